What follows belongs to an exercise in optimizing a design on an open flow for small area and a short achievable clock period; a production flow would make more cautious choices. At most, simulation tests tie the RTL to the original design; equivalence was not proved. Runs are listed by start time; runs that overlapped did not see each other's results, and the first one shown may already differ from the original design. Some runs may be left out. An edit can pass the tests and still lose a function that they never use. The RTL of runs 3 to 8, 11, 12 and 17 was laid out without a check of its function. The clock port is modelled as an ideal driver; clocking choices that lean on that would not hold on a real chip. Power is estimated from default activity; no workload was simulated.

==> flow/design.v <==
module half_adder(a, b, sum, carry);
	input a, b;
	output sum, carry;
	assign sum = a^b;
	assign carry = a&b;
endmodule
module add4b(a,b,sum);
	input [3:0] a,b;
	output [3:0] sum;
	wire [3:0] sum;
	assign sum = a + b;
endmodule
module add6b(a, b, sum);
	input [5:0] a,b;
	output [5:0] sum;
	wire [5:0] sum;
	assign sum = a + b;
endmodule
module add8b(a,b,sum);
	input [7:0] a,b;
	output [7:0] sum;
	wire [7:0] sum;
	assign sum = a + b;
endmodule
module add12b(a,b,sum);
	input [11:0] a,b;
	output [11:0] sum;
	wire [11:0] sum;
	assign sum = a + b;
endmodule
module add16b(a,b,sum);
	input [15:0] a,b;
	output [15:0] sum;
	wire [15:0] sum;
	assign sum = a + b;
endmodule
module add24b(a,b,sum);
	input [23:0] a,b;
	output [23:0] sum;
	wire [23:0] sum;
	assign sum = a + b;
endmodule
module add32b(a,b,sum);
	input [31:0] a,b;
	output [31:0] sum;
	wire [31:0] sum;
	assign sum = a + b;
endmodule
module add48b (
    input [47:0] a,
    input [47:0] b,
    output [47:0] sum
);
    assign sum = a + b;
endmodule
module vedic_multiplier_2x2(a, b, result_2x2);
	input[1:0] a, b;
	output[3:0] result_2x2;
	wire[3:0] temp;
	assign result_2x2[0] = a[0] & b[0];
	assign temp[0] = a[0] & b[1];
	assign temp[1] = a[1] & b[0];
	assign temp[2] = a[1] & b[1];
	half_adder h1(temp[0], temp[1], result_2x2[1], temp[3]);
	half_adder h2(temp[2], temp[3], result_2x2[2], result_2x2[3]);
endmodule
module vedic_multiplier_4x4(a, b, result_4x4);
	input[3:0] a, b;
	output[7:0] result_4x4;
	wire[3:0] q0, q1, q2, q3, w0, w1;
	wire[5:0] w2, w3, w4, w5, w6;
	vedic_multiplier_2x2 v2_0(a[1:0], b[1:0], q0[3:0]);
	vedic_multiplier_2x2 v2_1(a[1:0], b[3:2], q1[3:0]);
	vedic_multiplier_2x2 v2_2(a[3:2], b[1:0], q2[3:0]);
	vedic_multiplier_2x2 v2_3(a[3:2], b[3:2], q3[3:0]);
	assign w0[3:0] = {2'b0, q0[3:2]};
	add4b a4_0(w0[3:0], q1[3:0], w1[3:0]);
	assign w2 = {2'b0, q2[3:0]};
	assign w3 = {q3[3:0], 2'b0};
	add6b a6_0(w2, w3, w4);
	assign w5 = {2'b0, w1[3:0]};
	add6b a6_1(w4, w5, w6);
	assign result_4x4[7:2] = w6[5:0];
	assign result_4x4[1:0] = q0[1:0];
endmodule
module vedic_multiplier_8x8(a, b, result_8x8);
	input[7:0] a, b;
	output[15:0] result_8x8;
	wire[15:0] q0, q1, q2, q3;
	wire[7:0] w0, w1;
	wire[11:0] w2, w3, w4, w5, w6;
	vedic_multiplier_4x4 v4_0(a[3:0], b[3:0], q0[15:0]);
	vedic_multiplier_4x4 v4_1(a[3:0], b[7:4], q1[15:0]);
	vedic_multiplier_4x4 v4_2(a[7:4], b[3:0], q2[15:0]);
	vedic_multiplier_4x4 v4_3(a[7:4], b[7:4], q3[15:0]);
   assign w0[7:0] = {4'b0, q0[7:4]};
	add8b a8_0(w0, q1, w1);
	assign w2 = {4'b0, q2[7:0]};
	assign w3 = {q3[7:0], 4'b0};
	add12b a12_0(w2, w3, w4);
	assign w5 = {4'b0, w1[7:0]};
	add12b a12_1(w4, w5, w6);
	assign result_8x8[15:4] = w6[11:0];
	assign result_8x8[3:0] = q0[3:0];
endmodule
module vedic_multiplier_16x16(a, b, result_16x16);
	input[15:0] a, b;
	output[31:0] result_16x16;
	wire[15:0] q0, q1, q2, q3;
	wire[15:0] w0, w1;
	wire[23:0] w2, w3, w4, w5, w6;
	vedic_multiplier_8x8 v8_0(a[7:0], b[7:0], q0[15:0]);
	vedic_multiplier_8x8 v8_1(a[7:0], b[15:8], q1[15:0]);
	vedic_multiplier_8x8 v8_2(a[15:8], b[7:0], q2[15:0]);
	vedic_multiplier_8x8 v8_3(a[15:8], b[15:8], q3[15:0]);
   assign w0[15:0] = {8'b0, q0[15:8]};
	add16b a16_0(w0, q1, w1);
	assign w2 = {8'b0, q2[15:0]};
	assign w3 = {q3[15:0], 8'b0};
	add24b a24_0(w2, w3, w4);
	assign w5 = {8'b0, w1[15:0]};
	add24b a24_1(w4, w5, w6);
	assign result_16x16[31:8] = w6[23:0];
	assign result_16x16[7:0] = q0[7:0];
endmodule
module vedic_multiplier_32x32_pipelined(
    input clk,
    input [31:0] a, b,
    output reg [63:0] result_32x32
);
    wire [31:0] q0, q1, q2, q3;
    reg [31:0] q0_reg, q1_reg, q2_reg, q3_reg;
    reg [31:0] w1_reg;
    reg [47:0] w2, w3, w4_reg, w5_reg, w6_reg;
    reg [15:0] lo_d1, lo_d2, lo_d3;
    vedic_multiplier_16x16 v16_0(.a(a[15:0]), .b(b[15:0]), .result_16x16(q0));
    vedic_multiplier_16x16 v16_1(.a(a[15:0]), .b(b[31:16]), .result_16x16(q1));
    vedic_multiplier_16x16 v16_2(.a(a[31:16]), .b(b[15:0]), .result_16x16(q2));
    vedic_multiplier_16x16 v16_3(.a(a[31:16]), .b(b[31:16]), .result_16x16(q3));
    always @(posedge clk) begin
        q0_reg <= q0;
        q1_reg <= q1;
        q2_reg <= q2;
        q3_reg <= q3;
    end
    always @(posedge clk) begin
        w1_reg <= {16'b0, q0_reg[31:16]} + q1_reg;
    end
    always @(posedge clk) begin
        w2 <= {16'b0, q2_reg};
        w3 <= {q3_reg, 16'b0};
        w4_reg <= w2 + w3;
    end
    always @(posedge clk) begin
        w5_reg <= {16'b0, w1_reg};
        w6_reg <= w4_reg + w5_reg;
    end
    always @(posedge clk) begin
        lo_d1 <= q0_reg[15:0];
        lo_d2 <= lo_d1;
        lo_d3 <= lo_d2;
    end
	 always @(posedge clk) begin
	     result_32x32[63:16] <= w6_reg;
        result_32x32[15:0] <= lo_d3;
	 end 
endmodule
==> flow/run.sh <==
#!/bin/bash
# synth_recipe.tcl (not shown) runs the flow's synth.tcl, then flattens the netlist and writes it again
# the make line also repeats each setting of config.mk as NAME=value (left out here)
make -C /OpenROAD-flow-scripts/flow DESIGN_CONFIG=/design/flow/config.mk WORK_HOME=/design/flow/orfs CLKGATE_MAP_FILE= SYNTH_SCRIPT=/design/flow/synth_recipe.tcl finish
==> flow/config.mk <==
export PLATFORM = sky130hd
export DESIGN_NAME = vedic_multiplier_32x32_pipelined
export DESIGN_NICKNAME = vedic_multiplier_32x32_pipelined
export VERILOG_FILES = /design/flow/design.v
export SDC_FILE = /design/flow/constraint.sdc
export NUM_CORES = 4
export LEC_CHECK = 0
export CAP_MARGIN = 20
export CORE_MARGIN = 2
export CORE_UTILIZATION = 40
export SLEW_MARGIN = 20
==> flow/constraint.sdc <==
create_clock -name core_clock -period 11.5 [get_ports {clk}]
set_input_delay 2.3000 -clock core_clock [delete_from_list [all_inputs] [get_ports {clk}]]
set_output_delay 2.3000 -clock core_clock [all_outputs]
set_load 0.01 [all_outputs]
==> run summary, run 1 <==
CTS root buffer=clkbuf_16; Overflow after GRT=0; crit path kind=primary input to register; top cells by area, synth=ha_1, dfxtp_1, fa_1; Clk Latency, worst-skew pair=0.66 ns; FF+latch area=0.009289 mm2; Syn Inst Count=just under 7,000; via count=45,990; Arr. time, crit path=11.69 ns; crit-path max cell delay=0.57 ns; antenna violations before repair=12; drt first pass iters=5; Wirelength per Cell=16.18 um; total CTS buffers=52; fmax=90.09 MHz; share of synthesized registers carrying an async set or reset=0%; post-route ant nets=0; Yosys top cell area share=29.60%; CTS H-Tree Depth=2; Max-Cap Viols=0; Synth cell types=75; post-synthesis cell area=slightly above 0.06 mm2; most frequent cells in the layout=ha_1, and2_1, inv_1; Final #Nets=9,152; footprint of the multi-input gates=0.04977 mm2; CTS Buffer Depth=3; largest family of logic cells by synthesized area=adder cells; Crit-path slowest cell=fa_2; CORE AREA=0.1542 mm2; Worst Setup End Kind=register; Synth area leader=ha_1; PortBufs=128; area share of fa/ha/maj cells after synthesis=42.31%; fin. max-slew vios=0; RePlAce Congestion=0.8902; Synth Warn #=6; Main synth FF type=dfxtp_1; HPWL Detailed=125,100 um; Final Critical Period=11.10 ns; WL final=about 150,000 um; first-pass GRT wire length=around 240,000 um; Compound-Gate Fraction of Synth Area=10.62%; Slew headroom=about 35%; Post-synth EDFFs=0; Synth Area in Simple Gates=~15%; worst hold margin=0.3059 ns; clock-pin transition on the worst setup and hold timing paths=0.06 ns; Setup Skew=between 0.04 and 0.05 ns; layout cell share with drive strength beyond 1=9.087%; Mean Syn Cell Area=9.148 um2; register bit total from synthesis=~460; crit-path most repeated cell=ha_1; IO Pins=around 130; Rows=144; die width=398.4 um; vias in the first global route=47,690; Total Die Area=between 0.15 and 0.2 mm2; max reg flops=64; final hold viol count=0; outcome=finished clean; clk sinks=between 400 and 500; mux cell area share after synthesis=less than 1%; Min-Delay Path Class=register to register; 1st-iter DRT viols=roughly 1,700; Via density=4.940; Synth-to-Final Area Change=14.24%; TritonCTS clock tree=built; most common cell after layout, fill and taps aside=ha_1; Initial Util=40.34%; Finish-stage setup viols=0; Fillers=around 15,000; crit path launch type=primary input; Crit path required time=12.09 ns; post-synthesis xor/xnor area fraction=10.66%; final worst-path cycle share=about 97%; Tightest Pin Transition=0.9779 ns; gr usage total=~19%; largest net degree at the start of global routing=33; Seq/Total Area, Yosys=14.93%; DRC errors left=0; Die H=about 400 um; post-synthesis net count=between 8,000 and 9,000; Crit Path Max Fanout=5
## layer usage
layer / vias up / GRT usage (%) / wire length, um
li1: 23410 / - / -
met3: 157 / 2.673 / 6589
met1: 21840 / 25.45 / 71680
met2: 572 / 32.92 / 68600
met4: 6 / 4.367 / 3695
met5: - / 0 / 34
## synthesized netlist by cell type, types with 37 or more instances
| cell type | n |
|---|---|
| a21o_1 | 291 |
| nor2b_1 | 59 |
| inv_1 | 787 |
| nand2_1 | 247 |
| fa_1 | 395 |
| dfxtp_1 | 464 |
| a21oi_1 | 346 |
| and2_1 | 971 |
| o21bai_1 | 37 |
| o21ai_0 | 103 |
| nor2_1 | 176 |
| clkbuf_1 | 200 |
| o21a_1 | 51 |
| ha_1 | 1472 |
| xnor2_1 | 561 |
| xor2_1 | 196 |
| nand3_1 | 59 |
| nor3_1 | 50 |
## cell type report
class,instances,share of cell area (%)
clock inverter,36,0.6461
sequential,464,13.07
tap,2044,3.598
timing repair buffer,566,6.602
inverter,787,4.156
multi-input combinational,5349,70.02
clock buffer,61,1.907
antenna,1,0.003521
## cell families after synthesis
family	after synthesis
fa+ha+maj	1867
simple gates	1714
compound gates	1007
buf+inv	988
xor+xnor	757
flops	464
mux	4
## worst paths after layout
check                           slack, ns  depth (start not counted)       start    endpoint
worst min-delay path                 0.31                          0  q3_reg[10]      w3[26]
worst min register to register       0.31                          0  q3_reg[10]      w3[26]
worst max-delay path                 0.40                         46        a[1]  q1_reg[29]
worst max register to register       7.96                         10   q1_reg[1]  w1_reg[18]
## per-stage QoR
stage | instance area [um2] | setup TNS (ns) | utilization (%) | setup WS (ns) | cells
after floorplan | 62210 | 0 | - | 0.1889 | 6801
after global placement | 68640 | -16.20 | 44.51 | -0.7374 | 9202
after detailed placement | 68640 | -21.61 | 44.51 | -0.9505 | 9202
after CTS | 70470 | -0.02087 | 45.69 | -0.02087 | 9299
after global routing | 71070 | -0.7004 | 46.08 | -0.1203 | 9307
final | 71070 | 0 | 46.08 | 0.4005 | 9308
## worst max-delay path, delay by kind of cell
kind	cells	cell delay, ns
AO/OA/AOI/OAI	13	2.16
XOR/XNOR	6	0.90
adder cells (fa/ha/maj)	12	4.14
buffers and inverters	6	0.97
AND/OR/NAND/NOR	9	1.23
## timing repair
| item | in CTS | in global routing |
|---|---|---|
| setup buffers | 0 | 8 |
| hold buffers | 0 | 0 |
| pin swaps | 1 | 59 |
| resized for setup | 7 | 124 |
| setup endpoints to repair | 9 | 46 |
Power of run 1 is not shown: default switching activity piles up to over one toggle a cycle in this logic, so the estimate is an artifact.
--- run 2: outline of the changes from run 1 ---
flow/design.v: 167 -> 3117 lines; modules unchanged: 0
  fa_m: new, 4 lines
  ha_m: new, 4 lines
  vedic_multiplier_32x32_pipelined: edited, 42 -> 3109 lines, shown in part
  removed: half_adder, add4b, add6b, add8b, add12b, add16b, add24b, add32b, add48b, vedic_multiplier_2x2, vedic_multiplier_4x4, vedic_multiplier_8x8, vedic_multiplier_16x16
==> module fa_m as of run 2 <==
module fa_m(input x, input y, input z, output s, output c);
    assign s = x ^ y ^ z;
    assign c = (x & y) | (x & z) | (y & z);
endmodule
==> module ha_m as of run 2 <==
module ha_m(input x, input y, output s, output c);
    assign s = x ^ y;
    assign c = x & y;
endmodule
==> module vedic_multiplier_32x32_pipelined, changes in run 2, first 78 of 3143 lines <==
@@ -4,39 +4,3106 @@
     output reg [63:0] result_32x32
 );
-    wire [31:0] q0, q1, q2, q3;
-    reg [31:0] q0_reg, q1_reg, q2_reg, q3_reg;
-    reg [31:0] w1_reg;
-    reg [47:0] w2, w3, w4_reg, w5_reg, w6_reg;
-    reg [15:0] lo_d1, lo_d2, lo_d3;
-    vedic_multiplier_16x16 v16_0(.a(a[15:0]), .b(b[15:0]), .result_16x16(q0));
-    vedic_multiplier_16x16 v16_1(.a(a[15:0]), .b(b[31:16]), .result_16x16(q1));
-    vedic_multiplier_16x16 v16_2(.a(a[31:16]), .b(b[15:0]), .result_16x16(q2));
-    vedic_multiplier_16x16 v16_3(.a(a[31:16]), .b(b[31:16]), .result_16x16(q3));
-    always @(posedge clk) begin
-        q0_reg <= q0;
-        q1_reg <= q1;
-        q2_reg <= q2;
-        q3_reg <= q3;
-    end
-    always @(posedge clk) begin
-        w1_reg <= {16'b0, q0_reg[31:16]} + q1_reg;
-    end
-    always @(posedge clk) begin
-        w2 <= {16'b0, q2_reg};
-        w3 <= {q3_reg, 16'b0};
-        w4_reg <= w2 + w3;
-    end
-    always @(posedge clk) begin
-        w5_reg <= {16'b0, w1_reg};
-        w6_reg <= w4_reg + w5_reg;
-    end
-    always @(posedge clk) begin
-        lo_d1 <= q0_reg[15:0];
-        lo_d2 <= lo_d1;
-        lo_d3 <= lo_d2;
-    end
-	 always @(posedge clk) begin
-	     result_32x32[63:16] <= w6_reg;
-        result_32x32[15:0] <= lo_d3;
-	 end 
+reg [31:0] a_r, b_r;
+reg [223:0] r2;
+reg [63:0] p3, p4;
+wire one0, two0, neg0;
+wire pp1;
+wire pp2;
+wire pp3;
+wire pp4;
+wire pp5;
+wire pp6;
+wire pp7;
+wire pp8;
+wire pp9;
+wire pp10;
+wire pp11;
+wire pp12;
+wire pp13;
+wire pp14;
+wire pp15;
+wire pp16;
+wire pp17;
+wire pp18;
+wire pp19;
+wire pp20;
+wire pp21;
+wire pp22;
+wire pp23;
+wire pp24;
+wire pp25;
+wire pp26;
+wire pp27;
+wire pp28;
+wire pp29;
+wire pp30;
+wire pp31;
+wire pp32;
+wire pp33;
+wire ng34;
+wire nn35;
--- a/flow/config.mk
+++ b/flow/config.mk
@@ -6,6 +6,9 @@
 export NUM_CORES = 4
 export LEC_CHECK = 0
+export ABC_AREA = 1
 export CAP_MARGIN = 20
 export CORE_MARGIN = 2
-export CORE_UTILIZATION = 40
+export CORE_UTILIZATION = 55
 export SLEW_MARGIN = 20
+export SYNTH_HIERARCHICAL = 1
+export SYNTH_MINIMUM_KEEP_SIZE = 0
==> run summary, run 2 <==
layout cell share with drive strength beyond 1=10.60%; Via density=6.363; HPWL Detailed=77,310 um; crit-path most repeated cell=fa_2; Yosys top cell area share=30.54%; Clk Latency, worst-skew pair=about 0.64 ns; Final #Nets=between 3,000 and 4,000; antenna violations before repair=5; final setup TNS=0 ns; Post-CTS Hold Buffers=0; Tightest Pin Transition=~1.2 ns; commonest cells in the netlist=xor2_1, fa_1, dfxtp_1; Slew headroom=21.53%; max reg flops=224; drt first pass iters=6; Final Util=approximately three fifths; Worst Setup End Kind=register; CTS Buffer Depth=3; Synth area leader=fa_1; Synth-to-Final Area Change=11.57%; TritonCTS clock tree=built; WL final=118,700 um; Fillers=4,923; Setup Skew=~0.027 ns; DRC errors left=0; Synth Warn #=7; fmax=88.01 MHz; Syn Inst Count=3,262; Initial Util=55.50%; outcome=finished clean; first-pass GRT wire length=174,600 um; Seq/Total Area, Yosys=28.74%; most frequent cells in the layout=xor2_1, fa_1, o22ai_1; Crit Path Max Fanout=4; PortBufs=about 130; RePlAce Congestion=0.9308; Top reg by flops=r2; Mean Syn Cell Area=10.25 um2; Min-Delay Path Class=register to register; vias in the first global route=27,590; crit path launch type=register; Crit-path slowest cell=fa_2; Total Die Area=between 0.06 and 0.07 mm2; top cells by area, synth=fa_1, dfxtp_1, xor2_1; die width=~250 um; gr usage total=37.86%; most common cell in the netlist=xor2_1; via count=25,940; share of synthesized registers carrying an async set or reset=0%; clk sinks=480; RSZ-0062 raised after global routing=true; Overflow after GRT=0; dpl ws=-0.4492 ns; post-synthesis net count=3,876; final hold viol count=0; final worst-path cycle share=98.80%; largest net degree at the start of global routing=39; Rows=90; register bit total from synthesis=480; Crit path required time=11.99 ns; post-route ant nets=0; Max-Cap Viols=0; Final Critical Period=roughly 11 ns; CTS H-Tree Depth=2; crit-path max cell delay=0.58 ns; Final Instance Count excl. Fillers=4,077; 1st-iter DRT viols=2,810; Wirelength per Cell=29.11 um; crit path kind=register to register; final worst slack=~0.14 ns; Die H=~250 um; IO Pins=between 100 and 150; fin. max-slew vios=0; clock-pin transition on the worst setup and hold timing paths=0.06 ns; most common cell after layout, fill and taps aside=xor2_1; post-synthesis cell area=approximately 0.033 mm2; Synth cell types=34; Main synth FF type=dfxtp_1; CORE AREA=0.06025 mm2; CTS root buffer=clkbuf_16; Finish-stage setup viols=0; Post-synth EDFFs=0; total CTS buffers=52; Arr. time, crit path=11.85 ns; placed cell count=3,981
[run 2: final cells by class]
| type | count | area, um2 | share of cell area, % |
|---|---|---|---|
| diodes | 3 | 7.507 | 0.02012 |
| clock buffers | 76 | 1531 | 4.105 |
| clock inverters | 15 | 201.4 | 0.5400 |
| inverters | 262 | 983.4 | 2.636 |
| multi-input cells | 2257 | 22070 | 59.16 |
| flip-flops and latches | 480 | 9634 | 25.83 |
| well taps | 782 | 978.4 | 2.623 |
| repair buffers | 202 | 1897 | 5.085 |
[run 2: worst paths after layout]
kind | startpoint | end | slack, ns | depth (start not counted)
worst max-delay path | r2[6] | p3[36] | 0.14 | 35
worst min-delay path | p4[53] | result_32x32[53] | 0.32 | 0
worst max register to register | r2[6] | p3[36] | 0.14 | 35
worst min register to register | p4[53] | result_32x32[53] | 0.32 | 0
[run 2: stage by stage]
step           hold WS, ns  area (um2)
2_1_floorplan       0.3096       33510
3_5_place_dp        0.3121       35370
6_report            0.3225       37300
3_3_place_gp        0.3100       35310
5_1_grt             0.3276       37300
4_1_cts             0.3242       37130
[run 2: critical path, delay by kind of cell (launching register included)]
kind / cells / cell delay, ns
buf+inv: 3 / 0.32
simple gates: 3 / 0.37
xor+xnor: 1 / 0.14
compound gates: 1 / 0.09
flops: 1 / 0.32
fa+ha+maj: 27 / 9.97
[run 2: logic make-up after synthesis]
logic type               synth area share [%]
adder cells (fa/ha/maj)                 32.00
XOR/XNOR                                14.46
AND/OR/NAND/NOR                         7.383
AO/OA/AOI/OAI                           10.97
buffers and inverters                   6.448
flip-flops                              28.74
[run 2: modules after synthesis (local to each module, per instance)]
module                            times used  cells
vedic_multiplier_32x32_pipelined           1   2747
fa_m                                     510      1
ha_m                                       5      1
[run 2: layer usage]
metal | GRT usage, % | routed length, um | vias to the layer above
li1 | - | - | 10590
met1 | 46.16 | 43220 | 12800
met2 | 59.43 | 53120 | 1978
met3 | 12.56 | 14560 | 575
met4 | 20.80 | 7750 | 4
met5 | 0 | 24 | -
[run 2: timing repair]
item | in CTS | in global routing
pin swaps | 20 | 36
endpoints found under the setup margin | 32 | 32
setup buffers | 0 | 1
cloned | 0 | 0
gates resized for setup | 10 | 38
Power of run 2 is left out for the same reason.
--- run 3: outline of the changes from run 2 ---
flow/design.v: 3117 -> 4024 lines; modules unchanged: 2
  vedic_multiplier_32x32_pipelined: edited, 3109 -> 4016 lines, shown in part
==> module vedic_multiplier_32x32_pipelined, changes in run 3, first 104 of 2767 lines <==
@@ -4,8 +4,8 @@
     output reg [63:0] result_32x32
 );
-reg [31:0] a_r, b_r;
-reg [223:0] r2;
+reg [31:0] a_r;
+reg [174:0] r2;
 reg [63:0] p3, p4;
-wire one0, two0, neg0;
+reg one0, two0, neg0;
 wire pp1;
 wire pp2;
@@ -43,5 +43,5 @@
 wire ng34;
 wire nn35;
-wire one1, two1, neg1;
+reg one1, two1, neg1;
 wire pp36;
 wire pp37;
@@ -79,5 +79,5 @@
 wire ng69;
 wire nn70;
-wire one2, two2, neg2;
+reg one2, two2, neg2;
 wire pp71;
 wire pp72;
@@ -115,5 +115,5 @@
 wire ng104;
 wire nn105;
-wire one3, two3, neg3;
+reg one3, two3, neg3;
 wire pp106;
 wire pp107;
@@ -151,5 +151,5 @@
 wire ng139;
 wire nn140;
-wire one4, two4, neg4;
+reg one4, two4, neg4;
 wire pp141;
 wire pp142;
@@ -187,5 +187,5 @@
 wire ng174;
 wire nn175;
-wire one5, two5, neg5;
+reg one5, two5, neg5;
 wire pp176;
 wire pp177;
@@ -223,5 +223,5 @@
 wire ng209;
 wire nn210;
-wire one6, two6, neg6;
+reg one6, two6, neg6;
 wire pp211;
 wire pp212;
@@ -259,5 +259,5 @@
 wire ng244;
 wire nn245;
-wire one7, two7, neg7;
+reg one7, two7, neg7;
 wire pp246;
 wire pp247;
@@ -295,5 +295,5 @@
 wire ng279;
 wire nn280;
-wire one8, two8, neg8;
+reg one8, two8, neg8;
 wire pp281;
 wire pp282;
@@ -331,5 +331,5 @@
 wire ng314;
 wire nn315;
-wire one9, two9, neg9;
+reg one9, two9, neg9;
 wire pp316;
 wire pp317;
@@ -367,5 +367,5 @@
 wire ng349;
 wire nn350;
-wire one10, two10, neg10;
+reg one10, two10, neg10;
 wire pp351;
 wire pp352;
@@ -403,5 +403,5 @@
 wire ng384;
 wire nn385;
-wire one11, two11, neg11;
+reg one11, two11, neg11;
 wire pp386;
 wire pp387;
@@ -439,5 +439,5 @@
 wire ng419;
 wire nn420;
-wire one12, two12, neg12;
+reg one12, two12, neg12;
 wire pp421;
 wire pp422;
@@ -475,5 +475,5 @@
 wire ng454;
 wire nn455;
-wire one13, two13, neg13;
+reg one13, two13, neg13;
 wire pp456;
 wire pp457;
@@ -511,5 +511,5 @@
==> run summary, run 3 <==
layout cell share with drive strength beyond 1=between 8 and 9%; clk sinks=447; most common cell after layout, fill and taps aside=xor2_1; Crit path required time=roughly 12 ns; share of synthesized registers carrying an async set or reset=0%; RSZ-0062 raised after global routing=true; post-route design area=about 0.035 mm2; vias in the first global route=between 20,000 and 25,000; CP startpoint=r2[8]; outcome=finished clean; Slew headroom=25.14%; Synth Warn #=7; TritonCTS clock tree=built; WL final=about 95,000 um; total CTS buffers=47; DRC errors left=0; Yosys top cell area share=32.28%; Via density=6.070; Die H=243.8 um; reg-to-reg startpoint=r2[8]; Overflow after GRT=0; Mean Syn Cell Area=10.54 um2; die width=around 240 um; mux cell area share after synthesis=less than 1%; RePlAce Congestion=0.9156; PortBufs=128; commonest cells in the netlist=xor2_1, fa_1, o22ai_1; post-synthesis cell area=0.03163 mm2; CTS root buffer=clkbuf_16; placed cell areas=0.03358 mm2; largest net degree at the start of global routing=44; Synth area leader=fa_1; Crit-path slowest cell=fa_2; setup slack, reg-to-reg=0.19 ns; Arr. time, crit path=11.79 ns; 1st-iter DRT viols=approximately 2,600; R2R depth=37; post-synthesis net count=around 3,600; Finish-stage setup viols=0; Compound-Gate Fraction of Synth Area=about a tenth; Crit Path Max Fanout=15; RR Endpoint=p3[55]; final worst slack=approximately 0.19 ns; Post-CTS Hold Buffers=0; Total Die Area=0.05944 mm2; Wirelength per Cell=24.93 um; post-synthesis xor/xnor area fraction=15.18%; CTS Buffer Depth=3; most common cell in the netlist=xor2_1; crit-path max cell delay=0.41 ns; HPWL Detailed=62,550 um; Final Critical Period=11.31 ns; fmax=88.45 MHz; Main synth FF type=dfxtp_1; Synth-to-Final Area Change=11.77%; Top reg by flops=r2; CORE AREA=around 0.057 mm2; Critical Path End=p3[55]; Initial Util=between 50 and 60%; Clk Latency, worst-skew pair=0.60 ns; Seq/Total Area, Yosys=28.29%; Synth Area in Simple Gates=5.281%; crit-path most repeated cell=fa_2; Setup Skew=between 0.02 and 0.025 ns; register bit total from synthesis=between 400 and 500; drt first pass iters=7; Rows=between 80 and 90; via count=23,030; max reg flops=~180; crit path launch type=register; antenna violations before repair=8; clock-pin transition on the worst setup and hold timing paths=about 0.060 ns; CTS H-Tree Depth=2; first-pass GRT wire length=144,300 um; fin. max-slew vios=0; final hold viol count=0; Tightest Pin Transition=1.122 ns; IO Pins=129; crit path kind=register to register; largest family of logic cells by synthesized area=adder cells; most frequent cells in the layout=xor2_1, o22ai_1, fa_1; area share of fa/ha/maj cells after synthesis=between 30% and 40%; dpl ws=-0.5170 ns; final worst-path cycle share=between 90% and 100%; gr usage total=31.80%; Worst Setup End Kind=register; Synth cell types=36; Post-synth EDFFs=0; top cells by area, synth=fa_1, dfxtp_1, xor2_1; post-route ant nets=0; Final #Nets=around 3,600; Syn Inst Count=3,000; Max-Cap Viols=0; Min-Delay Path Class=register to register
[run 3: cell count changes in the layout (fill, tap and decap cells not counted), moves of 14 or more]
cell	before	now
dfxtp_1	462	432
a21oi_4	14	0
nand2_1	330	212
o22ai_1	466	496
o22ai_2	30	0
o21ai_0	29	10
inv_1	232	250
buf_4	71	85
mux2_2	0	15
nor2_1	116	78
nand2_2	28	9
inv_2	22	4
[run 3: layout make-up]
class / instances / area (um2)
clock buffers: 63 / 1359
inverters: 256 / 960.9
multi-input cells: 2034 / 20810
diodes: 1 / 2.502
flip-flops and latches: 447 / 8975
well taps: 756 / 945.9
clock inverters: 17 / 257.7
repair buffers: 219 / 2036
fillers: 4692 / 21250
[run 3: metal layers]
layer,vias up,share of wire (%),GRT usage (%)
li1,9779,-,-
met5,-,0.14,0.4902
met4,16,3.9,11.73
met3,297,12,11.05
met1,11530,40,43.10
met2,1402,44,47.19
[run 3: through the flow]
step	util (%)	hold slack (ns)	instances	setup TNS, ns
after CTS	62.23	0.3253	3788	0
after global routing	62.45	0.3273	3793	-1.390
after detailed placement	59.32	0.3121	3708	-11.76
final	62.45	0.3235	3793	0
after global placement	59.32	0.3095	3708	-10.32
after floorplan	-	0.3096	3000	0
[run 3: how the worst min path moves through the flow]
stage                     cells past startpoint   start                to  slack [ns]
final                                         0  p4[18]  result_32x32[18]        0.32
after global routing                          0  p4[11]  result_32x32[11]        0.33
after CTS                                     0  p4[59]  result_32x32[59]        0.33
after detailed placement                      0  p4[31]  result_32x32[31]        0.31
after global placement                        0  p4[46]  result_32x32[46]        0.31
after floorplan                               0   r2[0]             p3[0]        0.31
[run 3: critical path, delay by kind of cell, from the launching register on]
family                   cells  cell delay (ns)
adder cells (fa/ha/maj)     27             9.93
buffers and inverters        2             0.22
AND/OR/NAND/NOR              8             0.68
flip-flops                   1             0.32
[run 3: cells by family (layout without fill, tap and decap cells)]
| family | Yosys count | in the layout |
|---|---|---|
| fa+ha+maj | 552 | 552 |
| flops | 447 | 447 |
| xor+xnor | 548 | 548 |
| buf+inv | 519 | 555 |
| mux | 15 | 15 |
| other cells | 0 | 1 |
| compound gates | 531 | 531 |
| simple gates | 388 | 388 |
[run 3: timing repair]
action,in CTS,in global routing
endpoints found under the setup margin,31,30
gates cloned,0,2
resized for setup,8,17
buffers inserted,0,2
pin swaps,11,37
[run 3: Yosys stat by module, one instance, submodules excluded]
module                            flip-flops and latches  area (um2)  copies in the design  cells inside
fa_m                                                   0       20.02                   510             1
ha_m                                                   0       12.51                    22             1
vedic_multiplier_32x32_pipelined                     447       21140                     1          2468
Power of run 3 is not shown: the default activity estimate is doubtful for this run.
## Run 4: large edit since run 3, in outline
flow/design.v: 4024 -> 4565 lines; modules unchanged: 2
  vedic_multiplier_32x32_pipelined: edited, 4016 -> 4557 lines, shown in part
==> module vedic_multiplier_32x32_pipelined as of run 4, first 149 of 4557 lines <==
module vedic_multiplier_32x32_pipelined(
    input clk,
    input [31:0] a, b,
    output reg [63:0] result_32x32
);
reg [31:0] a_r;
reg [242:0] r2;
reg [63:0] p3, p4;
reg one0, two0, neg0;
wire pp1;
wire pp2;
wire pp3;
wire pp4;
wire pp5;
wire pp6;
wire pp7;
wire pp8;
wire pp9;
wire pp10;
wire pp11;
wire pp12;
wire pp13;
wire pp14;
wire pp15;
wire pp16;
wire pp17;
wire pp18;
wire pp19;
wire pp20;
wire pp21;
wire pp22;
wire pp23;
wire pp24;
wire pp25;
wire pp26;
wire pp27;
wire pp28;
wire pp29;
wire pp30;
wire pp31;
wire pp32;
wire pp33;
wire ng34;
wire nn35;
reg one1, two1, neg1;
wire pp36;
wire pp37;
wire pp38;
wire pp39;
wire pp40;
wire pp41;
wire pp42;
wire pp43;
wire pp44;
wire pp45;
wire pp46;
wire pp47;
wire pp48;
wire pp49;
wire pp50;
wire pp51;
wire pp52;
wire pp53;
wire pp54;
wire pp55;
wire pp56;
wire pp57;
wire pp58;
wire pp59;
wire pp60;
wire pp61;
wire pp62;
wire pp63;
wire pp64;
wire pp65;
wire pp66;
wire pp67;
wire pp68;
wire ng69;
wire nn70;
reg one2, two2, neg2;
wire pp71;
wire pp72;
wire pp73;
wire pp74;
wire pp75;
wire pp76;
wire pp77;
wire pp78;
wire pp79;
wire pp80;
wire pp81;
wire pp82;
wire pp83;
wire pp84;
wire pp85;
wire pp86;
wire pp87;
wire pp88;
wire pp89;
wire pp90;
wire pp91;
wire pp92;
wire pp93;
wire pp94;
wire pp95;
wire pp96;
wire pp97;
wire pp98;
wire pp99;
wire pp100;
wire pp101;
wire pp102;
wire pp103;
wire ng104;
wire nn105;
reg one3, two3, neg3;
wire pp106;
wire pp107;
wire pp108;
wire pp109;
wire pp110;
wire pp111;
wire pp112;
wire pp113;
wire pp114;
wire pp115;
wire pp116;
wire pp117;
wire pp118;
wire pp119;
wire pp120;
wire pp121;
wire pp122;
wire pp123;
wire pp124;
wire pp125;
wire pp126;
wire pp127;
wire pp128;
wire pp129;
wire pp130;
wire pp131;
wire pp132;
wire pp133;
wire pp134;
wire pp135;
wire pp136;
wire pp137;
--- a/flow/config.mk
+++ b/flow/config.mk
@@ -7,8 +7,8 @@
 export LEC_CHECK = 0
 export ABC_AREA = 1
-export CAP_MARGIN = 20
+export CAP_MARGIN = 50
 export CORE_MARGIN = 2
 export CORE_UTILIZATION = 55
-export SLEW_MARGIN = 20
+export SLEW_MARGIN = 70
 export SYNTH_HIERARCHICAL = 1
 export SYNTH_MINIMUM_KEEP_SIZE = 0
==> run summary, run 4 <==
outcome=finished clean; post-synthesis net count=3,898; vias in the first global route=26,480; antenna violations before repair=6; Syn Inst Count=roughly 3,200; most common cell after layout, fill and taps aside=xor2_1; Via density=roughly 6.1; Arr. time, crit path=1.51 ns; die width=approximately 250 um; Clk Latency, worst-skew pair=approximately 0.65 ns; gr usage total=between 30 and 40%; Post-synth EDFFs=0; top cells by area, synth=dfxtp_1, fa_1, xor2_1; post-CTS repair timing setup buffer count=0; DRC errors left=0; Worst Setup End Kind=output port; Crit-path slowest cell=clkdlybuf4s50_1; crit-path max cell delay=0.56 ns; HPWL Detailed=64,400 um; Rows=90; CTS root buffer=clkbuf_16; final worst-path cycle share=around 33%; CORE AREA=0.06058 mm2; total CTS buffers=55; Yosys top cell area share=30.59%; Setup Skew=about 0.056 ns; share of synthesized registers carrying an async set or reset=0%; Synth area leader=dfxtp_1; Tightest Pin Transition=between 0.4 and 0.5 ns; Die H=251.8 um; register bit total from synthesis=516; IO Pins=~130; Crit path required time=between 9 and 10 ns; n_diodes=0; Wirelength per Cell=between 20 and 25 um; 1st-iter DRT viols=2,476; post-route ant nets=0; Max-Cap Viols=0; Final Critical Period=3.811 ns; CTS Buffer Depth=3; via count=24,820; TritonCTS clock tree=built; Top reg by flops=r2; post-synthesis cell area=0.03377 mm2; Synth cell types=33; Min-Delay Path Class=register to register; Initial Util=55.74%; most frequent cells in the layout=xor2_1, o22ai_1, dfxtp_1; Synth-to-Final Area Change=12.72%; CP Cell Sequence=clkdlybuf4s50_1; WL final=98,460 um; crit path launch type=register; final hold viol count=0; RePlAce Congestion=0.8876; layout cell share with drive strength beyond 1=7.735%; commonest cells in the netlist=xor2_1, dfxtp_1, o22ai_1; Final #Nets=between 3,000 and 4,000; Total Die Area=0.06340 mm2; WP buf/inv=1; first-pass GRT wire length=~150,000 um; post-CTS sizing=0; delay-heaviest family, CP=buffers and inverters; Synth Warn #=7; Overflow after GRT=0; Mean Syn Cell Area=10.42 um2; fmax=262.4 MHz; crit path kind=register to output port; clock-pin transition on the worst setup and hold timing paths=0.06 ns; final setup TNS=0 ns; Slew headroom=69.09%; largest net degree at the start of global routing=36; PortBufs=between 100 and 150; RSZ-0062 raised after global routing=false; worst hold margin=0.3239 ns; most common cell in the netlist=xor2_1; Main synth FF type=dfxtp_1; Seq/Total Area, Yosys=~31%; clk sinks=roughly 520; CTS H-Tree Depth=2; Crit Path Max Fanout=1; max reg flops=about 240; Post-CTS Hold Buffers=0; Finish-stage setup viols=0; fin. max-slew vios=0; drt first pass iters=6
[run 4: layout make-up]
class | instances | area [um2]
Fill cell | 4838 | 22520
Multi-Input combinational cell | 2246 | 21580
Sequential cell | 516 | 10410
Timing Repair Buffer | 213 | 2529
Clock buffer | 69 | 1499
Tap cell | 782 | 978.4
Inverter | 182 | 683.2
Clock inverter | 32 | 390.4
[run 4: final timing paths]
path               startpoint               end  slack, ns  cells after the start
max          result_32x32[53]  result_32x32[53]       7.69                      1
min                    p3[46]            p4[46]       0.32                      0
max reg2reg           a_r[27]           r2[106]       7.89                      7
min reg2reg            p3[46]            p4[46]       0.32                      0
[run 4: stage by stage]
step	setup slack, ns	std cells	area (um2)	util (%)
after detailed placement	7.856	3939	36140	59.65
after global placement	7.667	3921	35370	58.39
after floorplan	8.315	3242	33770	-
after CTS	7.637	4040	38030	62.77
after global routing	7.642	4040	38070	62.83
final	7.689	4040	38070	62.83
[run 4: cell families after synthesis]
family,after synthesis,share of synthesized area (%)
buf+inv,480,5.576
xor+xnor,563,14.60
fa+ha+maj,591,32.35
simple gates,508,6.210
compound gates,584,10.67
flops,516,30.59
[run 4: modules after synthesis (local to each module, per instance)]
module,flip-flops and latches,cell area [um2],cells,times used
ha_m,0,12.51,1,105
vedic_multiplier_32x32_pipelined,516,23050,2667,1
fa_m,0,20.02,1,470
[run 4: layer usage]
metal | vias up | track usage (%) | share of wire [%]
met5 | - | 0 | 0.066
met2 | 1652 | 49.21 | 45
met1 | 12240 | 40.81 | 39
met3 | 338 | 8.903 | 11
met4 | 10 | 12.60 | 4.3
li1 | 10580 | - | -
Power of run 4 is not shown: the default activity estimate is doubtful for this run.
==> run 5: changes to the inputs <==
--- a/flow/config.mk
+++ b/flow/config.mk
@@ -7,8 +7,8 @@
 export LEC_CHECK = 0
 export ABC_AREA = 1
-export CAP_MARGIN = 50
+export CAP_MARGIN = 20
 export CORE_MARGIN = 2
 export CORE_UTILIZATION = 55
-export SLEW_MARGIN = 70
+export SLEW_MARGIN = 20
 export SYNTH_HIERARCHICAL = 1
 export SYNTH_MINIMUM_KEEP_SIZE = 0
==> run summary, run 5 <==
share of synthesized registers carrying an async set or reset=0%; register bit total from synthesis=516; Worst Setup End Kind=register; antenna violations before repair=4; reg-to-reg startpoint=r2[20]; most common cell in the netlist=xor2_1; total CTS buffers=54; Synth-to-Final Area Change=10.20%; Synth Warn #=7; Synth cell types=33; first-pass GRT wire length=150,500 um; Die H=251.8 um; largest net degree at the start of global routing=36; fmax=255.6 MHz; IO Pins=129; most frequent cells in the layout=xor2_1, o22ai_1, dfxtp_1; Overflow after GRT=0; CORE AREA=0.06058 mm2; CTS root buffer=clkbuf_16; post-route design area=0.03721 mm2; setup slack, reg-to-reg=7.59 ns; most common cell after layout, fill and taps aside=xor2_1; Post-synth EDFFs=0; Initial Util=between 50 and 60%; Tightest Pin Transition=roughly 1.1 ns; post-synthesis xor/xnor area fraction=14.60%; RePlAce Congestion=0.8876; area share of fa/ha/maj cells after synthesis=32.35%; Rows=90; post-CTS sizing=0; Syn Inst Count=3,242; CTS H-Tree Depth=2; R2R depth=12; drt first pass iters=6; final hold viol count=0; Setup Skew=0.02070 ns; post-synthesis cell area=0.03377 mm2; largest family of logic cells by synthesized area=adder cells; gr usage total=31.03%; Mean Syn Cell Area=roughly 10 um2; Critical Path End=p3[33]; Main synth FF type=dfxtp_1; Yosys top cell area share=30.59%; placed cell areas=0.03537 mm2; final worst-path cycle share=34.02%; mux cell area share after synthesis=0%; HPWL Detailed=62,020 um; DRC errors left=0; post-synthesis net count=3,898; Compound-Gate Fraction of Synth Area=a little over a tenth; final setup TNS=0 ns; Synth Area in Simple Gates=6.210%; clock-pin transition on the worst setup and hold timing paths=0.06 ns; Final Instance Count excl. Fillers=4,021; clk sinks=between 500 and 600; Max-Cap Viols=0; Via density=slightly above 6; Seq/Total Area, Yosys=between 30% and 40%; max reg flops=243; Top reg by flops=r2; crit path kind=register to register; outcome=finished clean; Arr. time, crit path=between 4 and 5 ns; Min-Delay Path Class=register to register; placed cell count=a little under 4,000; Wirelength per Cell=24.31 um; WL final=~100,000 um; CP startpoint=r2[20]; CTS Buffer Depth=3; Total Die Area=about 0.063 mm2; final worst slack=7.588 ns; Final Critical Period=about 4 ns; Fillers=approximately 4,900; Synth area leader=dfxtp_1; 1st-iter DRT viols=roughly 2,300; vias in the first global route=around 26,000; TritonCTS clock tree=built; Final #Nets=3,851; crit path launch type=register; layout cell share with drive strength beyond 1=6.977%; post-route ant nets=0; commonest cells in the netlist=xor2_1, dfxtp_1, o22ai_1; die width=~250 um; fin. max-slew vios=0; Crit Path Max Fanout=31; n_diodes=0; dpl ws=roughly 7.6 ns; Crit path required time=12.05 ns; via count=~25,000; Finish-stage setup viols=0; Slew headroom=27.22%; Clk Latency, worst-skew pair=0.63 ns; RR Endpoint=p3[33]; post-CTS repair timing setup buffer count=0; top cells by area, synth=dfxtp_1, fa_1, xor2_1; RSZ-0062 raised after global routing=false; PortBufs=around 130; Post-CTS Hold Buffers=0
## run 5: worst max-delay path: stages (launching register included)
cell and delay, ns:
dfxtp_1 0.31, fa_1 0.57, fa_1 0.43, ha_1 0.36
a21oi_1 0.21, nand3_2 0.18, nand2_1 0.09, nand2_1 0.33
nand2_1 0.19, nand2_2 0.45, ha_1 0.43, nor2_1 0.13
xnor2_1 0.13
## run 5: cell type report
class                      count  area (um2)  area share [%]
timing repair buffer         195        1784           4.795
sequential                   516       10370           27.87
clock inverter                22       269.0          0.7229
clock buffer                  78        1572           4.223
tap                          782       978.4           2.629
multi-input combinational   2246       21560           57.93
inverter                     182       683.2           1.836
## run 5: logic make-up (layout without fill, tap and decap cells)
family / after synthesis / in the layout
DFF: 516 / 516
and+or+nand+nor: 508 / 508
xor gates and xnor gates: 563 / 563
buffers and inverters: 480 / 477
adders and majority gates: 591 / 591
AOI/OAI and AO/OA: 584 / 584
## run 5: modules after synthesis, one instance, submodules excluded
module	flops+latches	cell area [um2]	cells	times used
fa_m	0	20.02	1	470
vedic_multiplier_32x32_pipelined	516	23050	2667	1
ha_m	0	12.51	1	105
## run 5: worst min-delay path by stage
stage	start	to	depth (start not counted)
finish	p4[19]	result_32x32[19]	0
global route	p4[31]	result_32x32[31]	0
CTS	p4[19]	result_32x32[19]	0
detailed placement	p4[16]	result_32x32[16]	0
global placement	p3[12]	p4[12]	0
floorplan	r2[0]	p3[0]	0
## run 5: per-layer routing
layer / share of wire (%) / global-route usage [%] / wire length, um / up-vias
li1: - / - / - / 10550
met3: 11 / 8.253 / 10950 / 332
met4: 4.2 / 13.05 / 4106 / 8
met1: 39 / 40.20 / 37880 / 12180
met2: 46 / 49.44 / 44790 / 1539
met5: 0.045 / 0 / 44 / -
## run 5: stage by stage
step	utilization [%]	hold WS [ns]
global route	61.42	0.3253
finish	61.42	0.3210
floorplan	-	0.3096
CTS	61.42	0.3227
detailed placement	58.39	0.3121
global placement	58.39	0.3095
Power of run 5 is not shown: the default activity estimate is doubtful for this run.
==> run 6: changes to the inputs <==
--- a/flow/config.mk
+++ b/flow/config.mk
@@ -7,8 +7,10 @@
 export LEC_CHECK = 0
 export ABC_AREA = 1
-export CAP_MARGIN = 20
+export CAP_MARGIN = 50
 export CORE_MARGIN = 2
 export CORE_UTILIZATION = 55
-export SLEW_MARGIN = 20
+export CTS_CLUSTER_DIAMETER = 60
+export CTS_CLUSTER_SIZE = 30
+export SLEW_MARGIN = 70
 export SYNTH_HIERARCHICAL = 1
 export SYNTH_MINIMUM_KEEP_SIZE = 0
==> run summary, run 6 <==
RePlAce Congestion=0.8876; crit path launch type=register; Max-Cap Viols=0; worst hold margin=0.3263 ns; most frequent cells in the layout=xor2_1, o22ai_1, dfxtp_1; Overflow after GRT=0; most common cell after layout, fill and taps aside=xor2_1; Final Util=62.34%; most common cell in the netlist=xor2_1; Rows=90; Total Die Area=0.06340 mm2; CTS H-Tree Depth=2; Initial Util=55.74%; Finish-stage setup viols=0; layout cell share with drive strength beyond 1=7.295%; antenna violations before repair=6; WP buf/inv=1; clk sinks=516; Post-synth EDFFs=0; Syn Inst Count=3,242; share of synthesized registers carrying an async set or reset=0%; Arr. time, crit path=1.49 ns; Final #Nets=3,858; Tightest Pin Transition=between 0.4 and 0.5 ns; max reg flops=243; commonest cells in the netlist=xor2_1, dfxtp_1, o22ai_1; top cells by area, synth=dfxtp_1, fa_1, xor2_1; Slew headroom=between 60% and 70%; vias in the first global route=around 26,000; n_diodes=0; final hold viol count=0; Top reg by flops=r2; via count=24,780; post-CTS sizing=0; total CTS buffers=between 40 and 50; final worst-path cycle share=between 30 and 40%; post-synthesis cell area=0.03377 mm2; Seq/Total Area, Yosys=30.59%; crit path kind=register to output port; die width=around 250 um; register bit total from synthesis=516; WL final=approximately 100,000 um; Fillers=4,847; Main synth FF type=dfxtp_1; CP Cell Sequence=clkdlybuf4s50_1; DRC errors left=0; Crit path required time=9.20 ns; Worst Setup End Kind=output port; outcome=finished clean; fin. max-slew vios=0; RSZ-0062 raised after global routing=false; Setup Skew=0.03258 ns; Post-CTS Hold Buffers=0; IO Pins=129; Final Critical Period=3.785 ns; 1st-iter DRT viols=2,531; drt first pass iters=6; Clk Latency, worst-skew pair=0.60 ns; Synth Warn #=7; post-CTS repair timing setup buffer count=0; FF+latch area=0.01041 mm2; first-pass GRT wire length=about 150,000 um; PortBufs=around 130; HPWL Detailed=64,400 um; CTS Buffer Depth=3; Synth area leader=dfxtp_1; CORE AREA=0.06058 mm2; Min-Delay Path Class=register to register; final setup TNS=0 ns; CTS root buffer=clkbuf_16; Synth cell types=33; delay-heaviest family, CP=buffers and inverters; Via density=~6.2; Wirelength per Cell=24.37 um; Crit-path slowest cell=clkdlybuf4s50_1; largest net degree at the start of global routing=36; crit-path max cell delay=0.57 ns; Yosys top cell area share=between 30 and 40%; Mean Syn Cell Area=approximately 10 um2; Die H=between 200 and 300 um; Crit Path Max Fanout=1; clock-pin transition on the worst setup and hold timing paths=0.08 ns; Synth-to-Final Area Change=11.84%; post-route ant nets=0; post-synthesis net count=3,898; gr usage total=31.07%; footprint of the multi-input gates=about 0.022 mm2; TritonCTS clock tree=built; fmax=264.2 MHz
==> run 6: cell counts after synthesis <==
Identical to the previous run, type by type.
==> run 6: layout make-up <==
class | count | area share [%]
clock buffers | 45 | 2.922
clock inverters | 31 | 1.133
inverters | 182 | 1.809
multi-input cells | 2246 | 57.14
flip-flops and latches | 516 | 27.55
well taps | 782 | 2.591
repair buffers | 215 | 6.851
==> run 6: final timing paths <==
check                   start                to  slack (ns)  cells after the start
max          result_32x32[53]  result_32x32[53]        7.71                      1
min                    p4[60]  result_32x32[60]        0.33                      0
max reg2reg           a_r[29]           r2[118]        7.86                      7
min reg2reg            p4[60]  result_32x32[60]        0.33                      0
==> run 6: kinds of logic (layout without fill, tap and decap cells) <==
| family | count (synthesis) | count (layout) | share of synthesized area, % |
|---|---|---|---|
| xor gates and xnor gates | 563 | 563 | 14.60 |
| DFF | 516 | 516 | 30.59 |
| AOI/OAI and AO/OA | 584 | 584 | 10.67 |
| buffers and inverters | 480 | 473 | 5.576 |
| adders and majority gates | 591 | 591 | 32.35 |
| and+or+nand+nor | 508 | 508 | 6.210 |
==> run 6: Yosys stat by module, one instance, submodules excluded <==
module                            area, um2  flip-flops and latches  cells
ha_m                                  12.51                       0      1
fa_m                                  20.02                       0      1
vedic_multiplier_32x32_pipelined      23050                     516   2667
==> run 6: routing by layer <==
metal / wire (um) / GRT usage, % / part of all wire [%] / vias to the layer above
met3: 10900 / 8.542 / 11 / 314
met5: 65 / 0 / 0.066 / -
met4: 4059 / 12.21 / 4.1 / 10
li1: - / - / - / 10560
met1: 38370 / 40.80 / 39 / 12320
met2: 44510 / 49.04 / 45 / 1585
==> run 6: stage by stage <==
stage | area [um2] | setup slack, ns | std cells
floorplan | 33770 | 8.315 | 3242
global placement | 35370 | 7.667 | 3921
detailed placement | 36140 | 7.856 | 3939
CTS | 37670 | 7.679 | 4015
global route | 37770 | 7.684 | 4017
finish | 37770 | 7.715 | 4017
Power of run 6 is not shown: the default activity estimate is doubtful for this run.
==> run 7: changes to the inputs <==
==> flow/flow/run.sh (new file) <==
#!/bin/bash
# Own layout flow: the standard ORFS flow (standard.sh, unchanged synthesis),
# with the I/O port buffers made of sky130_fd_sc_hd__buf_2 cells instead of the
# delay-cell buffer that buffer_ports picks by default.
# make's full output goes to standard_flow.log here; ORFS keeps each step's log
# under orfs/logs/.
set -euo pipefail
bash standard.sh "BUFFER_PORTS_ARGS=-buffer_cell sky130_fd_sc_hd__buf_2" finish > standard_flow.log 2>&1
==> flow/standard.sh (new file) <==
#!/bin/bash
# synth_recipe.tcl (not shown) runs the flow's synth.tcl, then flattens the netlist and writes it again
# the make line also repeats each setting of config.mk as NAME=value (left out here)
make -C /OpenROAD-flow-scripts/flow DESIGN_CONFIG=/design/flow/config.mk WORK_HOME=/design/flow/orfs CLKGATE_MAP_FILE= SYNTH_SCRIPT=/design/flow/synth_recipe.tcl "${@:-finish}"
--- a/flow/config.mk
+++ b/flow/config.mk
@@ -10,6 +10,4 @@
 export CORE_MARGIN = 2
 export CORE_UTILIZATION = 55
-export CTS_CLUSTER_DIAMETER = 60
-export CTS_CLUSTER_SIZE = 30
 export SLEW_MARGIN = 70
 export SYNTH_HIERARCHICAL = 1
removed: flow/run.sh
==> run summary, run 7 <==
Finish-stage setup viols=0; PortBufs=128; final hold viol count=0; first-pass GRT wire length=149,700 um; outcome=finished clean; Synth cell types=33; CTS root buffer=clkbuf_16; final worst-path cycle share=31.57%; most common cell in the netlist=xor2_1; Tightest Pin Transition=0.4582 ns; CP startpoint=a_r[29]; 1st-iter DRT viols=2,790; Mean Syn Cell Area=around 10 um2; Top reg by flops=r2; most common cell after layout, fill and taps aside=xor2_1; Final Critical Period=3.631 ns; crit path launch type=register; Crit Path Max Fanout=27; Max-Cap Viols=0; Post-synth EDFFs=0; worst hold start=p4[39]; Wirelength per Cell=23.85 um; clock-pin transition on the worst setup and hold timing paths=around 0.060 ns; layout cell share with drive strength beyond 1=~12%; Rows=90; antenna violations before repair=8; max reg flops=243; Initial Util=55.74%; total CTS buffers=55; Yosys top cell area share=30.59%; RSZ-0062 raised after global routing=false; Synth-to-Final Area Change=11.06%; fin. max-slew vios=0; Via density=slightly above 6; placed cell areas=between 0.03 and 0.04 mm2; Overflow after GRT=0; post-CTS sizing=0; Synth Warn #=7; Arr. time, crit path=a little over 4 ns; Seq/Total Area, Yosys=a little under a third; Synth area leader=dfxtp_1; commonest cells in the netlist=xor2_1, dfxtp_1, o22ai_1; post-route ant nets=0; post-route design area=between 0.03 and 0.04 mm2; Clk Latency, worst-skew pair=0.63 ns; most frequent cells in the layout=xor2_1, o22ai_1, dfxtp_1; Min-Delay Path Class=register to register; Crit path required time=11.97 ns; Final #Nets=3,874; CTS Buffer Depth=3; die width=251.8 um; post-synthesis cell area=0.03377 mm2; WL final=96,560 um; CTS H-Tree Depth=2; share of synthesized registers carrying an async set or reset=0%; register bit total from synthesis=516; Die H=around 250 um; HPWL Detailed=about 62,000 um; largest net degree at the start of global routing=36; Setup Skew=0.02428 ns; Syn Inst Count=3,242; fmax=around 280 MHz; Slew headroom=between 60% and 70%; IO Pins=129; TritonCTS clock tree=built; top cells by area, synth=dfxtp_1, fa_1, xor2_1; post-synthesis net count=3,898; CORE AREA=0.06058 mm2; drt first pass iters=5; Main synth FF type=dfxtp_1; final setup TNS=0 ns; Post-CTS Hold Buffers=0; clk sinks=~520; post-CTS repair timing setup buffer count=0; Worst Setup End Kind=register; crit path kind=register to register; via count=~25,000; vias in the first global route=26,490; worst hold margin=0.3188 ns; gr usage total=30.56%; Total Die Area=0.06340 mm2; reg-to-reg startpoint=a_r[29]; RePlAce Congestion=between 0.8 and 0.9; DRC errors left=0
-- run 7: cell counts after synthesis --
Identical to the previous run, type by type.
-- run 7: worst paths after layout --
| check | slack, ns | cells after the start | to |
|---|---|---|---|
| worst min register to register | 0.32 | 0 | result_32x32[39] |
| worst max register to register | 7.87 | 7 | r2[114] |
| worst min-delay path | 0.32 | 0 | result_32x32[39] |
| worst max-delay path | 7.87 | 7 | r2[114] |
-- run 7: metrics by stage --
stage	util, %	instances	setup slack [ns]
floorplan	-	3242	8.315
global placement	57.37	3925	7.655
detailed placement	58.51	3940	7.972
CTS	61.69	4042	7.958
global route	61.90	4047	7.762
finish	61.90	4048	7.869
-- run 7: area by class of cell --
class | count | area, um2
Multi-Input combinational cell | 2246 | 21570
Fill cell | 4951 | 23080
Inverter | 182 | 683.2
Tap cell | 782 | 978.4
Clock buffer | 77 | 1612
Timing Repair Buffer | 217 | 1941
Antenna cell | 3 | 7.507
Clock inverter | 25 | 316.6
Sequential cell | 516 | 10390
-- run 7: critical path: stages, from the launching register on --
cell and delay, ns:
dfxtp_1 0.49, buf_4 0.41, o22ai_1 0.17, xor2_1 0.19, fa_1 0.52, fa_1 0.63, fa_1 0.51, fa_1 0.53
-- run 7: Yosys stat by module (local to each module, per instance) --
| module | cell area [um2] | copies in the design |
|---|---|---|
| fa_m | 20.02 | 470 |
| vedic_multiplier_32x32_pipelined | 23050 | 1 |
| ha_m | 12.51 | 105 |
-- run 7: kinds of logic (layout without fill, tap and decap cells) --
kind of cell / Yosys count / count (layout) / synth area share (%)
compound gates: 584 / 584 / 10.67
xor+xnor: 563 / 563 / 14.60
fa+ha+maj: 591 / 591 / 32.35
buf+inv: 480 / 501 / 5.576
flops: 516 / 516 / 30.59
other cells: 0 / 3 / 0
simple gates: 508 / 508 / 6.210
-- run 7: metal layers --
layer / vias to the layer above / wire length (um) / global-route usage (%)
met5: - / 69 / 0
met4: 10 / 3761 / 11.99
met3: 315 / 11350 / 9.337
met2: 1639 / 43860 / 48.18
met1: 12310 / 37520 / 39.58
li1: 10610 / - / -
Power of run 7 is not shown: the default activity estimate is doubtful for this run.
## Run 8: large edit since run 7, in outline
flow/design.v: 4565 -> 4374 lines; modules unchanged: 2
  vedic_multiplier_32x32_pipelined: edited, 4557 -> 4366 lines, shown in part
==> module vedic_multiplier_32x32_pipelined as of run 8, first 150 of 4366 lines <==
module vedic_multiplier_32x32_pipelined(
    input clk,
    input [31:0] a, b,
    output reg [63:0] result_32x32
);
reg [31:0] a_r;
reg [223:0] r2;
reg one0, two0, neg0;
wire pp1;
wire pp2;
wire pp3;
wire pp4;
wire pp5;
wire pp6;
wire pp7;
wire pp8;
wire pp9;
wire pp10;
wire pp11;
wire pp12;
wire pp13;
wire pp14;
wire pp15;
wire pp16;
wire pp17;
wire pp18;
wire pp19;
wire pp20;
wire pp21;
wire pp22;
wire pp23;
wire pp24;
wire pp25;
wire pp26;
wire pp27;
wire pp28;
wire pp29;
wire pp30;
wire pp31;
wire pp32;
wire pp33;
wire ng34;
wire nn35;
reg one1, two1, neg1;
wire pp36;
wire pp37;
wire pp38;
wire pp39;
wire pp40;
wire pp41;
wire pp42;
wire pp43;
wire pp44;
wire pp45;
wire pp46;
wire pp47;
wire pp48;
wire pp49;
wire pp50;
wire pp51;
wire pp52;
wire pp53;
wire pp54;
wire pp55;
wire pp56;
wire pp57;
wire pp58;
wire pp59;
wire pp60;
wire pp61;
wire pp62;
wire pp63;
wire pp64;
wire pp65;
wire pp66;
wire pp67;
wire pp68;
wire ng69;
wire nn70;
reg one2, two2, neg2;
wire pp71;
wire pp72;
wire pp73;
wire pp74;
wire pp75;
wire pp76;
wire pp77;
wire pp78;
wire pp79;
wire pp80;
wire pp81;
wire pp82;
wire pp83;
wire pp84;
wire pp85;
wire pp86;
wire pp87;
wire pp88;
wire pp89;
wire pp90;
wire pp91;
wire pp92;
wire pp93;
wire pp94;
wire pp95;
wire pp96;
wire pp97;
wire pp98;
wire pp99;
wire pp100;
wire pp101;
wire pp102;
wire pp103;
wire ng104;
wire nn105;
reg one3, two3, neg3;
wire pp106;
wire pp107;
wire pp108;
wire pp109;
wire pp110;
wire pp111;
wire pp112;
wire pp113;
wire pp114;
wire pp115;
wire pp116;
wire pp117;
wire pp118;
wire pp119;
wire pp120;
wire pp121;
wire pp122;
wire pp123;
wire pp124;
wire pp125;
wire pp126;
wire pp127;
wire pp128;
wire pp129;
wire pp130;
wire pp131;
wire pp132;
wire pp133;
wire pp134;
wire pp135;
wire pp136;
wire pp137;
wire pp138;
wire ng139;
==> run summary, run 8 <==
share of synthesized registers carrying an async set or reset=0%; post-CTS repair timing setup buffer count=0; Total Power=12.34 mW; max reg flops=between 200 and 250; Max-Cap Viols=0; CTS root buffer=clkbuf_16; Synth-to-Final Area Change=12.28%; WL final=just over 90,000 um; Worst Setup End Kind=register; commonest cells in the netlist=xor2_1, dfxtp_1, o22ai_1; crit-path max cell delay=roughly 0.56 ns; register bit total from synthesis=530; CTS Buffer Depth=3; Worst Hold Depth=0; IO Pins=129; Die H=251.4 um; Mean Syn Cell Area=10.68 um2; Syn Inst Count=3,152; delay-heaviest family, CP=adder cells; clk sinks=530; Seq/Total Area, Yosys=roughly a third; PortBufs=128; Synth area leader=dfxtp_1; Post-CTS Hold Buffers=0; die width=251.4 um; first-pass GRT wire length=144,100 um; Crit-path slowest cell=fa_1; post-route ant nets=0; crit path kind=register to register; HPWL Detailed=63,600 um; Rows=90; Post-synth EDFFs=0; clock-pin transition on the worst setup and hold timing paths=0.06 ns; Fillers=4,794; Yosys top cell area share=31.51%; 1st-iter DRT viols=2,395; most common cell in the netlist=xor2_1; post-synthesis xor/xnor area fraction=14.69%; post-CTS sizing=0; Crit path required time=11.98 ns; mux cell area share after synthesis=0%; via count=24,170; most frequent cells in the layout=xor2_1, o22ai_1, dfxtp_1; largest family of logic cells by synthesized area=adder cells; fin. max-slew vios=0; Clk Latency, worst-skew pair=0.64 ns; post-synthesis cell area=0.03367 mm2; area share of fa/ha/maj cells after synthesis=approximately a third; gr usage total=between 20 and 30%; fmax=296.3 MHz; Slew headroom=69.40%; top cells by area, synth=dfxtp_1, fa_1, xor2_1; Via density=6.087; Wirelength per Cell=23.17 um; Max VDD drop=0.2336 mV; Final Critical Period=3.375 ns; CORE AREA=about 0.060 mm2; Initial Util=55.69%; Overflow after GRT=0; FF+latch area=0.01072 mm2; footprint of the multi-input gates=0.02125 mm2; Tightest Pin Transition=0.4590 ns; Stages on worst setup path=13; antenna violations before repair=7; Arr. time, crit path=3.86 ns; most common cell after layout, fill and taps aside=xor2_1; leak pwr=16.53 nW; Synth Warn #=7; DRC errors left=0; CP Cell Sequence=fa_1 > fa_1 > fa_1 > ha_1 > a21oi_1 > nor2_1 > nor2_1 > and2_1 > nor2_1 > nor2_1 > nand2_1 > ha_1 > or2_2; Final #Nets=3,805; Finish-stage setup viols=0; Compound-Gate Fraction of Synth Area=10.30%; total CTS buffers=54; WP buf/inv=0; Top reg by flops=r2; final worst-path cycle share=a little under 30%; Setup Skew=0.04993 ns; final setup TNS=0 ns; vias in the first global route=25,350; Total Die Area=0.06322 mm2; drt first pass iters=6; Synth cell types=35; TritonCTS clock tree=built; CTS H-Tree Depth=2; Synth Area in Simple Gates=5.362%; Crit Path Max Fanout=4; outcome=finished clean; Final Util=62.53%; largest net degree at the start of global routing=34; Main synth FF type=dfxtp_1; RSZ-0062 raised after global routing=false; power density over the cells=326.2 mW/mm2; crit-path most repeated cell=nor2_1; RePlAce Congestion=~0.86; crit path launch type=register; final hold viol count=0; layout cell share with drive strength beyond 1=between 10% and 20%; post-synthesis net count=3,817; Min-Delay Path Class=register to register; R2R depth=13
## run 8: path summary, 6_finish.rpt
check	slack, ns	to	from
max	8.13	r3[32]	r2[76]
min	0.32	result_32x32[13]	p3[13]
max reg2reg	8.13	r3[32]	r2[76]
min reg2reg	0.32	result_32x32[13]	p3[13]
## run 8: cells by family (layout without fill, tap and decap cells)
| group | after synthesis | in the layout |
|---|---|---|
| fa+ha+maj | 600 | 600 |
| xor+xnor | 565 | 565 |
| compound gates | 564 | 564 |
| flops | 530 | 530 |
| buf+inv | 463 | 497 |
| simple gates | 430 | 430 |
| other cells | 0 | 2 |
## run 8: per-stage QoR
| step | std cells | area, um2 | hold slack, ns | setup slack (ns) |
|---|---|---|---|---|
| detailed placement | 3861 | 35650 | 0.3121 | 8.126 |
| global placement | 3827 | 34590 | 0.3097 | 8.136 |
| CTS | 3963 | 37610 | 0.3262 | 8.088 |
| global route | 3970 | 37810 | 0.3293 | 7.897 |
| finish | 3970 | 37810 | 0.3219 | 8.125 |
| floorplan | 3152 | 33670 | 0.3096 | 8.316 |
## run 8: area by class of cell
cell class | count | area share [%]
clock buffer | 75 | 4.242
timing repair buffer | 225 | 5.983
tap | 782 | 2.588
clock inverter | 27 | 0.9398
multi-input combinational | 2159 | 56.21
antenna | 2 | 0.01324
sequential | 530 | 28.34
inverter | 170 | 1.688
## run 8: power by group
group	total [mW]	switching, mW	internal (mW)	leakage, nW
combinational	7.27	4.24	3.03	11.1
clock	1.89	0.749	1.14	0.958
sequential	3.17	0.325	2.85	4.48
total	12.3	5.31	7.02	16.5
## run 8: metal layers
metal	routed length, um	up-vias	GRT usage [%]
met5	64	-	0
met4	3100	10	11.17
met3	10020	278	8.821
met2	41180	1405	45.14
met1	37630	12120	39.65
li1	-	10350	-
## run 8: worst register-to-register path: stages, from the launching register on
cell,delay (ns)
dfxtp_1,0.31
fa_1,0.44
fa_1,0.56
fa_1,0.43
ha_1,0.36
a21oi_1,0.21
nor2_1,0.06
nor2_1,0.09
and2_1,0.17
nor2_1,0.05
nor2_1,0.08
nand2_1,0.06
ha_1,0.16
or2_2,0.28
## run 8: modules after synthesis (local to each module, per instance)
module	cells	cell area, um2	flip-flops and latches
fa_m	1	20.02	0
ha_m	1	12.51	0
vedic_multiplier_32x32_pipelined	2577	22970	530
--- run 9: outline of the changes from run 8 ---
flow/design.v: 4374 -> 4327 lines; modules unchanged: 2
  vedic_multiplier_32x32_pipelined: edited, 4366 -> 4319 lines, shown in part
==> module vedic_multiplier_32x32_pipelined, changes in run 9, first 134 of 3206 lines <==
@@ -5,5 +5,5 @@
 );
 reg [31:0] a_r;
-reg [223:0] r2;
+reg [213:0] r2;
 reg one0, two0, neg0;
 wire pp1;
@@ -1677,6 +1677,6 @@
 wire s1653;
 wire c1654;
-wire s1655;
-wire c1656;
+wire g1655;
+wire p1656;
 wire g1657;
 wire p1658;
@@ -1715,22 +1715,22 @@
 wire g1691;
 wire p1692;
-wire g1693;
-wire p1694;
-wire g1695;
-wire p1696;
-wire g1697;
-wire p1698;
-wire g1699;
-wire p1700;
-wire g1701;
-wire p1702;
-wire g1703;
-wire p1704;
-wire g1705;
-wire p1706;
-wire g1707;
-wire p1708;
-wire g1709;
-wire p1710;
+wire k1693;
+wire k1694;
+wire k1695;
+wire k1696;
+wire k1697;
+wire k1698;
+wire k1699;
+wire k1700;
+wire k1701;
+wire k1702;
+wire k1703;
+wire k1704;
+wire k1705;
+wire k1706;
+wire k1707;
+wire k1708;
+wire k1709;
+wire k1710;
 wire k1711;
 wire k1712;
@@ -1849,82 +1849,83 @@
 wire k1825;
 wire k1826;
-wire k1827;
-wire k1828;
-wire k1829;
-wire k1830;
-wire k1831;
-wire k1832;
-wire k1833;
-wire k1834;
-wire k1835;
-wire k1836;
-wire k1837;
-wire k1838;
-wire k1839;
-wire k1840;
-wire k1841;
-wire k1842;
-wire k1843;
-wire k1844;
-wire k1845;
-wire k1846;
-wire k1847;
-wire k1848;
-wire k1849;
-wire k1850;
-wire k1851;
-wire k1852;
-wire k1853;
-wire k1854;
-wire k1855;
-wire k1856;
-wire k1857;
-wire k1858;
-wire k1859;
-wire k1860;
-wire k1861;
-wire k1862;
-wire k1863;
-wire k1864;
-wire k1865;
-wire k1866;
-wire k1867;
-wire k1868;
-wire k1869;
-wire k1870;
-wire k1871;
-wire k1872;
-wire k1873;
-wire k1874;
-wire k1875;
-wire k1876;
-wire k1877;
-wire k1878;
-wire k1879;
-wire k1880;
-wire k1881;
-wire k1882;
-wire k1883;
-wire k1884;
-wire k1885;
-wire k1886;
-wire k1887;
-wire k1888;
-wire k1889;
-wire k1890;
-wire k1891;
-wire k1892;
-wire k1893;
-wire k1894;
-wire k1895;
-wire k1896;
-wire k1897;
-wire k1898;
-wire k1899;
-wire k1900;
==> run summary, run 9 <==
IO Pins=about 130; Initial Util=between 50% and 60%; reg-to-reg startpoint=neg6; Max VDD drop=approximately 0.29 mV; fin. max-slew vios=0; combinational share of power=55.0%; Final Critical Period=between 3 and 4 ns; Total Die Area=0.06256 mm2; Post-CTS Hold Buffers=0; Top reg by flops=r2; Crit path required time=9.20 ns; PortBufs=approximately 130; Synth-to-Final Area Change=9.930%; via count=around 24,000; drt first pass iters=8; DRC errors left=0; WL met1=just over 40,000 um; placed cell count=3,774; Worst Hold Depth=0; crit path kind=register to output port; final setup TNS=0 ns; Synth cell types=31; post-CTS sizing=0; CP startpoint=result_32x32[3]; Main synth FF type=dfxtp_1; Post-synth EDFFs=0; share of synthesized registers carrying an async set or reset=0%; met2 wire len=42,290 um; most common cell in the netlist=xor2_1; outcome=finished clean; Worst Setup End Kind=output port; CTS H-Tree Depth=2; RePlAce Congestion=0.8876; Finish-stage setup viols=0; Yosys top cell area share=a little under a third; Syn Inst Count=around 3,100; R2R depth=8; Crit Path Max Fanout=1; vias in the first global route=between 20,000 and 25,000; Mean Syn Cell Area=roughly 11 um2; worst hold start=r3[16]; Total Power=10.84 mW; post-route ant nets=0; 1st-iter DRT viols=around 2,600; CORE AREA=0.06013 mm2; register bit total from synthesis=roughly 530; Max-Cap Viols=0; largest net degree at the start of global routing=35; Synth area leader=dfxtp_1; crit path launch type=register; gr usage total=31.61%; total CTS buffers=52; Switching Share=41.64%; Crit-path slowest cell=dfxtp_1; CTS Buffer Depth=3; Via density=a little over 6; Overflow after GRT=0; fmax=297.8 MHz; Clk Latency, worst-skew pair=about 0.62 ns; clk sinks=527; Sequential Power Share=28.9%; Fillers=about 4,900; Final Util=60.91%; Rows=90; post-synthesis net count=about 3,700; routed wl met3=11,860 um; post-CTS repair timing setup buffer count=0; most common cell after layout, fill and taps aside=xor2_1; CP Cell Sequence=buf_2; Final #Nets=3,709; TritonCTS clock tree=built; crit-path max cell delay=0.32 ns; Slew headroom=69.51%; Die H=250.1 um; Synth Warn #=7; Seq/Total Area, Yosys=31.67%; switching power=4.512 mW; dpl ws=8.370 ns; Wirelength per Cell=25.48 um; top cells by area, synth=dfxtp_1, fa_1, xor2_1; WHS Endpoint=p3[16]; die width=250.1 um; WP buf/inv=1; final worst-path cycle share=29.20%; power density over the cells=295.9 mW/mm2; antenna violations before repair=4; layout cell share with drive strength beyond 1=11.31%; Min-Delay Path Class=register to register; clock-pin transition on the worst setup and hold timing paths=0.07 ns; WL final=98,580 um; Arr. time, crit path=around 1.1 ns; post-synthesis cell area=about 0.033 mm2; commonest cells in the netlist=xor2_1, dfxtp_1, o22ai_1; final hold viol count=0; Tightest Pin Transition=0.4573 ns; highest metal used=met5; first-pass GRT wire length=150,300 um; clock network power share=16.1%; final worst slack=8.142 ns; P_int=6.323 mW; most frequent cells in the layout=xor2_1, dfxtp_1, o22ai_1; RSZ-0062 raised after global routing=false; RR Endpoint=r2[173]; Setup Skew=0.03256 ns; setup slack, reg-to-reg=8.31 ns; HPWL Detailed=63,320 um; Final Instance Count excl. Fillers=3,869; CTS root buffer=clkbuf_16; leak pwr=15.99 nW; delay-heaviest family, CP=flip-flops; max reg flops=approximately 210
==> run 9: worst max-delay path by stage <==
| stage | end | depth (start not counted) | slack [ns] |
|---|---|---|---|
| 6_report | result_32x32[3] | 1 | 8.14 |
| 5_1_grt | result_32x32[1] | 1 | 8.10 |
| 4_1_cts | result_32x32[17] | 1 | 8.12 |
| 3_5_place_dp | r2[173] | 8 | 8.37 |
| 3_3_place_gp | r2[192] | 7 | 8.03 |
| 2_1_floorplan | r2[165] | 8 | 8.56 |
==> run 9: per-layer routing <==
layer / vias up / GRT usage, %
met2: 1489 / 46.71
met3: 278 / 10.05
met4: 6 / 10.66
met5: - / 0
li1: 10060 / -
met1: 11700 / 44.13
==> run 9: power groups by stage <==
stage	clock network [mW]	registers, mW	logic (mW)
final	1.74	3.13	5.96
after global routing	1.86	3.21	6.85
after CTS	1.79	3.14	6.02
after detailed placement	0	3.17	5.98
after global placement	0	3.15	5.79
after floorplan	0	3.15	4.06
==> run 9: through the flow <==
stage	cell area (um2)	hold slack (ns)
global placement	34380	0.3095
global route	36620	0.3306
detailed placement	34830	0.3121
floorplan	33320	0.3096
CTS	36600	0.3237
finish	36620	0.3223
==> run 9: area by class of cell <==
cell class                      count  area [um2]  area share, %
Antenna cell                        1       2.502       0.006833
Tap cell                          782       978.4          2.672
Sequential cell                   527       10580          28.88
Multi-Input combinational cell   2091       21000          57.33
Clock buffer                       68        1463          3.994
Timing Repair Buffer              213        1690          4.615
Inverter                          161       604.3          1.650
Clock inverter                     26       310.3         0.8473
==> run 9: cell families (layout without fill, tap and decap cells) <==
| kind of cell | Yosys count | in the layout | synth area share, % |
|---|---|---|---|
| fa+ha+maj | 598 | 598 | 33.03 |
| xor+xnor | 569 | 569 | 14.96 |
| compound gates | 568 | 568 | 10.56 |
| flops | 527 | 527 | 31.67 |
| buf+inv | 453 | 468 | 5.333 |
| simple gates | 356 | 356 | 4.458 |
| other cells | 0 | 1 | 0 |
==> run 9: modules after synthesis, one instance, submodules excluded <==
module,cells inside,flip-flops and latches
fa_m,1,0
vedic_multiplier_32x32_pipelined,2498,527
ha_m,1,0
==> run 10: changes to the inputs <==
--- a/flow/config.mk
+++ b/flow/config.mk
@@ -10,4 +10,6 @@
 export CORE_MARGIN = 2
 export CORE_UTILIZATION = 55
+export CTS_CLUSTER_DIAMETER = 120
+export CTS_CLUSTER_SIZE = 26
 export SLEW_MARGIN = 70
 export SYNTH_HIERARCHICAL = 1
==> run summary, run 10 <==
crit-path max cell delay=0.33 ns; Arr. time, crit path=roughly 1.1 ns; Initial Util=55.40%; die width=250.1 um; commonest cells in the netlist=xor2_1, dfxtp_1, o22ai_1; Final Util=between 50% and 60%; Fillers=4,978; Wirelength per Cell=25.66 um; Crit Path Max Fanout=1; Slew headroom=between 60% and 70%; Critical Path End=result_32x32[3]; WL met1=41,280 um; WP buf/inv=1; reg-to-reg startpoint=neg8; power density over the cells=282.1 mW/mm2; delay-heaviest family, CP=flip-flops; worst hold start=p3[1]; Synth area leader=dfxtp_1; Seq/Total Area, Yosys=31.67%; Crit path required time=9.20 ns; CTS root buffer=clkbuf_16; drt first pass iters=6; most common cell after layout, fill and taps aside=xor2_1; Min-Delay Path Class=register to register; Mean Syn Cell Area=10.85 um2; routed wl met3=11,120 um; Overflow after GRT=0; Stages on worst setup path=1; fin. max-slew vios=0; setup slack, reg-to-reg=8.34 ns; Main synth FF type=dfxtp_1; CTS Buffer Depth=3; Total Die Area=0.06256 mm2; Finish-stage setup viols=0; largest family of logic cells by synthesized area=adder cells; worst hold margin=0.3190 ns; CP Cell Sequence=buf_2; crit path launch type=register; RePlAce Congestion=0.8876; R2R depth=8; area share of fa/ha/maj cells after synthesis=33.03%; post-route design area=approximately 0.036 mm2; Via density=6.127; Rows=90; Syn Inst Count=3,071; Setup Skew=0.03910 ns; post-synthesis cell area=0.03332 mm2; CORE AREA=0.06013 mm2; crit path kind=register to output port; Post-synth EDFFs=0; leak pwr=roughly 15 nW; antenna violations before repair=4; Top reg by flops=r2; post-synthesis xor/xnor area fraction=between 10 and 15%; Tightest Pin Transition=0.4552 ns; Synth-to-Final Area Change=6.666%; Max-Cap Viols=0; DRC errors left=0; via count=23,310; Worst Setup End Kind=output port; highest metal used=met5; final hold viol count=0; Synth Warn #=7; most frequent cells in the layout=xor2_1, dfxtp_1, o22ai_1; mux cell area share after synthesis=0%; CTS H-Tree Depth=1; Yosys top cell area share=31.67%; Final Critical Period=3.355 ns; CP startpoint=result_32x32[3]; first-pass GRT wire length=148,800 um; post-synthesis net count=3,734; largest net degree at the start of global routing=35; Clk Latency, worst-skew pair=just over 0.6 ns; post-route ant nets=0; Max VDD drop=0.3036 mV; clock-pin transition on the worst setup and hold timing paths=0.10 ns; total CTS buffers=24; Compound-Gate Fraction of Synth Area=a little over a tenth; Die H=250.1 um; fmax=298.0 MHz; HPWL Detailed=63,320 um; Synth cell types=31; dpl ws=~8.4 ns; WL final=~100,000 um; RR Endpoint=r2[176]; Crit-path slowest cell=dfxtp_1; most common cell in the netlist=xor2_1; 1st-iter DRT viols=2,488; share of synthesized registers carrying an async set or reset=0%; post-CTS repair timing setup buffer count=0; final worst-path cycle share=29.18%; gr usage total=31.22%; Synth Area in Simple Gates=approximately 4.5%; outcome=finished clean; placed cell areas=0.03483 mm2; IO Pins=129; Final #Nets=3,682; Post-CTS Hold Buffers=0; max reg flops=214; vias in the first global route=24,320; PortBufs=128; final setup TNS=0 ns; register bit total from synthesis=527; RSZ-0062 raised after global routing=false; TritonCTS clock tree=built; top cells by area, synth=dfxtp_1, fa_1, xor2_1; post-CTS sizing=0; clk sinks=527; layout cell share with drive strength beyond 1=a little under a tenth; met2 wire len=41,750 um; final worst slack=between 8 and 9 ns
==> run 10: worst min-delay path by stage <==
stage,depth (start not counted),slack (ns),endpoint
4_1_cts,0,0.33,r3[0]
6_report,0,0.32,result_32x32[1]
2_1_floorplan,0,0.31,p3[0]
3_5_place_dp,0,0.31,result_32x32[8]
3_3_place_gp,0,0.31,p3[17]
5_1_grt,0,0.33,result_32x32[15]
==> run 10: per-stage QoR <==
step,instances,power (mW)
6_report,3805,10.03
5_1_grt,3805,11.10
4_1_cts,3803,10.14
3_5_place_dp,3774,9.156
3_3_place_gp,3768,8.945
2_1_floorplan,3071,7.215
==> run 10: per-module statistics from Yosys (local to each module, per instance) <==
module / cells / flops+latches / cell area [um2]
ha_m: 1 / 0 / 12.51
vedic_multiplier_32x32_pipelined: 2498 / 527 / 22630
fa_m: 1 / 0 / 20.02
==> run 10: power by group <==
group          switching, mW  internal, mW
Clock                  0.555         0.395
Sequential             0.297          2.82
Combinational           3.48          2.48
==> run 10: area by class of cell <==
| cell class | instances | area [um2] | area share (%) |
|---|---|---|---|
| Multi-Input combinational cell | 2091 | 21000 | 59.09 |
| Sequential cell | 527 | 10580 | 29.77 |
| Timing Repair Buffer | 214 | 1718 | 4.834 |
| Tap cell | 782 | 978.4 | 2.753 |
| Clock buffer | 27 | 633.1 | 1.782 |
| Inverter | 161 | 604.3 | 1.701 |
| Clock inverter | 2 | 25.02 | 0.07042 |
| Antenna cell | 1 | 2.502 | 0.007042 |
==> run 10: per-layer routing <==
| metal | global-route usage [%] | up-vias |
|---|---|---|
| li1 | - | 9965 |
| met1 | 44.33 | 11660 |
| met2 | 46.36 | 1409 |
| met3 | 8.449 | 272 |
| met4 | 10.62 | 6 |
| met5 | 0.2317 | - |
==> run 10: kinds of logic after synthesis <==
logic type | count (synthesis)
AO/OA/AOI/OAI | 568
flip-flops | 527
XOR/XNOR | 569
AND/OR/NAND/NOR | 356
buffers and inverters | 453
adder cells (fa/ha/maj) | 598
--- run 11: outline of the changes from run 10 ---
flow/design.v: 4327 -> 4297 lines; modules unchanged: 2
  vedic_multiplier_32x32_pipelined: edited, 4319 -> 4289 lines, shown in part
==> module vedic_multiplier_32x32_pipelined, changes in run 11, first 135 of 2892 lines <==
@@ -5,5 +5,5 @@
 );
 reg [31:0] a_r;
-reg [213:0] r2;
+reg [199:0] r2;
 reg one0, two0, neg0;
 wire pp1;
@@ -1715,36 +1715,36 @@
 wire g1691;
 wire p1692;
-wire k1693;
-wire k1694;
-wire k1695;
-wire k1696;
-wire k1697;
-wire k1698;
-wire k1699;
-wire k1700;
-wire k1701;
-wire k1702;
-wire k1703;
-wire k1704;
-wire k1705;
-wire k1706;
-wire k1707;
-wire k1708;
-wire k1709;
-wire k1710;
-wire k1711;
-wire k1712;
-wire k1713;
-wire k1714;
-wire k1715;
-wire k1716;
-wire k1717;
-wire k1718;
-wire k1719;
-wire k1720;
-wire k1721;
-wire k1722;
-wire k1723;
-wire k1724;
+wire g1693;
+wire p1694;
+wire g1695;
+wire p1696;
+wire g1697;
+wire p1698;
+wire g1699;
+wire p1700;
+wire g1701;
+wire p1702;
+wire g1703;
+wire p1704;
+wire g1705;
+wire p1706;
+wire g1707;
+wire p1708;
+wire g1709;
+wire p1710;
+wire g1711;
+wire p1712;
+wire g1713;
+wire p1714;
+wire g1715;
+wire p1716;
+wire g1717;
+wire p1718;
+wire g1719;
+wire p1720;
+wire g1721;
+wire p1722;
+wire g1723;
+wire p1724;
 wire k1725;
 wire k1726;
@@ -1849,83 +1849,82 @@
 wire k1825;
 wire k1826;
-reg [103:0] r3;
-wire g1827;
-wire p1828;
-wire g1829;
-wire p1830;
-wire g1831;
-wire p1832;
-wire g1833;
-wire p1834;
-wire g1835;
-wire p1836;
-wire g1837;
-wire p1838;
-wire g1839;
-wire p1840;
-wire g1841;
-wire p1842;
-wire g1843;
-wire p1844;
-wire g1845;
-wire p1846;
-wire g1847;
-wire p1848;
-wire g1849;
-wire p1850;
-wire g1851;
-wire p1852;
-wire g1853;
-wire p1854;
-wire g1855;
-wire p1856;
-wire g1857;
-wire p1858;
-wire g1859;
-wire p1860;
-wire g1861;
-wire p1862;
-wire g1863;
-wire p1864;
-wire g1865;
-wire p1866;
-wire g1867;
-wire p1868;
-wire g1869;
-wire p1870;
-wire g1871;
-wire p1872;
-wire g1873;
-wire p1874;
-wire g1875;
-wire p1876;
-wire g1877;
-wire p1878;
-wire g1879;
-wire p1880;
-wire g1881;
--- a/flow/config.mk
+++ b/flow/config.mk
@@ -9,7 +9,5 @@
 export CAP_MARGIN = 50
 export CORE_MARGIN = 2
-export CORE_UTILIZATION = 55
-export CTS_CLUSTER_DIAMETER = 120
-export CTS_CLUSTER_SIZE = 26
+export CORE_UTILIZATION = 65
 export SLEW_MARGIN = 70
 export SYNTH_HIERARCHICAL = 1
==> run summary, run 11 <==
Initial Util=65.50%; Clk Latency, worst-skew pair=0.60 ns; WL final=between 90,000 and 100,000 um; vias in the first global route=25,770; clock-pin transition on the worst setup and hold timing paths=0.06 ns; most common cell in the netlist=xor2_1; crit-path most repeated cell=fa_1; TritonCTS clock tree=built; antenna violations before repair=5; CORE AREA=~0.05 mm2; CTS H-Tree Depth=2; Slew headroom=a little over two thirds; HPWL Detailed=59,950 um; post-CTS repair timing setup buffer count=0; max reg flops=200; Crit Path Max Fanout=10; Die H=228.2 um; total CTS buffers=51; post-synthesis cell area=0.03266 mm2; commonest cells in the netlist=xor2_1, dfxtp_1, o22ai_1; clk sinks=497; Main synth FF type=dfxtp_1; PortBufs=128; crit-path max cell delay=0.55 ns; largest net degree at the start of global routing=36; Arr. time, crit path=3.90 ns; R2R depth=11; Rows=82; 1st-iter DRT viols=2,702; RePlAce Congestion=0.9033; RR Endpoint=r3[32]; drt first pass iters=12; Finish-stage setup viols=0; Post-synth EDFFs=0; Post-CTS Hold Buffers=0; Yosys top cell area share=a little under a third; Worst Hold Depth=0; Overflow after GRT=0; first-pass GRT wire length=147,100 um; post-CTS sizing=0; post-synthesis net count=around 3,700; die width=228.2 um; CP startpoint=r2[77]; Synth-to-Final Area Change=10.08%; Final Critical Period=3.386 ns; most frequent cells in the layout=xor2_1, o22ai_1, fa_1; delay-heaviest family, CP=adder cells; Final #Nets=between 3,000 and 4,000; WP buf/inv=0; IO Pins=about 130; gr usage total=36.66%; Total Die Area=0.05206 mm2; crit path kind=register to register; share of synthesized registers carrying an async set or reset=0%; Crit path required time=12.02 ns; final setup TNS=0 ns; Synth cell types=35; Max-Cap Viols=0; Synth Warn #=7; CTS root buffer=clkbuf_16; final hold viol count=0; layout cell share with drive strength beyond 1=11.97%; fin. max-slew vios=0; Seq/Total Area, Yosys=30.46%; worst hold start=p3[8]; Syn Inst Count=3,021; Crit-path slowest cell=fa_1; outcome=finished clean; setup slack, reg-to-reg=8.11 ns; Wirelength per Cell=25.36 um; Top reg by flops=r2; Mean Syn Cell Area=10.81 um2; Worst Setup End Kind=register; Setup Skew=0.02170 ns; post-route ant nets=0; most common cell after layout, fill and taps aside=xor2_1; top cells by area, synth=dfxtp_1, fa_1, xor2_1; final worst-path cycle share=29.44%; WHS Endpoint=result_32x32[8]; reg-to-reg startpoint=r2[77]; Via density=roughly 6.4; crit path launch type=register; register bit total from synthesis=497; Min-Delay Path Class=register to register; fmax=295.3 MHz; RSZ-0062 raised after global routing=false; via count=about 24,000; CTS Buffer Depth=3; Synth area leader=dfxtp_1; CP Cell Sequence=fa_1 > fa_1 > fa_1 > ha_1 > a21oi_1 > o21ai_0 > a21oi_1 > nand3_4 > ha_1 > nor2_1 > xnor2_1; DRC errors left=0; Tightest Pin Transition=0.4556 ns
-- run 11: cell types whose count changed in the layout (fill, tap and decap cells not counted), sizes merged, moves of 9 or more --
cell    previous run  this run
inv              160       151
nand3             27        38
dfxtp            527       497
a21oi             56        66
clkbuf            28        68
nand2            189       164
-- run 11: per-stage QoR --
| step | hold slack [ns] | setup WS, ns | std cells | cell area [um2] | util [%] |
|---|---|---|---|---|---|
| 3_5_place_dp | 0.3121 | 8.130 | 3609 | 34070 | 68.32 |
| 5_1_grt | 0.3235 | 7.907 | 3705 | 35950 | 72.10 |
| 6_report | 0.3223 | 8.114 | 3707 | 35950 | 72.11 |
| 2_1_floorplan | 0.3096 | 8.410 | 3021 | 32660 | - |
| 4_1_cts | 0.3217 | 8.085 | 3702 | 35810 | 71.83 |
| 3_3_place_gp | 0.3095 | 8.076 | 3599 | 33540 | 67.26 |
-- run 11: worst reg2reg max path, stage by stage (launching register included) --
cell     delay, ns
dfxtp_1       0.31
fa_1          0.45
fa_1          0.55
fa_1          0.44
ha_1          0.36
a21oi_1       0.15
o21ai_0       0.09
a21oi_1       0.22
nand3_4       0.22
ha_1          0.25
nor2_1        0.14
xnor2_1       0.14
-- run 11: cells by family (layout without fill, tap and decap cells) --
logic type,Yosys count,after routing,share of synthesized area (%)
buffers and inverters,436,448,5.229
other,0,2,0
AO/OA/AOI/OAI,574,574,10.78
adder cells (fa/ha/maj),598,598,33.69
AND/OR/NAND/NOR,343,343,4.474
flip-flops,497,497,30.46
XOR/XNOR,573,573,15.37
-- run 11: cell type report --
| type | instances | area, um2 |
|---|---|---|
| well taps | 672 | 840.8 |
| fillers | 3533 | 13910 |
| flip-flops and latches | 497 | 10020 |
| clock inverters | 27 | 304.0 |
| diodes | 2 | 5.005 |
| clock buffers | 66 | 1443 |
| inverters | 144 | 540.5 |
| multi-input cells | 2088 | 21000 |
| repair buffers | 211 | 1802 |
-- run 11: worst max-delay path by stage --
stage / cells past startpoint / end
6_report: 11 / r3[32]
5_1_grt: 11 / r3[32]
4_1_cts: 11 / r3[32]
3_5_place_dp: 11 / r3[32]
3_3_place_gp: 7 / r2[71]
2_1_floorplan: 11 / r3[32]
-- run 11: Yosys stat by module, one instance, submodules excluded --
module | cells | area [um2]
vedic_multiplier_32x32_pipelined | 2448 | 21970
ha_m | 1 | 12.51
fa_m | 1 | 20.02
-- run 11: routing by layer --
| metal | routed length, um | GRT usage [%] |
|---|---|---|
| met1 | 35430 | 48.29 |
| met2 | 41540 | 55.74 |
| met3 | 12540 | 12.15 |
| met4 | 4472 | 15.95 |
| met5 | 43 | 0 |
Power of run 11 is not shown: the default activity estimate is doubtful for this run.
==> run 12: changes to the inputs <==
--- a/flow/design.v
+++ b/flow/design.v
@@ -1948,50 +1948,51 @@
 wire k1916;
 wire k1917;
-wire k1918;
-wire k1919;
-wire k1920;
-wire k1921;
-wire k1922;
-wire k1923;
-wire k1924;
-wire k1925;
-wire k1926;
-wire k1927;
-wire k1928;
-wire k1929;
-wire k1930;
-wire k1931;
-wire k1932;
-wire k1933;
-wire k1934;
-wire k1935;
-wire k1936;
-wire k1937;
-wire k1938;
-wire k1939;
-wire k1940;
-wire k1941;
-wire k1942;
-wire k1943;
-wire k1944;
-wire k1945;
-wire k1946;
-wire k1947;
-wire k1948;
-wire k1949;
-wire k1950;
-wire k1951;
-wire k1952;
-wire k1953;
-wire k1954;
-wire k1955;
-wire k1956;
-wire k1957;
-wire k1958;
-wire k1959;
-wire k1960;
-wire k1961;
-wire k1962;
-wire k1963;
+reg [87:0] r3;
+wire g1918;
+wire p1919;
+wire g1920;
+wire p1921;
+wire g1922;
+wire p1923;
+wire g1924;
+wire p1925;
+wire g1926;
+wire p1927;
+wire g1928;
+wire p1929;
+wire g1930;
+wire p1931;
+wire g1932;
+wire p1933;
+wire g1934;
+wire p1935;
+wire g1936;
+wire p1937;
+wire g1938;
+wire p1939;
+wire g1940;
+wire p1941;
+wire g1942;
+wire p1943;
+wire g1944;
+wire p1945;
+wire g1946;
+wire p1947;
+wire g1948;
+wire p1949;
+wire g1950;
+wire p1951;
+wire g1952;
+wire p1953;
+wire g1954;
+wire p1955;
+wire g1956;
+wire p1957;
+wire g1958;
+wire p1959;
+wire g1960;
+wire p1961;
+wire g1962;
+wire p1963;
 wire k1964;
 wire k1965;
@@ -2033,51 +2034,50 @@
 wire k2001;
 wire k2002;
-reg [87:0] r3;
-wire g2003;
-wire p2004;
-wire g2005;
-wire p2006;
-wire g2007;
-wire p2008;
-wire g2009;
-wire p2010;
-wire g2011;
-wire p2012;
-wire g2013;
-wire p2014;
-wire g2015;
-wire p2016;
-wire g2017;
-wire p2018;
-wire g2019;
-wire p2020;
-wire g2021;
-wire p2022;
-wire g2023;
-wire p2024;
-wire g2025;
-wire p2026;
-wire g2027;
-wire p2028;
-wire g2029;
-wire p2030;
-wire g2031;
-wire p2032;
-wire g2033;
-wire p2034;
-wire g2035;
-wire p2036;
-wire g2037;
-wire p2038;
-wire g2039;
-wire p2040;
-wire g2041;
-wire p2042;
-wire g2043;
-wire p2044;
-wire g2045;
-wire p2046;
-wire g2047;
-wire p2048;
+wire k2003;
+wire k2004;
+wire k2005;
+wire k2006;
+wire k2007;
+wire k2008;
+wire k2009;
+wire k2010;
+wire k2011;
+wire k2012;
+wire k2013;
+wire k2014;
+wire k2015;
+wire k2016;
+wire k2017;
+wire k2018;
+wire k2019;
+wire k2020;
+wire k2021;
+wire k2022;
+wire k2023;
+wire k2024;
+wire k2025;
+wire k2026;
+wire k2027;
+wire k2028;
+wire k2029;
+wire k2030;
+wire k2031;
+wire k2032;
+wire k2033;
+wire k2034;
+wire k2035;
+wire k2036;
+wire k2037;
+wire k2038;
+wire k2039;
+wire k2040;
+wire k2041;
+wire k2042;
+wire k2043;
+wire k2044;
+wire k2045;
+wire k2046;
+wire k2047;
+wire k2048;
 wire k2049;
 wire k2050;
@@ -2120,125 +2120,4 @@
 wire k2087;
 wire k2088;
-wire k2089;
-wire k2090;
-wire k2091;
-wire k2092;
-wire k2093;
-wire k2094;
-wire k2095;
-wire k2096;
-wire k2097;
-wire k2098;
-wire k2099;
-wire k2100;
-wire k2101;
-wire k2102;
-wire k2103;
-wire k2104;
-wire k2105;
-wire k2106;
-wire k2107;
-wire k2108;
-wire k2109;
-wire k2110;
-wire k2111;
-wire k2112;
-wire k2113;
-wire k2114;
-wire k2115;
-wire k2116;
-wire k2117;
-wire k2118;
-wire k2119;
-wire k2120;
-wire k2121;
-wire k2122;
-wire k2123;
-wire k2124;
-wire k2125;
-wire k2126;
-wire k2127;
-wire k2128;
-wire k2129;
-wire k2130;
-wire k2131;
-wire k2132;
-wire k2133;
-wire k2134;
-wire k2135;
-wire k2136;
-wire k2137;
-wire k2138;
-wire k2139;
-wire k2140;
-wire k2141;
-wire k2142;
-wire k2143;
-wire k2144;
-wire k2145;
-wire k2146;
-wire k2147;
-wire k2148;
-wire k2149;
-wire k2150;
-wire k2151;
-wire k2152;
-wire k2153;
-wire k2154;
-wire k2155;
-wire k2156;
-wire k2157;
-wire k2158;
-wire k2159;
-wire k2160;
-wire k2161;
-wire k2162;
-wire k2163;
-wire k2164;
-wire k2165;
-wire k2166;
-wire k2167;
-wire k2168;
-wire k2169;
-wire k2170;
-wire k2171;
-wire k2172;
-wire k2173;
-wire k2174;
-wire k2175;
-wire k2176;
-wire k2177;
-wire k2178;
-wire k2179;
-wire k2180;
-wire k2181;
-wire k2182;
-wire k2183;
-wire k2184;
-wire k2185;
-wire k2186;
-wire k2187;
-wire k2188;
-wire k2189;
-wire k2190;
-wire k2191;
-wire k2192;
-wire k2193;
-wire k2194;
-wire k2195;
-wire k2196;
-wire k2197;
-wire k2198;
-wire k2199;
-wire k2200;
-wire k2201;
-wire k2202;
-wire k2203;
-wire k2204;
-wire k2205;
-wire k2206;
-wire k2207;
-wire k2208;
-wire k2209;
 reg [63:0] p3;
 wire [63:0] prod;
@@ -3726,229 +3605,144 @@
 assign k1776 = g1721 | (p1722 & g1719);
 assign k1777 = p1722 & p1720;
-assign k1778 = p1656 & k1726;
-assign k1779 = k1729 & k1726;
-assign k1780 = p1664 & k1731;
-assign k1781 = g1663 | (p1664 & k1731);
-assign k1782 = p1664 & k1732;
-assign k1783 = k1735 & k1731;
-assign k1784 = k1734 | (k1735 & k1731);
-assign k1785 = k1735 & k1732;
-assign k1786 = p1672 & k1737;
-assign k1787 = g1671 | (p1672 & k1737);
-assign k1788 = p1672 & k1738;
-assign k1789 = k1741 & k1737;
-assign k1790 = k1740 | (k1741 & k1737);
-assign k1791 = k1741 & k1738;
-assign k1792 = p1680 & k1743;
-assign k1793 = g1679 | (p1680 & k1743);
-assign k1794 = p1680 & k1744;
-assign k1795 = k1747 & k1743;
-assign k1796 = k1746 | (k1747 & k1743);
-assign k1797 = k1747 & k1744;
-assign k1798 = p1688 & k1749;
-assign k1799 = g1687 | (p1688 & k1749);
-assign k1800 = p1688 & k1750;
-assign k1801 = k1753 & k1749;
-assign k1802 = k1752 | (k1753 & k1749);
-assign k1803 = k1753 & k1750;
-assign k1804 = p1696 & k1755;
-assign k1805 = g1695 | (p1696 & k1755);
-assign k1806 = p1696 & k1756;
-assign k1807 = k1759 & k1755;
-assign k1808 = k1758 | (k1759 & k1755);
-assign k1809 = k1759 & k1756;
-assign k1810 = p1704 & k1761;
-assign k1811 = g1703 | (p1704 & k1761);
-assign k1812 = p1704 & k1762;
-assign k1813 = k1765 & k1761;
-assign k1814 = k1764 | (k1765 & k1761);
-assign k1815 = k1765 & k1762;
-assign k1816 = p1712 & k1767;
-assign k1817 = g1711 | (p1712 & k1767);
-assign k1818 = p1712 & k1768;
-assign k1819 = k1771 & k1767;
-assign k1820 = k1770 | (k1771 & k1767);
-assign k1821 = k1771 & k1768;
-assign k1822 = p1720 & k1773;
-assign k1823 = g1719 | (p1720 & k1773);
-assign k1824 = p1720 & k1774;
-assign k1825 = k1777 & k1773;
-assign k1826 = k1776 | (k1777 & k1773);
-assign k1827 = k1777 & k1774;
-assign k1828 = p1668 & k1784;
-assign k1829 = g1667 | (p1668 & k1784);
-assign k1830 = p1668 & k1785;
-assign k1831 = k1738 & k1784;
-assign k1832 = k1737 | (k1738 & k1784);
-assign k1833 = k1738 & k1785;
-assign k1834 = k1788 & k1784;
-assign k1835 = k1787 | (k1788 & k1784);
-assign k1836 = k1788 & k1785;
-assign k1837 = k1791 & k1784;
-assign k1838 = k1790 | (k1791 & k1784);
-assign k1839 = k1791 & k1785;
-assign k1840 = p1684 & k1796;
-assign k1841 = g1683 | (p1684 & k1796);
-assign k1842 = p1684 & k1797;
-assign k1843 = k1750 & k1796;
-assign k1844 = k1749 | (k1750 & k1796);
-assign k1845 = k1750 & k1797;
-assign k1846 = k1800 & k1796;
-assign k1847 = k1799 | (k1800 & k1796);
-assign k1848 = k1800 & k1797;
-assign k1849 = k1803 & k1796;
-assign k1850 = k1802 | (k1803 & k1796);
-assign k1851 = k1803 & k1797;
-assign k1852 = p1700 & k1808;
-assign k1853 = g1699 | (p1700 & k1808);
-assign k1854 = p1700 & k1809;
-assign k1855 = k1762 & k1808;
-assign k1856 = k1761 | (k1762 & k1808);
-assign k1857 = k1762 & k1809;
-assign k1858 = k1812 & k1808;
-assign k1859 = k1811 | (k1812 & k1808);
-assign k1860 = k1812 & k1809;
-assign k1861 = k1815 & k1808;
-assign k1862 = k1814 | (k1815 & k1808);
-assign k1863 = k1815 & k1809;
-assign k1864 = p1716 & k1820;
-assign k1865 = g1715 | (p1716 & k1820);
-assign k1866 = p1716 & k1821;
-assign k1867 = k1774 & k1820;
-assign k1868 = k1773 | (k1774 & k1820);
-assign k1869 = k1774 & k1821;
-assign k1870 = k1824 & k1820;
-assign k1871 = k1823 | (k1824 & k1820);
-assign k1872 = k1824 & k1821;
-assign k1873 = k1827 & k1820;
-assign k1874 = k1826 | (k1827 & k1820);
-assign k1875 = k1827 & k1821;
-assign k1876 = p1660 & k1728;
-assign k1877 = g1659 | (p1660 & k1728);
-assign k1878 = k1732 & k1728;
-assign k1879 = k1731 | (k1732 & k1728);
-assign k1880 = k1782 & k1728;
-assign k1881 = k1781 | (k1782 & k1728);
-assign k1882 = k1785 & k1728;
-assign k1883 = k1784 | (k1785 & k1728);
-assign k1884 = k1830 & k1728;
-assign k1885 = k1829 | (k1830 & k1728);
-assign k1886 = k1833 & k1728;
-assign k1887 = k1832 | (k1833 & k1728);
-assign k1888 = k1836 & k1728;
-assign k1889 = k1835 | (k1836 & k1728);
-assign k1890 = k1839 & k1728;
-assign k1891 = k1838 | (k1839 & k1728);
-assign k1892 = p1692 & k1850;
-assign k1893 = g1691 | (p1692 & k1850);
-assign k1894 = p1692 & k1851;
-assign k1895 = k1756 & k1850;
-assign k1896 = k1755 | (k1756 & k1850);
-assign k1897 = k1756 & k1851;
-assign k1898 = k1806 & k1850;
-assign k1899 = k1805 | (k1806 & k1850);
-assign k1900 = k1806 & k1851;
-assign k1901 = k1809 & k1850;
-assign k1902 = k1808 | (k1809 & k1850);
-assign k1903 = k1809 & k1851;
-assign k1904 = k1854 & k1850;
-assign k1905 = k1853 | (k1854 & k1850);
-assign k1906 = k1854 & k1851;
-assign k1907 = k1857 & k1850;
-assign k1908 = k1856 | (k1857 & k1850);
-assign k1909 = k1857 & k1851;
-assign k1910 = k1860 & k1850;
-assign k1911 = k1859 | (k1860 & k1850);
-assign k1912 = k1860 & k1851;
-assign k1913 = k1863 & k1850;
-assign k1914 = k1862 | (k1863 & k1850);
-assign k1915 = k1863 & k1851;
-assign k1916 = p1724 & k1874;
-assign k1917 = g1723 | (p1724 & k1874);
-assign k1918 = p1724 & k1875;
-assign k1919 = p1676 & k1891;
-assign k1920 = g1675 | (p1676 & k1891);
-assign k1921 = k1744 & k1891;
-assign k1922 = k1743 | (k1744 & k1891);
-assign k1923 = k1794 & k1891;
-assign k1924 = k1793 | (k1794 & k1891);
-assign k1925 = k1797 & k1891;
-assign k1926 = k1796 | (k1797 & k1891);
-assign k1927 = k1842 & k1891;
-assign k1928 = k1841 | (k1842 & k1891);
-assign k1929 = k1845 & k1891;
-assign k1930 = k1844 | (k1845 & k1891);
-assign k1931 = k1848 & k1891;
-assign k1932 = k1847 | (k1848 & k1891);
-assign k1933 = k1851 & k1891;
-assign k1934 = k1850 | (k1851 & k1891);
-assign k1935 = k1894 & k1891;
-assign k1936 = k1893 | (k1894 & k1891);
-assign k1937 = k1897 & k1891;
-assign k1938 = k1896 | (k1897 & k1891);
-assign k1939 = k1900 & k1891;
-assign k1940 = k1899 | (k1900 & k1891);
-assign k1941 = k1903 & k1891;
-assign k1942 = k1902 | (k1903 & k1891);
-assign k1943 = k1906 & k1891;
-assign k1944 = k1905 | (k1906 & k1891);
-assign k1945 = k1909 & k1891;
-assign k1946 = k1908 | (k1909 & k1891);
-assign k1947 = k1912 & k1891;
-assign k1948 = k1911 | (k1912 & k1891);
-assign k1949 = k1915 & k1891;
-assign k1950 = k1914 | (k1915 & k1891);
-assign k1951 = p1708 & k1950;
-assign k1952 = g1707 | (p1708 & k1950);
-assign k1953 = k1768 & k1950;
-assign k1954 = k1767 | (k1768 & k1950);
-assign k1955 = k1818 & k1950;
-assign k1956 = k1817 | (k1818 & k1950);
-assign k1957 = k1821 & k1950;
-assign k1958 = k1820 | (k1821 & k1950);
-assign k1959 = k1866 & k1950;
-assign k1960 = k1865 | (k1866 & k1950);
-assign k1961 = k1869 & k1950;
-assign k1962 = k1868 | (k1869 & k1950);
-assign k1963 = k1872 & k1950;
-assign k1964 = k1871 | (k1872 & k1950);
-assign k1965 = k1875 & k1950;
-assign k1966 = k1874 | (k1875 & k1950);
-assign k1967 = k1918 & k1950;
-assign k1968 = k1917 | (k1918 & k1950);
-assign k1969 = p1658 ^ g1655;
-assign k1970 = p1660 ^ k1728;
-assign k1971 = p1662 ^ k1877;
-assign k1972 = p1664 ^ k1879;
-assign k1973 = p1666 ^ k1881;
-assign k1974 = p1668 ^ k1883;
-assign k1975 = p1670 ^ k1885;
-assign k1976 = p1672 ^ k1887;
-assign k1977 = p1674 ^ k1889;
-assign k1978 = p1676 ^ k1891;
-assign k1979 = p1678 ^ k1920;
-assign k1980 = p1680 ^ k1922;
-assign k1981 = p1682 ^ k1924;
-assign k1982 = p1684 ^ k1926;
-assign k1983 = p1686 ^ k1928;
-assign k1984 = p1688 ^ k1930;
-assign k1985 = p1690 ^ k1932;
-assign k1986 = p1692 ^ k1934;
-assign k1987 = p1694 ^ k1936;
-assign k1988 = p1696 ^ k1938;
-assign k1989 = p1698 ^ k1940;
-assign k1990 = p1700 ^ k1942;
-assign k1991 = p1702 ^ k1944;
-assign k1992 = p1704 ^ k1946;
-assign k1993 = p1706 ^ k1948;
-assign k1994 = p1708 ^ k1950;
-assign k1995 = p1710 ^ k1952;
-assign k1996 = p1712 ^ k1954;
-assign k1997 = p1714 ^ k1956;
-assign k1998 = p1716 ^ k1958;
-assign k1999 = p1718 ^ k1960;
-assign k2000 = p1720 ^ k1962;
-assign k2001 = p1722 ^ k1964;
-assign k2002 = p1724 ^ k1966;
+assign k1778 = k1729 & k1726;
+assign k1779 = k1735 & k1731;
+assign k1780 = k1734 | (k1735 & k1731);
+assign k1781 = k1735 & k1732;
+assign k1782 = k1741 & k1737;
+assign k1783 = k1740 | (k1741 & k1737);
+assign k1784 = k1741 & k1738;
+assign k1785 = k1747 & k1743;
+assign k1786 = k1746 | (k1747 & k1743);
+assign k1787 = k1747 & k1744;
+assign k1788 = k1753 & k1749;
+assign k1789 = k1752 | (k1753 & k1749);
+assign k1790 = k1753 & k1750;
+assign k1791 = k1759 & k1755;
+assign k1792 = k1758 | (k1759 & k1755);
+assign k1793 = k1759 & k1756;
+assign k1794 = k1765 & k1761;
+assign k1795 = k1764 | (k1765 & k1761);
+assign k1796 = k1765 & k1762;
+assign k1797 = k1771 & k1767;
+assign k1798 = k1770 | (k1771 & k1767);
+assign k1799 = k1771 & k1768;
+assign k1800 = k1777 & k1773;
+assign k1801 = k1776 | (k1777 & k1773);
+assign k1802 = k1777 & k1774;
+assign k1803 = k1784 & k1780;
+assign k1804 = k1783 | (k1784 & k1780);
+assign k1805 = k1784 & k1781;
+assign k1806 = k1790 & k1786;
+assign k1807 = k1789 | (k1790 & k1786);
+assign k1808 = k1790 & k1787;
+assign k1809 = k1796 & k1792;
+assign k1810 = k1795 | (k1796 & k1792);
+assign k1811 = k1796 & k1793;
+assign k1812 = k1802 & k1798;
+assign k1813 = k1801 | (k1802 & k1798);
+assign k1814 = k1802 & k1799;
+assign k1815 = k1805 & k1728;
+assign k1816 = k1804 | (k1805 & k1728);
+assign k1817 = k1811 & k1807;
+assign k1818 = k1810 | (k1811 & k1807);
+assign k1819 = k1811 & k1808;
+assign k1820 = k1819 & k1816;
+assign k1821 = k1818 | (k1819 & k1816);
+assign k1822 = k1808 & k1816;
+assign k1823 = k1807 | (k1808 & k1816);
+assign k1824 = k1814 & k1821;
+assign k1825 = k1813 | (k1814 & k1821);
+assign k1826 = k1781 & k1728;
+assign k1827 = k1780 | (k1781 & k1728);
+assign k1828 = k1787 & k1816;
+assign k1829 = k1786 | (k1787 & k1816);
+assign k1830 = k1793 & k1823;
+assign k1831 = k1792 | (k1793 & k1823);
+assign k1832 = k1799 & k1821;
+assign k1833 = k1798 | (k1799 & k1821);
+assign k1834 = k1732 & k1728;
+assign k1835 = k1731 | (k1732 & k1728);
+assign k1836 = k1738 & k1827;
+assign k1837 = k1737 | (k1738 & k1827);
+assign k1838 = k1744 & k1816;
+assign k1839 = k1743 | (k1744 & k1816);
+assign k1840 = k1750 & k1829;
+assign k1841 = k1749 | (k1750 & k1829);
+assign k1842 = k1756 & k1823;
+assign k1843 = k1755 | (k1756 & k1823);
+assign k1844 = k1762 & k1831;
+assign k1845 = k1761 | (k1762 & k1831);
+assign k1846 = k1768 & k1821;
+assign k1847 = k1767 | (k1768 & k1821);
+assign k1848 = k1774 & k1833;
+assign k1849 = k1773 | (k1774 & k1833);
+assign k1850 = p1660 & k1728;
+assign k1851 = g1659 | (p1660 & k1728);
+assign k1852 = p1664 & k1835;
+assign k1853 = g1663 | (p1664 & k1835);
+assign k1854 = p1668 & k1827;
+assign k1855 = g1667 | (p1668 & k1827);
+assign k1856 = p1672 & k1837;
+assign k1857 = g1671 | (p1672 & k1837);
+assign k1858 = p1676 & k1816;
+assign k1859 = g1675 | (p1676 & k1816);
+assign k1860 = p1680 & k1839;
+assign k1861 = g1679 | (p1680 & k1839);
+assign k1862 = p1684 & k1829;
+assign k1863 = g1683 | (p1684 & k1829);
+assign k1864 = p1688 & k1841;
+assign k1865 = g1687 | (p1688 & k1841);
+assign k1866 = p1692 & k1823;
+assign k1867 = g1691 | (p1692 & k1823);
+assign k1868 = p1696 & k1843;
+assign k1869 = g1695 | (p1696 & k1843);
+assign k1870 = p1700 & k1831;
+assign k1871 = g1699 | (p1700 & k1831);
+assign k1872 = p1704 & k1845;
+assign k1873 = g1703 | (p1704 & k1845);
+assign k1874 = p1708 & k1821;
+assign k1875 = g1707 | (p1708 & k1821);
+assign k1876 = p1712 & k1847;
+assign k1877 = g1711 | (p1712 & k1847);
+assign k1878 = p1716 & k1833;
+assign k1879 = g1715 | (p1716 & k1833);
+assign k1880 = p1720 & k1849;
+assign k1881 = g1719 | (p1720 & k1849);
+assign k1882 = p1724 & k1825;
+assign k1883 = g1723 | (p1724 & k1825);
+assign k1884 = p1658 ^ g1655;
+assign k1885 = p1660 ^ k1728;
+assign k1886 = p1662 ^ k1851;
+assign k1887 = p1664 ^ k1835;
+assign k1888 = p1666 ^ k1853;
+assign k1889 = p1668 ^ k1827;
+assign k1890 = p1670 ^ k1855;
+assign k1891 = p1672 ^ k1837;
+assign k1892 = p1674 ^ k1857;
+assign k1893 = p1676 ^ k1816;
+assign k1894 = p1678 ^ k1859;
+assign k1895 = p1680 ^ k1839;
+assign k1896 = p1682 ^ k1861;
+assign k1897 = p1684 ^ k1829;
+assign k1898 = p1686 ^ k1863;
+assign k1899 = p1688 ^ k1841;
+assign k1900 = p1690 ^ k1865;
+assign k1901 = p1692 ^ k1823;
+assign k1902 = p1694 ^ k1867;
+assign k1903 = p1696 ^ k1843;
+assign k1904 = p1698 ^ k1869;
+assign k1905 = p1700 ^ k1831;
+assign k1906 = p1702 ^ k1871;
+assign k1907 = p1704 ^ k1845;
+assign k1908 = p1706 ^ k1873;
+assign k1909 = p1708 ^ k1821;
+assign k1910 = p1710 ^ k1875;
+assign k1911 = p1712 ^ k1847;
+assign k1912 = p1714 ^ k1877;
+assign k1913 = p1716 ^ k1833;
+assign k1914 = p1718 ^ k1879;
+assign k1915 = p1720 ^ k1849;
+assign k1916 = p1722 ^ k1881;
+assign k1917 = p1724 ^ k1825;
 always @(posedge clk) begin
   r3[0] <= r2[0];
@@ -3958,39 +3752,39 @@
   r3[4] <= r2[4];
   r3[5] <= p1656;
-  r3[6] <= k1969;
-  r3[7] <= k1970;
-  r3[8] <= k1971;
-  r3[9] <= k1972;
-  r3[10] <= k1973;
-  r3[11] <= k1974;
-  r3[12] <= k1975;
-  r3[13] <= k1976;
-  r3[14] <= k1977;
-  r3[15] <= k1978;
-  r3[16] <= k1979;
-  r3[17] <= k1980;
-  r3[18] <= k1981;
-  r3[19] <= k1982;
-  r3[20] <= k1983;
-  r3[21] <= k1984;
-  r3[22] <= k1985;
-  r3[23] <= k1986;
-  r3[24] <= k1987;
-  r3[25] <= k1988;
-  r3[26] <= k1989;
-  r3[27] <= k1990;
-  r3[28] <= k1991;
-  r3[29] <= k1992;
-  r3[30] <= k1993;
-  r3[31] <= k1994;
-  r3[32] <= k1995;
-  r3[33] <= k1996;
-  r3[34] <= k1997;
-  r3[35] <= k1998;
-  r3[36] <= k1999;
-  r3[37] <= k2000;
-  r3[38] <= k2001;
-  r3[39] <= k2002;
-  r3[40] <= k1968;
+  r3[6] <= k1884;
+  r3[7] <= k1885;
+  r3[8] <= k1886;
+  r3[9] <= k1887;
+  r3[10] <= k1888;
+  r3[11] <= k1889;
+  r3[12] <= k1890;
+  r3[13] <= k1891;
+  r3[14] <= k1892;
+  r3[15] <= k1893;
+  r3[16] <= k1894;
+  r3[17] <= k1895;
+  r3[18] <= k1896;
+  r3[19] <= k1897;
+  r3[20] <= k1898;
+  r3[21] <= k1899;
+  r3[22] <= k1900;
+  r3[23] <= k1901;
+  r3[24] <= k1902;
+  r3[25] <= k1903;
+  r3[26] <= k1904;
+  r3[27] <= k1905;
+  r3[28] <= k1906;
+  r3[29] <= k1907;
+  r3[30] <= k1908;
+  r3[31] <= k1909;
+  r3[32] <= k1910;
+  r3[33] <= k1911;
+  r3[34] <= k1912;
+  r3[35] <= k1913;
+  r3[36] <= k1914;
+  r3[37] <= k1915;
+  r3[38] <= k1916;
+  r3[39] <= k1917;
+  r3[40] <= k1883;
   r3[41] <= c1614;
   r3[42] <= c1616;
@@ -4041,188 +3835,152 @@
   r3[87] <= r2[199];
 end
-ha_m ug2003 (.x(r3[41]), .y(r3[65]), .s(p2004), .c(g2003));
-ha_m ug2005 (.x(r3[42]), .y(r3[66]), .s(p2006), .c(g2005));
-ha_m ug2007 (.x(r3[43]), .y(r3[67]), .s(p2008), .c(g2007));
-ha_m ug2009 (.x(r3[44]), .y(r3[68]), .s(p2010), .c(g2009));
-ha_m ug2011 (.x(r3[45]), .y(r3[69]), .s(p2012), .c(g2011));
-ha_m ug2013 (.x(r3[46]), .y(r3[70]), .s(p2014), .c(g2013));
-ha_m ug2015 (.x(r3[47]), .y(r3[71]), .s(p2016), .c(g2015));
-ha_m ug2017 (.x(r3[48]), .y(r3[72]), .s(p2018), .c(g2017));
-ha_m ug2019 (.x(r3[49]), .y(r3[73]), .s(p2020), .c(g2019));
-ha_m ug2021 (.x(r3[50]), .y(r3[74]), .s(p2022), .c(g2021));
-ha_m ug2023 (.x(r3[51]), .y(r3[75]), .s(p2024), .c(g2023));
-ha_m ug2025 (.x(r3[52]), .y(r3[76]), .s(p2026), .c(g2025));
-ha_m ug2027 (.x(r3[53]), .y(r3[77]), .s(p2028), .c(g2027));
-ha_m ug2029 (.x(r3[54]), .y(r3[78]), .s(p2030), .c(g2029));
-ha_m ug2031 (.x(r3[55]), .y(r3[79]), .s(p2032), .c(g2031));
-ha_m ug2033 (.x(r3[56]), .y(r3[80]), .s(p2034), .c(g2033));
-ha_m ug2035 (.x(r3[57]), .y(r3[81]), .s(p2036), .c(g2035));
-ha_m ug2037 (.x(r3[58]), .y(r3[82]), .s(p2038), .c(g2037));
-ha_m ug2039 (.x(r3[59]), .y(r3[83]), .s(p2040), .c(g2039));
-ha_m ug2041 (.x(r3[60]), .y(r3[84]), .s(p2042), .c(g2041));
-ha_m ug2043 (.x(r3[61]), .y(r3[85]), .s(p2044), .c(g2043));
-ha_m ug2045 (.x(r3[62]), .y(r3[86]), .s(p2046), .c(g2045));
-ha_m ug2047 (.x(r3[64]), .y(r3[87]), .s(p2048), .c(g2047));
-assign k2049 = p2004 & r3[40];
-assign k2050 = g2003 | (p2004 & r3[40]);
-assign k2051 = p2008 & g2005;
-assign k2052 = g2007 | (p2008 & g2005);
-assign k2053 = p2008 & p2006;
-assign k2054 = p2012 & g2009;
-assign k2055 = g2011 | (p2012 & g2009);
-assign k2056 = p2012 & p2010;
-assign k2057 = p2016 & g2013;
-assign k2058 = g2015 | (p2016 & g2013);
-assign k2059 = p2016 & p2014;
-assign k2060 = p2020 & g2017;
-assign k2061 = g2019 | (p2020 & g2017);
-assign k2062 = p2020 & p2018;
-assign k2063 = p2024 & g2021;
-assign k2064 = g2023 | (p2024 & g2021);
-assign k2065 = p2024 & p2022;
-assign k2066 = p2028 & g2025;
-assign k2067 = g2027 | (p2028 & g2025);
-assign k2068 = p2028 & p2026;
-assign k2069 = p2032 & g2029;
-assign k2070 = g2031 | (p2032 & g2029);
-assign k2071 = p2032 & p2030;
-assign k2072 = p2036 & g2033;
-assign k2073 = g2035 | (p2036 & g2033);
-assign k2074 = p2036 & p2034;
-assign k2075 = p2040 & g2037;
-assign k2076 = g2039 | (p2040 & g2037);
-assign k2077 = p2040 & p2038;
-assign k2078 = p2044 & g2041;
-assign k2079 = g2043 | (p2044 & g2041);
-assign k2080 = p2044 & p2042;
-assign k2081 = r3[63] & g2045;
-assign k2082 = r3[63] & p2046;
-assign k2083 = p2006 & k2050;
-assign k2084 = g2005 | (p2006 & k2050);
-assign k2085 = k2053 & k2050;
-assign k2086 = k2052 | (k2053 & k2050);
-assign k2087 = p2014 & k2055;
-assign k2088 = g2013 | (p2014 & k2055);
-assign k2089 = p2014 & k2056;
-assign k2090 = k2059 & k2055;
-assign k2091 = k2058 | (k2059 & k2055);
-assign k2092 = k2059 & k2056;
-assign k2093 = p2022 & k2061;
-assign k2094 = g2021 | (p2022 & k2061);
-assign k2095 = p2022 & k2062;
-assign k2096 = k2065 & k2061;
-assign k2097 = k2064 | (k2065 & k2061);
-assign k2098 = k2065 & k2062;
-assign k2099 = p2030 & k2067;
-assign k2100 = g2029 | (p2030 & k2067);
-assign k2101 = p2030 & k2068;
-assign k2102 = k2071 & k2067;
-assign k2103 = k2070 | (k2071 & k2067);
-assign k2104 = k2071 & k2068;
-assign k2105 = p2038 & k2073;
-assign k2106 = g2037 | (p2038 & k2073);
-assign k2107 = p2038 & k2074;
-assign k2108 = k2077 & k2073;
-assign k2109 = k2076 | (k2077 & k2073);
-assign k2110 = k2077 & k2074;
-assign k2111 = p2046 & k2079;
-assign k2112 = g2045 | (p2046 & k2079);
-assign k2113 = p2046 & k2080;
-assign k2114 = k2082 & k2079;
-assign k2115 = k2081 | (k2082 & k2079);
-assign k2116 = k2082 & k2080;
-assign k2117 = p2010 & k2086;
-assign k2118 = g2009 | (p2010 & k2086);
-assign k2119 = k2056 & k2086;
-assign k2120 = k2055 | (k2056 & k2086);
-assign k2121 = k2089 & k2086;
-assign k2122 = k2088 | (k2089 & k2086);
-assign k2123 = k2092 & k2086;
-assign k2124 = k2091 | (k2092 & k2086);
-assign k2125 = p2026 & k2097;
-assign k2126 = g2025 | (p2026 & k2097);
-assign k2127 = p2026 & k2098;
-assign k2128 = k2068 & k2097;
-assign k2129 = k2067 | (k2068 & k2097);
-assign k2130 = k2068 & k2098;
-assign k2131 = k2101 & k2097;
-assign k2132 = k2100 | (k2101 & k2097);
-assign k2133 = k2101 & k2098;
-assign k2134 = k2104 & k2097;
-assign k2135 = k2103 | (k2104 & k2097);
-assign k2136 = k2104 & k2098;
-assign k2137 = p2042 & k2109;
-assign k2138 = g2041 | (p2042 & k2109);
-assign k2139 = p2042 & k2110;
-assign k2140 = k2080 & k2109;
-assign k2141 = k2079 | (k2080 & k2109);
-assign k2142 = k2080 & k2110;
-assign k2143 = k2113 & k2109;
-assign k2144 = k2112 | (k2113 & k2109);
-assign k2145 = k2113 & k2110;
-assign k2146 = k2116 & k2109;
-assign k2147 = k2115 | (k2116 & k2109);
-assign k2148 = k2116 & k2110;
-assign k2149 = p2018 & k2124;
-assign k2150 = g2017 | (p2018 & k2124);
-assign k2151 = k2062 & k2124;
-assign k2152 = k2061 | (k2062 & k2124);
-assign k2153 = k2095 & k2124;
-assign k2154 = k2094 | (k2095 & k2124);
-assign k2155 = k2098 & k2124;
-assign k2156 = k2097 | (k2098 & k2124);
-assign k2157 = k2127 & k2124;
-assign k2158 = k2126 | (k2127 & k2124);
-assign k2159 = k2130 & k2124;
-assign k2160 = k2129 | (k2130 & k2124);
-assign k2161 = k2133 & k2124;
-assign k2162 = k2132 | (k2133 & k2124);
-assign k2163 = k2136 & k2124;
-assign k2164 = k2135 | (k2136 & k2124);
-assign k2165 = p2048 & k2147;
-assign k2166 = g2047 | (p2048 & k2147);
-assign k2167 = p2048 & k2148;
-assign k2168 = p2034 & k2164;
-assign k2169 = g2033 | (p2034 & k2164);
-assign k2170 = k2074 & k2164;
-assign k2171 = k2073 | (k2074 & k2164);
-assign k2172 = k2107 & k2164;
-assign k2173 = k2106 | (k2107 & k2164);
-assign k2174 = k2110 & k2164;
-assign k2175 = k2109 | (k2110 & k2164);
-assign k2176 = k2139 & k2164;
-assign k2177 = k2138 | (k2139 & k2164);
-assign k2178 = k2142 & k2164;
-assign k2179 = k2141 | (k2142 & k2164);
-assign k2180 = k2145 & k2164;
-assign k2181 = k2144 | (k2145 & k2164);
-assign k2182 = k2148 & k2164;
-assign k2183 = k2147 | (k2148 & k2164);
-assign k2184 = k2167 & k2164;
-assign k2185 = k2166 | (k2167 & k2164);
-assign k2186 = p2004 ^ r3[40];
-assign k2187 = p2006 ^ k2050;
-assign k2188 = p2008 ^ k2084;
-assign k2189 = p2010 ^ k2086;
-assign k2190 = p2012 ^ k2118;
-assign k2191 = p2014 ^ k2120;
-assign k2192 = p2016 ^ k2122;
-assign k2193 = p2018 ^ k2124;
-assign k2194 = p2020 ^ k2150;
-assign k2195 = p2022 ^ k2152;
-assign k2196 = p2024 ^ k2154;
-assign k2197 = p2026 ^ k2156;
-assign k2198 = p2028 ^ k2158;
-assign k2199 = p2030 ^ k2160;
-assign k2200 = p2032 ^ k2162;
-assign k2201 = p2034 ^ k2164;
-assign k2202 = p2036 ^ k2169;
-assign k2203 = p2038 ^ k2171;
-assign k2204 = p2040 ^ k2173;
-assign k2205 = p2042 ^ k2175;
-assign k2206 = p2044 ^ k2177;
-assign k2207 = p2046 ^ k2179;
-assign k2208 = r3[63] ^ k2181;
-assign k2209 = p2048 ^ k2183;
+ha_m ug1918 (.x(r3[41]), .y(r3[65]), .s(p1919), .c(g1918));
+ha_m ug1920 (.x(r3[42]), .y(r3[66]), .s(p1921), .c(g1920));
+ha_m ug1922 (.x(r3[43]), .y(r3[67]), .s(p1923), .c(g1922));
+ha_m ug1924 (.x(r3[44]), .y(r3[68]), .s(p1925), .c(g1924));
+ha_m ug1926 (.x(r3[45]), .y(r3[69]), .s(p1927), .c(g1926));
+ha_m ug1928 (.x(r3[46]), .y(r3[70]), .s(p1929), .c(g1928));
+ha_m ug1930 (.x(r3[47]), .y(r3[71]), .s(p1931), .c(g1930));
+ha_m ug1932 (.x(r3[48]), .y(r3[72]), .s(p1933), .c(g1932));
+ha_m ug1934 (.x(r3[49]), .y(r3[73]), .s(p1935), .c(g1934));
+ha_m ug1936 (.x(r3[50]), .y(r3[74]), .s(p1937), .c(g1936));
+ha_m ug1938 (.x(r3[51]), .y(r3[75]), .s(p1939), .c(g1938));
+ha_m ug1940 (.x(r3[52]), .y(r3[76]), .s(p1941), .c(g1940));
+ha_m ug1942 (.x(r3[53]), .y(r3[77]), .s(p1943), .c(g1942));
+ha_m ug1944 (.x(r3[54]), .y(r3[78]), .s(p1945), .c(g1944));
+ha_m ug1946 (.x(r3[55]), .y(r3[79]), .s(p1947), .c(g1946));
+ha_m ug1948 (.x(r3[56]), .y(r3[80]), .s(p1949), .c(g1948));
+ha_m ug1950 (.x(r3[57]), .y(r3[81]), .s(p1951), .c(g1950));
+ha_m ug1952 (.x(r3[58]), .y(r3[82]), .s(p1953), .c(g1952));
+ha_m ug1954 (.x(r3[59]), .y(r3[83]), .s(p1955), .c(g1954));
+ha_m ug1956 (.x(r3[60]), .y(r3[84]), .s(p1957), .c(g1956));
+ha_m ug1958 (.x(r3[61]), .y(r3[85]), .s(p1959), .c(g1958));
+ha_m ug1960 (.x(r3[62]), .y(r3[86]), .s(p1961), .c(g1960));
+ha_m ug1962 (.x(r3[64]), .y(r3[87]), .s(p1963), .c(g1962));
+assign k1964 = p1919 & r3[40];
+assign k1965 = g1918 | (p1919 & r3[40]);
+assign k1966 = p1923 & g1920;
+assign k1967 = g1922 | (p1923 & g1920);
+assign k1968 = p1923 & p1921;
+assign k1969 = p1927 & g1924;
+assign k1970 = g1926 | (p1927 & g1924);
+assign k1971 = p1927 & p1925;
+assign k1972 = p1931 & g1928;
+assign k1973 = g1930 | (p1931 & g1928);
+assign k1974 = p1931 & p1929;
+assign k1975 = p1935 & g1932;
+assign k1976 = g1934 | (p1935 & g1932);
+assign k1977 = p1935 & p1933;
+assign k1978 = p1939 & g1936;
+assign k1979 = g1938 | (p1939 & g1936);
+assign k1980 = p1939 & p1937;
+assign k1981 = p1943 & g1940;
+assign k1982 = g1942 | (p1943 & g1940);
+assign k1983 = p1943 & p1941;
+assign k1984 = p1947 & g1944;
+assign k1985 = g1946 | (p1947 & g1944);
+assign k1986 = p1947 & p1945;
+assign k1987 = p1951 & g1948;
+assign k1988 = g1950 | (p1951 & g1948);
+assign k1989 = p1951 & p1949;
+assign k1990 = p1955 & g1952;
+assign k1991 = g1954 | (p1955 & g1952);
+assign k1992 = p1955 & p1953;
+assign k1993 = p1959 & g1956;
+assign k1994 = g1958 | (p1959 & g1956);
+assign k1995 = p1959 & p1957;
+assign k1996 = r3[63] & g1960;
+assign k1997 = r3[63] & p1961;
+assign k1998 = k1968 & k1965;
+assign k1999 = k1967 | (k1968 & k1965);
+assign k2000 = k1974 & k1970;
+assign k2001 = k1973 | (k1974 & k1970);
+assign k2002 = k1974 & k1971;
+assign k2003 = k1980 & k1976;
+assign k2004 = k1979 | (k1980 & k1976);
+assign k2005 = k1980 & k1977;
+assign k2006 = k1986 & k1982;
+assign k2007 = k1985 | (k1986 & k1982);
+assign k2008 = k1986 & k1983;
+assign k2009 = k1992 & k1988;
+assign k2010 = k1991 | (k1992 & k1988);
+assign k2011 = k1992 & k1989;
+assign k2012 = k1997 & k1994;
+assign k2013 = k1996 | (k1997 & k1994);
+assign k2014 = k1997 & k1995;
+assign k2015 = k2002 & k1999;
+assign k2016 = k2001 | (k2002 & k1999);
+assign k2017 = k2008 & k2004;
+assign k2018 = k2007 | (k2008 & k2004);
+assign k2019 = k2008 & k2005;
+assign k2020 = k2014 & k2010;
+assign k2021 = k2013 | (k2014 & k2010);
+assign k2022 = k2014 & k2011;
+assign k2023 = k2019 & k2016;
+assign k2024 = k2018 | (k2019 & k2016);
+assign k2025 = k2022 & k2024;
+assign k2026 = k2021 | (k2022 & k2024);
+assign k2027 = k2005 & k2016;
+assign k2028 = k2004 | (k2005 & k2016);
+assign k2029 = k2011 & k2024;
+assign k2030 = k2010 | (k2011 & k2024);
+assign k2031 = k1971 & k1999;
+assign k2032 = k1970 | (k1971 & k1999);
+assign k2033 = k1977 & k2016;
+assign k2034 = k1976 | (k1977 & k2016);
+assign k2035 = k1983 & k2028;
+assign k2036 = k1982 | (k1983 & k2028);
+assign k2037 = k1989 & k2024;
+assign k2038 = k1988 | (k1989 & k2024);
+assign k2039 = k1995 & k2030;
+assign k2040 = k1994 | (k1995 & k2030);
+assign k2041 = p1921 & k1965;
+assign k2042 = g1920 | (p1921 & k1965);
+assign k2043 = p1925 & k1999;
+assign k2044 = g1924 | (p1925 & k1999);
+assign k2045 = p1929 & k2032;
+assign k2046 = g1928 | (p1929 & k2032);
+assign k2047 = p1933 & k2016;
+assign k2048 = g1932 | (p1933 & k2016);
+assign k2049 = p1937 & k2034;
+assign k2050 = g1936 | (p1937 & k2034);
+assign k2051 = p1941 & k2028;
+assign k2052 = g1940 | (p1941 & k2028);
+assign k2053 = p1945 & k2036;
+assign k2054 = g1944 | (p1945 & k2036);
+assign k2055 = p1949 & k2024;
+assign k2056 = g1948 | (p1949 & k2024);
+assign k2057 = p1953 & k2038;
+assign k2058 = g1952 | (p1953 & k2038);
+assign k2059 = p1957 & k2030;
+assign k2060 = g1956 | (p1957 & k2030);
+assign k2061 = p1961 & k2040;
+assign k2062 = g1960 | (p1961 & k2040);
+assign k2063 = p1963 & k2026;
+assign k2064 = g1962 | (p1963 & k2026);
+assign k2065 = p1919 ^ r3[40];
+assign k2066 = p1921 ^ k1965;
+assign k2067 = p1923 ^ k2042;
+assign k2068 = p1925 ^ k1999;
+assign k2069 = p1927 ^ k2044;
+assign k2070 = p1929 ^ k2032;
+assign k2071 = p1931 ^ k2046;
+assign k2072 = p1933 ^ k2016;
+assign k2073 = p1935 ^ k2048;
+assign k2074 = p1937 ^ k2034;
+assign k2075 = p1939 ^ k2050;
+assign k2076 = p1941 ^ k2028;
+assign k2077 = p1943 ^ k2052;
+assign k2078 = p1945 ^ k2036;
+assign k2079 = p1947 ^ k2054;
+assign k2080 = p1949 ^ k2024;
+assign k2081 = p1951 ^ k2056;
+assign k2082 = p1953 ^ k2038;
+assign k2083 = p1955 ^ k2058;
+assign k2084 = p1957 ^ k2030;
+assign k2085 = p1959 ^ k2060;
+assign k2086 = p1961 ^ k2040;
+assign k2087 = r3[63] ^ k2062;
+assign k2088 = p1963 ^ k2026;
 always @(posedge clk) begin
   p3[0] <= r3[0];
@@ -4266,28 +4024,28 @@
   p3[38] <= r3[38];
   p3[39] <= r3[39];
-  p3[40] <= k2186;
-  p3[41] <= k2187;
-  p3[42] <= k2188;
-  p3[43] <= k2189;
-  p3[44] <= k2190;
-  p3[45] <= k2191;
-  p3[46] <= k2192;
-  p3[47] <= k2193;
-  p3[48] <= k2194;
-  p3[49] <= k2195;
-  p3[50] <= k2196;
-  p3[51] <= k2197;
-  p3[52] <= k2198;
-  p3[53] <= k2199;
-  p3[54] <= k2200;
-  p3[55] <= k2201;
-  p3[56] <= k2202;
-  p3[57] <= k2203;
-  p3[58] <= k2204;
-  p3[59] <= k2205;
-  p3[60] <= k2206;
-  p3[61] <= k2207;
-  p3[62] <= k2208;
-  p3[63] <= k2209;
+  p3[40] <= k2065;
+  p3[41] <= k2066;
+  p3[42] <= k2067;
+  p3[43] <= k2068;
+  p3[44] <= k2069;
+  p3[45] <= k2070;
+  p3[46] <= k2071;
+  p3[47] <= k2072;
+  p3[48] <= k2073;
+  p3[49] <= k2074;
+  p3[50] <= k2075;
+  p3[51] <= k2076;
+  p3[52] <= k2077;
+  p3[53] <= k2078;
+  p3[54] <= k2079;
+  p3[55] <= k2080;
+  p3[56] <= k2081;
+  p3[57] <= k2082;
+  p3[58] <= k2083;
+  p3[59] <= k2084;
+  p3[60] <= k2085;
+  p3[61] <= k2086;
+  p3[62] <= k2087;
+  p3[63] <= k2088;
 end
 assign prod = {p3[63], p3[62], p3[61], p3[60], p3[59], p3[58], p3[57], p3[56], p3[55], p3[54], p3[53], p3[52], p3[51], p3[50], p3[49], p3[48], p3[47], p3[46], p3[45], p3[44], p3[43], p3[42], p3[41], p3[40], p3[39], p3[38], p3[37], p3[36], p3[35], p3[34], p3[33], p3[32], p3[31], p3[30], p3[29], p3[28], p3[27], p3[26], p3[25], p3[24], p3[23], p3[22], p3[21], p3[20], p3[19], p3[18], p3[17], p3[16], p3[15], p3[14], p3[13], p3[12], p3[11], p3[10], p3[9], p3[8], p3[7], p3[6], p3[5], p3[4], p3[3], p3[2], p3[1], p3[0]};
--- a/flow/config.mk
+++ b/flow/config.mk
@@ -9,5 +9,7 @@
 export CAP_MARGIN = 50
 export CORE_MARGIN = 2
-export CORE_UTILIZATION = 65
+export CORE_UTILIZATION = 55
+export CTS_CLUSTER_DIAMETER = 120
+export CTS_CLUSTER_SIZE = 26
 export SLEW_MARGIN = 70
 export SYNTH_HIERARCHICAL = 1
==> run summary, run 12 <==
total CTS buffers=23; Yosys top cell area share=30.81%; post-route design area=0.03489 mm2; Wirelength per Cell=25.59 um; Finish-stage setup viols=0; gr busiest metal=met2; CTS H-Tree Depth=1; post-synthesis net count=3,572; fmax=approximately 290 MHz; mux cell area share after synthesis=0%; clock-pin transition on the worst setup and hold timing paths=0.10 ns; share of synthesized registers carrying an async set or reset=0%; outcome=finished clean; Total Die Area=about 0.061 mm2; largest net degree at the start of global routing=36; post-CTS sizing=0; HPWL Detailed=62,400 um; placed cell count=3,573; most frequent cells in the layout=xor2_1, o22ai_1, fa_1; Via density=6.195; post-CTS repair timing setup buffer count=0; Mean Syn Cell Area=11.18 um2; fin. max-slew vios=0; delay-heaviest family, CP=adder cells; Min-Delay Path Class=register to register; crit path kind=register to register; crit-path max cell delay=0.54 ns; Synth Area in Simple Gates=3.367%; post-route ant nets=0; Main synth FF type=dfxtp_1; Final Critical Period=3.497 ns; most common cell in the netlist=xor2_1; met1 GRT Util=between 40% and 50%; most common cell after layout, fill and taps aside=xor2_1; 1st-iter DRT viols=between 2,000 and 2,500; Post-synth EDFFs=0; final setup TNS=0 ns; Crit Path Max Fanout=3; Final #Nets=about 3,500; power density over the cells=between 300 and 400 mW/mm2; CP Cell Sequence=fa_1 > fa_1 > fa_1 > ha_1 > nand2_1 > inv_1 > nand2_1 > nand2_1 > a21oi_1 > nand3_2 > nand2_2 > nand2_2 > nand2_1 > nand2_1 > ha_1 > or2_2; Clk Latency, worst-skew pair=roughly 0.60 ns; placed cell areas=0.03412 mm2; final worst-path cycle share=30.41%; crit-path most repeated cell=nand2_1; post-synthesis xor/xnor area fraction=15.46%; CTS root buffer=clkbuf_16; Crit path required time=about 12 ns; commonest cells in the netlist=xor2_1, dfxtp_1, o22ai_1; Max-Cap Viols=0; leak pwr=14.86 nW; gr usage total=30.96%; post-synthesis cell area=0.03230 mm2; Tightest Pin Transition=0.4705 ns; Compound-Gate Fraction of Synth Area=10.53%; IO Pins=roughly 130; dpl ws=7.972 ns; Final Instance Count excl. Fillers=3,612; drt first pass iters=6; top cells by area, synth=dfxtp_1, fa_1, xor2_1; largest family of logic cells by synthesized area=adder cells; Die H=246.3 um; Synth area leader=dfxtp_1; Arr. time, crit path=3.95 ns; register bit total from synthesis=497; layout cell share with drive strength beyond 1=11.28%; WL final=about 90,000 um; Initial Util=a little under three fifths; DRC errors left=0; Crit-path slowest cell=fa_1; CTS Buffer Depth=3; area share of fa/ha/maj cells after synthesis=roughly a third; crit path launch type=register; Syn Inst Count=between 2,000 and 3,000; final worst slack=8.003 ns; via count=22,380; RePlAce Congestion=0.8848; antenna violations before repair=3; die width=around 250 um; Worst Setup End Kind=register; grt met3 use=9.336%; Max VDD drop=0.4702 mV; Final Util=between 60 and 70%; Seq/Total Area, Yosys=30.81%; Synth Warn #=7; final hold viol count=0; vias in the first global route=about 24,000; Slew headroom=68.63%; first-pass GRT wire length=142,200 um; TritonCTS clock tree=built; WP buf/inv=1; Synth cell types=31; clk sinks=497; Top reg by flops=r2; CORE AREA=0.05792 mm2; Synth-to-Final Area Change=8.047%; Setup Skew=between 0.04 and 0.05 ns; PortBufs=128; Post-CTS Hold Buffers=0; met2 Use GR=between 40% and 50%; Rows=88; Overflow after GRT=0; RSZ-0062 raised after global routing=false; max reg flops=200
==> run 12: cell count changes in the layout (fill, tap and decap cells not counted), sizes merged, moves of 5 or more <==
cell      before  now
xnor2         26   40
a31o           0    5
clkinvlp       7    0
nand3         38   14
a21oi         66   35
clkinv         8    0
buf          209  214
inv          151  113
clkbuf        68   30
nand2        164  100
xor2         547  530
ha           129  150
bufinv         5    0
==> run 12: metrics by stage <==
stage	power (mW)	hold WS, ns
floorplan	7.980	0.3096
detailed placement	10.29	0.3121
global route	12.38	0.3390
finish	11.16	0.3287
global placement	10.05	0.3102
CTS	11.29	0.3339
==> run 12: modules after synthesis (local to each module, per instance) <==
module	times used	flops+latches	area, um2	cells inside
ha_m	104	0	12.51	1
fa_m	469	0	20.02	1
vedic_multiplier_32x32_pipelined	1	497	21610	2315
==> run 12: cell families (layout without fill, tap and decap cells) <==
logic type	after synthesis	count (layout)
adder cells (fa/ha/maj)	619	619
XOR/XNOR	570	570
AO/OA/AOI/OAI	546	546
flip-flops	497	497
buffers and inverters	400	357
AND/OR/NAND/NOR	256	256
other	0	2
==> run 12: per-layer routing <==
metal	vias to the layer above	share of wire (%)
met5	-	0.029
met2	1399	45
met3	257	11
li1	9458	-
met4	4	3.9
met1	11260	40
==> run 12: path summary, 6_finish.rpt <==
check / start / endpoint / slack, ns / depth (start not counted)
setup / recovery: r2[77] / r3[40] / 8.00 / 16
hold / removal: p3[39] / result_32x32[39] / 0.33 / 0
setup reg to reg: r2[77] / r3[40] / 8.00 / 16
hold reg to reg: p3[39] / result_32x32[39] / 0.33 / 0
==> run 12: where the power goes <==
group | switching (mW) | internal, mW
logic | 4.03 | 3.20
clock network | 0.539 | 0.374
registers | 0.314 | 2.70
==> run 12: area by class of cell <==
| cell class | instances | area [um2] |
|---|---|---|
| tap | 765 | 957.2 |
| sequential | 497 | 10060 |
| fill | 4793 | 23020 |
| clock inverter | 4 | 35.03 |
| timing repair buffer | 215 | 2079 |
| inverter | 109 | 409.1 |
| clock buffer | 29 | 598.1 |
| antenna | 2 | 5.005 |
| multi-input combinational | 1991 | 20750 |
--- run 13: outline of the changes from run 12 ---
flow/design.v: 4055 -> 4217 lines; modules unchanged: 2
  vedic_multiplier_32x32_pipelined: edited, 4047 -> 4209 lines, shown in part
==> module vedic_multiplier_32x32_pipelined, changes in run 13, first 133 of 2579 lines <==
@@ -5,5 +5,5 @@
 );
 reg [31:0] a_r;
-reg [199:0] r2;
+reg [213:0] r2;
 reg one0, two0, neg0;
 wire pp1;
@@ -1731,20 +1731,20 @@
 wire g1707;
 wire p1708;
-wire g1709;
-wire p1710;
-wire g1711;
-wire p1712;
-wire g1713;
-wire p1714;
-wire g1715;
-wire p1716;
-wire g1717;
-wire p1718;
-wire g1719;
-wire p1720;
-wire g1721;
-wire p1722;
-wire g1723;
-wire p1724;
+wire k1709;
+wire k1710;
+wire k1711;
+wire k1712;
+wire k1713;
+wire k1714;
+wire k1715;
+wire k1716;
+wire k1717;
+wire k1718;
+wire k1719;
+wire k1720;
+wire k1721;
+wire k1722;
+wire k1723;
+wire k1724;
 wire k1725;
 wire k1726;
@@ -1940,11 +1940,11 @@
 wire k1916;
 wire k1917;
-reg [87:0] r3;
-wire g1918;
-wire p1919;
-wire g1920;
-wire p1921;
-wire g1922;
-wire p1923;
+wire k1918;
+wire k1919;
+wire k1920;
+wire k1921;
+wire k1922;
+wire k1923;
+reg [95:0] r3;
 wire g1924;
 wire p1925;
@@ -1987,26 +1987,26 @@
 wire g1962;
 wire p1963;
-wire k1964;
-wire k1965;
-wire k1966;
-wire k1967;
-wire k1968;
-wire k1969;
-wire k1970;
-wire k1971;
-wire k1972;
-wire k1973;
-wire k1974;
-wire k1975;
-wire k1976;
-wire k1977;
-wire k1978;
-wire k1979;
-wire k1980;
-wire k1981;
-wire k1982;
-wire k1983;
-wire k1984;
-wire k1985;
+wire g1964;
+wire p1965;
+wire g1966;
+wire p1967;
+wire g1968;
+wire p1969;
+wire g1970;
+wire p1971;
+wire g1972;
+wire p1973;
+wire g1974;
+wire p1975;
+wire g1976;
+wire p1977;
+wire g1978;
+wire p1979;
+wire g1980;
+wire p1981;
+wire g1982;
+wire p1983;
+wire g1984;
+wire p1985;
 wire k1986;
 wire k1987;
@@ -2112,4 +2112,74 @@
 wire k2087;
 wire k2088;
+wire k2089;
+wire k2090;
+wire k2091;
+wire k2092;
+wire k2093;
+wire k2094;
+wire k2095;
+wire k2096;
+wire k2097;
+wire k2098;
+wire k2099;
+wire k2100;
+wire k2101;
+wire k2102;
+wire k2103;
+wire k2104;
+wire k2105;
+wire k2106;
==> run summary, run 13 <==
combinational share of power=63.6%; largest net degree at the start of global routing=36; post-route ant nets=0; Arr. time, crit path=1.05 ns; Worst Hold Depth=0; met2 Use GR=between 40% and 50%; via count=22,570; most frequent cells in the layout=xor2_1, dfxtp_1, o22ai_1; Die H=between 200 and 250 um; crit path launch type=register; Final Instance Count excl. Fillers=3,722; Crit Path Max Fanout=1; switching power=between 5 and 6 mW; fin. max-slew vios=0; placed cell count=3,683; WP buf/inv=1; die width=249.1 um; Initial Util=55.77%; Post-synth EDFFs=0; Wirelength per Cell=25.18 um; RSZ-0062 raised after global routing=false; crit-path max cell delay=0.33 ns; final hold viol count=0; IO Pins=129; Post-CTS Hold Buffers=0; drt first pass iters=6; most common cell after layout, fill and taps aside=xor2_1; Tightest Pin Transition=0.4614 ns; power density over the cells=318.4 mW/mm2; P_int=6.179 mW; Worst Setup End Kind=output port; Min-Delay Path Class=register to register; Seq/Total Area, Yosys=31.45%; Sequential Power Share=27.6%; Overflow after GRT=0; HPWL Detailed=about 64,000 um; total CTS buffers=24; max reg flops=approximately 210; dpl ws=8.187 ns; first-pass GRT wire length=144,300 um; CTS root buffer=clkbuf_16; TritonCTS clock tree=built; DRC errors left=0; final worst-path cycle share=between 20% and 30%; Syn Inst Count=2,991; 1st-iter DRT viols=2,131; vias in the first global route=23,700; CP Cell Sequence=buf_2; Final Util=59.54%; CTS H-Tree Depth=1; Main synth FF type=dfxtp_1; WL final=93,710 um; gr busiest metal=met2; CTS Buffer Depth=3; antenna violations before repair=5; Synth cell types=37; Final #Nets=3,616; Synth area leader=dfxtp_1; leak pwr=roughly 15 nW; gr usage total=30.20%; most common cell in the netlist=xor2_1; Crit-path slowest cell=dfxtp_1; Mean Syn Cell Area=between 10 and 15 um2; Max-Cap Viols=0; fmax=roughly 300 MHz; post-synthesis net count=3,665; post-CTS repair timing setup buffer count=0; Yosys top cell area share=31.45%; outcome=finished clean; PortBufs=128; commonest cells in the netlist=xor2_1, dfxtp_1, o22ai_1; clk sinks=519; CORE AREA=0.05924 mm2; RePlAce Congestion=0.8888; clock-pin transition on the worst setup and hold timing paths=0.11 ns; Final Critical Period=3.345 ns; Setup Skew=0.02183 ns; clock network power share=8.8%; top cells by area, synth=dfxtp_1, fa_1, xor2_1; layout cell share with drive strength beyond 1=a little over a tenth; setup slack, reg-to-reg=around 8.2 ns; Synth-to-Final Area Change=6.744%; post-synthesis cell area=0.03304 mm2; delay-heaviest family, CP=flip-flops; post-CTS sizing=0; final setup TNS=0 ns; Total Die Area=0.06205 mm2; Finish-stage setup viols=0; grt met3 use=6.813%; Via density=6.063; crit path kind=register to output port; Max VDD drop=0.2985 mV; final worst slack=8.155 ns; Switching Share=44.98%; R2R depth=10; Top reg by flops=r2; register bit total from synthesis=519; Rows=89; Stages on worst setup path=1; Clk Latency, worst-skew pair=0.60 ns; met1 GRT Util=44.44%; share of synthesized registers carrying an async set or reset=0%; Crit path required time=9.20 ns; Synth Warn #=7; Slew headroom=69.20%
[run 13: metal layers]
layer / vias to the layer above / wire (um)
met5: - / 44
met4: 8 / 2072
met3: 146 / 9141
met1: 11430 / 41580
li1: 9788 / -
met2: 1197 / 40870
[run 13: final cells by class]
class	count	area, um2
fillers	4907	23970
multi-input cells	2046	20990
flip-flops and latches	519	10420
repair buffers	217	1690
well taps	773	967.2
clock buffers	29	640.6
inverters	134	503.0
clock inverters	3	55.05
diodes	1	2.502
[run 13: power by group through the flow]
stage / clock (mW) / sequential (mW) / combinational (mW)
floorplan: 0 / 3.12 / 5.02
global placement: 0 / 3.13 / 6.89
detailed placement: 0 / 3.15 / 7.10
CTS: 1.02 / 3.12 / 7.16
global route: 1.09 / 3.19 / 8.14
finish: 0.984 / 3.10 / 7.14
[run 13: worst reg2reg max path: cells and delay by family (launching register included)]
kind,cells,cell delay [ns]
simple gates,1,0.29
fa+ha+maj,5,1.96
flops,1,0.33
compound gates,4,0.62
[run 13: kinds of logic after synthesis]
kind of cell               after synthesis  share of synthesized area [%]
and+or+nand+nor                        308                          4.169
DFF                                    519                          31.45
AOI/OAI and AO/OA                      562                          10.57
adders and majority gates              609                          33.72
buffers and inverters                  426                          5.070
xor gates and xnor gates               567                          15.03
[run 13: per-stage QoR]
step	total power, mW	hold WS [ns]	instance area (um2)
2_1_floorplan	8.134	0.3096	33040
3_3_place_gp	10.02	0.3097	34110
3_5_place_dp	10.24	0.3121	34390
4_1_cts	11.30	0.3182	35080
5_1_grt	12.41	0.3278	35270
6_report	11.23	0.3207	35270
[run 13: per-module statistics from Yosys, one instance, submodules excluded]
module | times used | area [um2] | flops+latches
fa_m | 469 | 20.02 | 0
ha_m | 104 | 12.51 | 0
vedic_multiplier_32x32_pipelined | 1 | 22350 | 519
[run 13: worst paths after layout]
| check | start | to |
|---|---|---|
| worst min-delay path | r2[0] | r3[0] |
| worst min register to register | r2[0] | r3[0] |
| worst max register to register | r2[74] | r3[32] |
| worst max-delay path | result_32x32[57] | result_32x32[57] |
==> run 14: changes to the inputs <==
--- a/flow/config.mk
+++ b/flow/config.mk
@@ -9,5 +9,5 @@
 export CAP_MARGIN = 50
 export CORE_MARGIN = 2
-export CORE_UTILIZATION = 55
+export CORE_UTILIZATION = 65
 export CTS_CLUSTER_DIAMETER = 120
 export CTS_CLUSTER_SIZE = 26
==> run summary, run 14 <==
Mean Syn Cell Area=11.05 um2; die width=229.5 um; top cells by area, synth=dfxtp_1, fa_1, xor2_1; antenna violations before repair=4; Seq/Total Area, Yosys=a little under a third; Synth-to-Final Area Change=6.006%; WP buf/inv=1; Min-Delay Path Class=register to register; Tightest Pin Transition=about 0.47 ns; final setup TNS=0 ns; WHS Endpoint=result_32x32[60]; Max-Cap Viols=0; post-synthesis cell area=0.03304 mm2; dpl ws=8.165 ns; Top reg by flops=r2; Initial Util=65.86%; Crit path required time=9.20 ns; Post-CTS Hold Buffers=0; Setup Skew=0.03530 ns; most common cell in the netlist=xor2_1; share of synthesized registers carrying an async set or reset=0%; post-synthesis xor/xnor area fraction=15.03%; Total Die Area=0.05265 mm2; post-synthesis net count=3,665; Stages on worst setup path=1; worst hold start=p3[60]; reg-to-reg startpoint=r2[74]; Via density=~6.4; CTS Buffer Depth=3; Overflow after GRT=0; WL final=91,340 um; Final #Nets=3,615; Final Critical Period=3.395 ns; post-CTS sizing=0; most frequent cells in the layout=xor2_1, dfxtp_1, o22ai_1; vias in the first global route=between 20,000 and 25,000; final worst slack=just over 8 ns; clock-pin transition on the worst setup and hold timing paths=0.11 ns; first-pass GRT wire length=between 100,000 and 150,000 um; area share of fa/ha/maj cells after synthesis=33.72%; CORE AREA=between 0.05 and 0.06 mm2; fin. max-slew vios=0; Yosys top cell area share=between 30% and 40%; DRC errors left=0; register bit total from synthesis=519; Crit Path Max Fanout=1; delay-heaviest family, CP=flip-flops; Fillers=3,659; setup slack, reg-to-reg=8.18 ns; Synth cell types=37; HPWL Detailed=61,860 um; Synth area leader=dfxtp_1; final worst-path cycle share=roughly 30%; placed cell areas=0.03431 mm2; total CTS buffers=23; outcome=finished clean; gr usage total=35.08%; Compound-Gate Fraction of Synth Area=10.57%; Finish-stage setup viols=0; CTS H-Tree Depth=1; post-CTS repair timing setup buffer count=0; TritonCTS clock tree=built; mux cell area share after synthesis=0%; max reg flops=between 200 and 250; Synth Area in Simple Gates=under 10%; clk sinks=519; Syn Inst Count=2,991; Worst Setup End Kind=output port; layout cell share with drive strength beyond 1=10.43%; Slew headroom=68.63%; IO Pins=129; Rows=82; crit path launch type=register; drt first pass iters=8; Die H=229.5 um; post-route design area=roughly 0.035 mm2; most common cell after layout, fill and taps aside=xor2_1; Arr. time, crit path=1.10 ns; CTS root buffer=clkbuf_16; largest net degree at the start of global routing=36; crit path kind=register to output port; Post-synth EDFFs=0; crit-path max cell delay=0.34 ns; final hold viol count=0; Clk Latency, worst-skew pair=0.61 ns; Wirelength per Cell=around 25 um; largest family of logic cells by synthesized area=adder cells; Worst Hold Depth=0; R2R depth=10; 1st-iter DRT viols=2,549; RR Endpoint=r3[32]; RePlAce Congestion=0.8971; commonest cells in the netlist=xor2_1, dfxtp_1, o22ai_1; fmax=294.5 MHz; via count=approximately 23,000; PortBufs=roughly 130; CP Cell Sequence=buf_2; Main synth FF type=dfxtp_1; Synth Warn #=7; post-route ant nets=0; Crit-path slowest cell=dfxtp_1; RSZ-0062 raised after global routing=false
==> run 14: cell types whose count changed in the layout (fill, tap and decap cells not counted), sizes merged <==
cell,change
clkbuf,-2
bufinv,-1
diode,+1
clkinv,-1
buf,-1
==> run 14: metrics by stage <==
step	cells	hold slack, ns	utilization [%]
floorplan	2991	0.3096	-
global placement	3579	0.3097	67.71
detailed placement	3585	0.3121	68.39
CTS	3612	0.3213	69.57
global route	3616	0.3258	69.81
finish	3617	0.3214	69.81
==> run 14: modules after synthesis (local to each module, per instance) <==
module                            copies in the design  flip-flops and latches
ha_m                                               104                       0
fa_m                                               469                       0
vedic_multiplier_32x32_pipelined                     1                     519
==> run 14: worst max-delay path by stage <==
stage	to	start	slack, ns
after floorplan	r3[32]	r2[74]	8.42
after global placement	r2[211]	neg15	8.12
after detailed placement	r3[32]	r2[74]	8.16
after CTS	result_32x32[60]	result_32x32[60]	8.10
after global routing	r3[32]	r2[74]	8.03
final	result_32x32[60]	result_32x32[60]	8.10
==> run 14: area by class of cell <==
cell class / count / area, um2 / area share, %
clock inverter: 1 / 8.758 / 0.02501
tap: 672 / 840.8 / 2.401
sequential: 519 / 10420 / 29.76
antenna: 2 / 5.005 / 0.01429
timing repair buffer: 217 / 1678 / 4.790
clock buffer: 26 / 586.8 / 1.675
inverter: 134 / 503.0 / 1.436
multi-input combinational: 2046 / 20980 / 59.90
==> run 14: routing by layer <==
| layer | GRT usage (%) | vias up | wire length [um] |
|---|---|---|---|
| met1 | 49.19 | 11340 | 36820 |
| li1 | - | 9788 | - |
| met2 | 53.27 | 1605 | 40400 |
| met5 | 0 | - | 21 |
| met4 | 10.75 | 4 | 2782 |
| met3 | 9.861 | 287 | 11320 |
==> run 14: kinds of logic after synthesis <==
group           Yosys count
simple gates            308
compound gates          562
buf+inv                 426
xor+xnor                567
flops                   519
fa+ha+maj               609
Power of run 14 is not shown: the default activity estimate is doubtful for this run.
==> run 15: changes to the inputs <==
--- a/flow/config.mk
+++ b/flow/config.mk
@@ -7,10 +7,10 @@
 export LEC_CHECK = 0
 export ABC_AREA = 1
-export CAP_MARGIN = 50
+export CAP_MARGIN = 60
 export CORE_MARGIN = 2
-export CORE_UTILIZATION = 65
+export CORE_UTILIZATION = 55
 export CTS_CLUSTER_DIAMETER = 120
 export CTS_CLUSTER_SIZE = 26
-export SLEW_MARGIN = 70
+export SLEW_MARGIN = 85
 export SYNTH_HIERARCHICAL = 1
 export SYNTH_MINIMUM_KEEP_SIZE = 0
==> run summary, run 15 <==
Crit-path slowest cell=dfxtp_1; largest net degree at the start of global routing=28; clock-pin transition on the worst setup and hold timing paths=about 0.10 ns; via count=between 20,000 and 25,000; Synth Warn #=7; HPWL Detailed=roughly 74,000 um; Overflow after GRT=0; Fillers=4,083; post-CTS sizing=0; worst hold margin=0.3243 ns; WL final=97,820 um; IO Pins=129; Max VDD drop=roughly 0.28 mV; crit path kind=register to output port; fin. max-slew vios=0; TritonCTS clock tree=built; outcome=finished clean; CTS Buffer Depth=3; gr busiest metal=met2; die width=249.1 um; Synth area leader=dfxtp_1; met2 Use GR=46.53%; placed cell areas=0.03835 mm2; CTS H-Tree Depth=1; power density over the cells=281.5 mW/mm2; final worst-path cycle share=29.24%; WP buf/inv=1; Mean Syn Cell Area=11.05 um2; leak pwr=17.33 nW; crit path launch type=register; post-synthesis net count=3,665; delay-heaviest family, CP=flip-flops; Worst Hold Depth=0; CORE AREA=0.05924 mm2; Finish-stage setup viols=0; RePlAce Congestion=0.8888; Arr. time, crit path=1.06 ns; grt met3 use=6.980%; top cells by area, synth=dfxtp_1, fa_1, xor2_1; post-CTS repair timing setup buffer count=0; Synth cell types=37; Rows=89; R2R depth=10; WHS Endpoint=result_32x32[9]; DRC errors left=0; post-synthesis cell area=0.03304 mm2; Setup Skew=0.03694 ns; register bit total from synthesis=519; final hold viol count=0; RR Endpoint=r2[144]; Tightest Pin Transition=0.2496 ns; FF+latch area=0.01045 mm2; Top reg by flops=r2; Final #Nets=3,764; most common cell after layout, fill and taps aside=dfxtp_1; Total Die Area=0.06205 mm2; Post-synth EDFFs=0; 1st-iter DRT viols=2,150; max reg flops=214; reg-to-reg startpoint=neg5; Main synth FF type=dfxtp_1; worst hold start=p3[9]; Max-Cap Viols=0; Clk Latency, worst-skew pair=0.60 ns; setup slack, reg-to-reg=around 8 ns; RSZ-0062 raised after global routing=false; Slew headroom=83.36%; share of synthesized registers carrying an async set or reset=0%; PortBufs=128; Via density=6.051; gr usage total=31.15%; post-route design area=0.04182 mm2; Die H=249.1 um; Total Power=11.77 mW; Seq/Total Area, Yosys=31.45%; vias in the first global route=24,570; Synth-to-Final Area Change=26.58%; first-pass GRT wire length=149,500 um; footprint of the multi-input gates=about 0.025 mm2; Final Critical Period=3.362 ns; commonest cells in the netlist=xor2_1, dfxtp_1, o22ai_1; met1 GRT Util=between 40% and 50%; antenna violations before repair=4; Yosys top cell area share=between 30% and 40%; drt first pass iters=7; Post-CTS Hold Buffers=0; Stages on worst setup path=1; Crit path required time=9.20 ns; Crit Path Max Fanout=1; Worst Setup End Kind=output port; post-route ant nets=0; clk sinks=519; crit-path max cell delay=0.34 ns; most frequent cells in the layout=dfxtp_1, fa_1, xor2_1; CTS root buffer=clkbuf_16; CP Cell Sequence=buf_2; layout cell share with drive strength beyond 1=32.11%; total CTS buffers=24; final setup TNS=0 ns; Syn Inst Count=approximately 3,000; Wirelength per Cell=around 25 um; most common cell in the netlist=xor2_1; Initial Util=55.77%; fmax=297.4 MHz; Min-Delay Path Class=register to register
-- run 15: logic make-up after synthesis --
logic type,after synthesis,synth area share [%]
compound gates,562,10.57
buf+inv,426,5.070
simple gates,308,4.169
xor+xnor,567,15.03
fa+ha+maj,609,33.72
flops,519,31.45
-- run 15: power breakdown --
part	internal (mW)	switching [mW]	leakage (nW)
clock	0.399	0.564	0.330
combinational	3.27	4.44	12.6
sequential	2.79	0.306	4.38
-- run 15: per-stage QoR --
step	setup WS (ns)	util, %	cells
floorplan	8.416	-	2991
global placement	8.246	57.57	3681
detailed placement	8.153	64.73	3825
CTS	8.091	65.86	3857
global route	8.009	70.59	3869
finish	8.138	70.60	3870
-- run 15: metal layers --
layer	wire, um	part of all wire, %
met1	41450	42
met2	43430	44
met3	10110	10
met4	2788	2.9
met5	38	0.039
-- run 15: worst register-to-register path, delay by kind of cell, from the launching register on --
kind                       cells  cell delay (ns)
xor gates and xnor gates       1             0.19
adders and majority gates      4             1.83
buffers and inverters          5             0.81
DFF                            1             0.34
-- run 15: cell type report --
| cell class | count | area share [%] |
|---|---|---|
| diodes | 1 | 0.005983 |
| clock inverters | 4 | 0.07778 |
| clock buffers | 28 | 1.523 |
| multi-input cells | 2046 | 59.19 |
| well taps | 773 | 2.313 |
| repair buffers | 365 | 10.70 |
| inverters | 134 | 1.203 |
| flip-flops and latches | 519 | 24.98 |
-- run 15: worst max-delay path by stage --
| stage | endpoint | from | slack [ns] |
|---|---|---|---|
| after global routing | r3[31] | r2[74] | 8.01 |
| after floorplan | r3[32] | r2[74] | 8.42 |
| after detailed placement | r3[32] | r2[74] | 8.15 |
| final | result_32x32[57] | result_32x32[57] | 8.14 |
| after global placement | r3[32] | r2[74] | 8.25 |
| after CTS | result_32x32[57] | result_32x32[57] | 8.09 |
-- run 15: modules after synthesis (local to each module, per instance) --
| module | cell area [um2] | copies in the design |
|---|---|---|
| vedic_multiplier_32x32_pipelined | 22350 | 1 |
| ha_m | 12.51 | 104 |
| fa_m | 20.02 | 469 |
==> run 16: changes to the inputs <==
==> flow/flow/run.sh (replaced) <==
#!/bin/bash
# Own layout flow: the standard ORFS flow (standard.sh, unchanged synthesis)
# with two changes:
#  - the I/O port buffers are sky130_fd_sc_hd__buf_2 cells instead of the
#    delay-cell buffer that buffer_ports picks by default;
#  - after CTS, post_cts.tcl drops the clock tree's root buffer when it only
#    feeds the few first-level clock buffers (one stage less for every register).
# make's full output goes to standard_flow.log here; ORFS keeps each step's log
# under orfs/logs/.
set -euo pipefail
here=$(pwd)
bash standard.sh "BUFFER_PORTS_ARGS=-buffer_cell sky130_fd_sc_hd__buf_2" \
  "POST_CTS_TCL=$here/flow/post_cts.tcl" finish > standard_flow.log 2>&1
==> flow/flow/post_cts.tcl (new file) <==
set block [ord::get_db_block]
set clknet [[$block findBTerm clk] getNet]
set loads {}
foreach it [$clknet getITerms] { lappend loads $it }
if {[llength $loads] == 1} {
  set root [[lindex $loads 0] getInst]
  set master [[$root getMaster] getName]
  set out [$root findITerm X]
  if {[string match "sky130_fd_sc_hd__clkbuf_*" $master] && $out ne "NULL"} {
    set onet [$out getNet]
    set sinks {}
    foreach it [$onet getITerms] {
      if {[$it getInst] ne $root} { lappend sinks $it }
    }
    set ok [expr {[llength $sinks] <= 4 && [llength [$onet getBTerms]] == 0}]
    foreach it $sinks {
      if {![string match "sky130_fd_sc_hd__clkbuf_*" [[[$it getInst] getMaster] getName]]} { set ok 0 }
    }
    if {$ok} {
      puts "post_cts: removing root clock buffer [$root getName] ($master), port clk now feeds [llength $sinks] buffers"
      foreach it $sinks { $it disconnect; $it connect $clknet }
      [lindex $loads 0] disconnect
      odb::dbInst_destroy $root
      odb::dbNet_destroy $onet
    } else {
      puts "post_cts: root clock buffer kept"
    }
  }
}
--- a/flow/config.mk
+++ b/flow/config.mk
@@ -7,10 +7,10 @@
 export LEC_CHECK = 0
 export ABC_AREA = 1
-export CAP_MARGIN = 60
+export CAP_MARGIN = 50
 export CORE_MARGIN = 2
 export CORE_UTILIZATION = 55
 export CTS_CLUSTER_DIAMETER = 120
 export CTS_CLUSTER_SIZE = 26
-export SLEW_MARGIN = 85
+export SLEW_MARGIN = 70
 export SYNTH_HIERARCHICAL = 1
 export SYNTH_MINIMUM_KEEP_SIZE = 0
==> run summary, run 16 <==
outcome=finished clean; Synth cell types=37; most frequent cells in the layout=xor2_1, dfxtp_1, o22ai_1; final setup TNS=0 ns; top cells by area, synth=dfxtp_1, fa_1, xor2_1; Overflow after GRT=0; vias in the first global route=23,710; largest net degree at the start of global routing=36; post-synthesis cell area=0.03304 mm2; max reg flops=214; Slew headroom=around two thirds; Final #Nets=3,614; Synth Warn #=7; commonest cells in the netlist=xor2_1, dfxtp_1, o22ai_1; register bit total from synthesis=519; share of synthesized registers carrying an async set or reset=0%; Final Instance Count excl. Fillers=3,720; leak pwr=15.11 nW; HPWL Detailed=63,680 um; Initial Util=55.77%; Mean Syn Cell Area=approximately 11 um2; layout cell share with drive strength beyond 1=10.45%; Tightest Pin Transition=around 0.48 ns; Yosys top cell area share=around a third; Total Die Area=0.06205 mm2; fmax=303.0 MHz; Arr. time, crit path=3.63 ns; power density over the cells=317.9 mW/mm2; footprint of the multi-input gates=between 0.02 and 0.025 mm2; clk sinks=519; Finish-stage setup viols=0; Synth-to-Final Area Change=6.585%; Wirelength per Cell=25.20 um; DRC errors left=0; most common cell after layout, fill and taps aside=xor2_1; Clk Latency, worst-skew pair=roughly 0.45 ns; Die H=249.1 um; CORE AREA=0.05924 mm2; drt first pass iters=8; Crit path required time=11.83 ns; clock-pin transition on the worst setup and hold timing paths=0.11 ns; Final Util=59.45%; RePlAce Congestion=roughly 0.9; Synth area leader=dfxtp_1; fin. max-slew vios=0; Fillers=4,912; die width=249.1 um; Final Critical Period=3.300 ns; Crit Path Max Fanout=4; first-pass GRT wire length=144,300 um; Syn Inst Count=2,991; Worst Setup End Kind=register; IO Pins=129; TritonCTS clock tree=built; Rows=89; Via density=around 6; post-route ant nets=0; antenna violations before repair=5; crit path launch type=register; PortBufs=128; RSZ-0062 raised after global routing=false; FF+latch area=0.01042 mm2; Main synth FF type=dfxtp_1; most common cell in the netlist=xor2_1; gr usage total=a little under a third; Max VDD drop=0.2988 mV; Post-synth EDFFs=0; crit path kind=register to register; Top reg by flops=r2; final worst-path cycle share=28.69%; final hold viol count=0; Max-Cap Viols=0; WL final=about 94,000 um; 1st-iter DRT viols=~2,100; post-synthesis net count=3,665; Min-Delay Path Class=register to register; via count=roughly 22,000; Seq/Total Area, Yosys=between 30% and 40%; placed cell count=3,683; Setup Skew=~0.021 ns
-- run 16: stage by stage --
stage	hold WS (ns)	area, um2	setup WS [ns]	power (mW)
final	0.3211	35220	8.200	11.20
after global routing	0.3278	35220	7.938	12.38
after detailed placement	0.3121	34390	8.187	10.24
after global placement	0.3097	34110	8.246	10.02
after floorplan	0.3096	33040	8.416	8.134
-- run 16: area by class of cell --
type	instances	share of cell area, %
antenna	1	0.007106
clock buffer	28	1.748
clock inverter	3	0.1563
inverter	134	1.428
multi-input combinational	2046	59.60
sequential	519	29.59
tap	773	2.746
timing repair buffer	216	4.722
-- run 16: report_power, final --
group / internal, mW / total [mW] / switching (mW)
clock network: 0.407 / 0.959 / 0.552
logic: 2.96 / 7.13 / 4.17
registers: 2.79 / 3.10 / 0.308
total: 6.16 / 11.2 / 5.04
-- run 16: cells by family (layout without fill, tap and decap cells) --
kind of cell / count (synthesis) / in the layout / share of synthesized area, %
adder cells (fa/ha/maj): 609 / 609 / 33.72
buffers and inverters: 426 / 381 / 5.070
other: 0 / 1 / 0
XOR/XNOR: 567 / 567 / 15.03
AO/OA/AOI/OAI: 562 / 562 / 10.57
flip-flops: 519 / 519 / 31.45
AND/OR/NAND/NOR: 308 / 308 / 4.169
-- run 16: per-layer routing --
layer,GRT usage (%),part of all wire (%)
met1,44.19,44
met2,45.27,43
met3,6.949,10
met4,7.711,2.4
met5,0,0.049
-- run 16: path summary, 6_finish.rpt --
kind / end / slack, ns / from / cells after the start
worst max-delay path: r3[32] / 8.20 / r2[74] / 10
worst min register to register: r3[0] / 0.32 / r2[0] / 0
worst min-delay path: r3[0] / 0.32 / r2[0] / 0
worst max register to register: r3[32] / 8.20 / r2[74] / 10
-- run 16: per-module statistics from Yosys, one instance, submodules excluded --
module	flip-flops and latches	cells	cell area, um2	copies in the design
vedic_multiplier_32x32_pipelined	519	2418	22350	1
fa_m	0	1	20.02	469
ha_m	0	1	12.51	104
-- run 16: worst max-delay path, cell delays in order, from the launching register on --
cell	delay, ns
dfxtp_1	0.33
fa_1	0.44
fa_1	0.54
fa_1	0.43
ha_1	0.36
a21oi_1	0.23
o21bai_1	0.12
a21oi_1	0.13
o2111ai_1	0.14
ha_1	0.19
or2_2	0.29
==> run 17: too many edits to list; what changed since run 16 <==
flow/design.v: 4217 -> 4172 lines; modules unchanged: 2
  vedic_multiplier_32x32_pipelined: edited, 4209 -> 4164 lines, shown in part
==> module vedic_multiplier_32x32_pipelined, changes in run 17, first 134 of 3050 lines <==
@@ -5,5 +5,5 @@
 );
 reg [31:0] a_r;
-reg [213:0] r2;
+reg [223:0] r2;
 reg one0, two0, neg0;
 wire pp1;
@@ -1677,6 +1677,6 @@
 wire s1653;
 wire c1654;
-wire g1655;
-wire p1656;
+wire s1655;
+wire c1656;
 wire g1657;
 wire p1658;
@@ -1717,18 +1717,18 @@
 wire g1693;
 wire p1694;
-wire g1695;
-wire p1696;
-wire g1697;
-wire p1698;
-wire g1699;
-wire p1700;
-wire g1701;
-wire p1702;
-wire g1703;
-wire p1704;
-wire g1705;
-wire p1706;
-wire g1707;
-wire p1708;
+wire k1695;
+wire k1696;
+wire k1697;
+wire k1698;
+wire k1699;
+wire k1700;
+wire k1701;
+wire k1702;
+wire k1703;
+wire k1704;
+wire k1705;
+wire k1706;
+wire k1707;
+wire k1708;
 wire k1709;
 wire k1710;
@@ -1851,84 +1851,85 @@
 wire k1827;
 wire k1828;
-wire k1829;
-wire k1830;
-wire k1831;
-wire k1832;
-wire k1833;
-wire k1834;
-wire k1835;
-wire k1836;
-wire k1837;
-wire k1838;
-wire k1839;
-wire k1840;
-wire k1841;
-wire k1842;
-wire k1843;
-wire k1844;
-wire k1845;
-wire k1846;
-wire k1847;
-wire k1848;
-wire k1849;
-wire k1850;
-wire k1851;
-wire k1852;
-wire k1853;
-wire k1854;
-wire k1855;
-wire k1856;
-wire k1857;
-wire k1858;
-wire k1859;
-wire k1860;
-wire k1861;
-wire k1862;
-wire k1863;
-wire k1864;
-wire k1865;
-wire k1866;
-wire k1867;
-wire k1868;
-wire k1869;
-wire k1870;
-wire k1871;
-wire k1872;
-wire k1873;
-wire k1874;
-wire k1875;
-wire k1876;
-wire k1877;
-wire k1878;
-wire k1879;
-wire k1880;
-wire k1881;
-wire k1882;
-wire k1883;
-wire k1884;
-wire k1885;
-wire k1886;
-wire k1887;
-wire k1888;
-wire k1889;
-wire k1890;
-wire k1891;
-wire k1892;
-wire k1893;
-wire k1894;
-wire k1895;
-wire k1896;
-wire k1897;
-wire k1898;
-wire k1899;
-wire k1900;
-wire k1901;
-wire k1902;
-wire k1903;
-wire k1904;
-wire k1905;
-wire k1906;
-wire k1907;
-wire k1908;
+reg [104:0] r3;
+wire g1829;
==> run summary, run 17 <==
outcome=finished clean; Initial Util=~55%; first-pass GRT wire length=146,600 um; share of synthesized registers carrying an async set or reset=0%; Crit-path slowest cell=dfxtp_1; Slew headroom=69.21%; power density over the cells=274.3 mW/mm2; Seq/Total Area, Yosys=32.37%; commonest cells in the netlist=dfxtp_1, xor2_1, o22ai_1; gr usage total=30.37%; PortBufs=128; Sequential Power Share=between 30 and 40%; reg-to-reg startpoint=neg1; crit path launch type=register; register bit total from synthesis=538; IO Pins=129; Wirelength per Cell=around 25 um; WP buf/inv=1; Main synth FF type=dfxtp_1; Worst Hold Depth=0; Via density=6.207; Post-synth EDFFs=0; final setup TNS=0 ns; Synth Warn #=7; RePlAce Congestion=0.8755; Synth cell types=35; Syn Inst Count=2,984; Tightest Pin Transition=0.4618 ns; most common cell after layout, fill and taps aside=xor2_1; post-synthesis cell area=0.03327 mm2; final worst-path cycle share=roughly 28%; most frequent cells in the layout=xor2_1, o22ai_1, dfxtp_1; WL final=94,110 um; Yosys top cell area share=32.37%; antenna violations before repair=5; Top reg by flops=r2; setup slack, reg-to-reg=around 8.6 ns; crit-path max cell delay=0.33 ns; DRC errors left=0; P_int=5.849 mW; Setup Skew=0.03748 ns; Final Critical Period=3.217 ns; Min-Delay Path Class=register to register; Clk Latency, worst-skew pair=0.48 ns; Rows=90; Die H=250.0 um; crit path kind=register to output port; worst hold start=p3[8]; vias in the first global route=24,900; die width=between 200 and 250 um; Total Power=10.11 mW; Overflow after GRT=0; final hold viol count=0; combinational share of power=58.2%; top cells by area, synth=dfxtp_1, fa_1, xor2_1; Max VDD drop=~0.21 mV; worst hold margin=0.3256 ns; RR Endpoint=r2[128]; delay-heaviest family, CP=flip-flops; layout cell share with drive strength beyond 1=12.16%; clock network power share=9.8%; Mean Syn Cell Area=11.15 um2; Total Die Area=0.06248 mm2; CP Cell Sequence=buf_2; post-synthesis net count=3,663; drt first pass iters=6; fmax=310.8 MHz; clock-pin transition on the worst setup and hold timing paths=0.10 ns; Switching Share=42.15%; Arr. time, crit path=0.92 ns; Crit path required time=9.20 ns; Finish-stage setup viols=0; Worst Setup End Kind=output port; final worst slack=8.283 ns; leak pwr=15.77 nW; max reg flops=224; fin. max-slew vios=0; Crit Path Max Fanout=1; Synth area leader=dfxtp_1; via count=23,290; CORE AREA=0.06013 mm2; Max-Cap Viols=0; Final #Nets=3,636; 1st-iter DRT viols=roughly 2,600; TritonCTS clock tree=built; RSZ-0062 raised after global routing=false; dpl ws=8.608 ns; Synth-to-Final Area Change=10.78%; most common cell in the netlist=dfxtp_1; largest net degree at the start of global routing=36; R2R depth=8; switching power=between 4 and 5 mW; HPWL Detailed=65,950 um; clk sinks=between 500 and 600; post-route ant nets=0; WHS Endpoint=result_32x32[8]
==> run 17: modules after synthesis, one instance, submodules excluded <==
module	cells inside	area (um2)
ha_m	1	12.51
vedic_multiplier_32x32_pipelined	2409	22570
fa_m	1	20.02
==> run 17: layout make-up <==
type	count	area, um2
diodes	1	2.502
clock buffers	35	641.9
clock inverters	3	50.05
fillers	4891	23270
inverters	129	484.2
multi-input cells	2026	20880
flip-flops and latches	538	10950
well taps	782	978.4
repair buffers	238	2868
==> run 17: stage by stage <==
step / util [%] / instance area (um2) / instances
6_report: 61.30 / 36860 / 3752
5_1_grt: 61.30 / 36860 / 3752
3_5_place_dp: 59.75 / 35930 / 3705
3_3_place_gp: 56.71 / 34100 / 3641
2_1_floorplan: - / 33270 / 2984
==> run 17: power by group through the flow <==
stage          clock network [mW]  logic (mW)  registers, mW
6_report                    0.990        5.89           3.24
5_1_grt                      1.09        6.77           3.32
3_5_place_dp                    0        5.88           3.29
3_3_place_gp                    0        5.55           3.36
2_1_floorplan                   0        4.02           3.21
==> run 17: cells by family (layout without fill, tap and decap cells) <==
kind of cell / count (synthesis) / count (layout) / synth area share, %
compound gates: 554 / 554 / 10.43
xor+xnor: 569 / 569 / 14.98
fa+ha+maj: 614 / 614 / 33.65
buf+inv: 420 / 405 / 4.918
flops: 538 / 538 / 32.37
other cells: 0 / 1 / 0
simple gates: 289 / 289 / 3.659
==> run 17: metal layers <==
layer | wire length (um) | part of all wire, % | global-route usage [%]
met3 | 10520 | 11 | 7.885
met2 | 42290 | 45 | 47.17
met4 | 3949 | 4.2 | 11.94
met5 | 75 | 0.080 | 0
met1 | 37270 | 40 | 40.84
==> run 17: worst max path at each step <==
stage,endpoint,depth (start not counted),slack [ns],startpoint
floorplan,r2[4],8,8.72,a_r[1]
global placement,r2[22],5,8.39,a_r[9]
detailed placement,r2[179],8,8.61,neg6
global route,result_32x32[49],1,8.22,result_32x32[49]
finish,result_32x32[49],1,8.28,result_32x32[49]
==> run 17: worst reg2reg max path, delay by kind of cell (launching register included) <==
kind,cells,cell delay (ns)
XOR/XNOR,1,0.21
adder cells (fa/ha/maj),4,1.59
buffers and inverters,3,0.67
flip-flops,1,0.33
==> run 18: changes to the inputs <==
--- a/flow/design.v
+++ b/flow/design.v
@@ -1725,12 +1725,12 @@
 wire g1693;
 wire p1694;
-wire k1695;
-wire k1696;
-wire k1697;
-wire k1698;
-wire k1699;
-wire k1700;
-wire k1701;
-wire k1702;
+wire g1695;
+wire p1696;
+wire g1697;
+wire p1698;
+wire g1699;
+wire p1700;
+wire g1701;
+wire p1702;
 wire k1703;
 wire k1704;
@@ -1859,124 +1859,124 @@
 wire k1827;
 wire k1828;
-reg [104:0] r3;
-wire g1829;
-wire p1830;
-wire g1831;
-wire p1832;
-wire g1833;
-wire p1834;
-wire g1835;
-wire p1836;
-wire g1837;
-wire p1838;
-wire g1839;
-wire p1840;
-wire g1841;
-wire p1842;
-wire g1843;
-wire p1844;
-wire g1845;
-wire p1846;
-wire g1847;
-wire p1848;
-wire g1849;
-wire p1850;
-wire g1851;
-wire p1852;
-wire g1853;
-wire p1854;
-wire g1855;
-wire p1856;
-wire g1857;
-wire p1858;
-wire g1859;
-wire p1860;
-wire g1861;
-wire p1862;
-wire g1863;
-wire p1864;
-wire g1865;
-wire p1866;
-wire g1867;
-wire p1868;
-wire g1869;
-wire p1870;
-wire g1871;
-wire p1872;
-wire g1873;
-wire p1874;
-wire g1875;
-wire p1876;
-wire g1877;
-wire p1878;
-wire g1879;
-wire p1880;
-wire g1881;
-wire p1882;
-wire g1883;
-wire p1884;
-wire g1885;
-wire p1886;
-wire g1887;
-wire p1888;
-wire g1889;
-wire p1890;
-wire g1891;
-wire p1892;
-wire g1893;
-wire p1894;
-wire g1895;
-wire p1896;
-wire g1897;
-wire p1898;
-wire g1899;
-wire p1900;
-wire g1901;
-wire p1902;
-wire g1903;
-wire p1904;
-wire g1905;
-wire p1906;
-wire g1907;
-wire p1908;
-wire k1909;
-wire k1910;
-wire k1911;
-wire k1912;
-wire k1913;
-wire k1914;
-wire k1915;
-wire k1916;
-wire k1917;
-wire k1918;
-wire k1919;
-wire k1920;
-wire k1921;
-wire k1922;
-wire k1923;
-wire k1924;
-wire k1925;
-wire k1926;
-wire k1927;
-wire k1928;
-wire k1929;
-wire k1930;
-wire k1931;
-wire k1932;
-wire k1933;
-wire k1934;
-wire k1935;
-wire k1936;
-wire k1937;
-wire k1938;
-wire k1939;
-wire k1940;
-wire k1941;
-wire k1942;
-wire k1943;
-wire k1944;
-wire k1945;
-wire k1946;
-wire k1947;
+wire k1829;
+wire k1830;
+wire k1831;
+wire k1832;
+wire k1833;
+wire k1834;
+wire k1835;
+wire k1836;
+wire k1837;
+wire k1838;
+wire k1839;
+wire k1840;
+wire k1841;
+wire k1842;
+wire k1843;
+wire k1844;
+wire k1845;
+wire k1846;
+wire k1847;
+wire k1848;
+wire k1849;
+wire k1850;
+wire k1851;
+wire k1852;
+wire k1853;
+wire k1854;
+wire k1855;
+wire k1856;
+wire k1857;
+wire k1858;
+wire k1859;
+wire k1860;
+wire k1861;
+wire k1862;
+wire k1863;
+wire k1864;
+wire k1865;
+wire k1866;
+wire k1867;
+wire k1868;
+wire k1869;
+wire k1870;
+wire k1871;
+wire k1872;
+wire k1873;
+wire k1874;
+wire k1875;
+reg [100:0] r3;
+wire g1876;
+wire p1877;
+wire g1878;
+wire p1879;
+wire g1880;
+wire p1881;
+wire g1882;
+wire p1883;
+wire g1884;
+wire p1885;
+wire g1886;
+wire p1887;
+wire g1888;
+wire p1889;
+wire g1890;
+wire p1891;
+wire g1892;
+wire p1893;
+wire g1894;
+wire p1895;
+wire g1896;
+wire p1897;
+wire g1898;
+wire p1899;
+wire g1900;
+wire p1901;
+wire g1902;
+wire p1903;
+wire g1904;
+wire p1905;
+wire g1906;
+wire p1907;
+wire g1908;
+wire p1909;
+wire g1910;
+wire p1911;
+wire g1912;
+wire p1913;
+wire g1914;
+wire p1915;
+wire g1916;
+wire p1917;
+wire g1918;
+wire p1919;
+wire g1920;
+wire p1921;
+wire g1922;
+wire p1923;
+wire g1924;
+wire p1925;
+wire g1926;
+wire p1927;
+wire g1928;
+wire p1929;
+wire g1930;
+wire p1931;
+wire g1932;
+wire p1933;
+wire g1934;
+wire p1935;
+wire g1936;
+wire p1937;
+wire g1938;
+wire p1939;
+wire g1940;
+wire p1941;
+wire g1942;
+wire p1943;
+wire g1944;
+wire p1945;
+wire g1946;
+wire p1947;
 wire k1948;
 wire k1949;
@@ -2159,4 +2159,19 @@
 wire k2126;
 wire k2127;
+wire k2128;
+wire k2129;
+wire k2130;
+wire k2131;
+wire k2132;
+wire k2133;
+wire k2134;
+wire k2135;
+wire k2136;
+wire k2137;
+wire k2138;
+wire k2139;
+wire k2140;
+wire k2141;
+wire k2142;
 reg [63:0] p3;
 wire [63:0] prod;
@@ -3600,138 +3615,181 @@
 ha_m ug1691 (.x(c1576), .y(s1577), .s(p1692), .c(g1691));
 ha_m ug1693 (.x(c1578), .y(s1579), .s(p1694), .c(g1693));
-assign k1695 = r2[2] & r2[1];
-assign k1696 = r2[4] & r2[3];
-assign k1697 = p1660 & g1657;
-assign k1698 = g1659 | (p1660 & g1657);
-assign k1699 = p1660 & p1658;
-assign k1700 = p1664 & g1661;
-assign k1701 = g1663 | (p1664 & g1661);
-assign k1702 = p1664 & p1662;
-assign k1703 = p1668 & g1665;
-assign k1704 = g1667 | (p1668 & g1665);
-assign k1705 = p1668 & p1666;
-assign k1706 = p1672 & g1669;
-assign k1707 = g1671 | (p1672 & g1669);
-assign k1708 = p1672 & p1670;
-assign k1709 = p1676 & g1673;
-assign k1710 = g1675 | (p1676 & g1673);
-assign k1711 = p1676 & p1674;
-assign k1712 = p1680 & g1677;
-assign k1713 = g1679 | (p1680 & g1677);
-assign k1714 = p1680 & p1678;
-assign k1715 = p1684 & g1681;
-assign k1716 = g1683 | (p1684 & g1681);
-assign k1717 = p1684 & p1682;
-assign k1718 = p1688 & g1685;
-assign k1719 = g1687 | (p1688 & g1685);
-assign k1720 = p1688 & p1686;
-assign k1721 = p1692 & g1689;
-assign k1722 = g1691 | (p1692 & g1689);
-assign k1723 = p1692 & p1690;
-assign k1724 = p1658 & k1696;
-assign k1725 = k1699 & k1696;
-assign k1726 = p1666 & k1701;
-assign k1727 = g1665 | (p1666 & k1701);
-assign k1728 = p1666 & k1702;
-assign k1729 = k1705 & k1701;
-assign k1730 = k1704 | (k1705 & k1701);
-assign k1731 = k1705 & k1702;
-assign k1732 = p1674 & k1707;
-assign k1733 = g1673 | (p1674 & k1707);
-assign k1734 = p1674 & k1708;
-assign k1735 = k1711 & k1707;
-assign k1736 = k1710 | (k1711 & k1707);
-assign k1737 = k1711 & k1708;
-assign k1738 = p1682 & k1713;
-assign k1739 = g1681 | (p1682 & k1713);
-assign k1740 = p1682 & k1714;
-assign k1741 = k1717 & k1713;
-assign k1742 = k1716 | (k1717 & k1713);
-assign k1743 = k1717 & k1714;
-assign k1744 = p1690 & k1719;
-assign k1745 = g1689 | (p1690 & k1719);
-assign k1746 = p1690 & k1720;
-assign k1747 = k1723 & k1719;
-assign k1748 = k1722 | (k1723 & k1719);
-assign k1749 = k1723 & k1720;
-assign k1750 = p1670 & k1730;
-assign k1751 = g1669 | (p1670 & k1730);
-assign k1752 = p1670 & k1731;
-assign k1753 = k1708 & k1730;
-assign k1754 = k1707 | (k1708 & k1730);
-assign k1755 = k1708 & k1731;
-assign k1756 = k1734 & k1730;
-assign k1757 = k1733 | (k1734 & k1730);
-assign k1758 = k1734 & k1731;
-assign k1759 = k1737 & k1730;
-assign k1760 = k1736 | (k1737 & k1730);
-assign k1761 = k1737 & k1731;
-assign k1762 = p1686 & k1742;
-assign k1763 = g1685 | (p1686 & k1742);
-assign k1764 = p1686 & k1743;
-assign k1765 = k1720 & k1742;
-assign k1766 = k1719 | (k1720 & k1742);
-assign k1767 = k1720 & k1743;
-assign k1768 = k1746 & k1742;
-assign k1769 = k1745 | (k1746 & k1742);
-assign k1770 = k1746 & k1743;
-assign k1771 = k1749 & k1742;
-assign k1772 = k1748 | (k1749 & k1742);
-assign k1773 = k1749 & k1743;
-assign k1774 = p1662 & k1698;
-assign k1775 = g1661 | (p1662 & k1698);
-assign k1776 = k1702 & k1698;
-assign k1777 = k1701 | (k1702 & k1698);
-assign k1778 = k1728 & k1698;
-assign k1779 = k1727 | (k1728 & k1698);
-assign k1780 = k1731 & k1698;
-assign k1781 = k1730 | (k1731 & k1698);
-assign k1782 = k1752 & k1698;
-assign k1783 = k1751 | (k1752 & k1698);
-assign k1784 = k1755 & k1698;
-assign k1785 = k1754 | (k1755 & k1698);
-assign k1786 = k1758 & k1698;
-assign k1787 = k1757 | (k1758 & k1698);
-assign k1788 = k1761 & k1698;
-assign k1789 = k1760 | (k1761 & k1698);
-assign k1790 = p1694 & k1772;
-assign k1791 = g1693 | (p1694 & k1772);
-assign k1792 = p1694 & k1773;
-assign k1793 = p1678 & k1789;
-assign k1794 = g1677 | (p1678 & k1789);
-assign k1795 = k1714 & k1789;
-assign k1796 = k1713 | (k1714 & k1789);
-assign k1797 = k1740 & k1789;
-assign k1798 = k1739 | (k1740 & k1789);
-assign k1799 = k1743 & k1789;
-assign k1800 = k1742 | (k1743 & k1789);
-assign k1801 = k1764 & k1789;
-assign k1802 = k1763 | (k1764 & k1789);
-assign k1803 = k1767 & k1789;
-assign k1804 = k1766 | (k1767 & k1789);
-assign k1805 = k1770 & k1789;
-assign k1806 = k1769 | (k1770 & k1789);
-assign k1807 = k1773 & k1789;
-assign k1808 = k1772 | (k1773 & k1789);
-assign k1809 = k1792 & k1789;
-assign k1810 = k1791 | (k1792 & k1789);
-assign k1811 = p1660 ^ g1657;
-assign k1812 = p1662 ^ k1698;
-assign k1813 = p1664 ^ k1775;
-assign k1814 = p1666 ^ k1777;
-assign k1815 = p1668 ^ k1779;
-assign k1816 = p1670 ^ k1781;
-assign k1817 = p1672 ^ k1783;
-assign k1818 = p1674 ^ k1785;
-assign k1819 = p1676 ^ k1787;
-assign k1820 = p1678 ^ k1789;
-assign k1821 = p1680 ^ k1794;
-assign k1822 = p1682 ^ k1796;
-assign k1823 = p1684 ^ k1798;
-assign k1824 = p1686 ^ k1800;
-assign k1825 = p1688 ^ k1802;
-assign k1826 = p1690 ^ k1804;
-assign k1827 = p1692 ^ k1806;
-assign k1828 = p1694 ^ k1808;
+ha_m ug1695 (.x(c1580), .y(s1581), .s(p1696), .c(g1695));
+ha_m ug1697 (.x(c1582), .y(s1583), .s(p1698), .c(g1697));
+ha_m ug1699 (.x(c1584), .y(s1585), .s(p1700), .c(g1699));
+ha_m ug1701 (.x(c1586), .y(s1587), .s(p1702), .c(g1701));
+assign k1703 = r2[2] & r2[1];
+assign k1704 = r2[4] & r2[3];
+assign k1705 = p1660 & g1657;
+assign k1706 = g1659 | (p1660 & g1657);
+assign k1707 = p1660 & p1658;
+assign k1708 = p1664 & g1661;
+assign k1709 = g1663 | (p1664 & g1661);
+assign k1710 = p1664 & p1662;
+assign k1711 = p1668 & g1665;
+assign k1712 = g1667 | (p1668 & g1665);
+assign k1713 = p1668 & p1666;
+assign k1714 = p1672 & g1669;
+assign k1715 = g1671 | (p1672 & g1669);
+assign k1716 = p1672 & p1670;
+assign k1717 = p1676 & g1673;
+assign k1718 = g1675 | (p1676 & g1673);
+assign k1719 = p1676 & p1674;
+assign k1720 = p1680 & g1677;
+assign k1721 = g1679 | (p1680 & g1677);
+assign k1722 = p1680 & p1678;
+assign k1723 = p1684 & g1681;
+assign k1724 = g1683 | (p1684 & g1681);
+assign k1725 = p1684 & p1682;
+assign k1726 = p1688 & g1685;
+assign k1727 = g1687 | (p1688 & g1685);
+assign k1728 = p1688 & p1686;
+assign k1729 = p1692 & g1689;
+assign k1730 = g1691 | (p1692 & g1689);
+assign k1731 = p1692 & p1690;
+assign k1732 = p1696 & g1693;
+assign k1733 = g1695 | (p1696 & g1693);
+assign k1734 = p1696 & p1694;
+assign k1735 = p1700 & g1697;
+assign k1736 = g1699 | (p1700 & g1697);
+assign k1737 = p1700 & p1698;
+assign k1738 = p1658 & k1704;
+assign k1739 = k1707 & k1704;
+assign k1740 = p1666 & k1709;
+assign k1741 = g1665 | (p1666 & k1709);
+assign k1742 = p1666 & k1710;
+assign k1743 = k1713 & k1709;
+assign k1744 = k1712 | (k1713 & k1709);
+assign k1745 = k1713 & k1710;
+assign k1746 = p1674 & k1715;
+assign k1747 = g1673 | (p1674 & k1715);
+assign k1748 = p1674 & k1716;
+assign k1749 = k1719 & k1715;
+assign k1750 = k1718 | (k1719 & k1715);
+assign k1751 = k1719 & k1716;
+assign k1752 = p1682 & k1721;
+assign k1753 = g1681 | (p1682 & k1721);
+assign k1754 = p1682 & k1722;
+assign k1755 = k1725 & k1721;
+assign k1756 = k1724 | (k1725 & k1721);
+assign k1757 = k1725 & k1722;
+assign k1758 = p1690 & k1727;
+assign k1759 = g1689 | (p1690 & k1727);
+assign k1760 = p1690 & k1728;
+assign k1761 = k1731 & k1727;
+assign k1762 = k1730 | (k1731 & k1727);
+assign k1763 = k1731 & k1728;
+assign k1764 = p1698 & k1733;
+assign k1765 = g1697 | (p1698 & k1733);
+assign k1766 = p1698 & k1734;
+assign k1767 = k1737 & k1733;
+assign k1768 = k1736 | (k1737 & k1733);
+assign k1769 = k1737 & k1734;
+assign k1770 = p1670 & k1744;
+assign k1771 = g1669 | (p1670 & k1744);
+assign k1772 = p1670 & k1745;
+assign k1773 = k1716 & k1744;
+assign k1774 = k1715 | (k1716 & k1744);
+assign k1775 = k1716 & k1745;
+assign k1776 = k1748 & k1744;
+assign k1777 = k1747 | (k1748 & k1744);
+assign k1778 = k1748 & k1745;
+assign k1779 = k1751 & k1744;
+assign k1780 = k1750 | (k1751 & k1744);
+assign k1781 = k1751 & k1745;
+assign k1782 = p1686 & k1756;
+assign k1783 = g1685 | (p1686 & k1756);
+assign k1784 = p1686 & k1757;
+assign k1785 = k1728 & k1756;
+assign k1786 = k1727 | (k1728 & k1756);
+assign k1787 = k1728 & k1757;
+assign k1788 = k1760 & k1756;
+assign k1789 = k1759 | (k1760 & k1756);
+assign k1790 = k1760 & k1757;
+assign k1791 = k1763 & k1756;
+assign k1792 = k1762 | (k1763 & k1756);
+assign k1793 = k1763 & k1757;
+assign k1794 = p1702 & k1768;
+assign k1795 = g1701 | (p1702 & k1768);
+assign k1796 = p1702 & k1769;
+assign k1797 = p1662 & k1706;
+assign k1798 = g1661 | (p1662 & k1706);
+assign k1799 = k1710 & k1706;
+assign k1800 = k1709 | (k1710 & k1706);
+assign k1801 = k1742 & k1706;
+assign k1802 = k1741 | (k1742 & k1706);
+assign k1803 = k1745 & k1706;
+assign k1804 = k1744 | (k1745 & k1706);
+assign k1805 = k1772 & k1706;
+assign k1806 = k1771 | (k1772 & k1706);
+assign k1807 = k1775 & k1706;
+assign k1808 = k1774 | (k1775 & k1706);
+assign k1809 = k1778 & k1706;
+assign k1810 = k1777 | (k1778 & k1706);
+assign k1811 = k1781 & k1706;
+assign k1812 = k1780 | (k1781 & k1706);
+assign k1813 = p1694 & k1792;
+assign k1814 = g1693 | (p1694 & k1792);
+assign k1815 = p1694 & k1793;
+assign k1816 = k1734 & k1792;
+assign k1817 = k1733 | (k1734 & k1792);
+assign k1818 = k1734 & k1793;
+assign k1819 = k1766 & k1792;
+assign k1820 = k1765 | (k1766 & k1792);
+assign k1821 = k1766 & k1793;
+assign k1822 = k1769 & k1792;
+assign k1823 = k1768 | (k1769 & k1792);
+assign k1824 = k1769 & k1793;
+assign k1825 = k1796 & k1792;
+assign k1826 = k1795 | (k1796 & k1792);
+assign k1827 = k1796 & k1793;
+assign k1828 = p1678 & k1812;
+assign k1829 = g1677 | (p1678 & k1812);
+assign k1830 = k1722 & k1812;
+assign k1831 = k1721 | (k1722 & k1812);
+assign k1832 = k1754 & k1812;
+assign k1833 = k1753 | (k1754 & k1812);
+assign k1834 = k1757 & k1812;
+assign k1835 = k1756 | (k1757 & k1812);
+assign k1836 = k1784 & k1812;
+assign k1837 = k1783 | (k1784 & k1812);
+assign k1838 = k1787 & k1812;
+assign k1839 = k1786 | (k1787 & k1812);
+assign k1840 = k1790 & k1812;
+assign k1841 = k1789 | (k1790 & k1812);
+assign k1842 = k1793 & k1812;
+assign k1843 = k1792 | (k1793 & k1812);
+assign k1844 = k1815 & k1812;
+assign k1845 = k1814 | (k1815 & k1812);
+assign k1846 = k1818 & k1812;
+assign k1847 = k1817 | (k1818 & k1812);
+assign k1848 = k1821 & k1812;
+assign k1849 = k1820 | (k1821 & k1812);
+assign k1850 = k1824 & k1812;
+assign k1851 = k1823 | (k1824 & k1812);
+assign k1852 = k1827 & k1812;
+assign k1853 = k1826 | (k1827 & k1812);
+assign k1854 = p1660 ^ g1657;
+assign k1855 = p1662 ^ k1706;
+assign k1856 = p1664 ^ k1798;
+assign k1857 = p1666 ^ k1800;
+assign k1858 = p1668 ^ k1802;
+assign k1859 = p1670 ^ k1804;
+assign k1860 = p1672 ^ k1806;
+assign k1861 = p1674 ^ k1808;
+assign k1862 = p1676 ^ k1810;
+assign k1863 = p1678 ^ k1812;
+assign k1864 = p1680 ^ k1829;
+assign k1865 = p1682 ^ k1831;
+assign k1866 = p1684 ^ k1833;
+assign k1867 = p1686 ^ k1835;
+assign k1868 = p1688 ^ k1837;
+assign k1869 = p1690 ^ k1839;
+assign k1870 = p1692 ^ k1841;
+assign k1871 = p1694 ^ k1843;
+assign k1872 = p1696 ^ k1845;
+assign k1873 = p1698 ^ k1847;
+assign k1874 = p1700 ^ k1849;
+assign k1875 = p1702 ^ k1851;
 always @(posedge clk) begin
   r3[0] <= r2[0];
@@ -3741,27 +3799,27 @@
   r3[4] <= r2[4];
   r3[5] <= p1658;
-  r3[6] <= k1811;
-  r3[7] <= k1812;
-  r3[8] <= k1813;
-  r3[9] <= k1814;
-  r3[10] <= k1815;
-  r3[11] <= k1816;
-  r3[12] <= k1817;
-  r3[13] <= k1818;
-  r3[14] <= k1819;
-  r3[15] <= k1820;
-  r3[16] <= k1821;
-  r3[17] <= k1822;
-  r3[18] <= k1823;
-  r3[19] <= k1824;
-  r3[20] <= k1825;
-  r3[21] <= k1826;
-  r3[22] <= k1827;
-  r3[23] <= k1828;
-  r3[24] <= k1810;
-  r3[25] <= c1580;
-  r3[26] <= c1582;
-  r3[27] <= c1584;
-  r3[28] <= c1586;
+  r3[6] <= k1854;
+  r3[7] <= k1855;
+  r3[8] <= k1856;
+  r3[9] <= k1857;
+  r3[10] <= k1858;
+  r3[11] <= k1859;
+  r3[12] <= k1860;
+  r3[13] <= k1861;
+  r3[14] <= k1862;
+  r3[15] <= k1863;
+  r3[16] <= k1864;
+  r3[17] <= k1865;
+  r3[18] <= k1866;
+  r3[19] <= k1867;
+  r3[20] <= k1868;
+  r3[21] <= k1869;
+  r3[22] <= k1870;
+  r3[23] <= k1871;
+  r3[24] <= k1872;
+  r3[25] <= k1873;
+  r3[26] <= k1874;
+  r3[27] <= k1875;
+  r3[28] <= k1853;
   r3[29] <= c1588;
   r3[30] <= c1590;
@@ -3800,304 +3858,272 @@
   r3[63] <= s1655;
   r3[64] <= c1656;
-  r3[65] <= s1581;
-  r3[66] <= s1583;
-  r3[67] <= s1585;
-  r3[68] <= s1587;
-  r3[69] <= s1589;
-  r3[70] <= s1591;
-  r3[71] <= s1593;
-  r3[72] <= s1595;
-  r3[73] <= s1597;
-  r3[74] <= s1599;
-  r3[75] <= s1601;
-  r3[76] <= s1603;
-  r3[77] <= s1605;
-  r3[78] <= s1607;
-  r3[79] <= s1609;
-  r3[80] <= s1611;
-  r3[81] <= s1613;
-  r3[82] <= s1615;
-  r3[83] <= s1617;
-  r3[84] <= s1619;
-  r3[85] <= s1621;
-  r3[86] <= s1623;
-  r3[87] <= s1625;
-  r3[88] <= s1627;
-  r3[89] <= s1629;
-  r3[90] <= s1631;
-  r3[91] <= s1633;
-  r3[92] <= s1635;
-  r3[93] <= s1637;
-  r3[94] <= s1639;
-  r3[95] <= s1641;
-  r3[96] <= s1643;
-  r3[97] <= s1645;
-  r3[98] <= s1647;
-  r3[99] <= s1649;
-  r3[100] <= s1651;
-  r3[101] <= s1653;
-  r3[102] <= r2[219];
-  r3[103] <= r2[222];
-  r3[104] <= r2[223];
+  r3[65] <= s1589;
+  r3[66] <= s1591;
+  r3[67] <= s1593;
+  r3[68] <= s1595;
+  r3[69] <= s1597;
+  r3[70] <= s1599;
+  r3[71] <= s1601;
+  r3[72] <= s1603;
+  r3[73] <= s1605;
+  r3[74] <= s1607;
+  r3[75] <= s1609;
+  r3[76] <= s1611;
+  r3[77] <= s1613;
+  r3[78] <= s1615;
+  r3[79] <= s1617;
+  r3[80] <= s1619;
+  r3[81] <= s1621;
+  r3[82] <= s1623;
+  r3[83] <= s1625;
+  r3[84] <= s1627;
+  r3[85] <= s1629;
+  r3[86] <= s1631;
+  r3[87] <= s1633;
+  r3[88] <= s1635;
+  r3[89] <= s1637;
+  r3[90] <= s1639;
+  r3[91] <= s1641;
+  r3[92] <= s1643;
+  r3[93] <= s1645;
+  r3[94] <= s1647;
+  r3[95] <= s1649;
+  r3[96] <= s1651;
+  r3[97] <= s1653;
+  r3[98] <= r2[219];
+  r3[99] <= r2[222];
+  r3[100] <= r2[223];
 end
-ha_m ug1829 (.x(r3[25]), .y(r3[65]), .s(p1830), .c(g1829));
-ha_m ug1831 (.x(r3[26]), .y(r3[66]), .s(p1832), .c(g1831));
-ha_m ug1833 (.x(r3[27]), .y(r3[67]), .s(p1834), .c(g1833));
-ha_m ug1835 (.x(r3[28]), .y(r3[68]), .s(p1836), .c(g1835));
-ha_m ug1837 (.x(r3[29]), .y(r3[69]), .s(p1838), .c(g1837));
-ha_m ug1839 (.x(r3[30]), .y(r3[70]), .s(p1840), .c(g1839));
-ha_m ug1841 (.x(r3[31]), .y(r3[71]), .s(p1842), .c(g1841));
-ha_m ug1843 (.x(r3[32]), .y(r3[72]), .s(p1844), .c(g1843));
-ha_m ug1845 (.x(r3[33]), .y(r3[73]), .s(p1846), .c(g1845));
-ha_m ug1847 (.x(r3[34]), .y(r3[74]), .s(p1848), .c(g1847));
-ha_m ug1849 (.x(r3[35]), .y(r3[75]), .s(p1850), .c(g1849));
-ha_m ug1851 (.x(r3[36]), .y(r3[76]), .s(p1852), .c(g1851));
-ha_m ug1853 (.x(r3[37]), .y(r3[77]), .s(p1854), .c(g1853));
-ha_m ug1855 (.x(r3[38]), .y(r3[78]), .s(p1856), .c(g1855));
-ha_m ug1857 (.x(r3[39]), .y(r3[79]), .s(p1858), .c(g1857));
-ha_m ug1859 (.x(r3[40]), .y(r3[80]), .s(p1860), .c(g1859));
-ha_m ug1861 (.x(r3[41]), .y(r3[81]), .s(p1862), .c(g1861));
-ha_m ug1863 (.x(r3[42]), .y(r3[82]), .s(p1864), .c(g1863));
-ha_m ug1865 (.x(r3[43]), .y(r3[83]), .s(p1866), .c(g1865));
-ha_m ug1867 (.x(r3[44]), .y(r3[84]), .s(p1868), .c(g1867));
-ha_m ug1869 (.x(r3[45]), .y(r3[85]), .s(p1870), .c(g1869));
-ha_m ug1871 (.x(r3[46]), .y(r3[86]), .s(p1872), .c(g1871));
-ha_m ug1873 (.x(r3[47]), .y(r3[87]), .s(p1874), .c(g1873));
-ha_m ug1875 (.x(r3[48]), .y(r3[88]), .s(p1876), .c(g1875));
-ha_m ug1877 (.x(r3[49]), .y(r3[89]), .s(p1878), .c(g1877));
-ha_m ug1879 (.x(r3[50]), .y(r3[90]), .s(p1880), .c(g1879));
-ha_m ug1881 (.x(r3[51]), .y(r3[91]), .s(p1882), .c(g1881));
-ha_m ug1883 (.x(r3[52]), .y(r3[92]), .s(p1884), .c(g1883));
-ha_m ug1885 (.x(r3[53]), .y(r3[93]), .s(p1886), .c(g1885));
-ha_m ug1887 (.x(r3[54]), .y(r3[94]), .s(p1888), .c(g1887));
-ha_m ug1889 (.x(r3[55]), .y(r3[95]), .s(p1890), .c(g1889));
-ha_m ug1891 (.x(r3[56]), .y(r3[96]), .s(p1892), .c(g1891));
-ha_m ug1893 (.x(r3[57]), .y(r3[97]), .s(p1894), .c(g1893));
-ha_m ug1895 (.x(r3[58]), .y(r3[98]), .s(p1896), .c(g1895));
-ha_m ug1897 (.x(r3[59]), .y(r3[99]), .s(p1898), .c(g1897));
-ha_m ug1899 (.x(r3[60]), .y(r3[100]), .s(p1900), .c(g1899));
-ha_m ug1901 (.x(r3[61]), .y(r3[101]), .s(p1902), .c(g1901));
-ha_m ug1903 (.x(r3[62]), .y(r3[102]), .s(p1904), .c(g1903));
-ha_m ug1905 (.x(r3[63]), .y(r3[103]), .s(p1906), .c(g1905));
-ha_m ug1907 (.x(r3[64]), .y(r3[104]), .s(p1908), .c(g1907));
-assign k1909 = p1830 & r3[24];
-assign k1910 = g1829 | (p1830 & r3[24]);
-assign k1911 = p1834 & g1831;
-assign k1912 = g1833 | (p1834 & g1831);
-assign k1913 = p1834 & p1832;
-assign k1914 = p1838 & g1835;
-assign k1915 = g1837 | (p1838 & g1835);
-assign k1916 = p1838 & p1836;
-assign k1917 = p1842 & g1839;
-assign k1918 = g1841 | (p1842 & g1839);
-assign k1919 = p1842 & p1840;
-assign k1920 = p1846 & g1843;
-assign k1921 = g1845 | (p1846 & g1843);
-assign k1922 = p1846 & p1844;
-assign k1923 = p1850 & g1847;
-assign k1924 = g1849 | (p1850 & g1847);
-assign k1925 = p1850 & p1848;
-assign k1926 = p1854 & g1851;
-assign k1927 = g1853 | (p1854 & g1851);
-assign k1928 = p1854 & p1852;
-assign k1929 = p1858 & g1855;
-assign k1930 = g1857 | (p1858 & g1855);
-assign k1931 = p1858 & p1856;
-assign k1932 = p1862 & g1859;
-assign k1933 = g1861 | (p1862 & g1859);
-assign k1934 = p1862 & p1860;
-assign k1935 = p1866 & g1863;
-assign k1936 = g1865 | (p1866 & g1863);
-assign k1937 = p1866 & p1864;
-assign k1938 = p1870 & g1867;
-assign k1939 = g1869 | (p1870 & g1867);
-assign k1940 = p1870 & p1868;
-assign k1941 = p1874 & g1871;
-assign k1942 = g1873 | (p1874 & g1871);
-assign k1943 = p1874 & p1872;
-assign k1944 = p1878 & g1875;
-assign k1945 = g1877 | (p1878 & g1875);
-assign k1946 = p1878 & p1876;
-assign k1947 = p1882 & g1879;
-assign k1948 = g1881 | (p1882 & g1879);
-assign k1949 = p1882 & p1880;
-assign k1950 = p1886 & g1883;
-assign k1951 = g1885 | (p1886 & g1883);
-assign k1952 = p1886 & p1884;
-assign k1953 = p1890 & g1887;
-assign k1954 = g1889 | (p1890 & g1887);
-assign k1955 = p1890 & p1888;
-assign k1956 = p1894 & g1891;
-assign k1957 = g1893 | (p1894 & g1891);
-assign k1958 = p1894 & p1892;
-assign k1959 = p1898 & g1895;
-assign k1960 = g1897 | (p1898 & g1895);
-assign k1961 = p1898 & p1896;
-assign k1962 = p1902 & g1899;
-assign k1963 = g1901 | (p1902 & g1899);
-assign k1964 = p1902 & p1900;
-assign k1965 = p1906 & g1903;
-assign k1966 = g1905 | (p1906 & g1903);
-assign k1967 = p1906 & p1904;
-assign k1968 = k1913 & k1910;
-assign k1969 = k1912 | (k1913 & k1910);
-assign k1970 = k1919 & k1915;
-assign k1971 = k1918 | (k1919 & k1915);
-assign k1972 = k1919 & k1916;
-assign k1973 = k1925 & k1921;
-assign k1974 = k1924 | (k1925 & k1921);
-assign k1975 = k1925 & k1922;
-assign k1976 = k1931 & k1927;
-assign k1977 = k1930 | (k1931 & k1927);
-assign k1978 = k1931 & k1928;
-assign k1979 = k1937 & k1933;
-assign k1980 = k1936 | (k1937 & k1933);
-assign k1981 = k1937 & k1934;
-assign k1982 = k1943 & k1939;
-assign k1983 = k1942 | (k1943 & k1939);
-assign k1984 = k1943 & k1940;
-assign k1985 = k1949 & k1945;
-assign k1986 = k1948 | (k1949 & k1945);
-assign k1987 = k1949 & k1946;
-assign k1988 = k1955 & k1951;
-assign k1989 = k1954 | (k1955 & k1951);
-assign k1990 = k1955 & k1952;
-assign k1991 = k1961 & k1957;
-assign k1992 = k1960 | (k1961 & k1957);
-assign k1993 = k1961 & k1958;
-assign k1994 = k1967 & k1963;
-assign k1995 = k1966 | (k1967 & k1963);
-assign k1996 = k1967 & k1964;
-assign k1997 = k1972 & k1969;
-assign k1998 = k1971 | (k1972 & k1969);
-assign k1999 = k1978 & k1974;
-assign k2000 = k1977 | (k1978 & k1974);
-assign k2001 = k1978 & k1975;
-assign k2002 = k1984 & k1980;
-assign k2003 = k1983 | (k1984 & k1980);
-assign k2004 = k1984 & k1981;
-assign k2005 = k1990 & k1986;
-assign k2006 = k1989 | (k1990 & k1986);
-assign k2007 = k1990 & k1987;
-assign k2008 = k1996 & k1992;
-assign k2009 = k1995 | (k1996 & k1992);
-assign k2010 = k1996 & k1993;
-assign k2011 = k2001 & k1998;
-assign k2012 = k2000 | (k2001 & k1998);
-assign k2013 = k2007 & k2003;
-assign k2014 = k2006 | (k2007 & k2003);
-assign k2015 = k2007 & k2004;
-assign k2016 = k2015 & k2012;
-assign k2017 = k2014 | (k2015 & k2012);
-assign k2018 = k2004 & k2012;
-assign k2019 = k2003 | (k2004 & k2012);
-assign k2020 = k2010 & k2017;
-assign k2021 = k2009 | (k2010 & k2017);
-assign k2022 = k1975 & k1998;
-assign k2023 = k1974 | (k1975 & k1998);
-assign k2024 = k1981 & k2012;
-assign k2025 = k1980 | (k1981 & k2012);
-assign k2026 = k1987 & k2019;
-assign k2027 = k1986 | (k1987 & k2019);
-assign k2028 = k1993 & k2017;
-assign k2029 = k1992 | (k1993 & k2017);
-assign k2030 = k1916 & k1969;
-assign k2031 = k1915 | (k1916 & k1969);
-assign k2032 = k1922 & k1998;
-assign k2033 = k1921 | (k1922 & k1998);
-assign k2034 = k1928 & k2023;
-assign k2035 = k1927 | (k1928 & k2023);
-assign k2036 = k1934 & k2012;
-assign k2037 = k1933 | (k1934 & k2012);
-assign k2038 = k1940 & k2025;
-assign k2039 = k1939 | (k1940 & k2025);
-assign k2040 = k1946 & k2019;
-assign k2041 = k1945 | (k1946 & k2019);
-assign k2042 = k1952 & k2027;
-assign k2043 = k1951 | (k1952 & k2027);
-assign k2044 = k1958 & k2017;
-assign k2045 = k1957 | (k1958 & k2017);
-assign k2046 = k1964 & k2029;
-assign k2047 = k1963 | (k1964 & k2029);
-assign k2048 = p1832 & k1910;
-assign k2049 = g1831 | (p1832 & k1910);
-assign k2050 = p1836 & k1969;
-assign k2051 = g1835 | (p1836 & k1969);
-assign k2052 = p1840 & k2031;
-assign k2053 = g1839 | (p1840 & k2031);
-assign k2054 = p1844 & k1998;
-assign k2055 = g1843 | (p1844 & k1998);
-assign k2056 = p1848 & k2033;
-assign k2057 = g1847 | (p1848 & k2033);
-assign k2058 = p1852 & k2023;
-assign k2059 = g1851 | (p1852 & k2023);
-assign k2060 = p1856 & k2035;
-assign k2061 = g1855 | (p1856 & k2035);
-assign k2062 = p1860 & k2012;
-assign k2063 = g1859 | (p1860 & k2012);
-assign k2064 = p1864 & k2037;
-assign k2065 = g1863 | (p1864 & k2037);
-assign k2066 = p1868 & k2025;
-assign k2067 = g1867 | (p1868 & k2025);
-assign k2068 = p1872 & k2039;
-assign k2069 = g1871 | (p1872 & k2039);
-assign k2070 = p1876 & k2019;
-assign k2071 = g1875 | (p1876 & k2019);
-assign k2072 = p1880 & k2041;
-assign k2073 = g1879 | (p1880 & k2041);
-assign k2074 = p1884 & k2027;
-assign k2075 = g1883 | (p1884 & k2027);
-assign k2076 = p1888 & k2043;
-assign k2077 = g1887 | (p1888 & k2043);
-assign k2078 = p1892 & k2017;
-assign k2079 = g1891 | (p1892 & k2017);
-assign k2080 = p1896 & k2045;
-assign k2081 = g1895 | (p1896 & k2045);
-assign k2082 = p1900 & k2029;
-assign k2083 = g1899 | (p1900 & k2029);
-assign k2084 = p1904 & k2047;
-assign k2085 = g1903 | (p1904 & k2047);
-assign k2086 = p1908 & k2021;
-assign k2087 = g1907 | (p1908 & k2021);
-assign k2088 = p1830 ^ r3[24];
-assign k2089 = p1832 ^ k1910;
-assign k2090 = p1834 ^ k2049;
-assign k2091 = p1836 ^ k1969;
-assign k2092 = p1838 ^ k2051;
-assign k2093 = p1840 ^ k2031;
-assign k2094 = p1842 ^ k2053;
-assign k2095 = p1844 ^ k1998;
-assign k2096 = p1846 ^ k2055;
-assign k2097 = p1848 ^ k2033;
-assign k2098 = p1850 ^ k2057;
-assign k2099 = p1852 ^ k2023;
-assign k2100 = p1854 ^ k2059;
-assign k2101 = p1856 ^ k2035;
-assign k2102 = p1858 ^ k2061;
-assign k2103 = p1860 ^ k2012;
-assign k2104 = p1862 ^ k2063;
-assign k2105 = p1864 ^ k2037;
-assign k2106 = p1866 ^ k2065;
-assign k2107 = p1868 ^ k2025;
-assign k2108 = p1870 ^ k2067;
-assign k2109 = p1872 ^ k2039;
-assign k2110 = p1874 ^ k2069;
-assign k2111 = p1876 ^ k2019;
-assign k2112 = p1878 ^ k2071;
-assign k2113 = p1880 ^ k2041;
-assign k2114 = p1882 ^ k2073;
-assign k2115 = p1884 ^ k2027;
-assign k2116 = p1886 ^ k2075;
-assign k2117 = p1888 ^ k2043;
-assign k2118 = p1890 ^ k2077;
-assign k2119 = p1892 ^ k2017;
-assign k2120 = p1894 ^ k2079;
-assign k2121 = p1896 ^ k2045;
-assign k2122 = p1898 ^ k2081;
-assign k2123 = p1900 ^ k2029;
-assign k2124 = p1902 ^ k2083;
-assign k2125 = p1904 ^ k2047;
-assign k2126 = p1906 ^ k2085;
-assign k2127 = p1908 ^ k2021;
+ha_m ug1876 (.x(r3[29]), .y(r3[65]), .s(p1877), .c(g1876));
+ha_m ug1878 (.x(r3[30]), .y(r3[66]), .s(p1879), .c(g1878));
+ha_m ug1880 (.x(r3[31]), .y(r3[67]), .s(p1881), .c(g1880));
+ha_m ug1882 (.x(r3[32]), .y(r3[68]), .s(p1883), .c(g1882));
+ha_m ug1884 (.x(r3[33]), .y(r3[69]), .s(p1885), .c(g1884));
+ha_m ug1886 (.x(r3[34]), .y(r3[70]), .s(p1887), .c(g1886));
+ha_m ug1888 (.x(r3[35]), .y(r3[71]), .s(p1889), .c(g1888));
+ha_m ug1890 (.x(r3[36]), .y(r3[72]), .s(p1891), .c(g1890));
+ha_m ug1892 (.x(r3[37]), .y(r3[73]), .s(p1893), .c(g1892));
+ha_m ug1894 (.x(r3[38]), .y(r3[74]), .s(p1895), .c(g1894));
+ha_m ug1896 (.x(r3[39]), .y(r3[75]), .s(p1897), .c(g1896));
+ha_m ug1898 (.x(r3[40]), .y(r3[76]), .s(p1899), .c(g1898));
+ha_m ug1900 (.x(r3[41]), .y(r3[77]), .s(p1901), .c(g1900));
+ha_m ug1902 (.x(r3[42]), .y(r3[78]), .s(p1903), .c(g1902));
+ha_m ug1904 (.x(r3[43]), .y(r3[79]), .s(p1905), .c(g1904));
+ha_m ug1906 (.x(r3[44]), .y(r3[80]), .s(p1907), .c(g1906));
+ha_m ug1908 (.x(r3[45]), .y(r3[81]), .s(p1909), .c(g1908));
+ha_m ug1910 (.x(r3[46]), .y(r3[82]), .s(p1911), .c(g1910));
+ha_m ug1912 (.x(r3[47]), .y(r3[83]), .s(p1913), .c(g1912));
+ha_m ug1914 (.x(r3[48]), .y(r3[84]), .s(p1915), .c(g1914));
+ha_m ug1916 (.x(r3[49]), .y(r3[85]), .s(p1917), .c(g1916));
+ha_m ug1918 (.x(r3[50]), .y(r3[86]), .s(p1919), .c(g1918));
+ha_m ug1920 (.x(r3[51]), .y(r3[87]), .s(p1921), .c(g1920));
+ha_m ug1922 (.x(r3[52]), .y(r3[88]), .s(p1923), .c(g1922));
+ha_m ug1924 (.x(r3[53]), .y(r3[89]), .s(p1925), .c(g1924));
+ha_m ug1926 (.x(r3[54]), .y(r3[90]), .s(p1927), .c(g1926));
+ha_m ug1928 (.x(r3[55]), .y(r3[91]), .s(p1929), .c(g1928));
+ha_m ug1930 (.x(r3[56]), .y(r3[92]), .s(p1931), .c(g1930));
+ha_m ug1932 (.x(r3[57]), .y(r3[93]), .s(p1933), .c(g1932));
+ha_m ug1934 (.x(r3[58]), .y(r3[94]), .s(p1935), .c(g1934));
+ha_m ug1936 (.x(r3[59]), .y(r3[95]), .s(p1937), .c(g1936));
+ha_m ug1938 (.x(r3[60]), .y(r3[96]), .s(p1939), .c(g1938));
+ha_m ug1940 (.x(r3[61]), .y(r3[97]), .s(p1941), .c(g1940));
+ha_m ug1942 (.x(r3[62]), .y(r3[98]), .s(p1943), .c(g1942));
+ha_m ug1944 (.x(r3[63]), .y(r3[99]), .s(p1945), .c(g1944));
+ha_m ug1946 (.x(r3[64]), .y(r3[100]), .s(p1947), .c(g1946));
+assign k1948 = p1877 & r3[28];
+assign k1949 = g1876 | (p1877 & r3[28]);
+assign k1950 = p1881 & g1878;
+assign k1951 = g1880 | (p1881 & g1878);
+assign k1952 = p1881 & p1879;
+assign k1953 = p1885 & g1882;
+assign k1954 = g1884 | (p1885 & g1882);
+assign k1955 = p1885 & p1883;
+assign k1956 = p1889 & g1886;
+assign k1957 = g1888 | (p1889 & g1886);
+assign k1958 = p1889 & p1887;
+assign k1959 = p1893 & g1890;
+assign k1960 = g1892 | (p1893 & g1890);
+assign k1961 = p1893 & p1891;
+assign k1962 = p1897 & g1894;
+assign k1963 = g1896 | (p1897 & g1894);
+assign k1964 = p1897 & p1895;
+assign k1965 = p1901 & g1898;
+assign k1966 = g1900 | (p1901 & g1898);
+assign k1967 = p1901 & p1899;
+assign k1968 = p1905 & g1902;
+assign k1969 = g1904 | (p1905 & g1902);
+assign k1970 = p1905 & p1903;
+assign k1971 = p1909 & g1906;
+assign k1972 = g1908 | (p1909 & g1906);
+assign k1973 = p1909 & p1907;
+assign k1974 = p1913 & g1910;
+assign k1975 = g1912 | (p1913 & g1910);
+assign k1976 = p1913 & p1911;
+assign k1977 = p1917 & g1914;
+assign k1978 = g1916 | (p1917 & g1914);
+assign k1979 = p1917 & p1915;
+assign k1980 = p1921 & g1918;
+assign k1981 = g1920 | (p1921 & g1918);
+assign k1982 = p1921 & p1919;
+assign k1983 = p1925 & g1922;
+assign k1984 = g1924 | (p1925 & g1922);
+assign k1985 = p1925 & p1923;
+assign k1986 = p1929 & g1926;
+assign k1987 = g1928 | (p1929 & g1926);
+assign k1988 = p1929 & p1927;
+assign k1989 = p1933 & g1930;
+assign k1990 = g1932 | (p1933 & g1930);
+assign k1991 = p1933 & p1931;
+assign k1992 = p1937 & g1934;
+assign k1993 = g1936 | (p1937 & g1934);
+assign k1994 = p1937 & p1935;
+assign k1995 = p1941 & g1938;
+assign k1996 = g1940 | (p1941 & g1938);
+assign k1997 = p1941 & p1939;
+assign k1998 = p1945 & g1942;
+assign k1999 = g1944 | (p1945 & g1942);
+assign k2000 = p1945 & p1943;
+assign k2001 = k1952 & k1949;
+assign k2002 = k1951 | (k1952 & k1949);
+assign k2003 = k1958 & k1954;
+assign k2004 = k1957 | (k1958 & k1954);
+assign k2005 = k1958 & k1955;
+assign k2006 = k1964 & k1960;
+assign k2007 = k1963 | (k1964 & k1960);
+assign k2008 = k1964 & k1961;
+assign k2009 = k1970 & k1966;
+assign k2010 = k1969 | (k1970 & k1966);
+assign k2011 = k1970 & k1967;
+assign k2012 = k1976 & k1972;
+assign k2013 = k1975 | (k1976 & k1972);
+assign k2014 = k1976 & k1973;
+assign k2015 = k1982 & k1978;
+assign k2016 = k1981 | (k1982 & k1978);
+assign k2017 = k1982 & k1979;
+assign k2018 = k1988 & k1984;
+assign k2019 = k1987 | (k1988 & k1984);
+assign k2020 = k1988 & k1985;
+assign k2021 = k1994 & k1990;
+assign k2022 = k1993 | (k1994 & k1990);
+assign k2023 = k1994 & k1991;
+assign k2024 = k2000 & k1996;
+assign k2025 = k1999 | (k2000 & k1996);
+assign k2026 = k2000 & k1997;
+assign k2027 = k2005 & k2002;
+assign k2028 = k2004 | (k2005 & k2002);
+assign k2029 = k2011 & k2007;
+assign k2030 = k2010 | (k2011 & k2007);
+assign k2031 = k2011 & k2008;
+assign k2032 = k2017 & k2013;
+assign k2033 = k2016 | (k2017 & k2013);
+assign k2034 = k2017 & k2014;
+assign k2035 = k2023 & k2019;
+assign k2036 = k2022 | (k2023 & k2019);
+assign k2037 = k2023 & k2020;
+assign k2038 = k2031 & k2028;
+assign k2039 = k2030 | (k2031 & k2028);
+assign k2040 = k2037 & k2033;
+assign k2041 = k2036 | (k2037 & k2033);
+assign k2042 = k2037 & k2034;
+assign k2043 = k2042 & k2039;
+assign k2044 = k2041 | (k2042 & k2039);
+assign k2045 = k2034 & k2039;
+assign k2046 = k2033 | (k2034 & k2039);
+assign k2047 = k2008 & k2028;
+assign k2048 = k2007 | (k2008 & k2028);
+assign k2049 = k2014 & k2039;
+assign k2050 = k2013 | (k2014 & k2039);
+assign k2051 = k2020 & k2046;
+assign k2052 = k2019 | (k2020 & k2046);
+assign k2053 = k2026 & k2044;
+assign k2054 = k2025 | (k2026 & k2044);
+assign k2055 = k1955 & k2002;
+assign k2056 = k1954 | (k1955 & k2002);
+assign k2057 = k1961 & k2028;
+assign k2058 = k1960 | (k1961 & k2028);
+assign k2059 = k1967 & k2048;
+assign k2060 = k1966 | (k1967 & k2048);
+assign k2061 = k1973 & k2039;
+assign k2062 = k1972 | (k1973 & k2039);
+assign k2063 = k1979 & k2050;
+assign k2064 = k1978 | (k1979 & k2050);
+assign k2065 = k1985 & k2046;
+assign k2066 = k1984 | (k1985 & k2046);
+assign k2067 = k1991 & k2052;
+assign k2068 = k1990 | (k1991 & k2052);
+assign k2069 = k1997 & k2044;
+assign k2070 = k1996 | (k1997 & k2044);
+assign k2071 = p1879 & k1949;
+assign k2072 = g1878 | (p1879 & k1949);
+assign k2073 = p1883 & k2002;
+assign k2074 = g1882 | (p1883 & k2002);
+assign k2075 = p1887 & k2056;
+assign k2076 = g1886 | (p1887 & k2056);
+assign k2077 = p1891 & k2028;
+assign k2078 = g1890 | (p1891 & k2028);
+assign k2079 = p1895 & k2058;
+assign k2080 = g1894 | (p1895 & k2058);
+assign k2081 = p1899 & k2048;
+assign k2082 = g1898 | (p1899 & k2048);
+assign k2083 = p1903 & k2060;
+assign k2084 = g1902 | (p1903 & k2060);
+assign k2085 = p1907 & k2039;
+assign k2086 = g1906 | (p1907 & k2039);
+assign k2087 = p1911 & k2062;
+assign k2088 = g1910 | (p1911 & k2062);
+assign k2089 = p1915 & k2050;
+assign k2090 = g1914 | (p1915 & k2050);
+assign k2091 = p1919 & k2064;
+assign k2092 = g1918 | (p1919 & k2064);
+assign k2093 = p1923 & k2046;
+assign k2094 = g1922 | (p1923 & k2046);
+assign k2095 = p1927 & k2066;
+assign k2096 = g1926 | (p1927 & k2066);
+assign k2097 = p1931 & k2052;
+assign k2098 = g1930 | (p1931 & k2052);
+assign k2099 = p1935 & k2068;
+assign k2100 = g1934 | (p1935 & k2068);
+assign k2101 = p1939 & k2044;
+assign k2102 = g1938 | (p1939 & k2044);
+assign k2103 = p1943 & k2070;
+assign k2104 = g1942 | (p1943 & k2070);
+assign k2105 = p1947 & k2054;
+assign k2106 = g1946 | (p1947 & k2054);
+assign k2107 = p1877 ^ r3[28];
+assign k2108 = p1879 ^ k1949;
+assign k2109 = p1881 ^ k2072;
+assign k2110 = p1883 ^ k2002;
+assign k2111 = p1885 ^ k2074;
+assign k2112 = p1887 ^ k2056;
+assign k2113 = p1889 ^ k2076;
+assign k2114 = p1891 ^ k2028;
+assign k2115 = p1893 ^ k2078;
+assign k2116 = p1895 ^ k2058;
+assign k2117 = p1897 ^ k2080;
+assign k2118 = p1899 ^ k2048;
+assign k2119 = p1901 ^ k2082;
+assign k2120 = p1903 ^ k2060;
+assign k2121 = p1905 ^ k2084;
+assign k2122 = p1907 ^ k2039;
+assign k2123 = p1909 ^ k2086;
+assign k2124 = p1911 ^ k2062;
+assign k2125 = p1913 ^ k2088;
+assign k2126 = p1915 ^ k2050;
+assign k2127 = p1917 ^ k2090;
+assign k2128 = p1919 ^ k2064;
+assign k2129 = p1921 ^ k2092;
+assign k2130 = p1923 ^ k2046;
+assign k2131 = p1925 ^ k2094;
+assign k2132 = p1927 ^ k2066;
+assign k2133 = p1929 ^ k2096;
+assign k2134 = p1931 ^ k2052;
+assign k2135 = p1933 ^ k2098;
+assign k2136 = p1935 ^ k2068;
+assign k2137 = p1937 ^ k2100;
+assign k2138 = p1939 ^ k2044;
+assign k2139 = p1941 ^ k2102;
+assign k2140 = p1943 ^ k2070;
+assign k2141 = p1945 ^ k2104;
+assign k2142 = p1947 ^ k2054;
 always @(posedge clk) begin
   p3[0] <= r3[0];
@@ -4125,44 +4151,44 @@
   p3[22] <= r3[22];
   p3[23] <= r3[23];
-  p3[24] <= k2088;
-  p3[25] <= k2089;
-  p3[26] <= k2090;
-  p3[27] <= k2091;
-  p3[28] <= k2092;
-  p3[29] <= k2093;
-  p3[30] <= k2094;
-  p3[31] <= k2095;
-  p3[32] <= k2096;
-  p3[33] <= k2097;
-  p3[34] <= k2098;
-  p3[35] <= k2099;
-  p3[36] <= k2100;
-  p3[37] <= k2101;
-  p3[38] <= k2102;
-  p3[39] <= k2103;
-  p3[40] <= k2104;
-  p3[41] <= k2105;
-  p3[42] <= k2106;
-  p3[43] <= k2107;
-  p3[44] <= k2108;
-  p3[45] <= k2109;
-  p3[46] <= k2110;
-  p3[47] <= k2111;
-  p3[48] <= k2112;
-  p3[49] <= k2113;
-  p3[50] <= k2114;
-  p3[51] <= k2115;
-  p3[52] <= k2116;
-  p3[53] <= k2117;
-  p3[54] <= k2118;
-  p3[55] <= k2119;
-  p3[56] <= k2120;
-  p3[57] <= k2121;
-  p3[58] <= k2122;
-  p3[59] <= k2123;
-  p3[60] <= k2124;
-  p3[61] <= k2125;
-  p3[62] <= k2126;
-  p3[63] <= k2127;
+  p3[24] <= r3[24];
+  p3[25] <= r3[25];
+  p3[26] <= r3[26];
+  p3[27] <= r3[27];
+  p3[28] <= k2107;
+  p3[29] <= k2108;
+  p3[30] <= k2109;
+  p3[31] <= k2110;
+  p3[32] <= k2111;
+  p3[33] <= k2112;
+  p3[34] <= k2113;
+  p3[35] <= k2114;
+  p3[36] <= k2115;
+  p3[37] <= k2116;
+  p3[38] <= k2117;
+  p3[39] <= k2118;
+  p3[40] <= k2119;
+  p3[41] <= k2120;
+  p3[42] <= k2121;
+  p3[43] <= k2122;
+  p3[44] <= k2123;
+  p3[45] <= k2124;
+  p3[46] <= k2125;
+  p3[47] <= k2126;
+  p3[48] <= k2127;
+  p3[49] <= k2128;
+  p3[50] <= k2129;
+  p3[51] <= k2130;
+  p3[52] <= k2131;
+  p3[53] <= k2132;
+  p3[54] <= k2133;
+  p3[55] <= k2134;
+  p3[56] <= k2135;
+  p3[57] <= k2136;
+  p3[58] <= k2137;
+  p3[59] <= k2138;
+  p3[60] <= k2139;
+  p3[61] <= k2140;
+  p3[62] <= k2141;
+  p3[63] <= k2142;
 end
 assign prod = {p3[63], p3[62], p3[61], p3[60], p3[59], p3[58], p3[57], p3[56], p3[55], p3[54], p3[53], p3[52], p3[51], p3[50], p3[49], p3[48], p3[47], p3[46], p3[45], p3[44], p3[43], p3[42], p3[41], p3[40], p3[39], p3[38], p3[37], p3[36], p3[35], p3[34], p3[33], p3[32], p3[31], p3[30], p3[29], p3[28], p3[27], p3[26], p3[25], p3[24], p3[23], p3[22], p3[21], p3[20], p3[19], p3[18], p3[17], p3[16], p3[15], p3[14], p3[13], p3[12], p3[11], p3[10], p3[9], p3[8], p3[7], p3[6], p3[5], p3[4], p3[3], p3[2], p3[1], p3[0]};
==> run summary, run 18 <==
clk sinks=534; Crit Path Max Fanout=1; largest family of logic cells by synthesized area=adder cells; DRC errors left=0; Syn Inst Count=2,999; TritonCTS clock tree=built; CP Cell Sequence=buf_2; RSZ-0062 raised after global routing=false; final setup TNS=0 ns; most common cell in the netlist=xor2_1; fin. max-slew vios=0; most frequent cells in the layout=xor2_1, o22ai_1, dfxtp_1; Post-synth EDFFs=0; Rows=90; gr busiest metal=met2; Via density=~6.3; Crit-path slowest cell=dfxtp_1; Main synth FF type=dfxtp_1; Arr. time, crit path=about 0.94 ns; Die H=249.7 um; WL final=between 90,000 and 100,000 um; post-synthesis net count=3,676; 1st-iter DRT viols=2,714; Top reg by flops=r2; met1 GRT Util=40.97%; delay-heaviest family, CP=flip-flops; Fillers=between 4,000 and 5,000; Worst Setup End Kind=output port; post-synthesis xor/xnor area fraction=approximately 15%; antenna violations before repair=5; max reg flops=224; Wirelength per Cell=~26 um; clock-pin transition on the worst setup and hold timing paths=0.11 ns; Initial Util=around 55%; largest net degree at the start of global routing=34; final worst slack=a little over 8 ns; grt met3 use=9.783%; Total Die Area=between 0.06 and 0.07 mm2; area share of fa/ha/maj cells after synthesis=33.63%; crit path kind=register to output port; register bit total from synthesis=534; first-pass GRT wire length=148,200 um; Max VDD drop=0.2255 mV; Setup Skew=between 0.04 and 0.05 ns; CORE AREA=0.06002 mm2; die width=roughly 250 um; Synth Warn #=7; post-synthesis cell area=0.03322 mm2; Synth Area in Simple Gates=3.808%; power density over the cells=290.1 mW/mm2; Final #Nets=3,631; Seq/Total Area, Yosys=32.18%; Yosys top cell area share=32.18%; final worst-path cycle share=28.16%; Min-Delay Path Class=register to register; Mean Syn Cell Area=11.08 um2; leak pwr=15.48 nW; Slew headroom=68.07%; HPWL Detailed=around 63,000 um; Final Critical Period=approximately 3.2 ns; layout cell share with drive strength beyond 1=10.71%; top cells by area, synth=dfxtp_1, fa_1, xor2_1; commonest cells in the netlist=xor2_1, dfxtp_1, o22ai_1; Synth area leader=dfxtp_1; Synth cell types=33; Overflow after GRT=0; RePlAce Congestion=~0.87; Clk Latency, worst-skew pair=between 0.4 and 0.5 ns; share of synthesized registers carrying an async set or reset=0%; crit-path max cell delay=0.33 ns; final hold viol count=0; Crit path required time=9.20 ns; via count=23,490; Tightest Pin Transition=0.4790 ns; Synth-to-Final Area Change=8.513%; WP buf/inv=1; Compound-Gate Fraction of Synth Area=roughly a tenth; mux cell area share after synthesis=0%; PortBufs=128; Finish-stage setup viols=0; gr usage total=31.05%; vias in the first global route=around 25,000; IO Pins=129; most common cell after layout, fill and taps aside=xor2_1; outcome=finished clean; post-route ant nets=0; Max-Cap Viols=0; met2 Use GR=47.53%; crit path launch type=register; fmax=308.8 MHz; drt first pass iters=5; dpl ws=roughly 8.5 ns
-- run 18: layout make-up --
cell class,instances,area (um2),area share [%]
multi-input combinational,2039,20860,57.88
sequential,534,10790,29.95
timing repair buffer,222,2277,6.318
tap,782,978.4,2.715
clock buffer,28,594.3,1.649
inverter,134,503.0,1.395
clock inverter,3,32.53,0.09026
antenna,1,2.502,0.006943
-- run 18: cell families after synthesis --
logic type,after synthesis
AND/OR/NAND/NOR,305
AO/OA/AOI/OAI,553
adder cells (fa/ha/maj),612
flip-flops,534
XOR/XNOR,569
buffers and inverters,426
-- run 18: stage by stage --
step	utilization, %	cells	power (mW)	instance area (um2)	hold slack, ns
after floorplan	-	2999	7.591	33220	0.3096
after global placement	56.91	3676	9.291	34160	0.3095
after detailed placement	58.62	3703	9.562	35180	0.3121
after global routing	60.05	3742	11.59	36040	0.3405
final	60.05	3743	10.45	36040	0.3243
-- run 18: where the power goes --
part	switching [mW]	total [mW]	internal [mW]	leakage (nW)
Sequential	0.362	3.22	2.86	4.51
Combinational	3.58	6.28	2.69	10.7
Clock	0.584	0.956	0.371	0.306
-- run 18: metal layers --
layer  wire length (um)  vias up
met5                 61        -
met4               3885        8
met3              11570      323
met2              43220     1569
met1              37910    11780
li1                   -     9804
-- run 18: worst paths after layout --
| kind | startpoint | endpoint | slack [ns] | cells past startpoint |
|---|---|---|---|---|
| worst max-delay path | result_32x32[17] | result_32x32[17] | 8.26 | 1 |
| worst min-delay path | p3[14] | result_32x32[14] | 0.32 | 0 |
| worst max register to register | two7 | r2[66] | 8.55 | 6 |
| worst min register to register | p3[14] | result_32x32[14] | 0.32 | 0 |
-- run 18: per-module statistics from Yosys, one instance, submodules excluded --
module,times used,cells,flip-flops and latches
fa_m,468,1,0
ha_m,107,1,0
vedic_multiplier_32x32_pipelined,1,2424,534
==> run 19: too many edits to list; what changed since run 18 <==
flow/design.v: 4198 -> 4217 lines; modules unchanged: 2
  vedic_multiplier_32x32_pipelined: edited, 4190 -> 4209 lines, shown in part
==> module vedic_multiplier_32x32_pipelined, changes in run 19, first 134 of 2044 lines <==
@@ -5,5 +5,5 @@
 );
 reg [31:0] a_r;
-reg [223:0] r2;
+reg [220:0] r2;
 reg one0, two0, neg0;
 wire pp1;
@@ -1725,8 +1725,8 @@
 wire g1701;
 wire p1702;
-wire k1703;
-wire k1704;
-wire k1705;
-wire k1706;
+wire g1703;
+wire p1704;
+wire g1705;
+wire p1706;
 wire k1707;
 wire k1708;
@@ -1898,33 +1898,33 @@
 wire k1874;
 wire k1875;
-reg [100:0] r3;
-wire g1876;
-wire p1877;
-wire g1878;
-wire p1879;
-wire g1880;
-wire p1881;
-wire g1882;
-wire p1883;
-wire g1884;
-wire p1885;
-wire g1886;
-wire p1887;
-wire g1888;
-wire p1889;
-wire g1890;
-wire p1891;
-wire g1892;
-wire p1893;
-wire g1894;
-wire p1895;
-wire g1896;
-wire p1897;
-wire g1898;
-wire p1899;
-wire g1900;
-wire p1901;
-wire g1902;
-wire p1903;
+wire k1876;
+wire k1877;
+wire k1878;
+wire k1879;
+wire k1880;
+wire k1881;
+wire k1882;
+wire k1883;
+wire k1884;
+wire k1885;
+wire k1886;
+wire k1887;
+wire k1888;
+wire k1889;
+wire k1890;
+wire k1891;
+wire k1892;
+wire k1893;
+wire k1894;
+wire k1895;
+wire k1896;
+wire k1897;
+wire k1898;
+wire k1899;
+wire k1900;
+wire k1901;
+wire k1902;
+wire k1903;
+reg [98:0] r3;
 wire g1904;
 wire p1905;
@@ -1971,28 +1971,28 @@
 wire g1946;
 wire p1947;
-wire k1948;
-wire k1949;
-wire k1950;
-wire k1951;
-wire k1952;
-wire k1953;
-wire k1954;
-wire k1955;
-wire k1956;
-wire k1957;
-wire k1958;
-wire k1959;
-wire k1960;
-wire k1961;
-wire k1962;
-wire k1963;
-wire k1964;
-wire k1965;
-wire k1966;
-wire k1967;
-wire k1968;
-wire k1969;
-wire k1970;
-wire k1971;
+wire g1948;
+wire p1949;
+wire g1950;
+wire p1951;
+wire g1952;
+wire p1953;
+wire g1954;
+wire p1955;
+wire g1956;
+wire p1957;
+wire g1958;
+wire p1959;
+wire g1960;
+wire p1961;
+wire g1962;
+wire p1963;
+wire g1964;
+wire p1965;
+wire g1966;
+wire p1967;
+wire g1968;
+wire p1969;
+wire g1970;
+wire p1971;
==> run summary, run 19 <==
final setup TNS=0 ns; Wirelength per Cell=25.91 um; Finish-stage setup viols=0; Crit path required time=just over 9 ns; first-pass GRT wire length=149,200 um; most common cell after layout, fill and taps aside=xor2_1; crit path launch type=register; post-synthesis net count=3,692; WP buf/inv=1; Syn Inst Count=between 3,000 and 4,000; Setup Skew=0.04302 ns; placed cell count=3,722; Min-Delay Path Class=register to register; power density over the cells=306.8 mW/mm2; Initial Util=~55%; Main synth FF type=dfxtp_1; commonest cells in the netlist=xor2_1, dfxtp_1, o22ai_1; RR Endpoint=r2[66]; TritonCTS clock tree=built; HPWL Detailed=about 64,000 um; max reg flops=around 220; Clk Latency, worst-skew pair=about 0.48 ns; Post-synth EDFFs=0; reg-to-reg startpoint=a_r[18]; vias in the first global route=roughly 25,000; Crit Path Max Fanout=1; Synth cell types=35; Arr. time, crit path=0.93 ns; WHS Endpoint=p3[9]; Max-Cap Viols=0; Final Instance Count excl. Fillers=3,756; PortBufs=128; final worst-path cycle share=28.08%; most frequent cells in the layout=xor2_1, dfxtp_1, o22ai_1; CP Cell Sequence=buf_2; Sequential Power Share=between 20 and 30%; WL final=a little under 100,000 um; n_diodes=0; Yosys top cell area share=31.84%; register bit total from synthesis=529; Synth Warn #=7; die width=between 200 and 250 um; layout cell share with drive strength beyond 1=10.66%; Via density=roughly 6.2; Mean Syn Cell Area=about 11 um2; Crit-path slowest cell=dfxtp_1; fin. max-slew vios=0; clk sinks=529; Worst Setup End Kind=output port; antenna violations before repair=5; 1st-iter DRT viols=roughly 2,500; most common cell in the netlist=xor2_1; outcome=finished clean; combinational share of power=62.2%; setup slack, reg-to-reg=between 8 and 9 ns; largest net degree at the start of global routing=34; Top reg by flops=r2; top cells by area, synth=dfxtp_1, fa_1, xor2_1; DRC errors left=0; via count=23,420; worst hold start=r3[9]; P_int=6.085 mW; Synth-to-Final Area Change=7.801%; Tightest Pin Transition=roughly 0.48 ns; Overflow after GRT=0; delay-heaviest family, CP=flip-flops; leak pwr=15.39 nW; Seq/Total Area, Yosys=31.84%; Switching Share=44.69%; Synth area leader=dfxtp_1; share of synthesized registers carrying an async set or reset=0%; Slew headroom=68.11%; final hold viol count=0; RSZ-0062 raised after global routing=false; Final Critical Period=3.229 ns; clock-pin transition on the worst setup and hold timing paths=0.10 ns; drt first pass iters=6; Final #Nets=3,643; fmax=~310 MHz; RePlAce Congestion=between 0.9 and 1; Worst Hold Depth=0; switching power=4.917 mW; Total Die Area=between 0.06 and 0.07 mm2; post-synthesis cell area=0.03326 mm2; post-route ant nets=0; IO Pins=between 100 and 150; Rows=90; crit path kind=register to output port; Die H=roughly 250 um; Max VDD drop=0.2652 mV; R2R depth=6; CORE AREA=0.06002 mm2; gr usage total=31.10%; crit-path max cell delay=0.33 ns; clock network power share=8.7%
-- run 19: cell count changes after synthesis, sizes merged, moves of 3 or more --
cell,before,now
buf,58,52
clkbuf,234,240
dfxtp,534,529
inv,134,139
nand2,137,147
nand3,29,32
nand4,2,6
-- run 19: cell families after synthesis --
kind of cell	share of synthesized area [%]
fa+ha+maj	33.55
xor+xnor	14.96
compound gates	10.37
flops	31.84
buf+inv	5.093
simple gates	4.194
-- run 19: power groups by stage --
stage / registers [mW] / clock network, mW / logic [mW]
after global routing: 3.28 / 1.06 / 7.79
after detailed placement: 3.24 / 0 / 6.83
after floorplan: 3.17 / 0 / 4.86
after global placement: 3.26 / 0 / 6.55
final: 3.20 / 0.961 / 6.84
-- run 19: per-module statistics from Yosys (local to each module, per instance) --
module / cell area [um2] / flip-flops and latches
fa_m: 20.02 / 0
ha_m: 12.51 / 0
vedic_multiplier_32x32_pipelined: 22560 / 529
-- run 19: layer usage --
| metal | track usage (%) | routed length, um | up-vias |
|---|---|---|---|
| met5 | 0 | 43 | - |
| met4 | 11.22 | 3478 | 6 |
| met3 | 8.865 | 11550 | 284 |
| met2 | 47.93 | 43680 | 1528 |
| met1 | 41.98 | 38570 | 11760 |
| li1 | - | - | 9844 |
-- run 19: cell type report --
cell class | instances | area [um2]
Inverter | 139 | 521.8
Timing Repair Buffer | 218 | 2057
Clock buffer | 30 | 623.1
Sequential cell | 529 | 10680
Clock inverter | 2 | 21.27
Tap cell | 782 | 978.4
Fill cell | 4876 | 24160
Multi-Input combinational cell | 2056 | 20980
-- run 19: worst max-delay path by stage --
| stage | from | endpoint | slack (ns) | cells after the start |
|---|---|---|---|---|
| floorplan | a_r[30] | r2[198] | 8.68 | 9 |
| global placement | a_r[29] | r2[198] | 7.92 | 7 |
| detailed placement | a_r[30] | r2[198] | 8.59 | 8 |
| global route | result_32x32[55] | result_32x32[55] | 8.21 | 1 |
| finish | result_32x32[47] | result_32x32[47] | 8.27 | 1 |
-- run 19: stage by stage --
step / setup WS, ns / util, % / hold WS, ns / power [mW] / cell area (um2)
floorplan: 8.677 / - / 0.3096 / 8.031 / 33260
global placement: 7.915 / 57.01 / 0.3101 / 9.816 / 34220
detailed placement: 8.591 / 58.56 / 0.3121 / 10.07 / 35150
global route: 8.208 / 59.74 / 0.3218 / 12.13 / 35860
finish: 8.271 / 59.74 / 0.3234 / 11.00 / 35860
==> run 20: changes to the inputs <==
--- a/flow/config.mk
+++ b/flow/config.mk
@@ -7,10 +7,10 @@
 export LEC_CHECK = 0
 export ABC_AREA = 1
-export CAP_MARGIN = 50
+export CAP_MARGIN = 30
 export CORE_MARGIN = 2
 export CORE_UTILIZATION = 55
 export CTS_CLUSTER_DIAMETER = 120
 export CTS_CLUSTER_SIZE = 26
-export SLEW_MARGIN = 70
+export SLEW_MARGIN = 50
 export SYNTH_HIERARCHICAL = 1
 export SYNTH_MINIMUM_KEEP_SIZE = 0
==> run summary, run 20 <==
Final Critical Period=3.223 ns; TritonCTS clock tree=built; largest net degree at the start of global routing=36; most common cell in the netlist=xor2_1; Wirelength per Cell=~26 um; Tightest Pin Transition=between 0.7 and 0.8 ns; Top reg by flops=r2; first-pass GRT wire length=148,000 um; Setup Skew=0.02652 ns; clock-pin transition on the worst setup and hold timing paths=0.10 ns; post-synthesis cell area=0.03326 mm2; crit path launch type=register; Total Die Area=0.06246 mm2; final setup TNS=0 ns; share of synthesized registers carrying an async set or reset=0%; Crit path required time=between 9 and 10 ns; Rows=90; final worst slack=8.277 ns; Clk Latency, worst-skew pair=0.48 ns; 1st-iter DRT viols=2,446; fin. max-slew vios=0; Synth-to-Final Area Change=5.063%; WL final=96,730 um; most frequent cells in the layout=xor2_1, dfxtp_1, o22ai_1; DRC errors left=0; top cells by area, synth=dfxtp_1, fa_1, xor2_1; Overflow after GRT=0; Yosys top cell area share=31.84%; final hold viol count=0; Max VDD drop=~0.26 mV; placed cell count=between 3,000 and 4,000; Synth cell types=35; Post-synth EDFFs=0; Crit-path slowest cell=dfxtp_1; RSZ-0062 raised after global routing=false; Max-Cap Viols=0; CP Cell Sequence=buf_2; Final #Nets=about 3,600; Via density=approximately 6.2; via count=23,180; CORE AREA=0.06002 mm2; delay-heaviest family, CP=flip-flops; power density over the cells=313.1 mW/mm2; Min-Delay Path Class=register to register; Initial Util=55.42%; Final Instance Count excl. Fillers=3,733; crit path kind=register to output port; die width=249.9 um; outcome=finished clean; Crit Path Max Fanout=1; crit-path max cell delay=0.33 ns; PortBufs=approximately 130; Seq/Total Area, Yosys=31.84%; Syn Inst Count=3,016; dpl ws=8.324 ns; fmax=between 300 and 400 MHz; gr usage total=30.90%; HPWL Detailed=60,990 um; drt first pass iters=5; vias in the first global route=24,750; Die H=roughly 250 um; post-route ant nets=0; Mean Syn Cell Area=11.03 um2; clk sinks=529; antenna violations before repair=6; layout cell share with drive strength beyond 1=9.868%; Finish-stage setup viols=0; commonest cells in the netlist=xor2_1, dfxtp_1, o22ai_1; Worst Setup End Kind=output port; post-synthesis net count=3,692; Synth Warn #=7; leak pwr=14.99 nW; Fillers=4,976; most common cell after layout, fill and taps aside=xor2_1; Main synth FF type=dfxtp_1; WP buf/inv=1; max reg flops=221; register bit total from synthesis=529; Slew headroom=between 40% and 50%; Arr. time, crit path=0.92 ns; RePlAce Congestion=0.9017; final worst-path cycle share=28.03%; Synth area leader=dfxtp_1; IO Pins=129
==> run 20: changes by cell type in the layout (fill, tap and decap cells not counted), sizes merged <==
cell,previous run,this run
buf,217,192
diode,0,2
==> run 20: Yosys stat by module (local to each module, per instance) <==
module | flops+latches | cells
ha_m | 0 | 1
vedic_multiplier_32x32_pipelined | 529 | 2441
fa_m | 0 | 1
==> run 20: power breakdown <==
group,switching (mW),internal (mW)
logic,3.93,2.82
clock network,0.577,0.386
registers,0.396,2.84
total,4.90,6.04
==> run 20: per-stage QoR <==
stage / area (um2) / hold slack (ns) / power, mW / utilization, %
5_1_grt: 34940 / 0.3368 / 12.09 / 58.22
2_1_floorplan: 33260 / 0.3096 / 8.031 / -
3_5_place_dp: 34270 / 0.3121 / 10.04 / 57.09
6_report: 34950 / 0.3319 / 10.94 / 58.23
3_3_place_gp: 34220 / 0.3101 / 9.816 / 57.01
==> run 20: worst paths after layout <==
path                    startpoint                to  slack [ns]  cells after the start
setup reg to reg             neg13           r2[212]        8.29                      8
setup / recovery  result_32x32[48]  result_32x32[48]        8.28                      1
hold reg to reg              p3[6]   result_32x32[6]        0.33                      0
hold / removal               p3[6]   result_32x32[6]        0.33                      0
==> run 20: layout make-up <==
| class | count | area [um2] | area share (%) |
|---|---|---|---|
| multi-input cells | 2056 | 20980 | 60.03 |
| inverters | 139 | 521.8 | 1.493 |
| repair buffers | 192 | 1141 | 3.265 |
| diodes | 2 | 5.005 | 0.01432 |
| flip-flops and latches | 529 | 10670 | 30.54 |
| clock inverters | 2 | 22.52 | 0.06444 |
| well taps | 782 | 978.4 | 2.800 |
| clock buffers | 31 | 626.9 | 1.794 |
==> run 20: kinds of logic (layout without fill, tap and decap cells) <==
logic type / Yosys count / in the layout / synth area share, %
buffers and inverters: 431 / 364 / 5.093
flip-flops: 529 / 529 / 31.84
AO/OA/AOI/OAI: 555 / 555 / 10.37
other: 0 / 2 / 0
XOR/XNOR: 568 / 568 / 14.96
AND/OR/NAND/NOR: 322 / 322 / 4.194
adder cells (fa/ha/maj): 611 / 611 / 33.55
==> run 20: layer usage <==
layer	wire length (um)	GRT usage, %	vias to the layer above
met4	4142	12.43	2
met5	13	0	-
li1	-	-	9785
met3	11750	9.814	309
met1	38220	41.14	11590
met2	42590	46.95	1495
==> run 21: changes to the inputs <==
==> flow/design.v: back to that of run 18 <==
--- a/flow/config.mk
+++ b/flow/config.mk
@@ -7,10 +7,10 @@
 export LEC_CHECK = 0
 export ABC_AREA = 1
-export CAP_MARGIN = 30
+export CAP_MARGIN = 20
 export CORE_MARGIN = 2
 export CORE_UTILIZATION = 55
 export CTS_CLUSTER_DIAMETER = 120
 export CTS_CLUSTER_SIZE = 26
-export SLEW_MARGIN = 50
+export SLEW_MARGIN = 30
 export SYNTH_HIERARCHICAL = 1
 export SYNTH_MINIMUM_KEEP_SIZE = 0
==> run summary, run 21 <==
vias in the first global route=25,020; Overflow after GRT=0; Min-Delay Path Class=register to register; WL final=96,060 um; die width=249.7 um; Synth-to-Final Area Change=5.002%; Via density=between 6 and 7; clock-pin transition on the worst setup and hold timing paths=around 0.10 ns; Switching Share=a little over two fifths; Synth cell types=33; antenna violations before repair=4; Die H=249.7 um; CP Cell Sequence=buf_2; Slew headroom=25.08%; Tightest Pin Transition=1.124 ns; Wirelength per Cell=25.89 um; post-synthesis cell area=0.03322 mm2; RSZ-0062 raised after global routing=false; WL met1=37,500 um; most frequent cells in the layout=xor2_1, dfxtp_1, o22ai_1; Finish-stage setup viols=0; register bit total from synthesis=534; clk sinks=around 530; setup slack, reg-to-reg=8.27 ns; Total Die Area=~0.062 mm2; DRC errors left=0; Final #Nets=3,598; Worst Setup End Kind=output port; RePlAce Congestion=0.8688; Mean Syn Cell Area=11.08 um2; switching power=4.528 mW; fmax=309.1 MHz; Clk Latency, worst-skew pair=0.49 ns; P_int=5.884 mW; crit path launch type=register; commonest cells in the netlist=xor2_1, dfxtp_1, o22ai_1; Yosys top cell area share=32.18%; Fillers=5,062; gr usage total=between 30% and 40%; Arr. time, crit path=0.93 ns; WP buf/inv=1; layout cell share with drive strength beyond 1=9.737%; Sequential Power Share=about a third; PortBufs=~130; via count=23,220; first-pass GRT wire length=roughly 150,000 um; max reg flops=224; Post-synth EDFFs=0; final setup TNS=0 ns; Synth area leader=dfxtp_1; delay-heaviest family, CP=flip-flops; final hold viol count=0; CORE AREA=~0.06 mm2; highest metal used=met5; outcome=finished clean; Syn Inst Count=2,999; top cells by area, synth=dfxtp_1, fa_1, xor2_1; leak pwr=14.98 nW; routed wl met3=12,070 um; worst hold margin=0.3203 ns; crit path kind=register to output port; crit-path max cell delay=between 0.3 and 0.4 ns; Crit path required time=9.20 ns; post-synthesis net count=between 3,000 and 4,000; Top reg by flops=r2; share of synthesized registers carrying an async set or reset=0%; Total Power=~10 mW; Final Critical Period=3.235 ns; final worst-path cycle share=28.13%; Max VDD drop=~0.24 mV; Rows=90; combinational share of power=roughly three fifths; largest net degree at the start of global routing=36; power density over the cells=298.5 mW/mm2; post-route ant nets=0; Synth Warn #=7; Crit-path slowest cell=dfxtp_1; footprint of the multi-input gates=between 0.02 and 0.025 mm2; fin. max-slew vios=0; clock network power share=9.5%; met2 wire len=42,450 um; Main synth FF type=dfxtp_1; most common cell after layout, fill and taps aside=xor2_1; IO Pins=129; Max-Cap Viols=0; TritonCTS clock tree=built; HPWL Detailed=between 50,000 and 60,000 um; drt first pass iters=6; 1st-iter DRT viols=between 2,000 and 3,000; most common cell in the netlist=xor2_1; Setup Skew=slightly above 0.05 ns; FF+latch area=0.01075 mm2; Initial Util=approximately 55%; Seq/Total Area, Yosys=32.18%; Crit Path Max Fanout=1
[run 21: cell types whose count changed after synthesis, sizes merged, moves of 2 or more]
cell / before / now
nand4: 6 / 2
nand2: 147 / 137
clkbuf: 240 / 234
inv: 139 / 134
nand3: 32 / 29
buf: 52 / 58
o21bai: 1 / 3
dfxtp: 529 / 534
[run 21: power groups by stage]
stage                     Sequential [mW]  Combinational [mW]  Clock (mW)
final                                3.27                6.15       0.988
after floorplan                      3.19                4.40           0
after global routing                 3.35                7.11        1.09
after global placement               3.30                5.99           0
after detailed placement             3.31                6.18           0
[run 21: cell type report]
| class | instances | share of cell area (%) |
|---|---|---|
| multi-input cells | 2039 | 59.81 |
| clock buffers | 26 | 1.772 |
| repair buffers | 188 | 3.186 |
| flip-flops and latches | 534 | 30.81 |
| well taps | 782 | 2.805 |
| inverters | 134 | 1.442 |
| diodes | 1 | 0.007175 |
| clock inverters | 6 | 0.1686 |
[run 21: cell families after synthesis]
family          Yosys count  synth area share, %
fa+ha+maj               612                33.63
flops                   534                32.18
compound gates          553                10.36
simple gates            305                3.808
buf+inv                 426                5.017
xor+xnor                569                15.00
[run 21: path summary, 6_finish.rpt]
kind | start | end | cells past startpoint
setup / recovery | result_32x32[6] | result_32x32[6] | 1
hold / removal | p3[13] | result_32x32[13] | 0
setup reg to reg | a_r[22] | r2[128] | 5
hold reg to reg | p3[13] | result_32x32[13] | 0
[run 21: Yosys stat by module (local to each module, per instance)]
module | times used | flip-flops and latches | cells
ha_m | 107 | 0 | 1
vedic_multiplier_32x32_pipelined | 1 | 534 | 2424
fa_m | 468 | 0 | 1
[run 21: metal layers]
layer  vias to the layer above  GRT usage, %
met4                         8         12.56
met3                       358         9.919
met2                      1623         47.45
li1                       9704             -
met5                         -             0
met1                     11530         41.02
[run 21: metrics by stage]
| step | cells | setup WS [ns] | utilization, % | instance area [um2] |
|---|---|---|---|---|
| 6_report | 3710 | 8.265 | 58.11 | 34880 |
| 2_1_floorplan | 2999 | 8.717 | - | 33220 |
| 3_3_place_gp | 3676 | 7.992 | 56.91 | 34160 |
| 5_1_grt | 3709 | 8.198 | 58.11 | 34870 |
| 3_5_place_dp | 3676 | 8.359 | 56.92 | 34160 |
==> run 22: changes to the inputs <==
--- a/flow/config.mk
+++ b/flow/config.mk
@@ -7,10 +7,10 @@
 export LEC_CHECK = 0
 export ABC_AREA = 1
-export CAP_MARGIN = 20
+export CAP_MARGIN = 30
 export CORE_MARGIN = 2
 export CORE_UTILIZATION = 55
 export CTS_CLUSTER_DIAMETER = 120
 export CTS_CLUSTER_SIZE = 26
-export SLEW_MARGIN = 30
+export SLEW_MARGIN = 50
 export SYNTH_HIERARCHICAL = 1
 export SYNTH_MINIMUM_KEEP_SIZE = 0
==> run summary, run 22 <==
worst hold margin=0.3242 ns; placed cell count=3,676; Synth cell types=33; post-route design area=between 0.03 and 0.04 mm2; Main synth FF type=dfxtp_1; RR Endpoint=r2[128]; Slew headroom=47.82%; Worst Hold Depth=0; power density over the cells=297.0 mW/mm2; Total Die Area=0.06237 mm2; highest metal used=met5; top cells by area, synth=dfxtp_1, fa_1, xor2_1; RSZ-0062 raised after global routing=false; Crit-path slowest cell=dfxtp_1; Synth-to-Final Area Change=4.942%; IO Pins=129; WL final=96,590 um; Clk Latency, worst-skew pair=0.46 ns; PortBufs=about 130; TritonCTS clock tree=built; Top reg by flops=r2; die width=249.7 um; Rows=90; met2 wire len=between 40,000 and 50,000 um; leak pwr=14.96 nW; WL met1=between 30,000 and 40,000 um; gr usage total=31.03%; worst hold start=r3[11]; Crit Path Max Fanout=1; register bit total from synthesis=534; Max VDD drop=0.2358 mV; clk sinks=roughly 530; fin. max-slew vios=0; Seq/Total Area, Yosys=32.18%; 1st-iter DRT viols=2,635; placed cell areas=0.03421 mm2; WHS Endpoint=p3[11]; Max-Cap Viols=0; reg-to-reg startpoint=neg1; Final Util=about 58%; Finish-stage setup viols=0; commonest cells in the netlist=xor2_1, dfxtp_1, o22ai_1; final hold viol count=0; delay-heaviest family, CP=flip-flops; Post-synth EDFFs=0; crit-path max cell delay=0.34 ns; Die H=roughly 250 um; Synth Warn #=7; Fillers=5,009; most frequent cells in the layout=xor2_1, dfxtp_1, o22ai_1; crit path kind=register to output port; crit path launch type=register; final setup TNS=0 ns; first-pass GRT wire length=approximately 150,000 um; share of synthesized registers carrying an async set or reset=0%; DRC errors left=0; clock-pin transition on the worst setup and hold timing paths=roughly 0.1 ns; setup slack, reg-to-reg=8.38 ns; HPWL Detailed=roughly 60,000 um; layout cell share with drive strength beyond 1=9.535%; Initial Util=55.34%; most common cell in the netlist=xor2_1; CP Cell Sequence=buf_2; Setup Skew=0.02594 ns; antenna violations before repair=6; outcome=finished clean; post-route ant nets=0; Via density=6.273; via count=23,270; most common cell after layout, fill and taps aside=xor2_1; Min-Delay Path Class=register to register; final worst-path cycle share=27.98%; post-synthesis net count=between 3,000 and 4,000; Syn Inst Count=approximately 3,000; Worst Setup End Kind=output port; CORE AREA=around 0.060 mm2; Final Instance Count excl. Fillers=3,709; Tightest Pin Transition=0.7827 ns; WP buf/inv=1; fmax=310.8 MHz; R2R depth=8; Wirelength per Cell=26.04 um; post-synthesis cell area=between 0.03 and 0.04 mm2; RePlAce Congestion=0.8688; Overflow after GRT=0; Final Critical Period=3.217 ns; vias in the first global route=25,000; Synth area leader=dfxtp_1; Arr. time, crit path=0.92 ns; routed wl met3=11,270 um; Final #Nets=3,596; Crit path required time=9.20 ns; max reg flops=224; drt first pass iters=8; Mean Syn Cell Area=11.08 um2; Yosys top cell area share=32.18%; largest net degree at the start of global routing=36
==> run 22: cell counts after synthesis <==
No cell type changed its count.
==> run 22: where the power goes <==
part,switching [mW],internal (mW)
sequential,0.416,2.86
combinational,3.50,2.63
clock,0.574,0.373
==> run 22: per-stage QoR <==
stage               setup slack [ns]  power, mW
global route                   8.232      11.49
global placement               7.992      9.291
detailed placement             8.455      9.484
finish                         8.283      10.35
floorplan                      8.717      7.591
==> run 22: worst register-to-register path, stage by stage, from the launching register on <==
cell	delay, ns
dfxtp_2	0.33
buf_4	0.51
inv_1	0.29
xor2_1	0.22
ha_1	0.18
inv_1	0.08
fa_1	0.47
fa_1	0.45
fa_1	0.48
==> run 22: worst max-delay path by stage <==
| stage | from | to | slack, ns | depth (start not counted) |
|---|---|---|---|---|
| floorplan | a_r[1] | r2[4] | 8.72 | 8 |
| global placement | two0 | r2[4] | 7.99 | 6 |
| detailed placement | neg1 | r2[128] | 8.46 | 8 |
| global route | result_32x32[63] | result_32x32[63] | 8.23 | 1 |
| finish | result_32x32[63] | result_32x32[63] | 8.28 | 1 |
==> run 22: logic make-up after synthesis <==
logic type | after synthesis | share of synthesized area, %
flip-flops | 534 | 32.18
adder cells (fa/ha/maj) | 612 | 33.63
AO/OA/AOI/OAI | 553 | 10.36
XOR/XNOR | 569 | 15.00
AND/OR/NAND/NOR | 305 | 3.808
buffers and inverters | 426 | 5.017
==> run 22: final cells by class <==
class                      count  area (um2)  area share [%]
clock inverter                 3       33.78         0.09692
antenna                        1       2.502        0.007179
multi-input combinational   2039       20860           59.84
sequential                   534       10790           30.96
timing repair buffer         187        1091           3.130
clock buffer                  29       598.1           1.716
tap                          782       978.4           2.807
inverter                     134       503.0           1.443
==> run 22: modules after synthesis, one instance, submodules excluded <==
| module | cells inside | copies in the design |
|---|---|---|
| ha_m | 1 | 107 |
| vedic_multiplier_32x32_pipelined | 2424 | 1 |
| fa_m | 1 | 468 |
==> run 22: routing by layer <==
| metal | vias to the layer above | GRT usage (%) |
|---|---|---|
| li1 | 9710 | - |
| met1 | 11570 | 41.52 |
| met2 | 1606 | 47.58 |
| met3 | 376 | 8.834 |
| met4 | 6 | 12.81 |
| met5 | - | 0 |
==> run 23: changes to the inputs <==
--- a/flow/config.mk
+++ b/flow/config.mk
@@ -12,4 +12,5 @@
 export CTS_CLUSTER_DIAMETER = 120
 export CTS_CLUSTER_SIZE = 26
+export GPL_TIMING_DRIVEN = 0
 export SLEW_MARGIN = 50
 export SYNTH_HIERARCHICAL = 1
==> run summary, run 23 <==
outcome=finished clean; register bit total from synthesis=534; Total Power=10.75 mW; vias in the first global route=25,390; Via density=6.179; Finish-stage setup viols=0; Worst Hold Depth=0; HPWL Detailed=92,260 um; Total Die Area=0.06237 mm2; post-synthesis net count=3,676; post-synthesis cell area=0.03322 mm2; antenna violations before repair=3; final worst-path cycle share=32.04%; Wirelength per Cell=between 20 and 30 um; Synth cell types=33; gr usage total=37.16%; clock-pin transition on the worst setup and hold timing paths=0.10 ns; clk sinks=534; Overflow after GRT=0; Yosys top cell area share=about a third; post-route ant nets=0; worst hold start=p3[11]; Synth area leader=dfxtp_1; share of synthesized registers carrying an async set or reset=0%; 1st-iter DRT viols=2,737; Max VDD drop=0.3205 mV; met1 GRT Util=a little over half; Initial Util=55.34%; Synth Warn #=7; Tightest Pin Transition=0.8231 ns; crit path kind=register to register; mux cell area share after synthesis=0%; placed cell count=just under 4,000; Final #Nets=3,829; power density over the cells=302.3 mW/mm2; fin. max-slew vios=0; Mean Syn Cell Area=about 11 um2; Crit path required time=11.82 ns; Synth-to-Final Area Change=7.052%; crit path launch type=register; commonest cells in the netlist=xor2_1, dfxtp_1, o22ai_1; max reg flops=~220; gr busiest metal=met2; Slew headroom=45.13%; post-synthesis xor/xnor area fraction=15.00%; fmax=271.4 MHz; Clk Latency, worst-skew pair=0.47 ns; reg-to-reg startpoint=a_r[8]; CORE AREA=0.06002 mm2; grt met3 use=8.876%; Synth Area in Simple Gates=3.808%; layout cell share with drive strength beyond 1=about 10%; top cells by area, synth=dfxtp_1, fa_1, xor2_1; RSZ-0062 raised after global routing=false; Fillers=4,914; IO Pins=129; Syn Inst Count=2,999; final hold viol count=0; WHS Endpoint=result_32x32[11]; met2 Use GR=between 50% and 60%; Crit Path Max Fanout=10; Arr. time, crit path=~4.0 ns; most common cell in the netlist=xor2_1; Compound-Gate Fraction of Synth Area=10.36%; largest net degree at the start of global routing=27; post-route design area=0.03556 mm2; Worst Setup End Kind=register; WL final=116,000 um; Final Util=59.24%; largest family of logic cells by synthesized area=adder cells; final worst slack=7.816 ns; Post-synth EDFFs=0; dpl ws=about 8.0 ns; RePlAce Congestion=1.025; DRC errors left=0; Die H=249.7 um; Rows=90; placed cell areas=0.03493 mm2; area share of fa/ha/maj cells after synthesis=33.63%; most frequent cells in the layout=xor2_1, dfxtp_1, o22ai_1; Final Instance Count excl. Fillers=~3,900; leak pwr=15.41 nW; final setup TNS=0 ns; Setup Skew=0.04039 ns; Min-Delay Path Class=register to register; Final Critical Period=3.684 ns; drt first pass iters=6; R2R depth=7; Top reg by flops=r2; first-pass GRT wire length=169,300 um; setup slack, reg-to-reg=7.82 ns; Main synth FF type=dfxtp_1; PortBufs=128; Max-Cap Viols=0; RR Endpoint=r2[70]; TritonCTS clock tree=built; Seq/Total Area, Yosys=between 30% and 40%; via count=24,320; most common cell after layout, fill and taps aside=xor2_1; die width=249.7 um; worst hold margin=slightly above 0.3 ns
==> run 23: cell count changes in the layout (fill, tap and decap cells not counted), moves of 8 or more <==
cell      previous run  this run
buf_2              128       177
dfxtp_2             15         0
clkbuf_1             6       145
dfxtp_4             22         0
clkbuf_2             0        89
buf_1                0         8
dfxtp_1            497       534
buf_4               57         0
==> run 23: cells by family after synthesis <==
group,after synthesis
buf+inv,426
flops,534
xor+xnor,569
simple gates,305
fa+ha+maj,612
compound gates,553
==> run 23: worst max-delay path: stages, from the launching register on <==
cell,delay [ns]
dfxtp_1,0.32
clkbuf_1,0.42
clkbuf_1,0.65
o22ai_1,0.22
xor2_1,0.36
fa_1,0.52
fa_1,0.60
fa_1,0.44
==> run 23: metal layers <==
layer,share of wire [%],wire length [um]
met2,44,50620
met5,0.036,42
met3,11,12320
met4,4.2,4875
met1,42,48150
==> run 23: worst max-delay path by stage <==
stage	from	end	slack [ns]
after detailed placement	a_r[8]	r2[70]	8.00
after floorplan	a_r[1]	r2[4]	8.72
after global routing	a_r[8]	r2[70]	7.87
final	a_r[8]	r2[70]	7.82
after global placement	a_r[4]	r2[100]	7.71
==> run 23: power by group <==
group | switching, mW | internal (mW)
Combinational | 3.91 | 2.76
Sequential | 0.319 | 2.86
Clock | 0.544 | 0.364
Total | 4.77 | 5.98
==> run 23: cell type report <==
class | instances | area (um2) | area share [%]
Timing Repair Buffer | 128 | 640.6 | 1.802
Buffer | 292 | 1276 | 3.589
Clock inverter | 2 | 32.53 | 0.09149
Clock buffer | 23 | 575.6 | 1.619
Inverter | 134 | 503.0 | 1.415
Sequential cell | 534 | 10690 | 30.06
Antenna cell | 1 | 2.502 | 0.007038
Tap cell | 782 | 978.4 | 2.752
Multi-Input combinational cell | 2039 | 20860 | 58.66
==> run 23: per-module statistics from Yosys (local to each module, per instance) <==
module	flops+latches	cell area, um2	cells inside	copies in the design
ha_m	0	12.51	1	107
fa_m	0	20.02	1	468
vedic_multiplier_32x32_pipelined	534	22510	2424	1
==> run 24: changes to the inputs <==
==> flow/design.v: back to that of run 13 <==
==> flow/flow/run.sh (replaced) <==
#!/bin/bash
# Own layout flow: the standard ORFS flow (standard.sh, unchanged synthesis),
# with the I/O port buffers made of sky130_fd_sc_hd__buf_2 cells instead of the
# delay-cell buffer that buffer_ports picks by default.
# make's full output goes to standard_flow.log here; ORFS keeps each step's log
# under orfs/logs/.
set -euo pipefail
bash standard.sh "BUFFER_PORTS_ARGS=-buffer_cell sky130_fd_sc_hd__buf_2" finish > standard_flow.log 2>&1
--- a/flow/config.mk
+++ b/flow/config.mk
@@ -12,5 +12,4 @@
 export CTS_CLUSTER_DIAMETER = 120
 export CTS_CLUSTER_SIZE = 26
-export GPL_TIMING_DRIVEN = 0
 export SLEW_MARGIN = 50
 export SYNTH_HIERARCHICAL = 1
removed: flow/flow/post_cts.tcl
==> run summary, run 24 <==
total CTS buffers=24; layout cell share with drive strength beyond 1=10.17%; outcome=finished clean; post-route ant nets=0; 1st-iter DRT viols=2,035; Main synth FF type=dfxtp_1; Arr. time, crit path=1.06 ns; Crit Path Max Fanout=1; R2R depth=7; Synth-to-Final Area Change=5.396%; Min-Delay Path Class=register to register; gr usage total=30.26%; TritonCTS clock tree=built; drt first pass iters=7; fin. max-slew vios=0; FF+latch area=0.01041 mm2; RSZ-0062 raised after global routing=false; DRC errors left=0; Syn Inst Count=2,991; WL final=~94,000 um; Yosys top cell area share=31.45%; crit path kind=register to output port; post-synthesis cell area=0.03304 mm2; CTS root buffer=clkbuf_16; Top reg by flops=r2; crit path launch type=register; CP Cell Sequence=buf_2; Post-CTS Hold Buffers=0; Tightest Pin Transition=0.7604 ns; setup slack, reg-to-reg=~8.2 ns; Synth cell types=37; reg-to-reg startpoint=two4; vias in the first global route=23,810; RePlAce Congestion=0.8888; commonest cells in the netlist=xor2_1, dfxtp_1, o22ai_1; CP startpoint=result_32x32[57]; Synth area leader=dfxtp_1; HPWL Detailed=63,500 um; Seq/Total Area, Yosys=roughly a third; share of synthesized registers carrying an async set or reset=0%; register bit total from synthesis=519; post-CTS sizing=0; Final Critical Period=3.362 ns; CTS H-Tree Depth=1; first-pass GRT wire length=144,500 um; Max-Cap Viols=0; Crit-path slowest cell=dfxtp_1; Post-synth EDFFs=0; Critical Path End=result_32x32[57]; post-CTS repair timing setup buffer count=0; fmax=297.4 MHz; Total Die Area=just over 0.06 mm2; most common cell after layout, fill and taps aside=xor2_1; Setup Skew=0.03330 ns; Final #Nets=3,609; delay-heaviest family, CP=flip-flops; RR Endpoint=r2[43]; max reg flops=214; die width=249.1 um; final setup TNS=0 ns; Mean Syn Cell Area=roughly 11 um2; Rows=89; clock-pin transition on the worst setup and hold timing paths=roughly 0.10 ns; footprint of the multi-input gates=0.02098 mm2; WP buf/inv=1; via count=22,430; Initial Util=55.77%; Slew headroom=49.31%; CTS Buffer Depth=3; most frequent cells in the layout=xor2_1, dfxtp_1, o22ai_1; Wirelength per Cell=25.24 um; Via density=6.041; largest net degree at the start of global routing=36; PortBufs=128; Finish-stage setup viols=0; post-synthesis net count=3,665; Die H=approximately 250 um; Stages on worst setup path=1; final hold viol count=0; clk sinks=approximately 520; Worst Setup End Kind=output port; top cells by area, synth=dfxtp_1, fa_1, xor2_1; CORE AREA=0.05924 mm2; Fillers=4,946; Synth Warn #=7; Overflow after GRT=0; Clk Latency, worst-skew pair=slightly below 0.6 ns; antenna violations before repair=3; Crit path required time=~9.2 ns; most common cell in the netlist=xor2_1; crit-path max cell delay=0.34 ns; final worst-path cycle share=about 30%; IO Pins=129
[run 24: cell type report]
class	count	share of cell area (%)
antenna	1	0.007186
clock buffer	25	1.796
tap	773	2.777
multi-input combinational	2046	60.23
sequential	519	29.89
timing repair buffer	210	3.676
clock inverter	5	0.1725
inverter	134	1.444
[run 24: metal layers]
metal  vias to the layer above  share of wire (%)  GRT usage (%)  wire [um]
li1                       9772                  -              -          -
met1                     11330                 44          44.45      41600
met2                      1146                 43          44.71      40150
met3                       182                 10          7.513       9467
met4                         6                2.6          8.210       2479
met5                         -              0.036              0         34
[run 24: logic make-up after synthesis]
kind of cell / after synthesis / share of synthesized area, %
compound gates: 562 / 10.57
xor+xnor: 567 / 15.03
fa+ha+maj: 609 / 33.72
buf+inv: 426 / 5.070
flops: 519 / 31.45
simple gates: 308 / 4.169
[run 24: modules after synthesis, one instance, submodules excluded]
| module | flip-flops and latches | copies in the design | cells |
|---|---|---|---|
| fa_m | 0 | 469 | 1 |
| vedic_multiplier_32x32_pipelined | 519 | 1 | 2418 |
| ha_m | 0 | 104 | 1 |
[run 24: worst min-delay path by stage]
| stage | start | endpoint | slack, ns | cells past startpoint |
|---|---|---|---|---|
| final | p3[11] | result_32x32[11] | 0.32 | 0 |
| after global routing | p3[9] | result_32x32[9] | 0.33 | 0 |
| after CTS | r2[0] | r3[0] | 0.32 | 0 |
| after detailed placement | r3[1] | p3[1] | 0.31 | 0 |
| after global placement | r3[19] | p3[19] | 0.31 | 0 |
| after floorplan | r3[0] | p3[0] | 0.31 | 0 |
[run 24: stage by stage]
stage	hold slack, ns	utilization (%)	std cells	worst slack (ns)	instance area (um2)
after floorplan	0.3096	-	2991	8.416	33040
after global placement	0.3097	57.57	3681	8.246	34110
after detailed placement	0.3121	57.57	3681	8.186	34110
after CTS	0.3234	58.73	3711	8.105	34790
after global routing	0.3256	58.78	3712	8.036	34820
final	0.3191	58.78	3713	8.138	34820
Power of run 24 is not shown: the default activity estimate is doubtful for this run.
==> run 25: changes to the inputs <==
==> flow/design.v: back to that of run 18 <==
==> flow/flow/run.sh (replaced) <==
#!/bin/bash
# Own layout flow: the standard ORFS flow (standard.sh, unchanged synthesis)
# with two changes:
#  - the I/O port buffers are sky130_fd_sc_hd__buf_2 cells instead of the
#    delay-cell buffer that buffer_ports picks by default;
#  - after CTS, post_cts.tcl drops the clock tree's root buffer when it only
#    feeds the few first-level clock buffers (one stage less for every register).
# make's full output goes to standard_flow.log here; ORFS keeps each step's log
# under orfs/logs/.
set -euo pipefail
here=$(pwd)
bash standard.sh "BUFFER_PORTS_ARGS=-buffer_cell sky130_fd_sc_hd__buf_2" \
  "POST_CTS_TCL=$here/flow/post_cts.tcl" finish > standard_flow.log 2>&1
==> flow/flow/post_cts.tcl (new file) <==
set block [ord::get_db_block]
set clknet [[$block findBTerm clk] getNet]
set loads {}
foreach it [$clknet getITerms] { lappend loads $it }
if {[llength $loads] == 1} {
  set root [[lindex $loads 0] getInst]
  set master [[$root getMaster] getName]
  set out [$root findITerm X]
  if {[string match "sky130_fd_sc_hd__clkbuf_*" $master] && $out ne "NULL"} {
    set onet [$out getNet]
    set sinks {}
    foreach it [$onet getITerms] {
      if {[$it getInst] ne $root} { lappend sinks $it }
    }
    set ok [expr {[llength $sinks] <= 4 && [llength [$onet getBTerms]] == 0}]
    foreach it $sinks {
      if {![string match "sky130_fd_sc_hd__clkbuf_*" [[[$it getInst] getMaster] getName]]} { set ok 0 }
    }
    if {$ok} {
      puts "post_cts: removing root clock buffer [$root getName] ($master), port clk now feeds [llength $sinks] buffers"
      foreach it $sinks { $it disconnect; $it connect $clknet }
      [lindex $loads 0] disconnect
      odb::dbInst_destroy $root
      odb::dbNet_destroy $onet
    } else {
      puts "post_cts: root clock buffer kept"
    }
  }
}
--- a/flow/config.mk
+++ b/flow/config.mk
@@ -12,4 +12,5 @@
 export CTS_CLUSTER_DIAMETER = 120
 export CTS_CLUSTER_SIZE = 26
+export PLACE_DENSITY = 0.75
 export SLEW_MARGIN = 50
 export SYNTH_HIERARCHICAL = 1
==> run summary, run 25 <==
Wirelength per Cell=24.61 um; post-route ant nets=0; most common cell after layout, fill and taps aside=xor2_1; Synth cell types=33; most common cell in the netlist=xor2_1; worst hold margin=0.3271 ns; placed cell areas=0.03419 mm2; Seq/Total Area, Yosys=roughly 32%; clk sinks=~530; Post-synth EDFFs=0; DRC errors left=0; post-synthesis net count=3,676; fmax=291.8 MHz; Max VDD drop=0.2211 mV; Total Power=10.52 mW; Syn Inst Count=2,999; Worst Setup End Kind=register; Finish-stage setup viols=0; post-synthesis cell area=0.03322 mm2; leak pwr=about 15 nW; Synth Warn #=7; Rows=90; PortBufs=approximately 130; Yosys top cell area share=32.18%; reg-to-reg startpoint=one8; met2 Use GR=between 40% and 50%; fin. max-slew vios=0; Slew headroom=48.98%; Total Die Area=0.06237 mm2; post-route design area=0.03487 mm2; Main synth FF type=dfxtp_1; final worst-path cycle share=between 20% and 30%; power density over the cells=301.6 mW/mm2; drt first pass iters=9; most frequent cells in the layout=xor2_1, dfxtp_1, o22ai_1; WL final=91,420 um; max reg flops=224; antenna violations before repair=8; largest net degree at the start of global routing=36; share of synthesized registers carrying an async set or reset=0%; gr usage total=29.15%; Setup Skew=0.02553 ns; Synth area leader=dfxtp_1; R2R depth=6; Crit path required time=11.84 ns; first-pass GRT wire length=between 100,000 and 150,000 um; top cells by area, synth=dfxtp_1, fa_1, xor2_1; Arr. time, crit path=between 3 and 4 ns; Die H=between 200 and 250 um; 1st-iter DRT viols=3,489; commonest cells in the netlist=xor2_1, dfxtp_1, o22ai_1; Clk Latency, worst-skew pair=0.47 ns; Tightest Pin Transition=0.7642 ns; register bit total from synthesis=534; Min-Delay Path Class=register to register; Final Critical Period=~3.4 ns; outcome=finished clean; RSZ-0062 raised after global routing=false; IO Pins=roughly 130; RePlAce Congestion=about 0.9; Top reg by flops=r2; Overflow after GRT=0; HPWL Detailed=58,010 um; Worst Hold Depth=0; Final #Nets=approximately 3,600; TritonCTS clock tree=built; Via density=6.469; Initial Util=about 55%; final setup TNS=0 ns; setup slack, reg-to-reg=8.07 ns; crit path kind=register to register; gr busiest metal=met2; final hold viol count=0; Max-Cap Viols=0; layout cell share with drive strength beyond 1=9.299%; RR Endpoint=r2[100]; met1 GRT Util=37.29%; Mean Syn Cell Area=11.08 um2; clock-pin transition on the worst setup and hold timing paths=0.11 ns; via count=24,030; crit path launch type=register; Synth-to-Final Area Change=4.995%; grt met3 use=10.63%; CP startpoint=one8; Crit Path Max Fanout=18; vias in the first global route=roughly 25,000; CORE AREA=0.06002 mm2; Critical Path End=r2[100]; die width=249.7 um
run 25: cell count changes in the layout (fill, tap and decap cells not counted), moves of 4 or more:
cell / change
clkbuf_1: +8
nand2_2: -4
diode_2: +6
ha_1: +4
nor2_1: +7
nand4_1: -7
dfxtp_4: +23
nand2_1: +11
nand3_2: -4
dfxtp_2: -6
buf_4: -22
run 25: metal layers:
metal  wire (um)  share of wire, %
met1       33070                36
met2       39400                43
met3       13370                15
met4        5406               5.9
met5         172              0.19
run 25: stage by stage:
step / cells / utilization [%] / setup WS [ns]
final: 3714 / 58.11 / 8.073
after global routing: 3708 / 58.08 / 8.127
after detailed placement: 3673 / 56.96 / 8.288
after global placement: 3673 / 56.86 / 8.161
after floorplan: 2999 / - / 8.717
run 25: area by class of cell:
cell class / count / area [um2]
diodes: 7 / 17.52
repair buffers: 185 / 1081
fillers: 4764 / 25150
clock inverters: 1 / 16.27
inverters: 134 / 503.0
multi-input cells: 2039 / 20860
clock buffers: 32 / 630.6
flip-flops and latches: 534 / 10790
well taps: 782 / 978.4
run 25: report_power, final:
group          switching [mW]  internal, mW
sequential              0.417          2.86
combinational            3.61          2.67
clock                   0.575         0.387
total                    4.60          5.91
run 25: modules after synthesis, one instance, submodules excluded:
| module | area (um2) | flops+latches | copies in the design |
|---|---|---|---|
| vedic_multiplier_32x32_pipelined | 22510 | 534 | 1 |
| ha_m | 12.51 | 0 | 107 |
| fa_m | 20.02 | 0 | 468 |
run 25: worst min path at each step:
| stage | from | end | slack (ns) |
|---|---|---|---|
| final | p3[0] | result_32x32[0] | 0.33 |
| after global routing | p3[63] | result_32x32[63] | 0.34 |
| after detailed placement | r3[18] | p3[18] | 0.31 |
| after global placement | p3[15] | result_32x32[15] | 0.31 |
| after floorplan | r3[0] | p3[0] | 0.31 |
run 25: worst max-delay path: stages, from the launching register on:
cell and delay (ns):
dfxtp_1 0.81, buf_4 0.47, o22ai_1 0.16, xor2_1 0.20, fa_1 0.52, fa_1 0.68, fa_1 0.47
run 25: logic make-up (layout without fill, tap and decap cells):
family          after synthesis  in the layout  share of synthesized area (%)
simple gates                305            305                          3.808
fa+ha+maj                   612            612                          33.63
buf+inv                     426            352                          5.017
compound gates              553            553                          10.36
other cells                   0              7                              0
flops                       534            534                          32.18
xor+xnor                    569            569                          15.00

## afterwards: timing with drivers on the ports
The results above use ideal ports. As a check the final layouts listed here were re-extracted and re-timed, cells and wires unchanged.
Step 1 (the two cells are an assumption about what drives the block):
set clk [get_ports {clk}]
set_driving_cell -lib_cell sky130_fd_sc_hd__clkbuf_16 $clk
set_driving_cell -lib_cell sky130_fd_sc_hd__buf_2 [delete_from_list [all_inputs] $clk]
Step 2 moves the port delays by t, midway between the first and last clock arrival at a register: inputs arrive t later, outputs are due t later. That takes back most of the time a late clock gives input paths.
Slacks: ideal ports / drivers / drivers and shift; pairs: ideal ports / drivers.
run | shift t [ns] | slack for setup (ns) | latest minus earliest clock arrival (ns) | slew at the worst register clock pin (ns)
run 1 | 0.716 | 0.401 / 0.430 / -0.287 | 0.044 / 0.045 | 0.07 / 0.07
run 2 | 0.690 | 0.137 / 0.137 / 0.137 | 0.028 / 0.028 | 0.07 / 0.07
run 3 | 0.651 | 0.195 / 0.195 / 0.195 | 0.021 / 0.021 | 0.06 / 0.06
run 4 | 0.682 | 7.689 / 7.628 / 7.885 | 0.056 / 0.056 | 0.07 / 0.07
run 5 | 0.685 | 7.588 / 7.588 / 7.588 | 0.022 / 0.022 | 0.07 / 0.07
run 6 | 0.645 | 7.715 / 7.653 / 7.861 | 0.033 / 0.033 | 0.09 / 0.09
run 7 | 0.682 | 7.869 / 7.869 / 7.869 | 0.024 / 0.024 | 0.07 / 0.07
run 8 | 0.682 | 8.125 / 8.063 / 8.125 | 0.050 / 0.051 | 0.08 / 0.08
run 9 | 0.663 | 8.142 / 8.077 / 8.313 | 0.033 / 0.033 | 0.07 / 0.07
run 10 | 0.659 | 8.145 / 8.076 / 8.340 | 0.040 / 0.041 | 0.11 / 0.11
run 11 | 0.655 | 8.114 / 8.074 / 8.114 | 0.022 / 0.023 | 0.07 / 0.07
run 12 | 0.638 | 8.003 / 8.003 / 8.003 | 0.044 / 0.044 | 0.11 / 0.11
run 13 | 0.649 | 8.155 / 8.090 / 8.197 | 0.022 / 0.023 | 0.11 / 0.11
run 14 | 0.655 | 8.105 / 8.043 / 8.176 | 0.036 / 0.037 | 0.11 / 0.11
run 15 | 0.645 | 8.138 / 8.076 / 8.188 | 0.038 / 0.038 | 0.11 / 0.11
run 16 | 0.526 | 8.200 / 8.200 / 8.200 | 0.022 / 0.022 | 0.11 / 0.11
run 17 | 0.533 | 8.283 / 8.199 / 8.583 | 0.054 / 0.054 | 0.12 / 0.12
run 18 | 0.557 | 8.262 / 8.174 / 8.549 | 0.049 / 0.048 | 0.12 / 0.12
run 19 | 0.534 | 8.271 / 8.192 / 8.572 | 0.050 / 0.050 | 0.12 / 0.12
run 20 | 0.538 | 8.277 / 8.199 / 8.285 | 0.039 / 0.039 | 0.11 / 0.11
run 21 | 0.555 | 8.265 / 8.178 / 8.274 | 0.052 / 0.052 | 0.11 / 0.11
run 22 | 0.530 | 8.283 / 8.200 / 8.382 | 0.026 / 0.026 | 0.11 / 0.11
run 23 | 0.532 | 7.816 / 7.816 / 7.816 | 0.040 / 0.041 | 0.11 / 0.11
run 24 | 0.636 | 8.138 / 8.076 / 8.178 | 0.037 / 0.036 | 0.11 / 0.11
run 25 | 0.532 | 8.073 / 8.073 / 8.073 | 0.027 / 0.027 | 0.12 / 0.12
Met with ideal ports but missed after step 2: setup timing in run 1. For run 1, which loses most, drivers alone change the setup slack by +0.029 ns; drivers and shift together by -0.688 ns.
